This is an optimization exercise on Yosys and OpenROAD, whose aim is small area, not a production implementation. The RTL was checked by simulation tests, not by an equivalence proof against the original design. The runs stand in the order in which they began. Some may have run side by side, so a run need not build on the results above it, and the first need not be the original design. Not every run is shown, and edits may drop behaviour that the tests do not exercise. Power is estimated from default activity; no workload was simulated.

File: design/flow/design.v
`timescale 1ns/1ns
module pixel_processing#(
    parameter          ROW_NUM = 9'd96,      
    parameter          COL_NUM = 9'd32,      
    parameter          DATA_WIDTH  = 16
)(
    input              rst,
    input              video_clk,
	input     [15:0]   rgb565_i,
    input              data_valid,
	output    [15:0]   pixel_mean,
    output             odata_val
   );
localparam AW = 22;             
localparam NL = 4;              
localparam NS = 8;              
reg [4:0]   col_cnt;
reg [6:0]   row_cnt;
reg         pend;
reg [15:0]  pix;
reg [2:0]   ph;
reg [NL*AW-1:0] ring [0:NS-1];
wire [NL*AW-1:0] port_q = ring[NS-1];
wire        hit  = pend && (ph == col_cnt[4:2]);
wire [1:0]  lane = col_cnt[1:0];
wire        clr  = row_cnt[1:0] == 2'd0;
wire        last_col = col_cnt == COL_NUM-1;
wire        edge_row = (row_cnt[6:2] == 5'd0) || (row_cnt[6:2] == ROW_NUM/4-1);
wire        emit = (row_cnt[1:0] == 2'd3) && (edge_row || col_cnt == 5'd0 || last_col);
wire [AW-1:0] acc = clr ? {AW{1'b0}} : port_q[lane*AW +: AW];
wire [6:0]  sum_r = acc[21:15] + pix[15:11];
wire [7:0]  sum_g = acc[14:7]  + pix[10:5];
wire [6:0]  sum_b = acc[6:0]   + pix[4:0];
wire [AW-1:0] sum = {sum_r, sum_g, sum_b};
assign pixel_mean = {sum_r[6:2], sum_g[7:2], sum_b[6:2]};
assign odata_val  = hit && emit;
integer i;
always@(posedge video_clk)begin
    for (i = 1; i < NS; i = i + 1) ring[i] <= ring[i-1];
    for (i = 0; i < NL; i = i + 1)
        ring[0][i*AW +: AW] <= (hit && lane == i) ? sum : port_q[i*AW +: AW];
end
always@(posedge video_clk)begin
    if (data_valid) pix <= rgb565_i;
end
always@(posedge video_clk or posedge rst)begin
    if(rst)begin
        ph      <= 'b0;
        pend    <= 1'b0;
        col_cnt <= 'b0;
        row_cnt <= 'b0;
    end else begin
        ph <= ph + 1'b1;
        if (data_valid)  pend <= 1'b1;
        else if (hit)    pend <= 1'b0;
        if (hit) begin
            col_cnt <= col_cnt + 1'b1;
            if (last_col) row_cnt <= (row_cnt == ROW_NUM-1) ? 7'd0 : row_cnt + 1'b1;
        end
    end
end
endmodule
File: design/flow/run.sh
#!/bin/bash
# synth_recipe.tcl (not shown) runs the flow's synth.tcl, then flattens the netlist and writes it again
# the make line also repeats each setting of config.mk as NAME=value (left out here)
make -C /OpenROAD-flow-scripts/flow DESIGN_CONFIG=/design/flow/config.mk WORK_HOME=/design/flow/orfs CLKGATE_MAP_FILE= SYNTH_SCRIPT=/design/flow/synth_recipe.tcl finish
File: design/flow/config.mk
export PLATFORM = sky130hd
export DESIGN_NAME = pixel_processing
export DESIGN_NICKNAME = pixel_processing
export VERILOG_FILES = /design/flow/design.v
export SDC_FILE = /design/flow/constraint.sdc
export NUM_CORES = 4
export LEC_CHECK = 0
export CAP_MARGIN = 20
export CORE_MARGIN = 2
export CORE_UTILIZATION = 40
export SLEW_MARGIN = 20
File: design/flow/constraint.sdc
create_clock -name core_clock -period 10.0 [get_ports {video_clk}]
set_input_delay 2.0000 -clock core_clock [delete_from_list [all_inputs] [get_ports {video_clk}]]
set_output_delay 2.0000 -clock core_clock [all_outputs]
set_load 0.01 [all_outputs]
==> results of run 1 <==
[cell usage in the layout (no fill, tap or decap), types with 8 or more instances in the layout]
cell type and instances:
xnor2_1 13, clkbuf_1 14, o21ai_0 38, clkbuf_8 12, clkbuf_16 68, dfrtp_1 15, edfxtp_1 16, mux2_2 38
bufinv_16 9, clkdlybuf4s50_1 34, ha_1 24, buf_4 11, clkinv_2 9, nand2_1 117, dfxtp_1 704, mux4_2 19
inv_1 18, a21oi_1 10, nor2b_1 24, nor2_1 8
[power groups by stage]
| stage | Combinational, mW | Sequential [mW] | Clock, mW |
|---|---|---|---|
| 2_1_floorplan | 0.327 | 3.35 | 0 |
| 3_3_place_gp | 0.471 | 3.40 | 0 |
| 6_report | 0.466 | 3.34 | 2.63 |
| 3_5_place_dp | 0.473 | 3.40 | 0 |
| 4_1_cts | 0.478 | 3.34 | 2.69 |
| 5_1_grt | 0.515 | 3.37 | 2.82 |
[registers in the layout, summed over array words and instances, names as in the netlist]
register and cells:
col_cnt 5, pend 1, ph 3, pix 16
ring 704, row_cnt 7
[cells by family (layout without fill, tap and decap cells)]
family / count (synthesis) / in the layout / share of synthesized area
xor gates and xnor gates: 19 / 19 / 0.0101
and+or+nand+nor: 178 / 178 / 0.0454
DFF: 736 / 736 / 0.836
AOI/OAI and AO/OA: 78 / 78 / 0.0276
adders and majority gates: 27 / 27 / 0.0201
buffers and inverters: 45 / 187 / 0.0112
muxes: 61 / 61 / 0.0500
[synthesized netlist by cell type, types with 10 or more instances]
cell type    n
xnor2_1     13
dfrtp_1     16
a21oi_1     10
edfxtp_1    16
mux4_2      19
o21ai_0     38
buf_2       17
ha_1        24
inv_1       18
dfxtp_1    704
nand2_1    117
mux2_2      38
nor2b_1     24
[worst max-delay path: cells and delay by family (launching register included)]
kind,cells,cell delay (ns)
AND/OR/NAND/NOR,2,0.22
AO/OA/AOI/OAI,2,0.71
flip-flops,1,0.34
adder cells (fa/ha/maj),2,0.42
buffers and inverters,3,1.05
multiplexers,2,1.02
[through the flow]
stage                util  area (um^2)
global placement    0.429        19000
CTS                 0.482        21300
global route        0.482        21300
detailed placement  0.429        19000
finish              0.482        21300
floorplan               -        17900
[final timing paths]
check,slack [ns],from,depth (start not counted),endpoint
hold / removal,0.31,ring[0][76],0,ring[1][76]
setup / recovery,3.64,col_cnt[0],11,pixel_mean[15]
setup reg to reg,6.31,col_cnt[0],11,ring[0][87]
max in group asynchronous,7.73,rst,2,col_cnt[0]
hold reg to reg,0.31,ring[0][76],0,ring[1][76]
min in group asynchronous,1.83,rst,2,row_cnt[2]
[metal layers]
metal / up-vias / part of all wire
li1: 3913 / -
met1: 3771 / 0.48
met2: 142 / 0.45
met3: 62 / 0.046
met4: 0 / 0.025
met5: - / 0
[final cells by class]
| class | instances | area [um^2] |
|---|---|---|
| fillers | 3794 | 22900 |
| flip-flops and latches | 736 | 15000 |
| multi-input cells | 363 | 2750 |
| clock buffers | 94 | 1920 |
| well taps | 592 | 741 |
| repair buffers | 46 | 428 |
| clock inverters | 29 | 417 |
| inverters | 18 | 67.6 |
==> run notes, run 1 <==
Critical path class = register to primary output
Final Wtd Congestion = 0.735
PwrDens = 302 nW/um^2
Grt ovf = 0
Post-synthesis cell type count = 45
Antenna violations before repair = 0
Worst rel slew slack = 0.533
Via Count = 7888
Nets = 1278
# diodes = 0
Startpoint Class = register
Outcome = timing/DRC/antenna clean
Layout area overhead = 18.8%
Worst hold path type = register to register
Int Power = 5.01 mW
Clock period minus worst slack = 6.36 ns
Routed WL = 27.9 mm
Share of power burned in registers = 0.519
Layout cell share with drive strength beyond 1 = 0.142
Asr flop ratio synth = 0.0217
Grt peak-use layer = met2
Tightest Pin Transition = 0.695 ns
Logic pwr share = 0.073
Worst vdd ir = 237 uV
Most used cell, CP = nor2b_1
Flops & latches, synth = 736
GRT met1 Usage = 0.163
Ys flop type = dfxtp_1
Slowest cell delay on critical path = 0.58 ns
Ys Warns = 2
Largest net degree at the start of global routing = 33
CTS max path bufs = 3
WP data required = 8.00 ns
Max_cap viols = 0
IO Pins = 36
Share of the yosys chip area belonging to registers = 0.836
Clock Skew = 0.0249 ns
Final period utilization = 0.636
Final routed DRC violation total = 0
Clock Power Share = 0.408
Hpwl dp = 16.2 mm
TritonCTS clock tree = built
Power, Total = 6.43 mW
Post-cts resize count = 0
Routed WL per cell = 14.8 um
Dpl cells = 1755
Data arrival, critical path = 4.36 ns
Clock Latency Late Sink = 0.57 ns
Endpoints failing setup = 0
Number of port buffers = 35
Pre-CTS setup slack = 4.16 ns
Global-route wire length before repair = 44.7 mm
Iter 0 DRT Violations = 298
CTS Sinks = 736
Number of flops mapped to enable cells by yosys = 16
Fmax achieved = 157 MHz
Die height = 216 um
Setup bufs post-CTS = 0
Vias in the first global route = 8258
Horiz. Die Dim = 216 um
Syn_nets = 1190
FP Rows = 77
Fin cells = 1878
Slowest stage cell, crit path = mux4_2
Inserted Clock Buffers = 67
Post-synth top area share = 0.786
Grt met2 use = 0.200
Final critical-path setup slack = 3.64 ns
Yosys top cell by area = dfxtp_1
Synth area leaders = dfxtp_1, edfxtp_1, nand2_1, mux2_2, mux4_2
Max H-tree Level = 3
All-layer global routing usage = 0.125
ANT nets after route = 0
Crit end category = primary output
CORE AREA = 44200 um^2
Die outline area = 46500 um^2
Mapped Cells = 1144
Met3 Use GR = 0.0303
Via density = 4.20
Hold_buf cts = 0
TNS Setup = 0 ns
Initial core utilization = 0.405
Unrepaired setup endpoints after global routing = no
Pins Over Slew Limit = 0
Syn Area/Cell = 15.7 um^2
Root Driver = clkbuf_16
First-pass DRT Iterations = 4
Synthesized area = 17900 um^2
WHS = 0.310 ns
Crit path cell chain = buf_4, mux4_2, nor2b_1, ha_1, inv_1, fa_1, nor2b_1, o31a_1, o21ai_0, mux2_2, clkdlybuf4s50_1
Worst-path fanout max = 29
Fin. Hold Viols = 0
Net Sw Frac = 0.221
Sw power = 1.42 mW
CTS clk-pin slew, worst paths = 0.06 ns
Static Leak = 8.66 nW
==> inputs of run 2 (changes only) <==
--- a/design/flow/config.mk
+++ b/design/flow/config.mk
@@ -7,5 +7,8 @@
 export LEC_CHECK = 0
 export CAP_MARGIN = 20
 export CORE_MARGIN = 2
-export CORE_UTILIZATION = 40
+export CORE_UTILIZATION = 70
+export CTS_BUF_LIST = sky130_fd_sc_hd__clkbuf_8
+export CTS_CLUSTER_DIAMETER = 40
+export CTS_CLUSTER_SIZE = 20
 export SLEW_MARGIN = 20
==> run 2 against run 1 <==
Effect of this change: via count fell by 1.3%; flip-flop and latch count did not move; largest power group unchanged; clock skew rose by 0.0019 ns; maximum frequency barely moved; synthesized area did not move; still clean; critical path depth did not move; clock power fell by about 40%.
==> run notes, run 2 <==
R2r setup slk = 6.34 ns
Critical R2R Capture = ring[0][87]
Post-synth top area share = 0.786
Share of the yosys chip area belonging to registers = 0.836
Dpl cell area = 18600 um^2
Worst hold path type = register to register
Inserted Clock Buffers = 51
Data arrival, critical path = 4.36 ns
Fin cells = 1583
Yosys top cell by area = dfxtp_1
WP data required = 8.00 ns
Ys Warns = 2
Nets = 1259
Final Wtd Congestion = 0.806
Post-cts resize count = 0
Number of port buffers = 35
Worst rel slew slack = 0.315
WHS = 0.315 ns
Vias in the first global route = 7805
Commonest non-fill, non-tap cell in the layout = dfxtp_1
Most frequent cell after synthesis = dfxtp_1
ANT nets after route = 0
Logic pwr share = 0.077
Final routed DRC violation total = 0
Commonest cells after routing, fill and taps aside = dfxtp_1, nand2_1, clkbuf_8
Util after Layout = 0.785
Setup bufs post-CTS = 0
Routed WL per cell = 17.4 um
Outcome = timing/DRC/antenna clean
Root Driver = clkbuf_8
Crit end category = primary output
Largest registers = ring x704, pix x16, row_cnt x7
Worst R2R Path Depth = 10
Initial core utilization = 0.712
Iter 0 DRT Violations = 405
Largest net degree at the start of global routing = 30
Number of flops mapped to enable cells by yosys = 16
CORE AREA = 25200 um^2
Via density = 4.92
Horiz. Die Dim = 164 um
FP Rows = 58
TritonCTS clock tree = built
Final critical-path setup slack = 3.64 ns
PwrDens = 272 nW/um^2
Clock period minus worst slack = 6.36 ns
Via Count = 7786
Layout area overhead = 10.2%
Fin. Hold Viols = 0
Antenna violations before repair = 0
Startpoint Class = register
Critical path class = register to primary output
CP endpoint = pixel_mean[9]
First-pass DRT Iterations = 4
Setup crit start = col_cnt[0]
CTS max path bufs = 3
Global-route wire length before repair = 42.7 mm
# diodes = 0
Static Leak = 8.10 nW
Max_cap viols = 0
Synth area leaders = dfxtp_1, edfxtp_1, nand2_1, mux2_2, mux4_2
Largest register FFs = 704
Sw power = 1.31 mW
Worst-path fanout max = 29
Dpl cells = 1490
Net Sw Frac = 0.244
Syn_nets = 1190
Design Area, Final = 19800 um^2
RR Startpoint = col_cnt[0]
Syn Area/Cell = 15.7 um^2
Routed WL = 27.5 mm
Layout cell share with drive strength beyond 1 = 0.123
IO Pins = 36
Die height = 164 um
Biggest register = ring
Endpoints failing setup = 0
Mapped Cells = 1144
Pins Over Slew Limit = 0
CTS Sinks = 736
Max H-tree Level = 2
TNS Setup = 0 ns
Flops & latches, synth = 736
Most frequent cells after synthesis = dfxtp_1, nand2_1, mux2_2, o21ai_0
Synthesized area = 17900 um^2
Grt ovf = 0
Power, Total = 5.38 mW
Worst vdd ir = 231 uV
Die outline area = 26900 um^2
Final period utilization = 0.636
Pre-CTS setup slack = 4.24 ns
Unrepaired setup endpoints after global routing = no
Share of power burned in registers = 0.630
Ys flop type = dfxtp_1
Int Power = 4.07 mW
Clock Power Share = 0.293
Clock Skew = 0.0268 ns
CTS clk-pin slew, worst paths = 0.11 ns
Tightest Pin Transition = 1.03 ns
Hold_buf cts = 0
All-layer global routing usage = 0.213
Post-synthesis cell type count = 45
Fmax achieved = 157 MHz
Asr flop ratio synth = 0.0217
Clock Latency Late Sink = 0.62 ns
Hpwl dp = 16.8 mm
==> run 2: cell types whose count changed in the layout (fill, tap and decap cells not counted), moves of 5 or more <==
| cell | change |
|---|---|
| clkbuf_1 | -14 |
| inv_1 | +10 |
| clkbuf_16 | -68 |
| bufinv_16 | -5 |
| clkinv_2 | -7 |
| clkbuf_8 | +44 |
==> run 2: layout make-up <==
| class | instances | area [um^2] |
|---|---|---|
| sequential | 736 | 15000 |
| fill | 1397 | 5420 |
| multi-input combinational | 363 | 2750 |
| clock buffer | 56 | 771 |
| tap | 330 | 413 |
| timing repair buffer | 43 | 405 |
| clock inverter | 37 | 380 |
| inverter | 18 | 67.6 |
==> run 2: cells by family after synthesis <==
family	synth area share
xor+xnor	0.0101
flops	0.836
buf+inv	0.0112
simple gates	0.0454
fa+ha+maj	0.0201
compound gates	0.0276
mux	0.0500
==> run 2: worst min-delay path by stage <==
stage / slack (ns) / from / cells past startpoint / end
after floorplan: 0.31 / ring[0][0] / 0 / ring[1][0]
after global placement: 0.31 / ring[5][72] / 0 / ring[6][72]
after detailed placement: 0.31 / ring[0][55] / 0 / ring[1][55]
after CTS: 0.32 / ring[1][56] / 0 / ring[2][56]
after global routing: 0.32 / ring[1][56] / 0 / ring[2][56]
final: 0.31 / ring[1][56] / 0 / ring[2][56]
==> run 2: routing by layer <==
layer / routed length, um / global-route usage
met5: 0 / 0
met4: 770 / 0.0746
met3: 1420 / 0.0485
met2: 12600 / 0.341
met1: 12800 / 0.291
==> run 2: worst max-delay path, cell delays in order (launching register included) <==
cell and delay (ns):
dfrtp_2 0.97, mux4_2 0.58, nor2b_1 0.14, ha_1 0.22, inv_1 0.08, fa_1 0.22, nor2b_1 0.07, o31a_1 0.28
o21a_1 0.27, nor2_1 0.16, xnor2_1 0.17, clkdlybuf4s50_1 0.58
==> run 2: power by group through the flow <==
stage / sequential (mW) / combinational, mW / clock [mW]
after detailed placement: 3.45 / 0.406 / 0
after global routing: 3.42 / 0.451 / 1.72
after global placement: 3.44 / 0.401 / 0
final: 3.39 / 0.412 / 1.58
after floorplan: 3.35 / 0.327 / 0
after CTS: 3.40 / 0.414 / 1.62
==> inputs of run 3 (changes only) <==
--- a/design/flow/config.mk
+++ b/design/flow/config.mk
@@ -8,7 +8,7 @@
 export CAP_MARGIN = 20
 export CORE_MARGIN = 2
 export CORE_UTILIZATION = 70
-export CTS_BUF_LIST = sky130_fd_sc_hd__clkbuf_8
-export CTS_CLUSTER_DIAMETER = 40
-export CTS_CLUSTER_SIZE = 20
+export CTS_BUF_LIST = sky130_fd_sc_hd__clkbuf_4
+export CTS_CLUSTER_DIAMETER = 25
+export CTS_CLUSTER_SIZE = 10
 export SLEW_MARGIN = 20
==> run 3 against run 2 <==
Effect of this change: still clean; design area up 3.1%; critical path depth fell by 1; maximum frequency is 2.1% lower; largest power group unchanged; highest routed layer is now met5.
==> run notes, run 3 <==
Outcome = timing/DRC/antenna clean
Final period utilization = 0.650
R2r setup slk = 6.32 ns
FP Rows = 58
TNS Setup = 0 ns
Max_cap viols = 0
Flops & latches, synth = 736
Data arrival, critical path = 4.50 ns
Tightest Pin Transition = 1.05 ns
Most frequent cell after synthesis = dfxtp_1
CP endpoint = pixel_mean[15]
Ys flop type = dfxtp_1
Mapped Cells = 1144
Final routed DRC violation total = 0
Via Count = 8207
Buf/Inv on CP = 2
Worst vdd ir = 223 uV
Initial core utilization = 0.712
Final Wtd Congestion = 0.806
Synthesized area = 17900 um^2
Synth area leaders = dfxtp_1, edfxtp_1, nand2_1, mux2_2, mux4_2
Routed length on met3 = 1.21 mm
Setup bufs post-CTS = 0
Iter 0 DRT Violations = 449
ANT nets after route = 0
Hold_buf cts = 0
Top Layer Used = met5
Nets = 1323
Syn Area/Cell = 15.7 um^2
PwrDens = 286 nW/um^2
Slowest cell delay on critical path = 0.97 ns
Horiz. Die Dim = 164 um
Cell family with most CP delay = multiplexers
Root Driver = clkbuf_4
RR Startpoint = col_cnt[0]
Critical path class = register to primary output
Commonest non-fill, non-tap cell in the layout = dfxtp_1
TritonCTS clock tree = built
Crit path cell chain = mux4_2, nor2b_1, ha_1, inv_1, fa_1, nor2b_1, o31a_1, o21ai_0, mux2_2, clkdlybuf4s50_1
Unrepaired setup endpoints after global routing = no
Vias in the first global route = 8431
Post-cts resize count = 0
Syn_nets = 1190
Via density = 4.81
Worst hold path depth = 0
Global-route wire length before repair = 44.0 mm
All-layer global routing usage = 0.219
Endpoints failing setup = 0
Grt ovf = 0
Yosys top cell by area = dfxtp_1
Fmax achieved = 154 MHz
CTS max path bufs = 3
Max H-tree Level = 3
Clock period minus worst slack = 6.50 ns
CORE AREA = 25200 um^2
Crit. path cell count = 10
Routed WL per cell = 16.4 um
Worst hold path type = register to register
Ys Warns = 2
IO Pins = 36
Pins Over Slew Limit = 0
Layout area overhead = 13.7%
Layout cell share with drive strength beyond 1 = 0.191
Worst rel slew slack = 0.297
Biggest register = ring
Post-synthesis cell type count = 45
Largest register FFs = 704
Power, Total = 5.82 mW
CTS clk-pin slew, worst paths = 0.10 ns
WP data required = 8.00 ns
Slowest stage cell, crit path = dfrtp_2
Worst R2R Path Depth = 10
Startpoint Class = register
Util after Layout = 0.809
Worst-path fanout max = 29
Antenna violations before repair = 1
Routed WL = 28.0 mm
Largest registers = ring x704, pix x16, row_cnt x7
Fin. Hold Viols = 0
First-pass DRT Iterations = 4
Number of flops mapped to enable cells by yosys = 16
Clock Skew = 0.0340 ns
Number of port buffers = 35
Inserted Clock Buffers = 115
Post-synth top area share = 0.786
Most frequent cells after synthesis = dfxtp_1, nand2_1, mux2_2, o21ai_0
Metal2 WL = 12.9 mm
Die outline area = 26900 um^2
Clock Latency Late Sink = 0.78 ns
Hpwl dp = 16.8 mm
Metal1 wirelength = 13.1 mm
Setup crit start = col_cnt[0]
Commonest cells after routing, fill and taps aside = dfxtp_1, clkbuf_4, nand2_1
Largest net degree at the start of global routing = 30
Die height = 164 um
Static Leak = 8.43 nW
Critical R2R Capture = ring[0][65]
CTS Sinks = 736
Asr flop ratio synth = 0.0217
Most used cell, CP = nor2b_1
Crit end category = primary output
Share of the yosys chip area belonging to registers = 0.836
[run 3: cell types whose count changed in the layout (fill, tap and decap cells not counted), sizes merged]
cell      previous run  this run
clkinv              10        42
diode                0         3
bufinv               4        11
inv                 36        25
clkbuf              56       137
clkinvlp             5        17
[run 3: worst register-to-register path, delay by kind of cell (launching register included)]
| family | cells | cell delay, ns |
|---|---|---|
| and+or+nand+nor | 2 | 0.21 |
| DFF | 1 | 0.97 |
| adders and majority gates | 2 | 0.44 |
| muxes | 3 | 1.31 |
| AOI/OAI and AO/OA | 2 | 0.55 |
| buffers and inverters | 1 | 0.07 |
[run 3: area by class of cell]
class | instances | area [um^2]
diodes | 3 | 7.51
clock buffers | 137 | 1030
clock inverters | 77 | 729
fillers | 1321 | 4810
inverters | 18 | 67.6
multi-input cells | 363 | 2750
flip-flops and latches | 736 | 15000
well taps | 330 | 413
repair buffers | 43 | 405
[run 3: worst min path at each step]
stage | startpoint | end | slack (ns)
finish | ring[0][20] | ring[1][20] | 0.31
global route | ring[4][51] | ring[5][51] | 0.30
CTS | ring[4][51] | ring[5][51] | 0.30
detailed placement | ring[0][55] | ring[1][55] | 0.31
global placement | ring[5][72] | ring[6][72] | 0.31
floorplan | ring[0][0] | ring[1][0] | 0.31
[run 3: cells by family (layout without fill, tap and decap cells)]
logic type                 Yosys count  count (layout)  synth area share
DFF                                736             736             0.836
and+or+nand+nor                    178             178            0.0454
AOI/OAI and AO/OA                   78              78            0.0276
muxes                               61              61            0.0500
buffers and inverters               45             275            0.0112
adders and majority gates           27              27            0.0201
xor gates and xnor gates            19              19            0.0101
other                                0               3                 0
[run 3: routing by layer]
layer | vias to the layer above | global-route usage
met2 | 175 | 0.341
met4 | 2 | 0.0893
met5 | - | 0.0133
met3 | 67 | 0.0654
li1 | 4078 | -
met1 | 3885 | 0.290
[run 3: per-stage QoR]
| step | instances | hold WS (ns) | setup slack [ns] | area [um^2] |
|---|---|---|---|---|
| after CTS | 1704 | 0.298 | 3.42 | 20400 |
| after global placement | 1490 | 0.310 | 4.30 | 18600 |
| after global routing | 1707 | 0.299 | 3.14 | 20400 |
| after floorplan | 1144 | 0.310 | 5.23 | 17900 |
| final | 1707 | 0.310 | 3.50 | 20400 |
| after detailed placement | 1490 | 0.312 | 4.24 | 18600 |
[run 3: where the power goes]
part           leakage, nW  switching, mW  internal, mW  total, mW
clock                0.934           1.04         0.981       2.02
combinational         1.42          0.225         0.187      0.412
sequential            6.07          0.165          3.23       3.39
==> inputs of run 4 (changes only) <==
==> design/flow/config.mk (replaced) <==
export PLATFORM = sky130hd
export DESIGN_NAME = pixel_processing
export DESIGN_NICKNAME = pixel_processing
export VERILOG_FILES = /design/flow/design.v
export SDC_FILE = /design/flow/constraint.sdc
export NUM_CORES = 4
export LEC_CHECK = 0
export ABC_AREA = 1
export CAP_MARGIN = 20
export CORE_MARGIN = 2
export CORE_UTILIZATION = 85
export CTS_BUF_LIST = sky130_fd_sc_hd__clkbuf_8
export CTS_CLUSTER_DIAMETER = 40
export CTS_CLUSTER_SIZE = 24
export PLACE_DENSITY = 0.9
export SLEW_MARGIN = 20
==> run 4 against run 3 <==
Effect of this change: the run now fails in detailed placement (3_5_place_dp); synthesized area grew 1.0%; synthesized cell count rose by 18%.
==> run notes, run 4 <==
Outcome = aborted with a tool error
Exit stage = detailed placement (3_5_place_dp)
Halt Reason = Error: detail_place.tcl, 38 bad optional access
Syn Area/Cell = 13.4 um^2
Horiz. Die Dim = 150 um
Post-synth top area share = 0.779
Ys flop type = dfxtp_1
FP Rows = 53
Yosys top cell by area = dfxtp_1
Synthesized area = 18100 um^2
Initial core utilization = 0.864
Mapped Cells = 1355
IO Pins = 36
Post-synthesis cell type count = 35
Synth area leaders = dfxtp_1, nand2_1, edfxtp_1, dfrtp_1, o21ai_0
Number of flops mapped to enable cells by yosys = 16
Most frequent cell after synthesis = dfxtp_1
Final Wtd Congestion = 0.816
Syn_nets = 1401
Die height = 150 um
Most frequent cells after synthesis = dfxtp_1, nand2_1, o21ai_0, inv_1, a21oi_1
Ys Warns = 2
Flops & latches, synth = 736
Share of the yosys chip area belonging to registers = 0.827
Number of port buffers = 35
Asr flop ratio synth = 0.0217
==> run 4: kinds of logic after synthesis <==
logic type      after synthesis  synth area share
xor+xnor                     22            0.0106
buf+inv                     100            0.0248
compound gates              145            0.0422
flops                       736             0.827
simple gates                325            0.0753
fa+ha+maj                    27            0.0199
==> run 4: worst max-delay path by stage <==
stage,start,to,slack (ns)
after floorplan,col_cnt[0],pixel_mean[4],5.30
after global placement,col_cnt[0],pixel_mean[9],4.52
==> run 4: metrics by stage <==
step	hold slack, ns	setup slack (ns)	instance area (um^2)
after floorplan	0.310	5.30	18100
after global placement	0.309	4.52	18600
==> run 4: power groups by stage <==
stage                   Combinational [mW]  Clock [mW]  Sequential, mW
after global placement               0.546           0            3.45
after floorplan                      0.414           0            3.41
==> inputs of run 5 (changes only) <==
--- a/design/flow/config.mk
+++ b/design/flow/config.mk
@@ -8,9 +8,8 @@
 export ABC_AREA = 1
 export CAP_MARGIN = 20
 export CORE_MARGIN = 2
-export CORE_UTILIZATION = 85
+export CORE_UTILIZATION = 70
 export CTS_BUF_LIST = sky130_fd_sc_hd__clkbuf_8
 export CTS_CLUSTER_DIAMETER = 40
-export CTS_CLUSTER_SIZE = 24
-export PLACE_DENSITY = 0.9
+export CTS_CLUSTER_SIZE = 20
 export SLEW_MARGIN = 20
==> run 5 against run 4 <==
Effect of this change: synthesized cell count unchanged; synthesized area unchanged; the run now finishes clean.
==> run notes, run 5 <==
Grt ovf = 0
Commonest non-fill, non-tap cell in the layout = dfxtp_1
Data arrival, critical path = 4.79 ns
Hold_buf cts = 0
Number of port buffers = 35
Iter 0 DRT Violations = 662
Synth area leaders = dfxtp_1, nand2_1, edfxtp_1, dfrtp_1, o21ai_0
Nets = 1458
Pins Over Slew Limit = 0
Asr flop ratio synth = 0.0217
Worst R2R Path Depth = 11
Routed WL per cell = 16.8 um
Largest net degree at the start of global routing = 52
Biggest register = ring
Largest registers = ring x704, pix x16, row_cnt x7
Fin. Hold Viols = 0
Post-synthesis mux area share = 0
Critical path class = register to primary output
Mapped Cells = 1355
Post-synth top area share = 0.779
Sw power = 1.44 mW
RR Startpoint = col_cnt[1]
Largest register FFs = 704
Worst Hold End = ring[1][70]
Syn Area/Cell = 13.4 um^2
Die height = 165 um
Via Count = 8657
Synth Area in XOR/XNOR = 0.0106
Util after Layout = 0.781
Max H-tree Level = 2
FP Rows = 58
Endpoints failing setup = 0
Crit end category = primary output
Startpoint Class = register
CTS Sinks = 736
Hpwl dp = 18.5 mm
Share of power burned in registers = 0.630
Most frequent cell after synthesis = dfxtp_1
Fmax achieved = 147 MHz
Register area = 15000 um^2
Int Power = 4.05 mW
All-layer global routing usage = 0.227
TritonCTS clock tree = built
Number of flops mapped to enable cells by yosys = 16
First-pass DRT Iterations = 5
Antenna violations before repair = 1
Most frequent cells after synthesis = dfxtp_1, nand2_1, o21ai_0, inv_1, a21oi_1
Design Area, Final = 19700 um^2
# diodes = 0
Clock Latency Late Sink = 0.62 ns
Dpl cell area = 18700 um^2
Net Sw Frac = 0.262
Layout area overhead = 8.96%
Post-synthesis adder-cell area fraction = 0.0199
Layout cell share with drive strength beyond 1 = 0.0653
WHS = 0.306 ns
Ys Warns = 2
Share of the yosys chip area belonging to registers = 0.827
Setup bufs post-CTS = 0
Horiz. Die Dim = 165 um
WP data required = 8.00 ns
Largest family of logic cells by synthesized area = simple AND/OR/NAND/NOR gates
Commonest cells after routing, fill and taps aside = dfxtp_1, nand2_1, o21ai_0
Worst-path fanout max = 27
Clock Skew = 0.0324 ns
Outcome = timing/DRC/antenna clean
Worst rel slew slack = 0.310
Post-cts resize count = 0
Hold Startpoint = ring[0][70]
Multi-input combinational cell area = 2680 um^2
IO Pins = 36
Worst hold path depth = 0
Layout filler cell count = 1507
Global-route wire length before repair = 45.7 mm
Max_cap viols = 0
Tightest Pin Transition = 1.04 ns
Power, Total = 5.49 mW
Vias in the first global route = 8413
Clock period minus worst slack = 6.79 ns
Static Leak = 8.35 nW
Initial core utilization = 0.717
ANT nets after route = 0
Critical R2R Capture = ring[0][41]
Clock Power Share = 0.274
Worst vdd ir = 246 uV
Logic pwr share = 0.096
Routed WL = 29.7 mm
Post-synthesis cell type count = 35
Simple-gate share of the synthesized area = 0.0753
Flops & latches, synth = 736
Root Driver = clkbuf_8
PwrDens = 278 nW/um^2
Syn_nets = 1401
Unrepaired setup endpoints after global routing = no
Die outline area = 27200 um^2
Final period utilization = 0.679
Ys flop type = dfxtp_1
CTS max path bufs = 3
CTS clk-pin slew, worst paths = 0.12 ns
Via density = 4.89
Yosys top cell by area = dfxtp_1
TNS Setup = 0 ns
Final Wtd Congestion = 0.796
Inserted Clock Buffers = 49
CORE AREA = 25300 um^2
Final routed DRC violation total = 0
Synthesized area = 18100 um^2
Compound-Gate Fraction of Synth Area = 0.0422
Worst hold path type = register to register
R2r setup slk = 6.21 ns
## run 5: cell counts after synthesis
No cell type changed its count.
## run 5: metrics by stage
| stage | setup slack [ns] | instances |
|---|---|---|
| CTS | 3.19 | 1770 |
| global route | 2.88 | 1770 |
| detailed placement | 3.90 | 1691 |
| finish | 3.21 | 1770 |
| global placement | 3.97 | 1691 |
| floorplan | 5.30 | 1355 |
## run 5: power groups by stage
stage | combinational, mW | clock [mW] | sequential (mW)
floorplan | 0.414 | 0 | 3.41
global placement | 0.510 | 0 | 3.50
detailed placement | 0.522 | 0 | 3.52
CTS | 0.526 | 1.53 | 3.46
global route | 0.594 | 1.63 | 3.49
finish | 0.528 | 1.50 | 3.46
## run 5: cell families (layout without fill, tap and decap cells)
family | count (synthesis) | after routing
XOR/XNOR | 22 | 22
AO/OA/AOI/OAI | 145 | 145
AND/OR/NAND/NOR | 325 | 325
buffers and inverters | 100 | 185
flip-flops | 736 | 736
adder cells (fa/ha/maj) | 27 | 27
## run 5: area by class of cell
type | count | share of cell area
clock buffers | 55 | 0.0384
repair buffers | 36 | 0.0181
flip-flops and latches | 736 | 0.759
clock inverters | 24 | 0.0140
well taps | 330 | 0.0209
inverters | 70 | 0.0136
multi-input cells | 519 | 0.136
## run 5: how the worst max path moves through the flow
| stage | cells past startpoint | slack, ns | endpoint | startpoint |
|---|---|---|---|---|
| finish | 14 | 3.21 | pixel_mean[15] | col_cnt[1] |
| global route | 14 | 2.88 | pixel_mean[15] | col_cnt[0] |
| CTS | 14 | 3.19 | pixel_mean[15] | col_cnt[0] |
| detailed placement | 14 | 3.90 | pixel_mean[15] | col_cnt[0] |
| global placement | 10 | 3.97 | pixel_mean[13] | col_cnt[1] |
| floorplan | 13 | 5.30 | pixel_mean[4] | col_cnt[0] |
## run 5: critical path, cell delays in order, from the launching register on
cell and delay [ns]:
dfrtp_1 1.03, inv_2 0.52, nor2_1 0.20, o21ai_0 0.09, a21oi_1 0.14, ha_1 0.25
inv_1 0.09, fa_1 0.41, o21ai_0 0.31, nand2_1 0.09, nand2_1 0.09, nand2_1 0.05
nand2_1 0.13, and2_1 0.21, clkdlybuf4s50_1 0.56
## run 5: per-layer routing
layer  routed length, um  up-vias  GRT usage
met3                1300       44     0.0417
met2               13500      182      0.360
met4                 598        2     0.0731
li1                    -     4366          -
met1               14300     4063      0.322
met5                  13        -          0
==> inputs of run 6 (changes only) <==
==> design/flow/flow/run.sh (new file) <==
#!/bin/bash
# Own layout flow: the standard flow (standard.sh) with two changes:
# CTS without dummy loads and with smaller clock buffers, and the smallest
# buffer cell for the port buffers. Each tool's output is in orfs/logs/;
# the whole make output is in flow_make.log.
set -euo pipefail
here=$(cd "$(dirname "$0")" && pwd)
source "$here/knobs.sh"
export CTS_ARGS BUFFER_PORTS_ARGS
bash standard.sh finish > flow_make.log 2>&1
==> design/flow/flow/knobs.sh (new file) <==
CTS_ARGS="-sink_clustering_enable -repair_clock_nets -sink_clustering_size 20 -sink_clustering_max_diameter 40 -buf_list sky130_fd_sc_hd__clkbuf_8 -dont_use_dummy_load"
BUFFER_PORTS_ARGS="-buffer_cell sky130_fd_sc_hd__buf_1"
==> design/flow/standard.sh (new file) <==
#!/bin/bash
# synth_recipe.tcl (not shown) runs the flow's synth.tcl, then flattens the netlist and writes it again
# the make line also repeats each setting of config.mk as NAME=value (left out here)
make -C /OpenROAD-flow-scripts/flow DESIGN_CONFIG=/design/flow/config.mk WORK_HOME=/design/flow/orfs CLKGATE_MAP_FILE= SYNTH_SCRIPT=/design/flow/synth_recipe.tcl "${@:-finish}"
==> design/flow/config.mk (replaced) <==
export PLATFORM = sky130hd
export DESIGN_NAME = pixel_processing
export DESIGN_NICKNAME = pixel_processing
export VERILOG_FILES = /design/flow/design.v
export SDC_FILE = /design/flow/constraint.sdc
export NUM_CORES = 4
export LEC_CHECK = 0
export CAP_MARGIN = 20
export CORE_MARGIN = 2
export CORE_UTILIZATION = 70
export SLEW_MARGIN = 20
removed: design/flow/run.sh
==> run 6 against run 5 <==
Effect of this change: still clean; clock power decreased by 18%; global-route usage decreased by 2.3 points; core utilization decreased by 2.3 points; design area decreased by 3.2%; wire length decreased by 11%; non-clock buffer count increased by 9; worst hold slack got worse by 0.023 ns; flip-flop and latch count unchanged; first-iteration DRC count decreased by 34%; cell count decreased by 13%; die area decreased by 0.97%; power decreased by 8.5%; critical endpoint is now pixel_mean[4].
==> run notes, run 6 <==
Die outline area = 26900 um^2
Outcome = timing/DRC/antenna clean
CTS max path bufs = 3
Dpl cell area = 18400 um^2
Data arrival, critical path = 4.03 ns
Iter 0 DRT Violations = 437
Asr flop ratio synth = 0.0217
Pre-CTS setup slack = 4.60 ns
Biggest register = ring
Synthesized area = 17900 um^2
WP data required = 8.00 ns
RR Startpoint = col_cnt[1]
Hpwl dp = 16.3 mm
Initial core utilization = 0.712
TritonCTS clock tree = built
Synth area leaders = dfxtp_1, edfxtp_1, nand2_1, mux2_2, mux4_2
Clock period minus worst slack = 6.03 ns
Pins Over Slew Limit = 0
Commonest non-fill, non-tap cell in the layout = dfxtp_1
TNS Setup = 0 ns
Antenna violations before repair = 1
Yosys top cell by area = dfxtp_1
Inserted Clock Buffers = 50
Commonest cells after routing, fill and taps aside = dfxtp_1, nand2_1, clkbuf_8
Dpl cells = 1492
Die height = 164 um
Fin. Hold Viols = 0
IO Pins = 36
Number of flops mapped to enable cells by yosys = 16
FP Rows = 58
Critical R2R Capture = ring[0][6]
Layout area overhead = 6.57%
Final routed DRC violation total = 0
Root Driver = clkbuf_8
Largest register FFs = 704
Routed WL = 26.3 mm
Post-synthesis cell type count = 45
Horiz. Die Dim = 164 um
Via Count = 7594
PwrDens = 263 nW/um^2
Grt ovf = 0
Tightest Pin Transition = 0.981 ns
Fmax achieved = 166 MHz
Crit end category = primary output
Most frequent cells after synthesis = dfxtp_1, nand2_1, mux2_2, o21ai_0
CTS Sinks = 736
Layout cell share with drive strength beyond 1 = 0.101
Worst R2R Path Depth = 11
Startpoint Class = register
Unrepaired setup endpoints after global routing = no
WHS = 0.283 ns
Ys flop type = dfxtp_1
Vias in the first global route = 7692
Power, Total = 5.02 mW
Util after Layout = 0.758
Most frequent cell after synthesis = dfxtp_1
Design Area, Final = 19100 um^2
Layout filler cell count = 1476
Ys Warns = 2
Critical path class = register to primary output
Max_cap viols = 0
Share of the yosys chip area belonging to registers = 0.836
Flops & latches, synth = 736
Worst-path fanout max = 19
Largest net degree at the start of global routing = 26
Syn_nets = 1190
Global-route wire length before repair = 41.1 mm
Setup bufs post-CTS = 0
Syn Area/Cell = 15.7 um^2
Nets = 1260
Routed WL per cell = 17.1 um
Worst rel slew slack = 0.345
Worst hold path type = register to register
Largest registers = ring x704, pix x16, row_cnt x7
Final Wtd Congestion = 0.784
Hold_buf cts = 0
Post-cts resize count = 0
Number of port buffers = 35
Final period utilization = 0.603
Fin cells = 1543
Max H-tree Level = 2
CTS clk-pin slew, worst paths = 0.11 ns
First-pass DRT Iterations = 4
Final critical-path setup slack = 3.97 ns
Via density = 4.92
R2r setup slk = 6.30 ns
Endpoints failing setup = 0
Clock Skew = 0.0629 ns
Worst hold path depth = 0
Static Leak = 7.77 nW
Clock Latency Late Sink = 0.61 ns
Worst vdd ir = 193 uV
Hold Startpoint = ring[3][56]
Mapped Cells = 1144
ANT nets after route = 0
All-layer global routing usage = 0.204
Post-synth top area share = 0.786
CORE AREA = 25200 um^2
Worst Hold End = ring[4][56]
-- run 6: layout make-up --
class,instances,area [um^2],area share
flip-flops and latches,736,15000,0.784
multi-input cells,363,2750,0.144
clock buffers,50,688,0.0360
well taps,330,413,0.0216
repair buffers,45,206,0.0108
inverters,18,67.6,0.00354
diodes,1,2.50,0.000131
-- run 6: report_power, final --
group	switching, mW	total (mW)	leakage [nW]	internal (mW)
clock	0.780	1.23	0.360	0.450
sequential	0.141	3.37	6.07	3.23
combinational	0.241	0.422	1.34	0.181
total	1.16	5.02	7.77	3.86
-- run 6: worst max path at each step --
stage	from	end	slack (ns)	depth (start not counted)
floorplan	col_cnt[0]	pixel_mean[4]	5.23	11
global placement	col_cnt[1]	pixel_mean[4]	4.67	11
detailed placement	col_cnt[1]	pixel_mean[4]	4.60	11
CTS	col_cnt[1]	pixel_mean[4]	3.94	11
global route	col_cnt[1]	pixel_mean[9]	3.69	12
finish	col_cnt[1]	pixel_mean[4]	3.97	11
-- run 6: per-layer routing --
metal  wire length, um  vias to the layer above  track usage
li1                  -                     3820            -
met1             12800                     3591        0.290
met2             11600                      125        0.312
met3              1270                       58       0.0475
met4               708                        0       0.0746
met5                 0                        -            0
-- run 6: logic make-up after synthesis --
group,Yosys count,synth area share
buffers and inverters,45,0.0112
AND/OR/NAND/NOR,178,0.0454
XOR/XNOR,19,0.0101
AO/OA/AOI/OAI,78,0.0276
adder cells (fa/ha/maj),27,0.0201
flip-flops,736,0.836
multiplexers,61,0.0500
-- run 6: worst max-delay path, cell delays in order, from the launching register on --
cell and delay [ns]:
dfrtp_1 0.78, buf_4 0.43, mux4_2 0.34, nor2b_1 0.14, ha_1 0.23, inv_1 0.08, fa_1 0.20, nor2b_1 0.07
o31a_1 0.27, o21ai_0 0.31, mux2_2 0.42, buf_1 0.14
==> inputs of run 7 (changes only) <==
==> design/flow/flow/knobs.sh (replaced) <==
CTS_ARGS="-sink_clustering_enable -repair_clock_nets -sink_clustering_size 40 -sink_clustering_max_diameter 60 -buf_list sky130_fd_sc_hd__clkbuf_16 -dont_use_dummy_load"
BUFFER_PORTS_ARGS="-buffer_cell sky130_fd_sc_hd__buf_1"
==> run 7 against run 6 <==
Effect of this change: flip-flop and latch count is the same; power grew 4.6%; sequential share of layout area shrank 0.85 points; register-to-register slack gained 0.04 ns; largest cell class unchanged; sequential power is essentially flat; maximum frequency grew 1.5%; still clean on timing, DRC and antenna; synthesized area is the same; synthesized cell count is the same; global-route usage grew 0.67 points; non-clock buffer count is the same; critical endpoint is now pixel_mean[10]; design area grew 1.1%.
==> run notes, run 7 <==
Layout area overhead = 7.74%
Hold_buf cts = 0
Commonest non-fill, non-tap cell in the layout = dfxtp_1
Via density = 4.98
Largest register FFs = 704
Routed WL = 27.1 mm
Most frequent cell after synthesis = dfxtp_1
Ys Warns = 2
Final routed DRC violation total = 0
Syn_nets = 1190
Endpoints failing setup = 0
Hpwl dp = 16.3 mm
Fin. Hold Viols = 0
Clock Latency Late Sink = 0.55 ns
Worst-path fanout max = 19
IO Pins = 36
Antenna violations before repair = 1
Most frequent cells after synthesis = dfxtp_1, nand2_1, mux2_2, o21ai_0
Largest family of logic cells by synthesized area = multiplexers
Clock period minus worst slack = 5.94 ns
PwrDens = 272 nW/um^2
FP Rows = 58
Data arrival, critical path = 3.94 ns
Asr flop ratio synth = 0.0217
Ys flop type = dfxtp_1
Worst vdd ir = 216 uV
Post-synthesis cell type count = 45
Grt ovf = 0
Die height = 164 um
TritonCTS clock tree = built
Unrepaired setup endpoints after global routing = no
Outcome = timing/DRC/antenna clean
Synth Area in XOR/XNOR = 0.0101
Share of the yosys chip area belonging to registers = 0.836
Vias in the first global route = 7876
Post-cts resize count = 0
Post-synthesis mux area share = 0.0500
Compound-Gate Fraction of Synth Area = 0.0276
Number of flops mapped to enable cells by yosys = 16
WP data required = 8.00 ns
Post-synthesis adder-cell area fraction = 0.0201
Nets = 1246
Register area = 15000 um^2
Inserted Clock Buffers = 36
Crit end category = primary output
Tightest Pin Transition = 1.03 ns
Static Leak = 7.86 nW
CTS clk-pin slew, worst paths = 0.12 ns
Worst hold path type = register to register
Synth area leaders = dfxtp_1, edfxtp_1, nand2_1, mux2_2, mux4_2
Pins Over Slew Limit = 0
TNS Setup = 0 ns
Multi-input combinational cell area = 2750 um^2
Horiz. Die Dim = 164 um
Routed WL per cell = 17.7 um
Biggest register = ring
First-pass DRT Iterations = 5
Largest registers = ring x704, pix x16, row_cnt x7
CTS Sinks = 736
Max_cap viols = 0
Final period utilization = 0.594
Mapped Cells = 1144
Yosys top cell by area = dfxtp_1
Worst rel slew slack = 0.310
Number of port buffers = 35
Critical path class = register to primary output
Fmax achieved = 168 MHz
CORE AREA = 25200 um^2
Setup bufs post-CTS = 0
Via Count = 7610
Commonest cells after routing, fill and taps aside = dfxtp_1, nand2_1, mux2_2, o21ai_0, clkbuf_16
Syn Area/Cell = 15.7 um^2
Flops & latches, synth = 736
Final Wtd Congestion = 0.784
Max H-tree Level = 2
Layout cell share with drive strength beyond 1 = 0.0902
# diodes = 0
Post-synth top area share = 0.786
CTS max path bufs = 3
Largest net degree at the start of global routing = 41
ANT nets after route = 0
Layout filler cell count = 1435
Die outline area = 26900 um^2
Final critical-path setup slack = 4.06 ns
Iter 0 DRT Violations = 487
Synthesized area = 17900 um^2
Global-route wire length before repair = 42.5 mm
Pre-CTS setup slack = 4.60 ns
All-layer global routing usage = 0.211
Initial core utilization = 0.712
Startpoint Class = register
Root Driver = clkbuf_16
Simple-gate share of the synthesized area = 0.0454
Clock Skew = 0.0498 ns
run 7: kinds of logic after synthesis:
family,Yosys count
multiplexers,61
adder cells (fa/ha/maj),27
AND/OR/NAND/NOR,178
flip-flops,736
buffers and inverters,45
XOR/XNOR,19
AO/OA/AOI/OAI,78
run 7: layout make-up:
| type | instances | share of cell area |
|---|---|---|
| Sequential cell | 736 | 0.776 |
| Multi-Input combinational cell | 363 | 0.142 |
| Clock buffer | 36 | 0.0467 |
| Tap cell | 330 | 0.0214 |
| Timing Repair Buffer | 45 | 0.0107 |
| Inverter | 18 | 0.00350 |
run 7: metal layers:
| layer | wire, um | track usage | vias to the layer above | share of wire |
|---|---|---|---|---|
| li1 | - | - | 3797 | - |
| met3 | 1170 | 0.0359 | 62 | 0.043 |
| met1 | 13000 | 0.301 | 3622 | 0.48 |
| met4 | 801 | 0.0750 | 0 | 0.030 |
| met5 | 0 | 0 | - | 0 |
| met2 | 12100 | 0.331 | 129 | 0.45 |
run 7: path summary, 6_finish.rpt:
| check | startpoint | endpoint | slack, ns | cells after the start |
|---|---|---|---|---|
| max in group asynchronous | rst | col_cnt[0] | 8.00 | 2 |
| min in group asynchronous | rst | row_cnt[5] | 1.54 | 2 |
| hold / removal | ring[5][44] | ring[6][44] | 0.27 | 0 |
| hold reg to reg | ring[5][44] | ring[6][44] | 0.27 | 0 |
| setup / recovery | col_cnt[1] | pixel_mean[10] | 4.06 | 11 |
| setup reg to reg | col_cnt[1] | ring[0][6] | 6.34 | 11 |
run 7: through the flow:
stage               hold WS (ns)  utilization  area (um^2)  total power [mW]  std cells
detailed placement         0.312        0.731        18400              3.85       1492
global route               0.282        0.767        19300              5.45       1528
floorplan                  0.310            -        17900              3.68       1144
global placement           0.309        0.731        18400              3.84       1492
CTS                        0.271        0.767        19300              5.28       1528
finish                     0.272        0.767        19300              5.25       1528
run 7: worst max-delay path: stages (launching register included):
cell	delay, ns
dfrtp_1	0.77
buf_4	0.43
nor2b_1	0.08
a211oi_1	0.22
a211o_1	0.18
inv_1	0.05
ha_1	0.29
a211oi_1	0.29
o21bai_1	0.22
o311ai_4	0.30
mux2i_1	0.38
buf_1	0.21
run 7: power by group:
part	switching, mW	internal [mW]
clock	0.803	0.646
sequential	0.145	3.23
combinational	0.246	0.181
total	1.19	4.05
==> inputs of run 8 (changes only) <==
==> design/flow/flow/knobs.sh (replaced) <==
CTS_ARGS="-sink_clustering_enable -repair_clock_nets -sink_clustering_size 22 -sink_clustering_max_diameter 30 -buf_list sky130_fd_sc_hd__clkbuf_8 -dont_use_dummy_load"
BUFFER_PORTS_ARGS="-buffer_cell sky130_fd_sc_hd__buf_1"
--- a/design/flow/config.mk
+++ b/design/flow/config.mk
@@ -8,4 +8,5 @@
 export CAP_MARGIN = 20
 export CORE_MARGIN = 2
 export CORE_UTILIZATION = 70
+export PLACE_DENSITY = 0.85
 export SLEW_MARGIN = 20
==> run 8 against run 7 <==
Effect of this change: flip-flop and latch count stayed put; clock power is about 10% higher; worst setup slack worse by 0.076 ns; synthesized area stayed put; sequential share of layout area is 0.92 points lower; via count is 5.7% higher; critical path type unchanged; critical endpoint is now pixel_mean[4]; largest power group unchanged.
==> run notes, run 8 <==
Outcome = timing/DRC/antenna clean
Initial core utilization = 0.712
Largest registers = ring x704, pix x16, row_cnt x7
Static Leak = 8.00 nW
Endpoints failing setup = 0
Routed WL = 28.0 mm
Layout area overhead = 9.04%
Hold_buf cts = 0
CTS clk-pin slew, worst paths = 0.07 ns
Number of flops mapped to enable cells by yosys = 16
Final Wtd Congestion = 0.780
PwrDens = 276 nW/um^2
Root Driver = clkbuf_8
Worst rel slew slack = 0.262
Most frequent cells after synthesis = dfxtp_1, nand2_1, mux2_2, o21ai_0
Via Count = 8045
Final critical-path setup slack = 3.98 ns
TNS Setup = 0 ns
Die height = 164 um
Synth area leaders = dfxtp_1, edfxtp_1, nand2_1, mux2_2, mux4_2
Max_cap viols = 0
Crit end category = primary output
Post-synth top area share = 0.786
Nets = 1291
CTS max path bufs = 3
Ys Warns = 2
Grt ovf = 0
Synthesized area = 17900 um^2
WHS = 0.283 ns
Syn Area/Cell = 15.7 um^2
Share of the yosys chip area belonging to registers = 0.836
Flops & latches, synth = 736
CTS Sinks = 736
Iter 0 DRT Violations = 477
WP data required = 8.00 ns
Vias in the first global route = 8498
Most frequent cell after synthesis = dfxtp_1
Layout cell share with drive strength beyond 1 = 0.123
Routed WL per cell = 17.8 um
# diodes = 0
Worst hold path type = register to register
R2r setup slk = 6.32 ns
Worst Hold End = ring[3][63]
Setup crit start = col_cnt[0]
Worst hold path depth = 0
Number of port buffers = 35
RR Startpoint = col_cnt[0]
Antenna violations before repair = 0
Final period utilization = 0.602
Pre-CTS setup slack = 4.60 ns
Final routed DRC violation total = 0
Biggest register = ring
CORE AREA = 25200 um^2
Worst R2R Path Depth = 10
Fmax achieved = 166 MHz
Critical R2R Capture = ring[0][6]
Startpoint Class = register
Largest net degree at the start of global routing = 33
Critical path class = register to primary output
Yosys top cell by area = dfxtp_1
Ys flop type = dfxtp_1
IO Pins = 36
Syn_nets = 1190
Post-cts resize count = 0
Inserted Clock Buffers = 84
Largest register FFs = 704
Horiz. Die Dim = 164 um
Die outline area = 26900 um^2
Unrepaired setup endpoints after global routing = no
Tightest Pin Transition = 1.11 ns
Commonest non-fill, non-tap cell in the layout = dfxtp_1
Asr flop ratio synth = 0.0217
Setup bufs post-CTS = 0
Clock Skew = 0.0577 ns
FP Rows = 58
Hpwl dp = 17.1 mm
All-layer global routing usage = 0.218
Worst-path fanout max = 29
Clock period minus worst slack = 6.02 ns
Fin. Hold Viols = 0
Via density = 5.11
TritonCTS clock tree = built
Post-synthesis cell type count = 45
Max H-tree Level = 3
ANT nets after route = 0
Global-route wire length before repair = 43.8 mm
First-pass DRT Iterations = 5
Pins Over Slew Limit = 0
Worst vdd ir = 195 uV
Mapped Cells = 1144
Clock Latency Late Sink = 0.61 ns
Hold Startpoint = ring[2][63]
Commonest cells after routing, fill and taps aside = dfxtp_1, nand2_1, clkbuf_8
Data arrival, critical path = 4.02 ns
run 8: critical path, cell delays in order, from the launching register on:
cell and delay (ns):
dfrtp_2 0.98, mux4_2 0.58, nor2b_1 0.15, ha_1 0.24
inv_1 0.08, fa_1 0.20, nor2b_1 0.08, o31a_1 0.27
o21ai_0 0.27, mux2_2 0.42, buf_1 0.14
run 8: stage by stage:
step	cells	power, mW	cell area (um^2)	utilization
after floorplan	1144	3.68	17900	-
after global placement	1489	3.82	18400	0.730
after detailed placement	1489	3.85	18400	0.730
after CTS	1573	5.44	19500	0.776
after global routing	1573	5.61	19500	0.776
final	1573	5.40	19500	0.776
run 8: logic make-up after synthesis:
family	synth area share
AO/OA/AOI/OAI	0.0276
XOR/XNOR	0.0101
adder cells (fa/ha/maj)	0.0201
buffers and inverters	0.0112
flip-flops	0.836
multiplexers	0.0500
AND/OR/NAND/NOR	0.0454
run 8: where the power goes:
| group | internal (mW) | total [mW] | switching [mW] |
|---|---|---|---|
| logic | 0.177 | 0.410 | 0.233 |
| clock network | 0.744 | 1.60 | 0.860 |
| registers | 3.23 | 3.39 | 0.157 |
| total | 4.15 | 5.40 | 1.25 |
run 8: cell type report:
type	count	area (um^2)
Fill cell	1327	5640
Timing Repair Buffer	42	184
Tap cell	330	413
Multi-Input combinational cell	363	2750
Inverter	18	67.6
Clock buffer	84	1160
Sequential cell	736	15000
run 8: per-layer routing:
| metal | vias up | wire length (um) | GRT usage |
|---|---|---|---|
| li1 | 3878 | - | - |
| met1 | 3922 | 12500 | 0.288 |
| met2 | 176 | 13400 | 0.351 |
| met3 | 69 | 1180 | 0.0467 |
| met4 | 0 | 923 | 0.0985 |
| met5 | - | 0 | 0 |
run 8: worst max-delay path by stage:
| stage | endpoint | slack (ns) | depth (start not counted) |
|---|---|---|---|
| 2_1_floorplan | pixel_mean[4] | 5.23 | 11 |
| 3_3_place_gp | pixel_mean[4] | 4.58 | 10 |
| 3_5_place_dp | pixel_mean[4] | 4.60 | 10 |
| 4_1_cts | pixel_mean[4] | 3.94 | 10 |
| 5_1_grt | pixel_mean[4] | 3.72 | 10 |
| 6_report | pixel_mean[4] | 3.98 | 10 |
==> inputs of run 9 (changes only) <==
--- a/design/flow/design.v
+++ b/design/flow/design.v
@@ -27,18 +27,38 @@
 wire        last_col = col_cnt == COL_NUM-1;
 wire        edge_row = (row_cnt[6:2] == 5'd0) || (row_cnt[6:2] == ROW_NUM/4-1);
 wire        emit = (row_cnt[1:0] == 2'd3) && (edge_row || col_cnt == 5'd0 || last_col);
-wire [AW-1:0] acc = clr ? {AW{1'b0}} : port_q[lane*AW +: AW];
-wire [6:0]  sum_r = acc[21:15] + pix[15:11];
-wire [7:0]  sum_g = acc[14:7]  + pix[10:5];
-wire [6:0]  sum_b = acc[6:0]   + pix[4:0];
-wire [AW-1:0] sum = {sum_r, sum_g, sum_b};
+wire [NL-1:0] wsel;    
+wire [NL-1:0] rsel;    
+reg  [AW-1:0] acc;
+genvar g;
+generate for (g = 0; g < NL; g = g + 1) begin : dec
+    assign wsel[g] = hit && lane == g;
+    assign rsel[g] = !clr && lane == g;
+end endgenerate
+integer k;
+always @(*) begin
+    acc = {AW{1'b0}};
+    for (k = 0; k < NL; k = k + 1) acc = acc | ({AW{rsel[k]}} & port_q[k*AW +: AW]);
+end
+wire [AW-1:0] addend = {2'b0, pix[15:11], 2'b0, pix[10:5], 2'b0, pix[4:0]};
+wire [AW-1:0] sum;
+wire [AW:0]   cy;
+genvar b;
+generate for (b = 0; b < AW; b = b + 1) begin : add
+    wire cin = (b == 0 || b == 7 || b == 15) ? 1'b0 : cy[b];
+    assign sum[b]  = acc[b] ^ addend[b] ^ cin;
+    assign cy[b+1] = (acc[b] & addend[b]) | (cin & (acc[b] ^ addend[b]));
+end endgenerate
+wire [6:0]  sum_r = sum[21:15];
+wire [7:0]  sum_g = sum[14:7];
+wire [6:0]  sum_b = sum[6:0];
 assign pixel_mean = {sum_r[6:2], sum_g[7:2], sum_b[6:2]};
 assign odata_val  = hit && emit;
 integer i;
 always@(posedge video_clk)begin
     for (i = 1; i < NS; i = i + 1) ring[i] <= ring[i-1];
     for (i = 0; i < NL; i = i + 1)
-        ring[0][i*AW +: AW] <= (hit && lane == i) ? sum : port_q[i*AW +: AW];
+        ring[0][i*AW +: AW] <= ({AW{wsel[i]}} & sum) | ({AW{~wsel[i]}} & port_q[i*AW +: AW]);
 end
 always@(posedge video_clk)begin
     if (data_valid) pix <= rgb565_i;
==> design/flow/flow/run.sh (replaced) <==
#!/bin/bash
# Own layout flow: the standard flow (standard.sh) with these changes:
#  - synthesis maps the logic with an area-oriented ABC script (abc_map.script)
#    instead of ORFS's speed script; the rest of the synthesis is unchanged,
#    so the registers are the standard synthesis's;
#  - CTS without dummy loads and with smaller clock buffers;
#  - the smallest buffer cell for the port buffers.
# Each tool's output is in orfs/logs/; the make output is in flow_make.log.
set -euo pipefail
here=$(cd "$(dirname "$0")" && pwd)
rm -rf scripts_local
cp -r "$FLOW_HOME/scripts" scripts_local
cp "$here/abc_map.script" scripts_local/abc_speed.script
export SCRIPTS_DIR=$PWD/scripts_local
source "$here/knobs.sh"
export CTS_ARGS BUFFER_PORTS_ARGS
bash standard.sh finish > flow_make.log 2>&1
==> design/flow/flow/abc_map.script (new file) <==
&get -n
&st
&dch
&nf
&st
&syn2
&if -g -K 6
&synch2
&nf
&st
&syn2
&if -g -K 6
&synch2
&nf
&put
topo
dnsize -c
==> design/flow/flow/knobs.sh (replaced) <==
CTS_ARGS="-sink_clustering_enable -repair_clock_nets -sink_clustering_size 20 -sink_clustering_max_diameter 40 -buf_list sky130_fd_sc_hd__clkbuf_8 -dont_use_dummy_load"
BUFFER_PORTS_ARGS="-buffer_cell sky130_fd_sc_hd__buf_1"
--- a/design/flow/config.mk
+++ b/design/flow/config.mk
@@ -8,5 +8,4 @@
 export CAP_MARGIN = 20
 export CORE_MARGIN = 2
 export CORE_UTILIZATION = 70
-export PLACE_DENSITY = 0.85
 export SLEW_MARGIN = 20
==> run 9 against run 8 <==
Effect of this change: power decreased by 9.7%; first-iteration DRC count increased by 12%; synthesized cell count decreased by 7.9%; sequential power decreased by 1%; die area decreased by 3.8%; design area decreased by 5.1%; maximum frequency decreased by 14%; combinational power decreased by 33%; clock power decreased by 22%; worst setup slack got worse by 1.0 ns; core utilization decreased by 1.2 points; register-to-register slack got worse by 0.72 ns; critical path type unchanged; highest routed layer unchanged.
==> run notes, run 9 <==
Outcome = timing/DRC/antenna clean
Root Driver = clkbuf_8
Dpl cells = 1421
Worst vdd ir = 205 uV
Yosys top cell by area = dfxtp_1
Hpwl dp = 15.7 mm
Number of flops mapped to enable cells by yosys = 16
Tightest Pin Transition = 0.847 ns
CTS clk-pin slew, worst paths = 0.11 ns
WHS = 0.279 ns
Worst Hold End = ring[6][20]
Die height = 161 um
TritonCTS clock tree = built
Most frequent cell after synthesis = dfxtp_1
Horiz. Die Dim = 161 um
First-pass DRT Iterations = 4
Share of power burned in registers = 0.687
Worst rel slew slack = 0.435
Share of the yosys chip area belonging to registers = 0.869
# diodes = 0
Most frequent cells after synthesis = dfxtp_1, nand2_1, o21ai_0, mux2_1, clkinv_1
Static Leak = 7.40 nW
Pins Over Slew Limit = 0
Global-route wire length before repair = 39.5 mm
All-layer global routing usage = 0.203
Power, Total = 4.88 mW
Final period utilization = 0.703
Fin. Hold Viols = 0
Buf/Inv on CP = 8
Cell family with most CP delay = adder cells
Commonest cells after routing, fill and taps aside = dfxtp_1, nand2_1, o21ai_0
Hold_buf cts = 0
Final routed DRC violation total = 0
IO Pins = 36
Int Power = 3.78 mW
CORE AREA = 24200 um^2
Worst hold path depth = 0
Antenna violations before repair = 0
CTS max path bufs = 3
Data arrival, critical path = 5.03 ns
Slowest cell delay on critical path = 0.41 ns
Critical path class = register to primary output
Largest net degree at the start of global routing = 37
Final Wtd Congestion = 0.800
GRT met1 Usage = 0.302
Via density = 4.88
Nets = 1197
RR Startpoint = row_cnt[1]
Clock Skew = 0.0719 ns
Number of port buffers = 35
Layout cell share with drive strength beyond 1 = 0.0566
PwrDens = 263 nW/um^2
Sw power = 1.10 mW
Syn_nets = 1100
Clock Power Share = 0.257
Ys flop type = dfxtp_1
Setup bufs post-CTS = 0
Max H-tree Level = 2
Syn Area/Cell = 16.3 um^2
Layout area overhead = 7.64%
Worst-path fanout max = 19
Startpoint Class = register
Flops & latches, synth = 736
Asr flop ratio synth = 0.0217
Slowest stage cell, crit path = dfrtp_1
Post-synth top area share = 0.818
Post-cts resize count = 0
Worst R2R Path Depth = 19
Commonest non-fill, non-tap cell in the layout = dfxtp_1
Biggest register = ring
FP Rows = 57
Post-synthesis cell type count = 29
Die outline area = 25900 um^2
Net Sw Frac = 0.225
ANT nets after route = 0
Max_cap viols = 0
Crit path cell chain = clkinv_1, ha_1, nor2b_2, buf_4, a22oi_1, nand2_1, ha_1, clkinv_1, fa_1, fa_1, fa_1, clkinv_1, fa_1, clkinv_1, fa_1, clkinv_1, ha_1, xnor2_1, clkinv_1, buf_1
Clock Latency Late Sink = 0.61 ns
TNS Setup = 0 ns
Fmax achieved = 142 MHz
R2r setup slk = 5.60 ns
Grt peak-use layer = met2
Grt met2 use = 0.305
Routed WL = 25.2 mm
Logic pwr share = 0.056
Via Count = 7192
Worst hold path type = register to register
Endpoints failing setup = 0
Synthesized area = 17200 um^2
Synth area leaders = dfxtp_1, edfxtp_1, mux2_1, dfrtp_1, o21ai_0
Unrepaired setup endpoints after global routing = no
Mapped Cells = 1054
Iter 0 DRT Violations = 536
CTS Sinks = 736
Hold Startpoint = ring[5][20]
WP data required = 8.00 ns
Routed WL per cell = 17.1 um
Largest registers = ring x704, pix x16, row_cnt x7
Util after Layout = 0.764
Critical R2R Capture = ring[0][58]
Initial core utilization = 0.710
Vias in the first global route = 7269
Largest register FFs = 704
Ys Warns = 2
Clock period minus worst slack = 7.03 ns
Grt ovf = 0
Crit end category = primary output
Most used cell, CP = clkinv_1
Met3 Use GR = 0.0364
Inserted Clock Buffers = 51
Fin cells = 1473
[run 9: cell types whose count changed after synthesis, sizes merged, moves of 18 or more]
cell / before / now
inv: 18 / 0
nor2b: 25 / 5
a22oi: 0 / 24
nand2: 117 / 69
clkinv: 0 / 34
o21ai: 38 / 56
mux4: 19 / 0
buf: 21 / 0
[run 9: worst reg2reg max path, stage by stage (launching register included)]
cell,delay (ns)
dfrtp_1,0.41
clkinv_1,0.11
ha_1,0.31
nor2b_2,0.15
buf_4,0.29
a22oi_1,0.15
nand2_1,0.08
ha_1,0.15
clkinv_1,0.08
fa_1,0.38
fa_1,0.39
fa_1,0.37
clkinv_1,0.06
fa_1,0.16
clkinv_1,0.12
fa_1,0.38
clkinv_1,0.06
ha_1,0.25
xnor2_1,0.25
o21ai_0,0.16
[run 9: metal layers]
layer	share of wire	up-vias
met5	0	-
met4	0.024	0
met3	0.035	49
met2	0.43	120
met1	0.51	3432
li1	-	3591
[run 9: metrics by stage]
step                      area, um^2  worst slack [ns]
final                          18500              2.97
after global routing           18500              2.69
after CTS                      18500              2.93
after detailed placement       17800              3.53
after global placement         17800              3.64
after floorplan                17200              3.82
[run 9: area by class of cell]
class | count | area [um^2]
clock buffers | 51 | 702
multi-input cells | 284 | 2130
inverters | 34 | 128
well taps | 324 | 405
flip-flops and latches | 736 | 15000
repair buffers | 44 | 196
fillers | 1452 | 5710
[run 9: power groups by stage]
stage / clock network, mW / logic, mW / registers (mW)
6_report: 1.25 / 0.275 / 3.35
5_1_grt: 1.39 / 0.307 / 3.38
4_1_cts: 1.28 / 0.279 / 3.35
3_5_place_dp: 0 / 0.276 / 3.42
3_3_place_gp: 0 / 0.268 / 3.41
2_1_floorplan: 0 / 0.174 / 3.36
[run 9: cells by family after synthesis]
| kind of cell | share of synthesized area |
|---|---|
| adder cells (fa/ha/maj) | 0.0253 |
| flip-flops | 0.869 |
| multiplexers | 0.0261 |
| AND/OR/NAND/NOR | 0.0251 |
| XOR/XNOR | 0.00763 |
| AO/OA/AOI/OAI | 0.0391 |
| buffers and inverters | 0.00741 |
[run 9: worst max-delay path by stage]
stage / start / to / slack, ns / cells after the start
finish: row_cnt[1] / pixel_mean[10] / 2.97 / 20
global route: row_cnt[1] / pixel_mean[10] / 2.69 / 20
CTS: row_cnt[1] / pixel_mean[10] / 2.93 / 20
detailed placement: row_cnt[0] / pixel_mean[10] / 3.53 / 20
global placement: row_cnt[0] / pixel_mean[10] / 3.64 / 20
floorplan: row_cnt[0] / pixel_mean[10] / 3.82 / 18
==> inputs of run 10 (changes only) <==
==> design/flow/flow/run.sh (replaced) <==
#!/bin/bash
# Own layout flow: the standard flow (standard.sh) with two changes:
# CTS without dummy loads and with smaller clock buffers, and the smallest
# buffer cell for the port buffers. Each tool's output is in orfs/logs/;
# the whole make output is in flow_make.log.
set -euo pipefail
here=$(cd "$(dirname "$0")" && pwd)
source "$here/knobs.sh"
export CTS_ARGS BUFFER_PORTS_ARGS
bash standard.sh finish > flow_make.log 2>&1
removed: design/flow/flow/abc_map.script
==> run 10 against run 9 <==
Effect of this change: first-iteration DRC count shrank 16%; critical path type unchanged; largest power group unchanged; global-route usage fell by 0.26 points; design area is 0.28% higher; wire length increased by 1.7%.
==> run notes, run 10 <==
Largest register FFs = 704
Number of flops mapped to enable cells by yosys = 16
Asr flop ratio synth = 0.0217
Most frequent cells after synthesis = dfxtp_1, nand2_1, o21ai_0, inv_1
Unrepaired setup endpoints after global routing = no
Fmax achieved = 143 MHz
Register area = 15000 um^2
Critical R2R Capture = ring[0][58]
Ys Warns = 2
Worst R2R Path Depth = 19
First-pass DRT Iterations = 4
Post-synth top area share = 0.806
TNS Setup = 0 ns
Multi-input combinational cell area = 2220 um^2
Crit path cell chain = inv_1, ha_1, nor2b_2, buf_4, a22oi_1, nand2_1, ha_1, inv_1, fa_1, fa_1, fa_1, inv_1, fa_1, inv_1, fa_1, inv_1, ha_1, xnor2_1, inv_1, buf_1
Inserted Clock Buffers = 49
CTS max path bufs = 3
Data arrival, critical path = 4.99 ns
Most frequent cell after synthesis = dfxtp_1
Nets = 1193
Buf/Inv on CP = 8
Hold Startpoint = ring[4][68]
Layout filler cell count = 1517
All-layer global routing usage = 0.200
Most used cell, CP = inv_1
PwrDens = 263 nW/um^2
Startpoint Class = register
Max_cap viols = 0
Slowest stage cell, crit path = dfrtp_1
Global-route wire length before repair = 39.5 mm
Worst rel slew slack = 0.384
Flops & latches, synth = 736
Final routed DRC violation total = 0
Endpoints failing setup = 0
TritonCTS clock tree = built
Post-synthesis mux area share = 0.0289
Crit. path cell count = 20
Vias in the first global route = 7394
Initial core utilization = 0.717
ANT nets after route = 0
FP Rows = 57
Layout cell share with drive strength beyond 1 = 0.0908
Syn Area/Cell = 16.2 um^2
CTS clk-pin slew, worst paths = 0.11 ns
Hold_buf cts = 0
Clock Skew = 0.0593 ns
Critical path class = register to primary output
Number of port buffers = 35
Synthesized area = 17500 um^2
Power, Total = 4.89 mW
Slowest cell delay on critical path = 0.43 ns
Biggest register = ring
# diodes = 0
Post-synthesis adder-cell area fraction = 0.0249
Via Count = 7205
Grt ovf = 0
Root Driver = clkbuf_8
Ys flop type = dfxtp_1
Hpwl dp = 15.6 mm
Syn_nets = 1126
Clock period minus worst slack = 6.99 ns
IO Pins = 36
Iter 0 DRT Violations = 448
Worst hold path type = register to register
Pins Over Slew Limit = 0
Worst vdd ir = 184 uV
WP data required = 8.00 ns
Horiz. Die Dim = 162 um
Share of the yosys chip area belonging to registers = 0.857
Fin. Hold Viols = 0
Routed WL = 25.6 mm
Post-cts resize count = 0
Commonest cells after routing, fill and taps aside = dfxtp_1, nand2_1, o21ai_0
Die height = 162 um
Final period utilization = 0.699
Yosys top cell by area = dfxtp_1
Via density = 4.90
Max H-tree Level = 2
Compound-Gate Fraction of Synth Area = 0.0385
Commonest non-fill, non-tap cell in the layout = dfxtp_1
Setup bufs post-CTS = 0
Routed WL per cell = 17.4 um
Mapped Cells = 1080
Largest net degree at the start of global routing = 37
Setup crit start = col_cnt[0]
CORE AREA = 24400 um^2
Static Leak = 7.55 nW
Die outline area = 26300 um^2
Clock Latency Late Sink = 0.59 ns
Post-synthesis cell type count = 36
Outcome = timing/DRC/antenna clean
Synth area leaders = dfxtp_1, edfxtp_1, dfrtp_1, o21ai_0, mux2_2
Layout area overhead = 6.33%
Worst-path fanout max = 19
CP endpoint = pixel_mean[10]
RR Startpoint = col_cnt[0]
Largest family of logic cells by synthesized area = compound AO/OA/AOI/OAI gates
R2r setup slk = 5.51 ns
CTS Sinks = 736
Simple-gate share of the synthesized area = 0.0256
Synth Area in XOR/XNOR = 0.00859
Tightest Pin Transition = 0.924 ns
Antenna violations before repair = 0
Cell family with most CP delay = adder cells
Crit end category = primary output
Final Wtd Congestion = 0.765
Largest registers = ring x704, pix x16, row_cnt x7
run 10: changes by cell type after synthesis, moves of 2 or more:
cell / before / now
mux2_2: 0 / 24
mux2_1: 39 / 0
buf_2: 0 / 3
inv_1: 0 / 34
mux2_4: 0 / 15
clkbuf_1: 0 / 12
clkinv_1: 34 / 0
buf_6: 0 / 9
buf_1: 0 / 2
run 10: worst min path at each step:
stage,endpoint,cells past startpoint
after CTS,ring[5][68],0
after global routing,ring[5][68],0
after detailed placement,ring[7][83],0
after floorplan,ring[1][0],0
after global placement,ring[5][31],0
final,ring[5][68],0
run 10: report_power, final:
part	switching, mW	total, mW	internal (mW)
combinational	0.190	0.310	0.120
clock	0.784	1.22	0.441
sequential	0.129	3.35	3.23
run 10: routing by layer:
metal  GRT usage  up-vias  routed length, um
met5           0        -                  0
met2       0.312      158              11300
met4      0.0849        0                892
met1       0.279     3397              12200
li1            -     3583                  -
met3      0.0393       67               1160
run 10: worst reg2reg max path, cell delays in order (launching register included):
cell and delay [ns]:
dfrtp_1 0.43, inv_1 0.13, ha_1 0.29, nor2b_2 0.20
buf_4 0.31, a22oi_1 0.15, nand2_1 0.09, ha_1 0.15
inv_1 0.05, fa_1 0.38, fa_1 0.39, fa_1 0.38
inv_1 0.08, fa_1 0.16, inv_1 0.05, fa_1 0.37
inv_1 0.13, ha_1 0.21, xnor2_1 0.22, o21ai_0 0.17
run 10: cells by family after synthesis:
group | count (synthesis)
AOI/OAI and AO/OA | 106
buffers and inverters | 60
and+or+nand+nor | 96
muxes | 40
DFF | 736
adders and majority gates | 27
xor gates and xnor gates | 15
run 10: area by class of cell:
class,instances,share of cell area
sequential,736,0.806
multi-input combinational,284,0.120
clock buffer,49,0.0363
tap,324,0.0218
timing repair buffer,42,0.00989
inverter,34,0.00687
run 10: metrics by stage:
step / cell area [um^2] / utilization / setup slack [ns] / instances / hold slack, ns
6_report: 18600 / 0.762 / 3.01 / 1469 / 0.270
3_5_place_dp: 17900 / 0.734 / 3.71 / 1420 / 0.312
3_3_place_gp: 17900 / 0.734 / 3.83 / 1420 / 0.310
5_1_grt: 18600 / 0.762 / 2.63 / 1469 / 0.267
2_1_floorplan: 17500 / - / 4.02 / 1080 / 0.310
4_1_cts: 18600 / 0.762 / 2.95 / 1469 / 0.270
==> inputs of run 11 (changes only) <==
==> design/flow/flow/knobs.sh (replaced) <==
CTS_ARGS="-sink_clustering_enable -repair_clock_nets -sink_clustering_size 20 -sink_clustering_max_diameter 60 -buf_list sky130_fd_sc_hd__clkbuf_8 -dont_use_dummy_load"
BUFFER_PORTS_ARGS="-buffer_cell sky130_fd_sc_hd__buf_1"
==> run 11 against run 10 <==
Effect of this change: still clean on timing, DRC and antenna; count of clock-buffer cells in the layout is 7 lower; design area is 0.52% lower; critical path depth is the same.
==> run notes, run 11 <==
Final Wtd Congestion = 0.765
Most frequent cell after synthesis = dfxtp_1
Static Leak = 7.50 nW
Worst vdd ir = 180 uV
Crit path cell chain = inv_1, ha_1, nor2b_2, buf_4, a22oi_1, nand2_1, ha_1, inv_1, fa_1, fa_1, fa_1, inv_1, fa_1, inv_1, fa_1, inv_1, ha_1, xnor2_1, inv_1, buf_1
Final period utilization = 0.691
All-layer global routing usage = 0.200
Share of the yosys chip area belonging to registers = 0.857
Pre-CTS setup slack = 3.71 ns
Via Count = 7184
Initial core utilization = 0.717
Post-synthesis mux area share = 0.0289
Commonest cells after routing, fill and taps aside = dfxtp_1, nand2_1, o21ai_0
ANT nets after route = 0
Yosys top cell by area = dfxtp_1
Dpl cell area = 17900 um^2
Fmax achieved = 145 MHz
Most used cell, CP = inv_1
Layout cell share with drive strength beyond 1 = 0.0852
Final routed DRC violation total = 0
Mapped Cells = 1080
Synth area leaders = dfxtp_1, edfxtp_1, dfrtp_1, o21ai_0, mux2_2
Fin. Hold Viols = 0
Die height = 162 um
Routed WL per cell = 17.5 um
CTS clk-pin slew, worst paths = 0.11 ns
Via density = 4.91
IO Pins = 36
Number of port buffers = 35
TritonCTS clock tree = built
Clock period minus worst slack = 6.91 ns
Endpoints failing setup = 0
Hold_buf cts = 0
Post-synthesis adder-cell area fraction = 0.0249
Nets = 1186
Simple-gate share of the synthesized area = 0.0256
Grt ovf = 0
Tightest Pin Transition = 0.916 ns
Slowest stage cell, crit path = dfrtp_1
Ys Warns = 2
Largest net degree at the start of global routing = 37
First-pass DRT Iterations = 4
Crit end category = primary output
Number of flops mapped to enable cells by yosys = 16
TNS Setup = 0 ns
Max H-tree Level = 2
Post-synth top area share = 0.806
Outcome = timing/DRC/antenna clean
Die outline area = 26300 um^2
Iter 0 DRT Violations = 438
R2r setup slk = 5.57 ns
Routed WL = 25.5 mm
Synth Area in XOR/XNOR = 0.00859
Ys flop type = dfxtp_1
CTS max path bufs = 3
Hpwl dp = 15.6 mm
Vias in the first global route = 7312
# diodes = 0
Post-cts resize count = 0
Post-synthesis cell type count = 36
PwrDens = 260 nW/um^2
Data arrival, critical path = 4.91 ns
Setup bufs post-CTS = 0
Asr flop ratio synth = 0.0217
Worst-path fanout max = 19
Max_cap viols = 0
Largest register FFs = 704
Global-route wire length before repair = 39.6 mm
Syn Area/Cell = 16.2 um^2
Syn_nets = 1126
Synthesized area = 17500 um^2
CTS Sinks = 736
Design Area, Final = 18500 um^2
Horiz. Die Dim = 162 um
Worst rel slew slack = 0.389
Flops & latches, synth = 736
Compound-Gate Fraction of Synth Area = 0.0385
FP Rows = 57
Largest registers = ring x704, pix x16, row_cnt x7
Final critical-path setup slack = 3.09 ns
Pins Over Slew Limit = 0
Inserted Clock Buffers = 42
Clock Skew = 0.0278 ns
Startpoint Class = register
WP data required = 8.00 ns
Slowest cell delay on critical path = 0.43 ns
Layout area overhead = 5.78%
Root Driver = clkbuf_8
Clock Latency Late Sink = 0.59 ns
Biggest register = ring
Largest family of logic cells by synthesized area = compound AO/OA/AOI/OAI gates
CORE AREA = 24400 um^2
Most frequent cells after synthesis = dfxtp_1, nand2_1, o21ai_0, inv_1
Unrepaired setup endpoints after global routing = no
Antenna violations before repair = 0
Worst hold path type = register to register
Critical path class = register to primary output
Commonest non-fill, non-tap cell in the layout = dfxtp_1
## run 11: cell counts after synthesis
Identical to the previous run, type by type.
## run 11: cells by family after synthesis
| logic type | Yosys count |
|---|---|
| AOI/OAI and AO/OA | 106 |
| muxes | 40 |
| xor gates and xnor gates | 15 |
| and+or+nand+nor | 96 |
| DFF | 736 |
| adders and majority gates | 27 |
| buffers and inverters | 60 |
## run 11: final cells by class
cell class | count | area (um^2)
Clock buffer | 42 | 578
Fill cell | 1508 | 5900
Inverter | 34 | 128
Multi-Input combinational cell | 284 | 2220
Sequential cell | 736 | 15000
Tap cell | 324 | 405
Timing Repair Buffer | 42 | 184
## run 11: per-layer routing
metal,GRT usage,part of all wire,routed length (um),vias to the layer above
met5,0,0,0,-
met4,0.0700,0.028,704,0
met3,0.0386,0.033,854,50
met2,0.315,0.45,11500,111
met1,0.283,0.49,12500,3460
li1,-,-,-,3563
## run 11: per-stage QoR
step	total power [mW]	utilization	cells	hold WS, ns
detailed placement	3.72	0.734	1420	0.312
global route	5.00	0.758	1462	0.324
floorplan	3.59	-	1080	0.310
CTS	4.85	0.758	1462	0.317
finish	4.82	0.758	1462	0.319
global placement	3.71	0.734	1420	0.310
## run 11: worst max-delay path, delay by kind of cell (launching register included)
| kind | cells | cell delay (ns) |
|---|---|---|
| and+or+nand+nor | 2 | 0.25 |
| adders and majority gates | 8 | 2.32 |
| AOI/OAI and AO/OA | 1 | 0.14 |
| DFF | 1 | 0.43 |
| buffers and inverters | 8 | 0.98 |
| xor gates and xnor gates | 1 | 0.22 |
## run 11: worst paths after layout
path,start,to,depth (start not counted)
max,col_cnt[0],pixel_mean[10],20
min,ring[3][46],ring[4][46],0
max reg2reg,col_cnt[0],ring[0][58],19
min reg2reg,ring[3][46],ring[4][46],0
max in group asynchronous,rst,pend,2
min in group asynchronous,rst,row_cnt[3],2
## run 11: report_power, final
group | total, mW | internal, mW | leakage [nW] | switching, mW
Clock | 1.15 | 0.382 | 0.302 | 0.771
Sequential | 3.35 | 3.23 | 6.07 | 0.129
Combinational | 0.309 | 0.120 | 1.12 | 0.189
Total | 4.82 | 3.73 | 7.50 | 1.09
==> inputs of run 12 (changes only) <==
--- a/design/flow/config.mk
+++ b/design/flow/config.mk
@@ -5,7 +5,7 @@
 export SDC_FILE = /design/flow/constraint.sdc
 export NUM_CORES = 4
 export LEC_CHECK = 0
-export CAP_MARGIN = 20
+export CAP_MARGIN = 0
 export CORE_MARGIN = 2
 export CORE_UTILIZATION = 70
-export SLEW_MARGIN = 20
+export SLEW_MARGIN = 0
==> run 12 against run 11 <==
Effect of this change: global-route usage is the same; worst hold slack unchanged; still clean; core utilization unchanged; cell count unchanged; largest cell class unchanged.
==> run notes, run 12 <==
Outcome = timing/DRC/antenna clean
CTS clk-pin slew, worst paths = 0.11 ns
All-layer global routing usage = 0.200
Largest registers = ring x704, pix x16, row_cnt x7
Fmax achieved = 145 MHz
Dpl cells = 1420
Final period utilization = 0.691
Max_cap viols = 0
Die outline area = 26300 um^2
Largest register FFs = 704
Largest net degree at the start of global routing = 37
Int Power = 3.73 mW
Flops & latches, synth = 736
Root Driver = clkbuf_8
CORE AREA = 24400 um^2
Cell family with most CP delay = adder cells
Clock period minus worst slack = 6.91 ns
Routed WL = 25.5 mm
Ys Warns = 2
ANT nets after route = 0
Sw power = 1.09 mW
Syn Area/Cell = 16.2 um^2
Most used cell, CP = inv_1
Pre-CTS setup slack = 3.71 ns
Crit path cell chain = inv_1, ha_1, nor2b_2, buf_4, a22oi_1, nand2_1, ha_1, inv_1, fa_1, fa_1, fa_1, inv_1, fa_1, inv_1, fa_1, inv_1, ha_1, xnor2_1, inv_1, buf_1
Endpoints failing setup = 0
Die height = 162 um
Vias in the first global route = 7312
Crit end category = primary output
Most frequent cells after synthesis = dfxtp_1, nand2_1, o21ai_0, inv_1
Worst hold path type = register to register
Net Sw Frac = 0.226
Power, Total = 4.82 mW
Commonest cells after routing, fill and taps aside = dfxtp_1, nand2_1, o21ai_0
Via Count = 7184
Hold_buf cts = 0
CTS Sinks = 736
Critical path class = register to primary output
Synthesized area = 17500 um^2
Biggest register = ring
# diodes = 0
Nets = 1186
Most frequent cell after synthesis = dfxtp_1
Iter 0 DRT Violations = 438
First-pass DRT Iterations = 4
IO Pins = 36
Fin cells = 1462
Post-synth top area share = 0.806
Initial core utilization = 0.717
Static Leak = 7.50 nW
Fin. Hold Viols = 0
Antenna violations before repair = 0
Share of power burned in registers = 0.696
Final critical-path setup slack = 3.09 ns
Synth area leaders = dfxtp_1, edfxtp_1, dfrtp_1, o21ai_0, mux2_2
Layout cell share with drive strength beyond 1 = 0.0852
Ys flop type = dfxtp_1
Final routed DRC violation total = 0
Util after Layout = 0.758
Commonest non-fill, non-tap cell in the layout = dfxtp_1
Layout area overhead = 5.78%
Tightest Pin Transition = 0.916 ns
Routed WL per cell = 17.5 um
Post-cts resize count = 0
Final Wtd Congestion = 0.765
Clock Power Share = 0.239
Post-synthesis cell type count = 36
Horiz. Die Dim = 162 um
Worst vdd ir = 180 uV
Slowest stage cell, crit path = dfrtp_1
Yosys top cell by area = dfxtp_1
Number of port buffers = 35
Worst rel slew slack = 0.389
Clock Skew = 0.0278 ns
TritonCTS clock tree = built
Pins Over Slew Limit = 0
Grt ovf = 0
TNS Setup = 0 ns
Number of flops mapped to enable cells by yosys = 16
CTS max path bufs = 3
Unrepaired setup endpoints after global routing = no
Global-route wire length before repair = 39.6 mm
Inserted Clock Buffers = 42
Buf/Inv on CP = 8
Mapped Cells = 1080
Share of the yosys chip area belonging to registers = 0.857
FP Rows = 57
Worst-path fanout max = 19
Via density = 4.91
Startpoint Class = register
Setup bufs post-CTS = 0
Layout filler cell count = 1508
Syn_nets = 1126
Logic pwr share = 0.064
WP data required = 8.00 ns
Hpwl dp = 15.6 mm
Asr flop ratio synth = 0.0217
Data arrival, critical path = 4.91 ns
Max H-tree Level = 2
Clock Latency Late Sink = 0.59 ns
PwrDens = 260 nW/um^2
Slowest cell delay on critical path = 0.43 ns
-- run 12: cell counts after synthesis --
Identical to the previous run, type by type.
-- run 12: routing by layer --
layer  share of wire  vias up  global-route usage
li1                -     3563                   -
met1            0.49     3460               0.283
met2            0.45      111               0.315
met3           0.033       50              0.0386
met4           0.028        0              0.0700
met5               0        -                   0
-- run 12: worst paths after layout --
kind	from	to	slack, ns	cells past startpoint
min in group asynchronous	rst	row_cnt[3]	1.48	2
max in group asynchronous	rst	pend	8.08	2
setup / recovery	col_cnt[0]	pixel_mean[10]	3.09	20
hold reg to reg	ring[3][46]	ring[4][46]	0.32	0
hold / removal	ring[3][46]	ring[4][46]	0.32	0
setup reg to reg	col_cnt[0]	ring[0][58]	5.57	19
-- run 12: layout make-up --
cell class	instances	area [um^2]	share of cell area
clock buffer	42	578	0.0313
inverter	34	128	0.00690
multi-input combinational	284	2220	0.120
sequential	736	15000	0.810
tap	324	405	0.0219
timing repair buffer	42	184	0.00995
-- run 12: cell families (layout without fill, tap and decap cells) --
family	count (synthesis)	after routing	synth area share
AO/OA/AOI/OAI	106	106	0.0385
XOR/XNOR	15	15	0.00859
adder cells (fa/ha/maj)	27	27	0.0249
buffers and inverters	60	118	0.0170
flip-flops	736	736	0.857
multiplexers	40	40	0.0289
AND/OR/NAND/NOR	96	96	0.0256
-- run 12: power by group through the flow --
stage                     sequential (mW)  clock, mW  combinational, mW
final                                3.35       1.15              0.309
after global routing                 3.38       1.29              0.340
after CTS                            3.36       1.18              0.310
after detailed placement             3.42          0              0.306
after global placement               3.41          0              0.302
after floorplan                      3.35          0              0.240
-- run 12: per-stage QoR --
step           area, um^2  hold slack, ns
4_1_cts             18500           0.317
6_report            18500           0.319
3_5_place_dp        17900           0.312
3_3_place_gp        17900           0.310
2_1_floorplan       17500           0.310
5_1_grt             18500           0.324
==> inputs of run 13 (changes only) <==
==> design/flow/flow/run.sh (replaced) <==
#!/bin/bash
# Own layout flow: the standard flow (standard.sh) with these changes:
#  - synthesis maps the logic with an area-oriented ABC script (abc_map.script)
#    instead of ORFS's speed script; the rest of the synthesis is unchanged,
#    so the registers are the standard synthesis's;
#  - CTS without dummy loads and with smaller clock buffers;
#  - the smallest buffer cell for the port buffers.
# Each tool's output is in orfs/logs/; the make output is in flow_make.log.
set -euo pipefail
here=$(cd "$(dirname "$0")" && pwd)
rm -rf scripts_local
cp -r "$FLOW_HOME/scripts" scripts_local
cp "$here/abc_map.script" scripts_local/abc_speed.script
export SCRIPTS_DIR=$PWD/scripts_local
source "$here/knobs.sh"
export CTS_ARGS BUFFER_PORTS_ARGS
bash standard.sh finish > flow_make.log 2>&1
==> design/flow/flow/abc_map.script (new file) <==
&get -n
&st
&syn2
&dch -f
&nf -R 1000 -p
&st
&syn2
&dch -f
&nf -R 1000 -p
&put
--- a/design/flow/config.mk
+++ b/design/flow/config.mk
@@ -5,7 +5,7 @@
 export SDC_FILE = /design/flow/constraint.sdc
 export NUM_CORES = 4
 export LEC_CHECK = 0
-export CAP_MARGIN = 0
+export CAP_MARGIN = 20
 export CORE_MARGIN = 2
 export CORE_UTILIZATION = 70
-export SLEW_MARGIN = 0
+export SLEW_MARGIN = 20
==> run 13 against run 12 <==
Effect of this change: still clean; wire length down 8.5%; synthesized cell count down 2.9%; non-clock buffer count up 1; critical path depth unchanged; design area down 0.93%; critical endpoint unchanged; synthesized area down 2.0%.
==> run notes, run 13 <==
Post-synthesis cell type count = 33
WP data required = 8.00 ns
Final routed DRC violation total = 0
Yosys top cell by area = dfxtp_1
Startpoint Class = register
Global-route wire length before repair = 36.7 mm
Max H-tree Level = 2
# diodes = 0
Ys flop type = dfxtp_1
Crit end category = primary output
Inserted Clock Buffers = 42
Layout cell share with drive strength beyond 1 = 0.0503
Post-synth top area share = 0.823
Register area = 15000 um^2
Layout area overhead = 6.96%
Most used cell, CP = clkinv_1
Slowest cell delay on critical path = 0.44 ns
PwrDens = 254 nW/um^2
ANT nets after route = 0
Post-cts resize count = 0
Number of flops mapped to enable cells by yosys = 16
Slowest stage cell, crit path = fa_1
TritonCTS clock tree = built
Worst R2R Path Depth = 18
CORE AREA = 24200 um^2
Horiz. Die Dim = 160 um
Asr flop ratio synth = 0.0217
Multi-input combinational cell area = 2040 um^2
Root Driver = clkbuf_8
Crit path cell chain = clkinv_1, ha_1, nor2b_2, buf_4, a222oi_1, nand2_1, ha_1, clkinv_1, fa_1, fa_1, fa_1, clkinv_1, fa_1, clkinv_1, fa_1, clkinv_1, ha_1, xnor2_1, clkinv_1, buf_1
Final period utilization = 0.696
Nets = 1182
Hold Startpoint = ring[0][87]
Commonest non-fill, non-tap cell in the layout = dfxtp_1
Endpoints failing setup = 0
Largest net degree at the start of global routing = 37
Largest registers = ring x704, pix x16, row_cnt x7
Clock Latency Late Sink = 0.58 ns
R2r setup slk = 5.55 ns
Commonest cells after routing, fill and taps aside = dfxtp_1, nand2_1, o21ai_0
Vias in the first global route = 7091
IO Pins = 36
Critical path class = register to primary output
Static Leak = 7.36 nW
Worst Hold End = ring[1][87]
Syn_nets = 1095
Flops & latches, synth = 736
CTS max path bufs = 3
Tightest Pin Transition = 0.955 ns
Cell family with most CP delay = adder cells
Layout filler cell count = 1467
Fmax achieved = 144 MHz
Synthesized area = 17100 um^2
Routed WL = 23.4 mm
Outcome = timing/DRC/antenna clean
First-pass DRT Iterations = 5
Worst rel slew slack = 0.361
Routed WL per cell = 16.0 um
Setup bufs post-CTS = 0
WHS = 0.318 ns
All-layer global routing usage = 0.187
Clock Skew = 0.0333 ns
Mapped Cells = 1049
Initial core utilization = 0.708
Grt ovf = 0
Critical R2R Capture = ring[0][57]
RR Startpoint = row_cnt[0]
Most frequent cells after synthesis = dfxtp_1, nand2_1, o21ai_0, mux2_1, clkinv_1
Biggest register = ring
Buf/Inv on CP = 8
CTS clk-pin slew, worst paths = 0.11 ns
TNS Setup = 0 ns
Iter 0 DRT Violations = 543
Antenna violations before repair = 0
Share of the yosys chip area belonging to registers = 0.874
Worst-path fanout max = 22
Worst vdd ir = 187 uV
Largest register FFs = 704
Hpwl dp = 13.5 mm
Clock period minus worst slack = 6.96 ns
Hold_buf cts = 0
FP Rows = 57
Worst hold path type = register to register
Die height = 160 um
Worst hold path depth = 0
Max_cap viols = 0
Die outline area = 25700 um^2
Most frequent cell after synthesis = dfxtp_1
Fin. Hold Viols = 0
Ys Warns = 2
Pins Over Slew Limit = 0
Number of port buffers = 35
CTS Sinks = 736
Synth area leaders = dfxtp_1, edfxtp_1, mux2_1, dfrtp_1, nand2_1
Unrepaired setup endpoints after global routing = no
Final Wtd Congestion = 0.704
Syn Area/Cell = 16.3 um^2
Data arrival, critical path = 4.96 ns
Via Count = 7031
Via density = 4.82
-- run 13: cells by family (layout without fill, tap and decap cells) --
family | after synthesis | in the layout | synth area share
buffers and inverters | 36 | 121 | 0.00789
xor gates and xnor gates | 9 | 9 | 0.00460
and+or+nand+nor | 106 | 106 | 0.0257
AOI/OAI and AO/OA | 98 | 98 | 0.0378
adders and majority gates | 27 | 27 | 0.0254
muxes | 37 | 37 | 0.0243
DFF | 736 | 736 | 0.874
-- run 13: how the worst max path moves through the flow --
stage / start / end / slack, ns / cells after the start
after floorplan: row_cnt[0] / pixel_mean[10] / 3.76 / 18
after global placement: row_cnt[0] / pixel_mean[10] / 3.77 / 20
after detailed placement: row_cnt[0] / pixel_mean[10] / 3.67 / 20
after CTS: row_cnt[0] / pixel_mean[10] / 3.01 / 20
after global routing: row_cnt[0] / pixel_mean[10] / 2.71 / 20
final: row_cnt[0] / pixel_mean[10] / 3.04 / 20
-- run 13: cell type report --
cell class / instances / share of cell area
Clock buffer: 42 / 0.0316
Multi-Input combinational cell: 277 / 0.111
Tap cell: 324 / 0.0221
Timing Repair Buffer: 43 / 0.0104
Inverter: 36 / 0.00738
Sequential cell: 736 / 0.817
-- run 13: worst register-to-register path: cells and delay by family, from the launching register on --
kind	cells	cell delay, ns
multiplexers	1	0.31
buffers and inverters	6	0.75
flip-flops	1	0.41
AND/OR/NAND/NOR	2	0.22
adder cells (fa/ha/maj)	8	2.48
AO/OA/AOI/OAI	1	0.18
-- run 13: report_power, final --
part           leakage (nW)  internal [mW]  switching, mW  total, mW
Clock                 0.302          0.382          0.766       1.15
Combinational         0.972         0.0992          0.196      0.295
Sequential             6.09           3.13         0.0814       3.21
Total                  7.36           3.61           1.04       4.65
-- run 13: per-stage QoR --
step,worst slack [ns],utilization,power (mW),cell area [um^2],instances
3_5_place_dp,3.67,0.734,3.57,17700,1416
5_1_grt,2.71,0.758,4.84,18300,1458
6_report,3.04,0.758,4.65,18300,1458
4_1_cts,3.01,0.758,4.69,18300,1458
2_1_floorplan,3.76,-,3.42,17100,1049
3_3_place_gp,3.77,0.734,3.56,17700,1416
-- run 13: routing by layer --
metal	share of wire	up-vias	global-route usage
li1	-	3545	-
met1	0.50	3311	0.273
met2	0.43	131	0.286
met3	0.043	44	0.0341
met4	0.022	0	0.0659
met5	0	-	0
==> inputs of run 14 (changes only) <==
--- a/design/flow/design.v
+++ b/design/flow/design.v
@@ -22,24 +22,11 @@
 reg [NL*AW-1:0] ring [0:NS-1];
 wire [NL*AW-1:0] port_q = ring[NS-1];
 wire        hit  = pend && (ph == col_cnt[4:2]);
-wire [1:0]  lane = col_cnt[1:0];
 wire        clr  = row_cnt[1:0] == 2'd0;
 wire        last_col = col_cnt == COL_NUM-1;
 wire        edge_row = (row_cnt[6:2] == 5'd0) || (row_cnt[6:2] == ROW_NUM/4-1);
 wire        emit = (row_cnt[1:0] == 2'd3) && (edge_row || col_cnt == 5'd0 || last_col);
-wire [NL-1:0] wsel;    
-wire [NL-1:0] rsel;    
-reg  [AW-1:0] acc;
-genvar g;
-generate for (g = 0; g < NL; g = g + 1) begin : dec
-    assign wsel[g] = hit && lane == g;
-    assign rsel[g] = !clr && lane == g;
-end endgenerate
-integer k;
-always @(*) begin
-    acc = {AW{1'b0}};
-    for (k = 0; k < NL; k = k + 1) acc = acc | ({AW{rsel[k]}} & port_q[k*AW +: AW]);
-end
+wire [AW-1:0] acc = clr ? {AW{1'b0}} : port_q[AW-1:0];
 wire [AW-1:0] addend = {2'b0, pix[15:11], 2'b0, pix[10:5], 2'b0, pix[4:0]};
 wire [AW-1:0] sum;
 wire [AW:0]   cy;
@@ -49,16 +36,12 @@
     assign sum[b]  = acc[b] ^ addend[b] ^ cin;
     assign cy[b+1] = (acc[b] & addend[b]) | (cin & (acc[b] ^ addend[b]));
 end endgenerate
-wire [6:0]  sum_r = sum[21:15];
-wire [7:0]  sum_g = sum[14:7];
-wire [6:0]  sum_b = sum[6:0];
-assign pixel_mean = {sum_r[6:2], sum_g[7:2], sum_b[6:2]};
+assign pixel_mean = {sum[21:17], sum[14:9], sum[6:2]};
 assign odata_val  = hit && emit;
 integer i;
 always@(posedge video_clk)begin
     for (i = 1; i < NS; i = i + 1) ring[i] <= ring[i-1];
-    for (i = 0; i < NL; i = i + 1)
-        ring[0][i*AW +: AW] <= ({AW{wsel[i]}} & sum) | ({AW{~wsel[i]}} & port_q[i*AW +: AW]);
+    ring[0] <= hit ? {sum, port_q[NL*AW-1:AW]} : port_q;
 end
 always@(posedge video_clk)begin
     if (data_valid) pix <= rgb565_i;
==> run 14 against run 13 <==
Effect of this change: sequential power is essentially flat; worst hold slack lost 0.0053 ns; synthesized cell count shrank 9.1%; maximum frequency grew 13%; worst setup slack gained 0.80 ns; design area shrank 1.5%; critical path depth shrank 4; flip-flop and latch count is the same; largest cell class unchanged.
==> run notes, run 14 <==
Outcome = timing/DRC/antenna clean
Most frequent cells after synthesis = dfxtp_1, mux2_1, clkinv_1, dfrtp_1, edfxtp_1
CTS Sinks = 736
R2r setup slk = 6.22 ns
Synth area leaders = dfxtp_1, mux2_1, edfxtp_1, dfrtp_1, fa_1
Dpl cell area = 17500 um^2
Int Power = 3.66 mW
ANT nets after route = 0
Worst hold path depth = 0
Layout cell share with drive strength beyond 1 = 0.0445
Largest register FFs = 704
Share of power burned in registers = 0.685
Ys flop type = dfxtp_1
PwrDens = 259 nW/um^2
Crit path cell chain = clkinv_1, ha_1, nor2b_1, ha_1, clkinv_1, fa_1, fa_1, clkinv_1, fa_1, clkinv_1, fa_1, fa_1, clkinv_1, ha_1, xnor2_1, buf_1
Largest registers = ring x704, pix x16, row_cnt x7
Buf/Inv on CP = 6
TNS Setup = 0 ns
Data arrival, critical path = 4.16 ns
Worst R2R Path Depth = 15
Endpoints failing setup = 0
Tightest Pin Transition = 1.05 ns
Hold Startpoint = ring[1][34]
Asr flop ratio synth = 0.0217
Mapped Cells = 954
TritonCTS clock tree = built
Grt ovf = 0
Syn Area/Cell = 17.7 um^2
WHS = 0.313 ns
Register area = 15000 um^2
Via density = 4.69
Cell family with most CP delay = adder cells
Die outline area = 25400 um^2
First-pass DRT Iterations = 4
Critical path class = register to primary output
Horiz. Die Dim = 159 um
Design Area, Final = 18000 um^2
Post-synth top area share = 0.833
Commonest non-fill, non-tap cell in the layout = dfxtp_1
Layout filler cell count = 1412
Startpoint Class = register
Worst rel slew slack = 0.300
Clock Latency Late Sink = 0.57 ns
Inserted Clock Buffers = 42
Routed WL per cell = 15.1 um
Max_cap viols = 0
Share of the yosys chip area belonging to registers = 0.886
Ys Warns = 2
Post-cts resize count = 0
Yosys top cell by area = dfxtp_1
All-layer global routing usage = 0.170
Iter 0 DRT Violations = 285
Hpwl dp = 12.1 mm
Synthesized area = 16900 um^2
Number of flops mapped to enable cells by yosys = 16
Pre-CTS setup slack = 4.46 ns
Multi-input combinational cell area = 1830 um^2
Nets = 1080
Final routed DRC violation total = 0
Flops & latches, synth = 736
Fmax achieved = 162 MHz
Vias in the first global route = 6934
Setup bufs post-CTS = 0
Commonest cells after routing, fill and taps aside = dfxtp_1, mux2_1, clkbuf_8
Die height = 159 um
Global-route wire length before repair = 34.7 mm
Sw power = 1.01 mW
Layout area overhead = 6.72%
Final Wtd Congestion = 0.764
Via Count = 6352
CORE AREA = 23600 um^2
Slowest stage cell, crit path = dfrtp_1
Unrepaired setup endpoints after global routing = no
# diodes = 0
FP Rows = 56
Hold_buf cts = 0
CTS clk-pin slew, worst paths = 0.11 ns
Root Driver = clkbuf_8
Net Sw Frac = 0.216
Syn_nets = 998
IO Pins = 36
RR Startpoint = row_cnt[0]
Clock Power Share = 0.245
Static Leak = 7.29 nW
Fin. Hold Viols = 0
Crit end category = primary output
WP data required = 8.00 ns
Critical R2R Capture = ring[0][79]
Fin cells = 1353
Most frequent cell after synthesis = dfxtp_1
Routed WL = 20.5 mm
Worst Hold End = ring[2][34]
Biggest register = ring
Logic pwr share = 0.070
Dpl cells = 1311
Clock Skew = 0.0292 ns
Slowest cell delay on critical path = 0.46 ns
Worst hold path type = register to register
Worst-path fanout max = 6
Antenna violations before repair = 0
Number of port buffers = 35
Largest net degree at the start of global routing = 76
Pins Over Slew Limit = 0
Post-synthesis cell type count = 26
Crit. path cell count = 16
Final period utilization = 0.616
Worst vdd ir = 206 uV
Clock period minus worst slack = 6.16 ns
Final critical-path setup slack = 3.84 ns
Initial core utilization = 0.716
Max H-tree Level = 2
CTS max path bufs = 3
==> run 14: layout make-up <==
cell class,count,share of cell area
clock buffer,42,0.0320
sequential,736,0.830
tap,319,0.0221
timing repair buffer,38,0.00853
multi-input combinational,188,0.101
inverter,30,0.00624
==> run 14: cell families after synthesis <==
| group | count (synthesis) | synth area share |
|---|---|---|
| DFF | 736 | 0.886 |
| muxes | 82 | 0.0546 |
| and+or+nand+nor | 49 | 0.0158 |
| buffers and inverters | 30 | 0.00666 |
| adders and majority gates | 25 | 0.0243 |
| AOI/OAI and AO/OA | 20 | 0.00696 |
| xor gates and xnor gates | 12 | 0.00622 |
==> run 14: how the worst max path moves through the flow <==
| stage | startpoint | end | slack (ns) |
|---|---|---|---|
| 3_3_place_gp | row_cnt[0] | pixel_mean[10] | 4.51 |
| 2_1_floorplan | col_cnt[3] | odata_val | 4.44 |
| 5_1_grt | row_cnt[0] | pixel_mean[10] | 3.44 |
| 4_1_cts | row_cnt[0] | pixel_mean[10] | 3.76 |
| 6_report | row_cnt[0] | pixel_mean[10] | 3.84 |
| 3_5_place_dp | row_cnt[0] | pixel_mean[10] | 4.46 |
==> run 14: layer usage <==
layer,track usage,share of wire,up-vias
li1,-,-,3167
met1,0.246,0.51,3062
met2,0.262,0.43,78
met3,0.0336,0.033,45
met4,0.0595,0.025,0
met5,0,0,-
==> run 14: stage by stage <==
| step | utilization | power, mW |
|---|---|---|
| 5_1_grt | 0.764 | 4.87 |
| 4_1_cts | 0.764 | 4.72 |
| 3_3_place_gp | 0.740 | 3.58 |
| 6_report | 0.764 | 4.67 |
| 2_1_floorplan | - | 3.50 |
| 3_5_place_dp | 0.740 | 3.60 |
==> run 14: power by group through the flow <==
| stage | registers (mW) | logic (mW) | clock network (mW) |
|---|---|---|---|
| floorplan | 3.24 | 0.264 | 0 |
| global placement | 3.26 | 0.322 | 0 |
| detailed placement | 3.27 | 0.334 | 0 |
| CTS | 3.20 | 0.336 | 1.18 |
| global route | 3.22 | 0.362 | 1.28 |
| finish | 3.20 | 0.327 | 1.14 |
==> inputs of run 15 (changes only) <==
--- a/design/flow/design.v
+++ b/design/flow/design.v
@@ -21,7 +21,11 @@
 reg [2:0]   ph;
 reg [NL*AW-1:0] ring [0:NS-1];
 wire [NL*AW-1:0] port_q = ring[NS-1];
-wire        hit  = pend && (ph == col_cnt[4:2]);
+reg         hit, hit_n;
+wire        pend_nx = data_valid || (pend && !hit);
+wire [4:0]  col_nx  = hit ? col_cnt + 1'b1 : col_cnt;
+wire [2:0]  ph_nx   = ph + 1'b1;
+wire        hit_nx  = pend_nx && (ph_nx == col_nx[4:2]);
 wire        clr  = row_cnt[1:0] == 2'd0;
 wire        last_col = col_cnt == COL_NUM-1;
 wire        edge_row = (row_cnt[6:2] == 5'd0) || (row_cnt[6:2] == ROW_NUM/4-1);
@@ -41,7 +45,8 @@
 integer i;
 always@(posedge video_clk)begin
     for (i = 1; i < NS; i = i + 1) ring[i] <= ring[i-1];
-    ring[0] <= hit ? {sum, port_q[NL*AW-1:AW]} : port_q;
+    ring[0] <= ({NL*AW{hit}}   & {sum, port_q[NL*AW-1:AW]})
+             | ({NL*AW{hit_n}} & port_q);
 end
 always@(posedge video_clk)begin
     if (data_valid) pix <= rgb565_i;
@@ -50,14 +55,17 @@
     if(rst)begin
         ph      <= 'b0;
         pend    <= 1'b0;
+        hit     <= 1'b0;
+        hit_n   <= 1'b1;
         col_cnt <= 'b0;
         row_cnt <= 'b0;
     end else begin
-        ph <= ph + 1'b1;
-        if (data_valid)  pend <= 1'b1;
-        else if (hit)    pend <= 1'b0;
+        ph    <= ph_nx;
+        pend  <= pend_nx;
+        hit   <= hit_nx;
+        hit_n <= !hit_nx;
+        col_cnt <= col_nx;
         if (hit) begin
-            col_cnt <= col_cnt + 1'b1;
             if (last_col) row_cnt <= (row_cnt == ROW_NUM-1) ? 7'd0 : row_cnt + 1'b1;
         end
     end
==> design/flow/flow/run.sh (replaced) <==
#!/bin/bash
# Own layout flow: the standard flow (standard.sh) with two changes:
# CTS without dummy loads and with smaller clock buffers, and the smallest
# buffer cell for the port buffers. Each tool's output is in orfs/logs/;
# the whole make output is in flow_make.log.
set -euo pipefail
here=$(cd "$(dirname "$0")" && pwd)
source "$here/knobs.sh"
export CTS_ARGS BUFFER_PORTS_ARGS
bash standard.sh finish > flow_make.log 2>&1
removed: design/flow/flow/abc_map.script
==> run 15 against run 14 <==
Effect of this change: core utilization fell by 0.24 points; maximum frequency fell by 4.8%; register-to-register slack got worse by 0.24 ns; clock skew fell by 0.0072 ns; sequential share of layout area rose by 0.59 points; sequential power fell by 2%; clock power barely moved; combinational power fell by 63%; critical endpoint unchanged; flip-flop and latch count rose by 2; non-clock buffer count did not move; wire length rose by 2.4%.
==> run notes, run 15 <==
Outcome = timing/DRC/antenna clean
Root Driver = clkbuf_8
Fin cells = 1369
Commonest cells after routing, fill and taps aside = dfxtp_1, a22o_1, clkbuf_8
Static Leak = 7.27 nW
Antenna violations before repair = 2
Pins Over Slew Limit = 0
First-pass DRT Iterations = 4
Data arrival, critical path = 4.47 ns
WP data required = 8.00 ns
Post-cts resize count = 0
FP Rows = 56
Critical R2R Capture = ring[0][79]
Endpoints failing setup = 0
Via Count = 6496
Final critical-path setup slack = 3.53 ns
Worst-path fanout max = 22
Power, Total = 4.40 mW
All-layer global routing usage = 0.170
Multi-input combinational cell area = 1690 um^2
Ys flop type = dfxtp_1
Crit end category = primary output
Pre-CTS setup slack = 4.08 ns
Hpwl dp = 11.9 mm
Nets = 1096
Final routed DRC violation total = 0
# diodes = 0
Register area = 15000 um^2
Via density = 4.75
Hold_buf cts = 0
CTS clk-pin slew, worst paths = 0.11 ns
Ys Warns = 2
WHS = 0.321 ns
Die height = 160 um
Unrepaired setup endpoints after global routing = no
Post-synthesis cell type count = 39
Iter 0 DRT Violations = 411
CORE AREA = 23600 um^2
TritonCTS clock tree = built
Tightest Pin Transition = 0.911 ns
Startpoint Class = register
Worst R2R Path Depth = 14
Largest register FFs = 704
Number of port buffers = 35
Synthesized area = 17000 um^2
Synth area leaders = dfxtp_1, a22o_1, edfxtp_1, dfrtp_1, fa_1
Die outline area = 25500 um^2
Worst Hold End = ring[4][4]
Share of the yosys chip area belonging to registers = 0.886
Most frequent cells after synthesis = dfxtp_1, a22o_1, inv_1, nand2_1, dfrtp_1
Dpl cells = 1327
Layout cell share with drive strength beyond 1 = 0.0495
Commonest non-fill, non-tap cell in the layout = dfxtp_1
Setup bufs post-CTS = 0
Post-synth top area share = 0.831
CTS max path bufs = 3
Mapped Cells = 993
Final Wtd Congestion = 0.734
Critical path class = register to primary output
Clock period minus worst slack = 6.47 ns
PwrDens = 244 nW/um^2
Yosys top cell by area = dfxtp_1
TNS Setup = 0 ns
Layout filler cell count = 1400
Inserted Clock Buffers = 42
Syn Area/Cell = 17.1 um^2
Fmax achieved = 155 MHz
Hold Startpoint = ring[3][4]
Number of flops mapped to enable cells by yosys = 16
Worst hold path depth = 0
Grt ovf = 0
Initial core utilization = 0.718
ANT nets after route = 0
Largest net degree at the start of global routing = 89
Asr flop ratio synth = 0.0244
Vias in the first global route = 6563
Biggest register = ring
CTS Sinks = 738
RR Startpoint = row_cnt[0]
Syn_nets = 1037
Largest registers = ring x704, pix x16, row_cnt x7
Layout area overhead = 6.12%
R2r setup slk = 5.98 ns
Global-route wire length before repair = 33.9 mm
Final period utilization = 0.647
Worst rel slew slack = 0.393
Clock Latency Late Sink = 0.57 ns
Worst hold path type = register to register
Max_cap viols = 0
Max H-tree Level = 2
Flops & latches, synth = 738
Routed WL = 21.0 mm
Fin. Hold Viols = 0
Horiz. Die Dim = 160 um
IO Pins = 36
Clock Skew = 0.0220 ns
Worst vdd ir = 176 uV
Routed WL per cell = 15.3 um
Most frequent cell after synthesis = dfxtp_1
-- run 15: cell families after synthesis --
logic type	synth area share
flops	0.886
compound gates	0.0464
simple gates	0.0194
buf+inv	0.0137
fa+ha+maj	0.0242
xor+xnor	0.00782
mux	0.00214
-- run 15: how the worst max path moves through the flow --
stage | from | end | slack, ns | depth (start not counted)
global route | row_cnt[0] | pixel_mean[10] | 3.25 | 15
global placement | row_cnt[0] | pixel_mean[10] | 4.23 | 15
detailed placement | row_cnt[0] | pixel_mean[10] | 4.08 | 15
CTS | row_cnt[0] | pixel_mean[10] | 3.43 | 15
floorplan | row_cnt[0] | pixel_mean[10] | 4.60 | 13
finish | row_cnt[0] | pixel_mean[10] | 3.53 | 15
-- run 15: cell type report --
cell class                 instances  area share
sequential                       738       0.836
multi-input combinational        197      0.0942
clock buffer                      42      0.0321
tap                              319      0.0222
timing repair buffer              38     0.00855
inverter                          35     0.00730
-- run 15: power breakdown --
group | leakage (nW) | switching [mW] | internal [mW]
Combinational | 0.861 | 0.0650 | 0.0557
Sequential | 6.11 | 0.0920 | 3.04
Clock | 0.302 | 0.763 | 0.382
Total | 7.27 | 0.920 | 3.48
-- run 15: worst max-delay path, cell delays in order (launching register included) --
cell	delay (ns)
dfrtp_1	0.39
inv_1	0.08
ha_1	0.20
buf_4	0.21
nor2b_1	0.16
ha_1	0.17
inv_1	0.05
fa_1	0.38
fa_1	0.42
fa_1	0.41
fa_1	0.41
fa_1	0.41
inv_1	0.10
ha_1	0.17
xnor2_1	0.14
buf_1	0.17
-- run 15: routing by layer --
metal	GRT usage	vias up	share of wire
met5	0	-	0.00052
met4	0.0558	2	0.023
met3	0.0345	43	0.040
met2	0.246	82	0.41
met1	0.262	3095	0.52
li1	-	3274	-
-- run 15: stage by stage --
stage           util  instance area [um^2]
2_1_floorplan      -                 17000
3_5_place_dp   0.737                 17400
4_1_cts        0.762                 18000
3_3_place_gp   0.737                 17400
6_report       0.762                 18000
5_1_grt        0.762                 18000
==> inputs of run 16 (changes only) <==
==> design/flow/flow/run.sh (replaced) <==
#!/bin/bash
# Own layout flow: the standard flow (standard.sh) with these changes:
#  - synthesis maps the logic with an area-oriented ABC script (abc_map.script)
#    instead of ORFS's speed script; the rest of the synthesis is unchanged,
#    so the registers are the standard synthesis's;
#  - CTS without dummy loads and with smaller clock buffers;
#  - the smallest buffer cell for the port buffers.
# Each tool's output is in orfs/logs/; the make output is in flow_make.log.
set -euo pipefail
here=$(cd "$(dirname "$0")" && pwd)
rm -rf scripts_local
cp -r "$FLOW_HOME/scripts" scripts_local
cp "$here/abc_map.script" scripts_local/abc_speed.script
export SCRIPTS_DIR=$PWD/scripts_local
source "$here/knobs.sh"
export CTS_ARGS BUFFER_PORTS_ARGS
bash standard.sh finish > flow_make.log 2>&1
==> design/flow/flow/abc_map.script (new file) <==
&get -n
&st
&syn2
&dch -f
&nf -R 1000 -p
&st
&syn2
&dch -f
&nf -R 1000 -p
&put
==> run 16 against run 15 <==
Effect of this change: first-iteration DRC count fell by 21%; largest cell class unchanged; sequential power fell by 2%; synthesized area decreased by 1.0%; clock power barely moved; still clean; critical endpoint unchanged; synthesized cell count decreased by 2.6%; combinational power is 44% higher; design area fell by 0.38%; power up 0.26%; critical path depth unchanged; via count up 1.9%.
==> run notes, run 16 <==
Routed WL per cell = 16.3 um
Antenna violations before repair = 0
Hold Startpoint = ring[6][29]
IO Pins = 36
Final period utilization = 0.648
Endpoints failing setup = 0
Mapped Cells = 967
Asr flop ratio synth = 0.0244
FP Rows = 56
Inserted Clock Buffers = 42
Synth area leaders = dfxtp_1, a22o_1, edfxtp_1, dfrtp_1, fa_1
Layout area overhead = 6.79%
Ys Warns = 2
Tightest Pin Transition = 1.04 ns
Routed WL = 22.3 mm
Post-synth top area share = 0.840
Clock period minus worst slack = 6.48 ns
Global-route wire length before repair = 37.1 mm
Clock Skew = 0.0225 ns
Critical R2R Capture = ring[0][79]
Largest registers = ring x704, pix x16, row_cnt x7
Final Wtd Congestion = 0.751
Worst Hold End = ring[7][29]
Pins Over Slew Limit = 0
Worst-path fanout max = 22
Commonest cells after routing, fill and taps aside = dfxtp_1, a22o_1, clkbuf_8
All-layer global routing usage = 0.184
CTS Sinks = 738
Horiz. Die Dim = 159 um
Post-cts resize count = 0
RR Startpoint = row_cnt[0]
Vias in the first global route = 7138
CORE AREA = 23500 um^2
Post-synthesis cell type count = 27
Worst rel slew slack = 0.306
Via density = 4.84
Most frequent cell after synthesis = dfxtp_1
Hold_buf cts = 0
# diodes = 0
Largest register FFs = 704
Clock Latency Late Sink = 0.58 ns
Worst hold path depth = 0
Setup bufs post-CTS = 0
Initial core utilization = 0.715
Final routed DRC violation total = 0
Ys flop type = dfxtp_1
CTS clk-pin slew, worst paths = 0.11 ns
Crit end category = primary output
Most used cell, CP = fa_1
Nets = 1094
Most frequent cells after synthesis = dfxtp_1, a22o_1, clkinv_1, nand2_1, dfrtp_1
Slowest cell delay on critical path = 0.45 ns
Layout cell share with drive strength beyond 1 = 0.0458
Largest net degree at the start of global routing = 89
Slowest stage cell, crit path = dfrtp_1
Number of flops mapped to enable cells by yosys = 16
Biggest register = ring
Syn_nets = 1011
Max H-tree Level = 2
Power, Total = 4.41 mW
Static Leak = 7.11 nW
Crit path cell chain = clkinv_1, ha_1, buf_4, nor2b_1, ha_1, clkinv_1, fa_1, fa_1, fa_1, fa_1, fa_1, clkinv_1, ha_1, xnor2_1, buf_1
Flops & latches, synth = 738
Worst hold path type = register to register
PwrDens = 246 nW/um^2
Cell family with most CP delay = adder cells
Number of port buffers = 35
Syn Area/Cell = 17.4 um^2
Hpwl dp = 12.5 mm
Data arrival, critical path = 4.48 ns
WP data required = 8.00 ns
Yosys top cell by area = dfxtp_1
Worst R2R Path Depth = 14
Unrepaired setup endpoints after global routing = no
Grt ovf = 0
Die outline area = 25200 um^2
Commonest non-fill, non-tap cell in the layout = dfxtp_1
First-pass DRT Iterations = 4
Iter 0 DRT Violations = 323
Die height = 159 um
Fmax achieved = 154 MHz
CTS max path bufs = 3
Buf/Inv on CP = 5
Fin. Hold Viols = 0
Max_cap viols = 0
ANT nets after route = 0
R2r setup slk = 5.99 ns
Outcome = timing/DRC/antenna clean
Root Driver = clkbuf_8
Critical path class = register to primary output
TNS Setup = 0 ns
Synthesized area = 16800 um^2
Via Count = 6620
TritonCTS clock tree = built
Worst vdd ir = 158 uV
Share of the yosys chip area belonging to registers = 0.895
Setup crit start = row_cnt[0]
Startpoint Class = register
-- run 16: changes by cell type in the layout (fill, tap and decap cells not counted), moves of 3 or more --
cell / delta
clkinv_1: +35
inv_1: -35
a21oi_1: +5
xnor2_1: +3
and3_1: +3
-- run 16: kinds of logic after synthesis --
kind of cell	after synthesis	synth area share
buffers and inverters	35	0.00783
adder cells (fa/ha/maj)	25	0.0245
flip-flops	738	0.895
multiplexers	1	0.000671
XOR/XNOR	12	0.00626
AND/OR/NAND/NOR	57	0.0182
AO/OA/AOI/OAI	99	0.0472
-- run 16: worst max path at each step --
stage	to	slack (ns)	cells past startpoint
CTS	pixel_mean[10]	3.46	15
floorplan	pixel_mean[10]	4.58	13
detailed placement	pixel_mean[10]	4.10	15
global placement	pixel_mean[10]	4.19	15
finish	pixel_mean[10]	3.52	15
global route	pixel_mean[10]	3.31	15
-- run 16: area by class of cell --
class | instances | area [um^2]
Sequential cell | 738 | 15000
Fill cell | 1381 | 5550
Multi-Input combinational cell | 194 | 1620
Clock buffer | 42 | 578
Tap cell | 319 | 399
Timing Repair Buffer | 39 | 161
Inverter | 35 | 131
-- run 16: per-layer routing --
| layer | vias up | GRT usage | routed length, um | part of all wire |
|---|---|---|---|---|
| met5 | - | 0 | 0 | 0 |
| met4 | 0 | 0.0634 | 546 | 0.025 |
| met3 | 48 | 0.0327 | 700 | 0.031 |
| met2 | 86 | 0.282 | 9920 | 0.45 |
| met1 | 3218 | 0.268 | 11100 | 0.50 |
| li1 | 3268 | - | - | - |
-- run 16: power breakdown --
part / leakage, nW / switching (mW) / internal [mW]
Clock: 0.302 / 0.771 / 0.382
Combinational: 0.706 / 0.118 / 0.0563
Sequential: 6.11 / 0.0443 / 3.04
Total: 7.11 / 0.933 / 3.48
-- run 16: worst register-to-register path: stages, from the launching register on --
cell and delay (ns):
dfrtp_1 0.45, clkinv_1 0.10, ha_1 0.20, buf_4 0.23, nor2b_1 0.16, ha_1 0.15, clkinv_1 0.07, fa_1 0.39
fa_1 0.39, fa_1 0.41, fa_1 0.44, fa_1 0.39, clkinv_1 0.06, ha_1 0.25, a22o_1 0.24
-- run 16: through the flow --
| stage | util | hold slack, ns | std cells | setup WS (ns) | cell area [um^2] |
|---|---|---|---|---|---|
| 2_1_floorplan | - | 0.310 | 967 | 4.58 | 16800 |
| 3_3_place_gp | 0.739 | 0.311 | 1325 | 4.19 | 17300 |
| 3_5_place_dp | 0.739 | 0.312 | 1325 | 4.10 | 17300 |
| 4_1_cts | 0.763 | 0.316 | 1367 | 3.46 | 17900 |
| 5_1_grt | 0.763 | 0.324 | 1367 | 3.31 | 17900 |
| 6_report | 0.763 | 0.326 | 1367 | 3.52 | 17900 |
==> inputs of run 17 (changes only) <==
==> design/flow/flow/knobs.sh (replaced) <==
CTS_ARGS="-sink_clustering_enable -repair_clock_nets -sink_clustering_size 20 -sink_clustering_max_diameter 60 -buf_list sky130_fd_sc_hd__clkbuf_8 -root_buf sky130_fd_sc_hd__clkbuf_4 -tree_buf sky130_fd_sc_hd__clkbuf_4 -dont_use_dummy_load"
BUFFER_PORTS_ARGS="-buffer_cell sky130_fd_sc_hd__buf_1"
==> run 17 against run 16 <==
Effect of this change: sequential share of layout area rose by 0.13 points; worst setup slack got worse by 0.12 ns; wire length fell by 0.13%; maximum frequency fell by 1.8%; flip-flop and latch count did not move; sequential power barely moved; critical path type unchanged; critical endpoint unchanged; highest routed layer unchanged.
==> run notes, run 17 <==
Outcome = timing/DRC/antenna clean
Most frequent cells after synthesis = dfxtp_1, a22o_1, clkinv_1, nand2_1, dfrtp_1
FP Rows = 56
Horiz. Die Dim = 159 um
Clock Latency Late Sink = 0.70 ns
Layout filler cell count = 1385
Flops & latches, synth = 738
Vias in the first global route = 7138
TNS Setup = 0 ns
Grt ovf = 0
Design Area, Final = 17900 um^2
Largest register FFs = 704
Data arrival, critical path = 4.60 ns
Worst hold path type = register to register
Antenna violations before repair = 1
Fin. Hold Viols = 0
Routed WL = 22.2 mm
RR Startpoint = row_cnt[0]
Worst rel slew slack = 0.306
Dpl cell area = 17300 um^2
R2r setup slk = 6.00 ns
Syn Area/Cell = 17.4 um^2
Setup crit start = row_cnt[0]
Worst R2R Path Depth = 14
First-pass DRT Iterations = 4
Asr flop ratio synth = 0.0244
Synthesized area = 16800 um^2
Max H-tree Level = 2
Tightest Pin Transition = 1.04 ns
Final period utilization = 0.660
Most frequent cell after synthesis = dfxtp_1
Largest registers = ring x704, pix x16, row_cnt x7
PwrDens = 244 nW/um^2
Register area = 15000 um^2
Hold_buf cts = 0
CTS clk-pin slew, worst paths = 0.11 ns
Max_cap viols = 0
Global-route wire length before repair = 37.1 mm
Root Driver = clkbuf_4
Number of port buffers = 35
CORE AREA = 23500 um^2
Biggest register = ring
Die height = 159 um
Pins Over Slew Limit = 0
Ys flop type = dfxtp_1
Critical R2R Capture = ring[0][79]
WP data required = 8.00 ns
All-layer global routing usage = 0.183
Via Count = 6641
Critical path class = register to primary output
Final Wtd Congestion = 0.751
Post-synth top area share = 0.840
Via density = 4.85
Commonest non-fill, non-tap cell in the layout = dfxtp_1
Layout cell share with drive strength beyond 1 = 0.0458
Syn_nets = 1011
Post-cts resize count = 0
Inserted Clock Buffers = 42
Ys Warns = 2
Power, Total = 4.37 mW
Post-synthesis cell type count = 27
Die outline area = 25200 um^2
Fmax achieved = 152 MHz
Hpwl dp = 12.5 mm
Startpoint Class = register
Yosys top cell by area = dfxtp_1
Synth area leaders = dfxtp_1, a22o_1, edfxtp_1, dfrtp_1, fa_1
Worst-path fanout max = 22
Pre-CTS setup slack = 4.10 ns
TritonCTS clock tree = built
ANT nets after route = 0
Mapped Cells = 967
Clock Skew = 0.0319 ns
Worst vdd ir = 158 uV
Largest net degree at the start of global routing = 89
Setup bufs post-CTS = 0
Clock period minus worst slack = 6.60 ns
Unrepaired setup endpoints after global routing = no
Number of flops mapped to enable cells by yosys = 16
Share of the yosys chip area belonging to registers = 0.895
IO Pins = 36
Routed WL per cell = 16.3 um
CP endpoint = pixel_mean[10]
Endpoints failing setup = 0
Crit end category = primary output
Layout area overhead = 6.62%
Nets = 1094
Static Leak = 7.10 nW
Final critical-path setup slack = 3.40 ns
CTS max path bufs = 3
Commonest cells after routing, fill and taps aside = dfxtp_1, a22o_1, clkbuf_8
CTS Sinks = 738
Multi-input combinational cell area = 1620 um^2
Final routed DRC violation total = 0
Initial core utilization = 0.715
Iter 0 DRT Violations = 350
==> run 17: changes by cell type in the layout (fill, tap and decap cells not counted) <==
cell      previous run  this run
clkbuf_4             0         5
clkbuf_8            42        37
diode_2              0         1
==> run 17: worst min path at each step <==
| stage | start | to | slack (ns) | cells past startpoint |
|---|---|---|---|---|
| 6_report | ring[6][29] | ring[7][29] | 0.32 | 0 |
| 5_1_grt | ring[3][43] | ring[4][43] | 0.31 | 0 |
| 4_1_cts | ring[6][29] | ring[7][29] | 0.30 | 0 |
| 3_5_place_dp | ring[2][84] | ring[3][84] | 0.31 | 0 |
| 3_3_place_gp | ring[6][80] | ring[7][80] | 0.31 | 0 |
| 2_1_floorplan | ring[0][0] | ring[1][0] | 0.31 | 0 |
==> run 17: worst max-delay path, stage by stage (launching register included) <==
cell	delay (ns)
dfrtp_1	0.45
clkinv_1	0.10
ha_1	0.20
buf_4	0.23
nor2b_1	0.15
ha_1	0.15
clkinv_1	0.07
fa_1	0.39
fa_1	0.39
fa_1	0.41
fa_1	0.44
fa_1	0.38
clkinv_1	0.06
ha_1	0.15
xnor2_1	0.15
buf_1	0.19
==> run 17: cells by family (layout without fill, tap and decap cells) <==
| family | after synthesis | count (layout) | share of synthesized area |
|---|---|---|---|
| fa+ha+maj | 25 | 25 | 0.0245 |
| mux | 1 | 1 | 0.000671 |
| compound gates | 99 | 99 | 0.0472 |
| flops | 738 | 738 | 0.895 |
| simple gates | 57 | 57 | 0.0182 |
| other cells | 0 | 1 | 0 |
| xor+xnor | 12 | 12 | 0.00626 |
| buf+inv | 35 | 116 | 0.00783 |
==> run 17: report_power, final <==
part	switching, mW	internal [mW]
registers	0.0441	3.04
logic	0.118	0.0563
clock network	0.765	0.355
total	0.927	3.45
==> run 17: stage by stage <==
stage	utilization	hold WS [ns]	cells
after floorplan	-	0.310	967
after global placement	0.739	0.311	1325
after global routing	0.762	0.307	1368
after CTS	0.762	0.299	1367
after detailed placement	0.739	0.312	1325
final	0.762	0.322	1368
==> run 17: layout make-up <==
cell class / instances / share of cell area
inverters: 35 / 0.00734
repair buffers: 39 / 0.00902
clock buffers: 42 / 0.0306
diodes: 1 / 0.000140
flip-flops and latches: 738 / 0.840
multi-input cells: 194 / 0.0908
well taps: 319 / 0.0223
==> run 17: routing by layer <==
metal | part of all wire | up-vias | track usage
met5 | 0 | - | 0
met4 | 0.025 | 0 | 0.0609
met3 | 0.030 | 49 | 0.0327
met2 | 0.45 | 84 | 0.282
met1 | 0.50 | 3237 | 0.268
li1 | - | 3271 | -
==> inputs of run 18 (changes only) <==
==> design/flow/flow/knobs.sh (replaced) <==
CTS_ARGS="-sink_clustering_enable -repair_clock_nets -sink_clustering_size 20 -sink_clustering_max_diameter 60 -buf_list sky130_fd_sc_hd__clkbuf_8 -root_buf sky130_fd_sc_hd__clkbuf_4 -tree_buf sky130_fd_sc_hd__clkbuf_2 -dont_use_dummy_load"
BUFFER_PORTS_ARGS="-buffer_cell sky130_fd_sc_hd__buf_1"
==> run 18 against run 17 <==
Effect of this change: sequential power hardly changed; critical path depth stayed put; design area stayed put; clock skew stayed put; largest cell class unchanged; power stayed put; global-route usage stayed put; count of clock-buffer cells in the layout stayed put; sequential share of layout area stayed put.
==> run notes, run 18 <==
Outcome = timing/DRC/antenna clean
Layout cell share with drive strength beyond 1 = 0.0458
Most frequent cell after synthesis = dfxtp_1
Most frequent cells after synthesis = dfxtp_1, a22o_1, clkinv_1, nand2_1, dfrtp_1
Syn Area/Cell = 17.4 um^2
Root Driver = clkbuf_4
Horiz. Die Dim = 159 um
Layout area overhead = 6.62%
Fin. Hold Viols = 0
Asr flop ratio synth = 0.0244
PwrDens = 244 nW/um^2
Via Count = 6641
Worst rel slew slack = 0.306
CTS Sinks = 738
Unrepaired setup endpoints after global routing = no
RR Startpoint = row_cnt[0]
Vias in the first global route = 7138
Number of port buffers = 35
Ys flop type = dfxtp_1
Dpl cell area = 17300 um^2
FP Rows = 56
Post-synth top area share = 0.840
Antenna violations before repair = 1
Synthesized area = 16800 um^2
Share of the yosys chip area belonging to registers = 0.895
Max H-tree Level = 2
Worst-path fanout max = 22
Flops & latches, synth = 738
Hpwl dp = 12.5 mm
Compound-Gate Fraction of Synth Area = 0.0472
Tightest Pin Transition = 1.04 ns
WP data required = 8.00 ns
Largest register FFs = 704
Fmax achieved = 152 MHz
Final routed DRC violation total = 0
Via density = 4.85
Commonest non-fill, non-tap cell in the layout = dfxtp_1
ANT nets after route = 0
Syn_nets = 1011
Clock Latency Late Sink = 0.70 ns
Static Leak = 7.10 nW
Post-synthesis cell type count = 27
Post-cts resize count = 0
Hold_buf cts = 0
Critical R2R Capture = ring[0][79]
Yosys top cell by area = dfxtp_1
Worst R2R Path Depth = 14
Routed WL = 22.2 mm
Largest family of logic cells by synthesized area = compound AO/OA/AOI/OAI gates
Clock Skew = 0.0319 ns
Worst hold path type = register to register
Die outline area = 25200 um^2
Synth Area in XOR/XNOR = 0.00626
Inserted Clock Buffers = 42
Nets = 1094
Number of flops mapped to enable cells by yosys = 16
Pins Over Slew Limit = 0
IO Pins = 36
Max_cap viols = 0
Setup bufs post-CTS = 0
Post-synthesis mux area share = 0.000671
Iter 0 DRT Violations = 350
CTS max path bufs = 3
Clock period minus worst slack = 6.60 ns
R2r setup slk = 6.00 ns
Synth area leaders = dfxtp_1, a22o_1, edfxtp_1, dfrtp_1, fa_1
All-layer global routing usage = 0.183
Die height = 159 um
Largest net degree at the start of global routing = 89
Grt ovf = 0
Data arrival, critical path = 4.60 ns
Critical path class = register to primary output
TNS Setup = 0 ns
Global-route wire length before repair = 37.1 mm
Largest registers = ring x704, pix x16, row_cnt x7
Commonest cells after routing, fill and taps aside = dfxtp_1, a22o_1, clkbuf_8
Mapped Cells = 967
TritonCTS clock tree = built
Design Area, Final = 17900 um^2
Endpoints failing setup = 0
Setup crit start = row_cnt[0]
Routed WL per cell = 16.3 um
CTS clk-pin slew, worst paths = 0.11 ns
Crit end category = primary output
Simple-gate share of the synthesized area = 0.0182
Worst vdd ir = 158 uV
Initial core utilization = 0.715
Final Wtd Congestion = 0.751
CORE AREA = 23500 um^2
WHS = 0.322 ns
Startpoint Class = register
Ys Warns = 2
Final period utilization = 0.660
Biggest register = ring
Post-synthesis adder-cell area fraction = 0.0245
First-pass DRT Iterations = 4
CP endpoint = pixel_mean[10]
## run 18: metal layers
layer	track usage	vias to the layer above	part of all wire
li1	-	3271	-
met3	0.0327	49	0.030
met2	0.282	84	0.45
met4	0.0609	0	0.025
met5	0	-	0
met1	0.268	3237	0.50
## run 18: critical path, stage by stage (launching register included)
cell and delay, ns:
dfrtp_1 0.45, clkinv_1 0.10, ha_1 0.20, buf_4 0.23, nor2b_1 0.15, ha_1 0.15
clkinv_1 0.07, fa_1 0.39, fa_1 0.39, fa_1 0.41, fa_1 0.44, fa_1 0.38
clkinv_1 0.06, ha_1 0.15, xnor2_1 0.15, buf_1 0.19
## run 18: stage by stage
step	util	power, mW	instances	setup WS, ns
after global routing	0.762	4.54	1368	3.17
final	0.762	4.37	1368	3.40
after floorplan	-	3.24	967	4.58
after detailed placement	0.739	3.32	1325	4.10
after CTS	0.762	4.41	1367	3.32
after global placement	0.739	3.32	1325	4.19
## run 18: area by class of cell
type	instances	area (um^2)
multi-input combinational	194	1620
clock buffer	42	547
timing repair buffer	39	161
fill	1385	5580
antenna	1	2.50
sequential	738	15000
inverter	35	131
tap	319	399
## run 18: how the worst min path moves through the flow
stage	cells after the start	end	slack (ns)	start
final	0	ring[7][29]	0.32	ring[6][29]
after global routing	0	ring[4][43]	0.31	ring[3][43]
after global placement	0	ring[7][80]	0.31	ring[6][80]
after floorplan	0	ring[1][0]	0.31	ring[0][0]
after CTS	0	ring[7][29]	0.30	ring[6][29]
after detailed placement	0	ring[3][84]	0.31	ring[2][84]
## run 18: report_power, final
part,switching (mW),leakage (nW),internal (mW)
Combinational,0.118,0.706,0.0563
Clock,0.765,0.289,0.355
Sequential,0.0441,6.11,3.04
## run 18: kinds of logic after synthesis
| family | after synthesis |
|---|---|
| XOR/XNOR | 12 |
| buffers and inverters | 35 |
| AND/OR/NAND/NOR | 57 |
| flip-flops | 738 |
| multiplexers | 1 |
| AO/OA/AOI/OAI | 99 |
| adder cells (fa/ha/maj) | 25 |
==> inputs of run 19 (changes only) <==
==> design/flow/flow/knobs.sh (replaced) <==
CTS_ARGS="-sink_clustering_enable -repair_clock_nets -sink_clustering_size 21 -sink_clustering_max_diameter 60 -buf_list sky130_fd_sc_hd__clkbuf_8 -root_buf sky130_fd_sc_hd__clkbuf_4 -tree_buf sky130_fd_sc_hd__clkbuf_4 -dont_use_dummy_load"
BUFFER_PORTS_ARGS="-buffer_cell sky130_fd_sc_hd__buf_1"
==> run 19 against run 18 <==
Effect of this change: maximum frequency rose by 1.5%; clock skew is 0.062 ns higher; wire length barely moved; synthesized area unchanged; synthesized cell count unchanged; count of clock-buffer cells in the layout fell by 1; worst setup slack improved by 0.096 ns; core utilization is 0.059 points lower; combinational power about the same; non-clock buffer count unchanged.
==> run notes, run 19 <==
Buf/Inv on CP = 5
Nets = 1093
Die outline area = 25200 um^2
Ys Warns = 2
Unrepaired setup endpoints after global routing = no
Fmax achieved = 154 MHz
Fin cells = 1367
Layout area overhead = 6.54%
Routed WL = 22.2 mm
CORE AREA = 23500 um^2
Worst-path fanout max = 22
All-layer global routing usage = 0.183
Ys flop type = dfxtp_1
Outcome = timing/DRC/antenna clean
Hold_buf cts = 0
Clock Skew = 0.0939 ns
Most frequent cell after synthesis = dfxtp_1
Layout cell share with drive strength beyond 1 = 0.0449
Fin. Hold Viols = 0
Most used cell, CP = fa_1
Startpoint Class = register
Largest net degree at the start of global routing = 89
CTS Sinks = 738
Iter 0 DRT Violations = 303
Worst hold path type = register to register
CTS clk-pin slew, worst paths = 0.11 ns
Data arrival, critical path = 4.50 ns
Final Wtd Congestion = 0.751
Worst rel slew slack = 0.307
Biggest register = ring
Pins Over Slew Limit = 0
Largest registers = ring x704, pix x16, row_cnt x7
Routed WL per cell = 16.3 um
Flops & latches, synth = 738
Die height = 159 um
Syn_nets = 1011
Grt ovf = 0
Asr flop ratio synth = 0.0244
Initial core utilization = 0.715
Slowest stage cell, crit path = fa_1
Share of the yosys chip area belonging to registers = 0.895
IO Pins = 36
Final period utilization = 0.650
Clock period minus worst slack = 6.50 ns
Layout filler cell count = 1389
Synthesized area = 16800 um^2
Inserted Clock Buffers = 41
Max_cap viols = 0
Slowest cell delay on critical path = 0.44 ns
Via density = 4.84
Setup bufs post-CTS = 0
Max H-tree Level = 2
Synth area leaders = dfxtp_1, a22o_1, edfxtp_1, dfrtp_1, fa_1
Hpwl dp = 12.5 mm
Syn Area/Cell = 17.4 um^2
Crit path cell chain = clkinv_1, ha_1, buf_4, nor2b_1, ha_1, clkinv_1, fa_1, fa_1, fa_1, fa_1, fa_1, clkinv_1, ha_1, xnor2_1, buf_1
Horiz. Die Dim = 159 um
Static Leak = 7.09 nW
Via Count = 6615
Global-route wire length before repair = 37.0 mm
FP Rows = 56
Root Driver = clkbuf_4
Number of port buffers = 35
Largest register FFs = 704
Final routed DRC violation total = 0
Post-cts resize count = 0
Most frequent cells after synthesis = dfxtp_1, a22o_1, clkinv_1, nand2_1, dfrtp_1
Tightest Pin Transition = 1.04 ns
TNS Setup = 0 ns
TritonCTS clock tree = built
First-pass DRT Iterations = 5
ANT nets after route = 0
Clock Latency Late Sink = 0.71 ns
Critical path class = register to primary output
Worst vdd ir = 199 uV
Antenna violations before repair = 1
WP data required = 8.00 ns
Post-synth top area share = 0.840
Commonest cells after routing, fill and taps aside = dfxtp_1, a22o_1, clkbuf_8
Mapped Cells = 967
Commonest non-fill, non-tap cell in the layout = dfxtp_1
Endpoints failing setup = 0
Cell family with most CP delay = adder cells
Crit end category = primary output
Post-synthesis cell type count = 27
Yosys top cell by area = dfxtp_1
CTS max path bufs = 3
Dpl cells = 1325
Vias in the first global route = 7106
PwrDens = 244 nW/um^2
Number of flops mapped to enable cells by yosys = 16
## run 19: cell count changes in the layout (fill, tap and decap cells not counted)
cell | previous run | this run
clkbuf_8 | 37 | 36
## run 19: logic make-up after synthesis
kind of cell,after synthesis,synth area share
DFF,738,0.895
adders and majority gates,25,0.0245
buffers and inverters,35,0.00783
and+or+nand+nor,57,0.0182
AOI/OAI and AO/OA,99,0.0472
xor gates and xnor gates,12,0.00626
muxes,1,0.000671
## run 19: layer usage
metal / routed length [um] / GRT usage
met1: 11200 / 0.268
met2: 10000 / 0.284
met3: 644 / 0.0329
met4: 421 / 0.0530
met5: 0 / 0
## run 19: cell type report
cell class,count,area [um^2],area share
Tap cell,319,399,0.0223
Multi-Input combinational cell,194,1620,0.0908
Antenna cell,1,2.50,0.000140
Inverter,35,131,0.00735
Sequential cell,738,15000,0.841
Timing Repair Buffer,39,161,0.00903
Clock buffer,41,533,0.0298
## run 19: worst reg2reg max path, stage by stage, from the launching register on
cell,delay [ns]
dfrtp_1,0.43
clkinv_1,0.10
ha_1,0.20
buf_4,0.23
nor2b_1,0.16
ha_1,0.15
clkinv_1,0.07
fa_1,0.39
fa_1,0.39
fa_1,0.41
fa_1,0.44
fa_1,0.39
clkinv_1,0.06
ha_1,0.25
a22o_1,0.25
## run 19: where the power goes
group,switching (mW),internal [mW]
Clock,0.762,0.347
Combinational,0.118,0.0563
Sequential,0.0444,3.04
## run 19: final timing paths
| check | slack, ns | startpoint | to | depth (start not counted) |
|---|---|---|---|---|
| setup / recovery | 3.50 | row_cnt[0] | pixel_mean[10] | 15 |
| hold / removal | 0.28 | ring[4][84] | ring[5][84] | 0 |
| setup reg to reg | 6.08 | row_cnt[0] | ring[0][79] | 14 |
| hold reg to reg | 0.28 | ring[4][84] | ring[5][84] | 0 |
| max in group asynchronous | 8.34 | rst | row_cnt[2] | 2 |
| min in group asynchronous | 1.30 | rst | col_cnt[1] | 2 |
## run 19: stage by stage
stage               instance area [um^2]  hold WS [ns]  worst slack, ns  power (mW)   util
finish                             17900         0.275             3.50        4.36  0.762
detailed placement                 17300         0.312             4.10        3.32  0.739
global route                       17900         0.263             3.28        4.53  0.762
floorplan                          16800         0.310             4.58        3.24      -
CTS                                17900         0.272             3.42        4.40  0.762
global placement                   17300         0.311             4.19        3.32  0.739
==> inputs of run 20 (changes only) <==
==> design/flow/flow/run.sh (replaced) <==
#!/bin/bash
# Own layout flow: the standard flow (standard.sh) with these changes:
#  - synthesis maps the logic with an area-oriented ABC script (abc_map.script)
#    instead of ORFS's speed script, and looks for full adders (extract_fa)
#    on the design's own gates, before Yosys's generic ABC pass restructures
#    them (patch_synth.py); registers are mapped exactly as in the standard
#    synthesis;
#  - CTS without dummy loads and with smaller clock buffers (knobs.sh);
#  - the smallest buffer cell for the port buffers (knobs.sh).
# Each tool's output is in orfs/logs/; the make output is in flow_make.log.
set -euo pipefail
here=$(cd "$(dirname "$0")" && pwd)
rm -rf scripts_local
cp -r "$FLOW_HOME/scripts" scripts_local
cp "$here/abc_map.script" scripts_local/abc_speed.script
python3 "$here/patch_synth.py" scripts_local/synth.tcl
export SCRIPTS_DIR=$PWD/scripts_local
source "$here/knobs.sh"
export CTS_ARGS BUFFER_PORTS_ARGS
bash standard.sh finish > flow_make.log 2>&1
==> design/flow/flow/patch_synth.py (new file) <==
import sys
p=sys.argv[1]; s=open(p).read()
anchor="  synth -top $::env(DESIGN_NAME) -run fine: {*}$synth_full_args\n"
assert anchor in s
s=s.replace(anchor,"  techmap\n  opt -fast\n  extract_fa\n  techmap -map $::env(ADDER_MAP_FILE)\n  opt -fast\n"+anchor,1)
open(p,'w').write(s)
==> run 20 against run 19 <==
Effect of this change: still clean; worst setup slack improved by 0.092 ns; synthesized cell count decreased by 2.3%; global-route usage decreased by 0.48 points; count of clock-buffer cells in the layout unchanged; die area increased by 0.35%; register-to-register slack improved by 0.08 ns; critical endpoint unchanged; largest cell class unchanged.
==> run notes, run 20 <==
Worst hold path type = register to register
Post-synth top area share = 0.837
Layout area overhead = 5.81%
Layout cell share with drive strength beyond 1 = 0.0456
CTS clk-pin slew, worst paths = 0.12 ns
Final routed DRC violation total = 0
Critical R2R Capture = ring[0][80]
Share of power burned in registers = 0.716
Worst hold path depth = 0
Clock Skew = 0.0586 ns
Sw power = 0.938 mW
Via density = 4.87
TritonCTS clock tree = built
CTS max path bufs = 3
Yosys top cell by area = dfxtp_1
Worst vdd ir = 152 uV
Iter 0 DRT Violations = 344
Flops & latches, synth = 738
Syn Area/Cell = 17.8 um^2
Mapped Cells = 945
Post-cts resize count = 0
CORE AREA = 23500 um^2
Design Area, Final = 17800 um^2
Largest registers = ring x704, pix x16, row_cnt x7
Antenna violations before repair = 2
Clock period minus worst slack = 6.41 ns
Critical path class = register to primary output
Routed WL = 21.8 mm
Initial core utilization = 0.715
Asr flop ratio synth = 0.0244
Final period utilization = 0.641
Commonest cells after routing, fill and taps aside = dfxtp_1, a22o_1, clkbuf_8
Most frequent cell after synthesis = dfxtp_1
WP data required = 8.00 ns
First-pass DRT Iterations = 5
Tightest Pin Transition = 0.927 ns
Crit end category = primary output
TNS Setup = 0 ns
Layout filler cell count = 1422
FP Rows = 56
Grt ovf = 0
Synthesized area = 16800 um^2
Horiz. Die Dim = 159 um
IO Pins = 36
Clock Power Share = 0.250
CTS Sinks = 738
Unrepaired setup endpoints after global routing = no
Final Wtd Congestion = 0.734
R2r setup slk = 6.16 ns
Inserted Clock Buffers = 41
Net Sw Frac = 0.213
Clock Latency Late Sink = 0.67 ns
Most frequent cells after synthesis = dfxtp_1, a22o_1, nor2b_1, dfrtp_1
Global-route wire length before repair = 36.0 mm
Routed WL per cell = 16.4 um
Util after Layout = 0.757
Die outline area = 25300 um^2
Worst Hold End = ring[2][14]
Number of flops mapped to enable cells by yosys = 16
Fmax achieved = 156 MHz
Dpl cell area = 17300 um^2
Commonest non-fill, non-tap cell in the layout = dfxtp_1
Vias in the first global route = 6897
Worst R2R Path Depth = 12
Via Count = 6476
Pins Over Slew Limit = 0
Startpoint Class = register
Post-synthesis cell type count = 29
Outcome = timing/DRC/antenna clean
Fin. Hold Viols = 0
Hold Startpoint = ring[1][14]
Worst-path fanout max = 5
Static Leak = 7.14 nW
Largest register FFs = 704
Die height = 159 um
Syn_nets = 993
Ys Warns = 2
Setup bufs post-CTS = 0
Hpwl dp = 12.3 mm
Ys flop type = dfxtp_1
Share of the yosys chip area belonging to registers = 0.892
Data arrival, critical path = 4.41 ns
Largest net degree at the start of global routing = 89
All-layer global routing usage = 0.178
Number of port buffers = 35
Max H-tree Level = 2
Hold_buf cts = 0
Max_cap viols = 0
RR Startpoint = row_cnt[0]
Worst rel slew slack = 0.382
Int Power = 3.47 mW
Nets = 1058
ANT nets after route = 0
Biggest register = ring
PwrDens = 247 nW/um^2
Endpoints failing setup = 0
Synth area leaders = dfxtp_1, a22o_1, edfxtp_1, dfrtp_1, fa_1
Root Driver = clkbuf_4
Logic pwr share = 0.034
run 20: cell types whose count changed after synthesis, moves of 2 or more:
cell      previous run  this run
clkinv_1            35         9
buf_4                0        16
a22o_1              76        90
nand2_1             18         4
nand2b_1            15         3
o21ai_0             15         3
nor2b_1              8        19
ha_1                12        16
and3_1               4         1
xnor2_1              8         5
a311oi_1             0         2
run 20: logic make-up (layout without fill, tap and decap cells):
family          after synthesis  count (layout)  share of synthesized area
mux                           1               1                   0.000669
other cells                   0               2                          0
xor+xnor                     10              10                    0.00520
simple gates                 40              40                     0.0142
compound gates              102             102                     0.0513
fa+ha+maj                    29              29                     0.0273
buf+inv                      25              88                    0.00914
flops                       738             738                      0.892
run 20: critical path, stage by stage (launching register included):
cell,delay (ns)
dfrtp_1,0.44
clkinv_1,0.06
ha_1,0.25
nor2b_1,0.07
ha_1,0.20
fa_1,0.40
fa_1,0.40
fa_1,0.40
fa_1,0.48
fa_1,0.40
ha_1,0.22
xnor2_1,0.24
buf_1,0.19
run 20: stage by stage:
step / setup WS, ns / cells / hold WS (ns) / power, mW
final: 3.59 / 1329 / 0.264 / 4.40
after global routing: 3.32 / 1329 / 0.266 / 4.58
after CTS: 3.52 / 1327 / 0.266 / 4.45
after detailed placement: 4.32 / 1286 / 0.312 / 3.37
after global placement: 4.38 / 1286 / 0.310 / 3.36
after floorplan: 4.40 / 945 / 0.310 / 3.29
run 20: power groups by stage:
stage	Combinational (mW)	Clock [mW]	Sequential, mW
2_1_floorplan	0.0912	0	3.19
3_3_place_gp	0.144	0	3.22
3_5_place_dp	0.148	0	3.22
4_1_cts	0.151	1.14	3.16
5_1_grt	0.168	1.24	3.17
6_report	0.150	1.10	3.15
run 20: final cells by class:
| type | instances | area [um^2] | area share |
|---|---|---|---|
| Sequential cell | 738 | 15000 | 0.844 |
| Multi-Input combinational cell | 182 | 1660 | 0.0932 |
| Clock buffer | 41 | 533 | 0.0299 |
| Tap cell | 319 | 399 | 0.0224 |
| Timing Repair Buffer | 38 | 154 | 0.00864 |
| Inverter | 9 | 33.8 | 0.00190 |
| Antenna cell | 2 | 5.00 | 0.000281 |
run 20: how the worst max path moves through the flow:
stage                     startpoint              to  slack [ns]  cells past startpoint
after floorplan           row_cnt[0]  pixel_mean[10]        4.40                     12
after global placement    row_cnt[0]  pixel_mean[10]        4.38                     12
after detailed placement  row_cnt[0]  pixel_mean[10]        4.32                     12
after CTS                 row_cnt[0]  pixel_mean[10]        3.52                     12
after global routing      row_cnt[0]  pixel_mean[10]        3.32                     12
final                     row_cnt[0]  pixel_mean[10]        3.59                     12
run 20: per-layer routing:
layer  global-route usage  up-vias  part of all wire
li1                     -     3194                 -
met2                0.269       91              0.44
met4               0.0583        2             0.019
met1                0.264     3148              0.51
met3               0.0339       41             0.033
met5                    0        -           0.00050
==> inputs of run 21 (changes only) <==
==> design/flow/flow/knobs.sh (replaced) <==
CTS_ARGS="-sink_clustering_enable -repair_clock_nets -sink_clustering_size 22 -sink_clustering_max_diameter 60 -buf_list sky130_fd_sc_hd__clkbuf_8 -root_buf sky130_fd_sc_hd__clkbuf_4 -tree_buf sky130_fd_sc_hd__clkbuf_4 -dont_use_dummy_load"
BUFFER_PORTS_ARGS="-buffer_cell sky130_fd_sc_hd__buf_1"
--- a/design/flow/config.mk
+++ b/design/flow/config.mk
@@ -8,4 +8,5 @@
 export CAP_MARGIN = 20
 export CORE_MARGIN = 2
 export CORE_UTILIZATION = 70
+export PLACE_DENSITY = 0.8
 export SLEW_MARGIN = 20
==> run 21 against run 20 <==
Effect of this change: worst hold slack better by 0.043 ns; still clean on timing, DRC and antenna; count of clock-buffer cells in the layout fell by 2; wire length fell by 0.22%; via count about the same; first-iteration DRC count down 1.2%; largest power group unchanged; worst setup slack got worse by 0.29 ns; clock skew shrank 0.013 ns; critical path type unchanged.
==> run notes, run 21 <==
Clock Skew = 0.0455 ns
Dpl cells = 1286
Post-cts resize count = 0
Worst hold path type = register to register
Buf/Inv on CP = 3
Synthesized area = 16800 um^2
Global-route wire length before repair = 34.9 mm
Hold_buf cts = 0
Outcome = timing/DRC/antenna clean
Commonest cells after routing, fill and taps aside = dfxtp_1, a22o_1, buf_1
Slowest cell delay on critical path = 0.47 ns
CTS Sinks = 738
Commonest non-fill, non-tap cell in the layout = dfxtp_1
Number of flops mapped to enable cells by yosys = 16
Largest registers = ring x704, pix x16, row_cnt x7
Most used cell, CP = fa_1
Setup bufs post-CTS = 0
Pre-CTS setup slack = 3.92 ns
Setup crit start = row_cnt[0]
PwrDens = 247 nW/um^2
Most frequent cell after synthesis = dfxtp_1
Slowest stage cell, crit path = ha_1
Biggest register = ring
Pins Over Slew Limit = 0
Layout area overhead = 5.63%
Mapped Cells = 945
Clock Latency Late Sink = 0.70 ns
RR Startpoint = row_cnt[0]
Static Leak = 7.13 nW
Via Count = 6473
TritonCTS clock tree = built
Routed WL per cell = 16.4 um
Via density = 4.88
Worst-path fanout max = 13
Initial core utilization = 0.715
Most frequent cells after synthesis = dfxtp_1, a22o_1, nor2b_1, dfrtp_1
Final critical-path setup slack = 3.30 ns
ANT nets after route = 0
All-layer global routing usage = 0.176
Antenna violations before repair = 2
Syn_nets = 993
Number of port buffers = 35
Largest net degree at the start of global routing = 98
Final period utilization = 0.670
FP Rows = 56
Asr flop ratio synth = 0.0244
Grt ovf = 0
Horiz. Die Dim = 159 um
IO Pins = 36
Final routed DRC violation total = 0
Die outline area = 25300 um^2
Worst vdd ir = 172 uV
Hold Startpoint = ring[4][69]
Data arrival, critical path = 4.70 ns
WP data required = 8.00 ns
Syn Area/Cell = 17.8 um^2
Hpwl dp = 12.8 mm
Yosys top cell by area = dfxtp_1
CTS max path bufs = 3
Die height = 159 um
Clock period minus worst slack = 6.70 ns
CORE AREA = 23500 um^2
Crit end category = primary output
Root Driver = clkbuf_4
Nets = 1056
Synth area leaders = dfxtp_1, a22o_1, edfxtp_1, dfrtp_1, fa_1
Fin. Hold Viols = 0
Ys Warns = 2
Post-synth top area share = 0.837
Endpoints failing setup = 0
CTS clk-pin slew, worst paths = 0.12 ns
Unrepaired setup endpoints after global routing = no
Cell family with most CP delay = adder cells
Post-synthesis cell type count = 29
Crit path cell chain = clkinv_1, ha_1, buf_4, nor2b_1, ha_1, fa_1, fa_1, fa_1, fa_1, ha_1, xnor2_1, buf_1
Routed WL = 21.8 mm
Flops & latches, synth = 738
Share of the yosys chip area belonging to registers = 0.892
Startpoint Class = register
Final Wtd Congestion = 0.708
Vias in the first global route = 6676
Worst rel slew slack = 0.286
First-pass DRT Iterations = 4
Tightest Pin Transition = 1.07 ns
Fin cells = 1326
Iter 0 DRT Violations = 340
Ys flop type = dfxtp_1
Critical path class = register to primary output
Fmax achieved = 149 MHz
Layout cell share with drive strength beyond 1 = 0.0437
Largest register FFs = 704
Inserted Clock Buffers = 39
TNS Setup = 0 ns
Max_cap viols = 0
Max H-tree Level = 2
-- run 21: cell counts after synthesis --
Identical to the previous run, type by type.
-- run 21: kinds of logic (layout without fill, tap and decap cells) --
kind of cell	Yosys count	after routing	synth area share
xor+xnor	10	10	0.00520
simple gates	40	40	0.0142
other cells	0	1	0
buf+inv	25	86	0.00914
compound gates	102	102	0.0513
flops	738	738	0.892
fa+ha+maj	29	29	0.0273
mux	1	1	0.000669
-- run 21: power by group --
part	switching (mW)	internal [mW]	total [mW]
sequential	0.0832	3.05	3.14
clock	0.762	0.330	1.09
combinational	0.0961	0.0687	0.165
total	0.941	3.45	4.39
-- run 21: cell type report --
type	instances	area, um^2
sequential	738	15000
fill	1373	5750
multi-input combinational	182	1660
clock buffer	39	505
tap	319	399
timing repair buffer	38	154
inverter	9	33.8
antenna	1	2.50
-- run 21: metrics by stage --
| step | util | cell area, um^2 | total power [mW] | hold slack [ns] |
|---|---|---|---|---|
| 3_3_place_gp | 0.734 | 17300 | 3.36 | 0.310 |
| 4_1_cts | 0.756 | 17800 | 4.42 | 0.308 |
| 5_1_grt | 0.756 | 17800 | 4.56 | 0.313 |
| 2_1_floorplan | - | 16800 | 3.29 | 0.310 |
| 3_5_place_dp | 0.734 | 17300 | 3.37 | 0.312 |
| 6_report | 0.756 | 17800 | 4.39 | 0.307 |
-- run 21: path summary, 6_finish.rpt --
path / cells after the start / to / slack (ns)
max in group asynchronous: 2 / hit / 8.36
worst min register to register: 0 / ring[5][69] / 0.31
worst max-delay path: 12 / pixel_mean[4] / 3.30
worst max register to register: 12 / ring[0][72] / 5.95
min in group asynchronous: 2 / ph[1] / 1.29
worst min-delay path: 0 / ring[5][69] / 0.31
-- run 21: per-layer routing --
layer  vias up  part of all wire  track usage
met2        92              0.43        0.260
li1       3191                 -            -
met3        39             0.036       0.0339
met1      3149              0.51        0.270
met5         -           0.00060            0
met4         2             0.021       0.0517
==> inputs of run 22 (changes only) <==
==> design/flow/flow/knobs.sh (replaced) <==
CTS_ARGS="-sink_clustering_enable -repair_clock_nets -sink_clustering_size 21 -sink_clustering_max_diameter 80 -buf_list sky130_fd_sc_hd__clkbuf_8 -root_buf sky130_fd_sc_hd__clkbuf_4 -tree_buf sky130_fd_sc_hd__clkbuf_4 -dont_use_dummy_load"
BUFFER_PORTS_ARGS="-buffer_cell sky130_fd_sc_hd__buf_1"
--- a/design/flow/config.mk
+++ b/design/flow/config.mk
@@ -8,5 +8,4 @@
 export CAP_MARGIN = 20
 export CORE_MARGIN = 2
 export CORE_UTILIZATION = 70
-export PLACE_DENSITY = 0.8
 export SLEW_MARGIN = 20
==> run 22 against run 21 <==
Effect of this change: still clean on timing, DRC and antenna; via count barely moved; cell count up 0.23%; worst hold slack worse by 0.054 ns; sequential share of layout area shrank 0.14 points; register-to-register slack improved by 0.21 ns; critical path depth is the same; synthesized cell count is the same; wire length is 0.34% higher; first-iteration DRC count grew 8.8%; critical path type unchanged.
==> run notes, run 22 <==
Fmax achieved = 156 MHz
Die outline area = 25300 um^2
CORE AREA = 23500 um^2
Inserted Clock Buffers = 41
Unrepaired setup endpoints after global routing = no
Grt ovf = 0
Startpoint Class = register
Root Driver = clkbuf_4
Routed WL = 21.9 mm
Worst vdd ir = 169 uV
Ys Warns = 2
Worst hold path type = register to register
Biggest register = ring
Grt met2 use = 0.269
RR Startpoint = row_cnt[0]
Global-route wire length before repair = 35.9 mm
Final routed DRC violation total = 0
All-layer global routing usage = 0.178
Ys flop type = dfxtp_1
R2r setup slk = 6.16 ns
Largest net degree at the start of global routing = 89
Syn Area/Cell = 17.8 um^2
Post-cts resize count = 0
GRT met1 Usage = 0.263
Clock Skew = 0.0679 ns
Worst rel slew slack = 0.381
Layout area overhead = 5.81%
Via density = 4.87
Worst-path fanout max = 5
Synthesized area = 16800 um^2
Endpoints failing setup = 0
Util after Layout = 0.757
Iter 0 DRT Violations = 370
Worst hold path depth = 0
Share of the yosys chip area belonging to registers = 0.892
Initial core utilization = 0.715
Yosys top cell by area = dfxtp_1
Commonest cells after routing, fill and taps aside = dfxtp_1, a22o_1, clkbuf_8
Final Wtd Congestion = 0.734
Most frequent cells after synthesis = dfxtp_1, a22o_1, nor2b_1, dfrtp_1
Fin. Hold Viols = 0
Worst R2R Path Depth = 12
Hpwl dp = 12.3 mm
Routed WL per cell = 16.5 um
Synth area leaders = dfxtp_1, a22o_1, edfxtp_1, dfrtp_1, fa_1
Static Leak = 7.14 nW
Met3 Use GR = 0.0336
Pins Over Slew Limit = 0
Via Count = 6467
First-pass DRT Iterations = 4
Antenna violations before repair = 2
Hold_buf cts = 0
Outcome = timing/DRC/antenna clean
Grt peak-use layer = met2
Asr flop ratio synth = 0.0244
Horiz. Die Dim = 159 um
Hold Startpoint = ring[3][14]
Largest registers = ring x704, pix x16, row_cnt x7
Number of port buffers = 35
Setup bufs post-CTS = 0
Post-synthesis cell type count = 29
Mapped Cells = 945
Worst Hold End = ring[4][14]
Vias in the first global route = 6884
TNS Setup = 0 ns
Critical path class = register to primary output
CTS max path bufs = 3
ANT nets after route = 0
TritonCTS clock tree = built
Max H-tree Level = 2
Nets = 1058
Layout cell share with drive strength beyond 1 = 0.0456
Clock Latency Late Sink = 0.69 ns
Max_cap viols = 0
Post-synth top area share = 0.837
Clock period minus worst slack = 6.41 ns
CTS Sinks = 738
Final period utilization = 0.641
Commonest non-fill, non-tap cell in the layout = dfxtp_1
WP data required = 8.00 ns
Most frequent cell after synthesis = dfxtp_1
Critical R2R Capture = ring[0][80]
CTS clk-pin slew, worst paths = 0.12 ns
PwrDens = 247 nW/um^2
Number of flops mapped to enable cells by yosys = 16
Tightest Pin Transition = 0.929 ns
Flops & latches, synth = 738
Largest register FFs = 704
Syn_nets = 993
IO Pins = 36
Die height = 159 um
Data arrival, critical path = 4.41 ns
Crit end category = primary output
FP Rows = 56
run 22: cell types whose count changed in the layout (fill, tap and decap cells not counted), sizes merged:
cell	before	now
clkbuf	39	41
diode	1	2
run 22: logic make-up after synthesis:
| group | Yosys count | synth area share |
|---|---|---|
| muxes | 1 | 0.000669 |
| xor gates and xnor gates | 10 | 0.00520 |
| and+or+nand+nor | 40 | 0.0142 |
| adders and majority gates | 29 | 0.0273 |
| buffers and inverters | 25 | 0.00914 |
| DFF | 738 | 0.892 |
| AOI/OAI and AO/OA | 102 | 0.0513 |
run 22: metal layers:
metal / routed length [um] / part of all wire
met2: 9480 / 0.43
met3: 727 / 0.033
met5: 0 / 0
met4: 460 / 0.021
met1: 11200 / 0.51
run 22: final cells by class:
class                   count  area (um^2)
diodes                      2         5.00
multi-input cells         182         1660
repair buffers             38          154
well taps                 319          399
clock buffers              41          533
inverters                   9         33.8
flip-flops and latches    738        15000
fillers                  1428         5720
run 22: worst max path at each step:
stage	start	to	slack, ns	cells after the start
floorplan	row_cnt[0]	pixel_mean[10]	4.40	12
global placement	row_cnt[0]	pixel_mean[10]	4.38	12
detailed placement	row_cnt[0]	pixel_mean[10]	4.32	12
CTS	row_cnt[0]	pixel_mean[10]	3.51	12
global route	row_cnt[0]	pixel_mean[10]	3.32	12
finish	row_cnt[0]	pixel_mean[10]	3.59	12
run 22: where the power goes:
part | switching, mW | leakage [nW] | total (mW) | internal, mW
Combinational | 0.0816 | 0.753 | 0.149 | 0.0679
Clock | 0.760 | 0.282 | 1.11 | 0.346
Sequential | 0.102 | 6.11 | 3.15 | 3.05
Total | 0.943 | 7.14 | 4.41 | 3.47
run 22: worst max-delay path, stage by stage (launching register included):
cell and delay (ns):
dfrtp_1 0.44, clkinv_1 0.06, ha_1 0.25, nor2b_1 0.07, ha_1 0.20, fa_1 0.40, fa_1 0.40, fa_1 0.40
fa_1 0.48, fa_1 0.40, ha_1 0.22, xnor2_1 0.22, buf_1 0.18
run 22: stage by stage:
stage,cells,area [um^2],hold WS [ns],setup slack (ns),power (mW)
6_report,1329,17800,0.253,3.59,4.41
5_1_grt,1328,17800,0.244,3.32,4.58
4_1_cts,1327,17800,0.250,3.51,4.45
3_5_place_dp,1286,17300,0.312,4.32,3.37
3_3_place_gp,1286,17300,0.310,4.38,3.36
2_1_floorplan,945,16800,0.310,4.40,3.29
==> inputs of run 23 (changes only) <==
==> design/flow/flow/knobs.sh (replaced) <==
CTS_ARGS="-sink_clustering_enable -repair_clock_nets -sink_clustering_size 21 -sink_clustering_max_diameter 45 -buf_list sky130_fd_sc_hd__clkbuf_8 -root_buf sky130_fd_sc_hd__clkbuf_4 -tree_buf sky130_fd_sc_hd__clkbuf_4 -dont_use_dummy_load"
BUFFER_PORTS_ARGS="-buffer_cell sky130_fd_sc_hd__buf_1"
==> run 23 against run 22 <==
Effect of this change: global-route usage grew 0.082 points; sequential power about the same; still clean on timing, DRC and antenna; largest cell class unchanged; sequential share of layout area shrank 0.25 points; cell count is 0.23% higher; count of clock-buffer cells in the layout up 4; worst hold slack gained 0.029 ns; via count shrank 0.32%; synthesized area unchanged; synthesized cell count stayed put; core utilization grew 0.22 points; clock skew down 0.011 ns.
==> run notes, run 23 <==
Clock Power Share = 0.258
Share of power burned in registers = 0.708
Most frequent cell after synthesis = dfxtp_1
Final routed DRC violation total = 0
CTS max path bufs = 3
Iter 0 DRT Violations = 287
FP Rows = 56
Most frequent cells after synthesis = dfxtp_1, a22o_1, nor2b_1, dfrtp_1
Number of flops mapped to enable cells by yosys = 16
Data arrival, critical path = 4.37 ns
WP data required = 8.00 ns
First-pass DRT Iterations = 4
Static Leak = 7.17 nW
Asr flop ratio synth = 0.0244
Met3 Use GR = 0.0341
Post-synthesis cell type count = 29
Setup bufs post-CTS = 0
Dpl cell area = 17300 um^2
Routed WL per cell = 16.6 um
Via density = 4.84
Horiz. Die Dim = 159 um
Startpoint Class = register
Synthesized area = 16800 um^2
Share of the yosys chip area belonging to registers = 0.892
Post-synth top area share = 0.837
Worst vdd ir = 165 uV
Die outline area = 25300 um^2
Worst R2R Path Depth = 11
Largest registers = ring x704, pix x16, row_cnt x7
Outcome = timing/DRC/antenna clean
IO Pins = 36
Logic pwr share = 0.034
CORE AREA = 23500 um^2
Grt ovf = 0
Fin. Hold Viols = 0
Nets = 1062
Final critical-path setup slack = 3.63 ns
Design Area, Final = 17900 um^2
Number of port buffers = 35
Yosys top cell by area = dfxtp_1
Die height = 159 um
Global-route wire length before repair = 36.0 mm
Commonest cells after routing, fill and taps aside = dfxtp_1, a22o_1, clkbuf_8
Sw power = 0.952 mW
Multi-input combinational cell area = 1660 um^2
Register area = 15000 um^2
Commonest non-fill, non-tap cell in the layout = dfxtp_1
Worst-path fanout max = 5
Syn_nets = 993
Critical path class = register to primary output
CTS Sinks = 738
Biggest register = ring
Inserted Clock Buffers = 45
Crit end category = primary output
Fin cells = 1332
Via Count = 6446
TritonCTS clock tree = built
Synth area leaders = dfxtp_1, a22o_1, edfxtp_1, dfrtp_1, fa_1
PwrDens = 249 nW/um^2
Dpl cells = 1286
Largest net degree at the start of global routing = 89
Final period utilization = 0.637
Max_cap viols = 0
Grt peak-use layer = met2
Antenna violations before repair = 2
Max H-tree Level = 2
Ys Warns = 2
Flops & latches, synth = 738
Post-cts resize count = 0
Mapped Cells = 945
Power, Total = 4.45 mW
Initial core utilization = 0.715
Ys flop type = dfxtp_1
Layout filler cell count = 1422
Pre-CTS setup slack = 4.32 ns
Pins Over Slew Limit = 0
Unrepaired setup endpoints after global routing = no
Tightest Pin Transition = 0.933 ns
Net Sw Frac = 0.214
Int Power = 3.50 mW
All-layer global routing usage = 0.179
Worst rel slew slack = 0.378
Syn Area/Cell = 17.8 um^2
Root Driver = clkbuf_4
TNS Setup = 0 ns
GRT met1 Usage = 0.267
Hold_buf cts = 0
WHS = 0.283 ns
Largest register FFs = 704
Hpwl dp = 12.3 mm
ANT nets after route = 0
Fmax achieved = 157 MHz
Layout area overhead = 6.12%
Routed WL = 22.1 mm
Worst hold path type = register to register
Grt met2 use = 0.267
Clock Skew = 0.0572 ns
Endpoints failing setup = 0
Clock period minus worst slack = 6.37 ns
Util after Layout = 0.759
Final Wtd Congestion = 0.734
Vias in the first global route = 6859
Clock Latency Late Sink = 0.71 ns
Layout cell share with drive strength beyond 1 = 0.0494
Worst hold path depth = 0
CTS clk-pin slew, worst paths = 0.11 ns
## run 23: worst max-delay path, stage by stage, from the launching register on
cell and delay (ns):
dfrtp_1 0.43, clkinv_1 0.06, ha_1 0.25, nor2b_1 0.07, ha_1 0.20, fa_1 0.40
fa_1 0.40, fa_1 0.40, fa_1 0.48, fa_1 0.40, ha_1 0.21, xnor2_1 0.22
buf_1 0.18
## run 23: power by group through the flow
stage / Clock [mW] / Sequential (mW) / Combinational, mW
final: 1.15 / 3.15 / 0.149
after global routing: 1.29 / 3.17 / 0.168
after CTS: 1.18 / 3.16 / 0.151
after detailed placement: 0 / 3.22 / 0.148
after global placement: 0 / 3.22 / 0.144
after floorplan: 0 / 3.19 / 0.0912
## run 23: kinds of logic after synthesis
group / share of synthesized area
flops: 0.892
buf+inv: 0.00914
compound gates: 0.0513
xor+xnor: 0.00520
simple gates: 0.0142
mux: 0.000669
fa+ha+maj: 0.0273
## run 23: worst paths after layout
kind | slack (ns) | startpoint | end
min in group asynchronous | 1.29 | rst | col_cnt[4]
worst max register to register | 6.25 | row_cnt[0] | ring[0][79]
worst min-delay path | 0.28 | ring[6][18] | ring[7][18]
worst max-delay path | 3.63 | row_cnt[0] | pixel_mean[10]
worst min register to register | 0.28 | ring[6][18] | ring[7][18]
max in group asynchronous | 8.34 | rst | hit
## run 23: layer usage
layer / up-vias / wire (um)
met1: 3116 / 11200
met2: 83 / 9680
met4: 2 / 469
li1: 3203 / -
met5: - / 11
met3: 42 / 734
## run 23: final cells by class
type | count | area share
diodes | 1 | 0.000140
clock buffers | 45 | 0.0329
inverters | 9 | 0.00189
multi-input cells | 182 | 0.0930
flip-flops and latches | 738 | 0.841
well taps | 319 | 0.0223
repair buffers | 38 | 0.00861
==> inputs of run 24 (changes only) <==
--- a/design/flow/design.v
+++ b/design/flow/design.v
@@ -12,6 +12,7 @@
     output             odata_val
    );
 localparam AW = 22;             
+localparam SW = 21;             
 localparam NL = 4;              
 localparam NS = 8;              
 reg [4:0]   col_cnt;
@@ -19,8 +20,8 @@
 reg         pend;
 reg [15:0]  pix;
 reg [2:0]   ph;
-reg [NL*AW-1:0] ring [0:NS-1];
-wire [NL*AW-1:0] port_q = ring[NS-1];
+reg [NL*SW-1:0] ring [0:NS-1];
+wire [NL*SW-1:0] port_q = ring[NS-1];
 reg         hit, hit_n;
 wire        pend_nx = data_valid || (pend && !hit);
 wire [4:0]  col_nx  = hit ? col_cnt + 1'b1 : col_cnt;
@@ -30,7 +31,16 @@
 wire        last_col = col_cnt == COL_NUM-1;
 wire        edge_row = (row_cnt[6:2] == 5'd0) || (row_cnt[6:2] == ROW_NUM/4-1);
 wire        emit = (row_cnt[1:0] == 2'd3) && (edge_row || col_cnt == 5'd0 || last_col);
-wire [AW-1:0] acc = clr ? {AW{1'b0}} : port_q[AW-1:0];
+wire [SW-1:0] q0 = port_q[SW-1:0];
+wire        h4 = q0[20];
+wire [1:0]  rf = q0[19:18];
+wire [1:0]  gf = q0[17:16];
+wire        rf3 = &rf;
+wire        gf3 = &gf;
+wire [1:0]  hi_r = rf3 ? {1'b0, h4} : gf3 ? 2'd2 : rf;
+wire [1:0]  hi_g = (rf3 || !gf3) ? gf : rf;
+wire [1:0]  hi_b = (rf3 || gf3) ? 2'd2 : {1'b0, h4};
+wire [AW-1:0] acc = clr ? {AW{1'b0}} : {hi_r, q0[15:11], hi_g, q0[10:5], hi_b, q0[4:0]};
 wire [AW-1:0] addend = {2'b0, pix[15:11], 2'b0, pix[10:5], 2'b0, pix[4:0]};
 wire [AW-1:0] sum;
 wire [AW:0]   cy;
@@ -41,12 +51,20 @@
     assign cy[b+1] = (acc[b] & addend[b]) | (cin & (acc[b] ^ addend[b]));
 end endgenerate
 assign pixel_mean = {sum[21:17], sum[14:9], sum[6:2]};
+wire [1:0]  s_r = sum[21:20];
+wire [1:0]  s_g = sum[14:13];
+wire [1:0]  s_b = sum[6:5];
+wire        st_h4 = s_b[1] ? (!s_r[1] && s_r[0]) : s_b[0];
+wire [1:0]  st_rf = s_b[1] ? (s_r[1] ? s_g : 2'd3) : s_r;
+wire [1:0]  st_gf = (s_b[1] && s_r[1]) ? 2'd3 : s_g;
+wire [4:0]  sum_hi = {st_h4, st_rf, st_gf};
+wire [SW-1:0] sum_st = {sum_hi, sum[19:15], sum[12:7], sum[4:0]};
 assign odata_val  = hit && emit;
 integer i;
 always@(posedge video_clk)begin
     for (i = 1; i < NS; i = i + 1) ring[i] <= ring[i-1];
-    ring[0] <= ({NL*AW{hit}}   & {sum, port_q[NL*AW-1:AW]})
-             | ({NL*AW{hit_n}} & port_q);
+    ring[0] <= ({NL*SW{hit}}   & {sum_st, port_q[NL*SW-1:SW]})
+             | ({NL*SW{hit_n}} & port_q);
 end
 always@(posedge video_clk)begin
     if (data_valid) pix <= rgb565_i;
==> design/flow/flow/run.sh (replaced) <==
#!/bin/bash
# Own layout flow: the standard flow (standard.sh) with two changes:
# CTS without dummy loads and with smaller clock buffers, and the smallest
# buffer cell for the port buffers. Each tool's output is in orfs/logs/;
# the whole make output is in flow_make.log.
set -euo pipefail
here=$(cd "$(dirname "$0")" && pwd)
source "$here/knobs.sh"
export CTS_ARGS BUFFER_PORTS_ARGS
bash standard.sh finish > flow_make.log 2>&1
==> design/flow/flow/knobs.sh (replaced) <==
CTS_ARGS="-sink_clustering_enable -repair_clock_nets -sink_clustering_size 21 -sink_clustering_max_diameter 60 -buf_list sky130_fd_sc_hd__clkbuf_8 -root_buf sky130_fd_sc_hd__clkbuf_4 -tree_buf sky130_fd_sc_hd__clkbuf_4 -dont_use_dummy_load"
BUFFER_PORTS_ARGS="-buffer_cell sky130_fd_sc_hd__buf_1"
removed: design/flow/flow/abc_map.script
removed: design/flow/flow/patch_synth.py
==> run 24 against run 23 <==
Effect of this change: largest power group unchanged; synthesized area down 2.6%; cell count up 2.5%; core utilization down 1.2 points; critical endpoint unchanged; combinational power up 46%.
==> run notes, run 24 <==
Inserted Clock Buffers = 39
Ys Warns = 2
Cell family with most CP delay = adder cells
Global-route wire length before repair = 35.8 mm
Sw power = 0.993 mW
Via density = 4.86
Iter 0 DRT Violations = 368
Asr flop ratio synth = 0.0255
Fin. Hold Viols = 0
Setup bufs post-CTS = 0
Syn Area/Cell = 16.6 um^2
Largest net degree at the start of global routing = 69
Slowest cell delay on critical path = 0.59 ns
Number of flops mapped to enable cells by yosys = 16
Final routed DRC violation total = 0
Mapped Cells = 990
Antenna violations before repair = 1
Biggest register = ring
Register area = 14400 um^2
Dpl cell area = 16900 um^2
Final Wtd Congestion = 0.834
Final period utilization = 0.719
Die outline area = 24700 um^2
Clock Latency Late Sink = 0.70 ns
Horiz. Die Dim = 157 um
Fmax achieved = 139 MHz
Slowest stage cell, crit path = inv_1
Hold_buf cts = 0
CORE AREA = 23300 um^2
CTS clk-pin slew, worst paths = 0.12 ns
Outcome = timing/DRC/antenna clean
Pins Over Slew Limit = 0
Dpl cells = 1325
Most used cell, CP = fa_1
Fin cells = 1365
Crit end category = primary output
Initial core utilization = 0.705
CTS Sinks = 706
Largest registers = ring x672, pix x16, row_cnt x7
Startpoint Class = register
WP data required = 8.00 ns
Layout cell share with drive strength beyond 1 = 0.0517
Unrepaired setup endpoints after global routing = no
Number of port buffers = 35
Grt ovf = 0
Most frequent cells after synthesis = dfxtp_1, a22o_1, inv_1, nand2_1, clkbuf_1
Vias in the first global route = 6962
CTS max path bufs = 3
Synth area leaders = dfxtp_1, a22o_1, edfxtp_1, dfrtp_1, fa_1
Routed WL per cell = 16.3 um
Commonest cells after routing, fill and taps aside = dfxtp_1, a22o_1, nand2_1, inv_1, buf_1
Multi-input combinational cell area = 1780 um^2
Logic pwr share = 0.049
Max H-tree Level = 2
Yosys top cell by area = dfxtp_1
R2r setup slk = 5.30 ns
Endpoints failing setup = 0
Share of the yosys chip area belonging to registers = 0.877
PwrDens = 258 nW/um^2
Clock Skew = 0.0613 ns
Routed WL = 22.3 mm
Post-cts resize count = 0
Flops & latches, synth = 706
Synthesized area = 16400 um^2
Clock period minus worst slack = 7.19 ns
Buf/Inv on CP = 4
Most frequent cell after synthesis = dfxtp_1
Nets = 1091
Largest register FFs = 672
Syn_nets = 1034
IO Pins = 36
Tightest Pin Transition = 0.847 ns
Int Power = 3.49 mW
Layout filler cell count = 1490
Post-synth top area share = 0.820
TNS Setup = 0 ns
Share of power burned in registers = 0.715
Design Area, Final = 17400 um^2
Layout area overhead = 5.92%
First-pass DRT Iterations = 4
FP Rows = 56
Worst hold path type = register to register
Worst rel slew slack = 0.435
Worst-path fanout max = 16
All-layer global routing usage = 0.189
Clock Power Share = 0.236
Static Leak = 7.04 nW
Max_cap viols = 0
Via Count = 6631
Hpwl dp = 13.1 mm
Worst vdd ir = 195 uV
Root Driver = clkbuf_4
Commonest non-fill, non-tap cell in the layout = dfxtp_1
Die height = 157 um
Net Sw Frac = 0.222
Critical path class = register to primary output
TritonCTS clock tree = built
Data arrival, critical path = 5.19 ns
Power, Total = 4.48 mW
Ys flop type = dfxtp_1
Crit path cell chain = inv_1, ha_1, inv_1, nand2_1, fa_1, fa_1, fa_1, fa_1, fa_1, inv_1, ha_1, nor4_1, or2_2, buf_1
ANT nets after route = 0
Post-synthesis cell type count = 54
WHS = 0.271 ns
[run 24: cell type report]
cell class                 count  share of cell area
multi-input combinational    221               0.102
sequential                   706               0.828
clock buffer                  39              0.0291
antenna                        1            0.000144
timing repair buffer          38             0.00885
tap                          319              0.0230
inverter                      41             0.00885
[run 24: logic make-up after synthesis]
kind of cell               Yosys count  share of synthesized area
AOI/OAI and AO/OA                  106                     0.0515
xor gates and xnor gates            10                    0.00580
adders and majority gates           25                     0.0250
buffers and inverters               63                     0.0149
DFF                                706                      0.877
muxes                                3                    0.00229
and+or+nand+nor                     77                     0.0238
[run 24: metal layers]
layer / share of wire / global-route usage / vias up / routed length [um]
met1: 0.49 / 0.268 / 3204 / 11000
met4: 0.024 / 0.0658 / 0 / 542
met5: 0 / 0 / - / 0
li1: - / - / 3288 / -
met2: 0.45 / 0.296 / 93 / 9970
met3: 0.035 / 0.0350 / 46 / 785
[run 24: power by group through the flow]
stage	Clock, mW	Combinational (mW)	Sequential (mW)
after floorplan	0	0.179	3.20
after global placement	0	0.216	3.25
after detailed placement	0	0.222	3.26
after CTS	1.09	0.225	3.21
after global routing	1.19	0.245	3.23
final	1.06	0.218	3.20
[run 24: worst reg2reg max path, cell delays in order, from the launching register on]
cell and delay, ns:
dfrtp_1 0.44, inv_1 0.08, ha_1 0.42, inv_1 0.59, nand2_1 0.14, fa_1 0.42
fa_1 0.44, fa_1 0.44, fa_1 0.40, inv_1 0.10, ha_1 0.16, inv_1 0.07
or3_2 0.51, a221oi_2 0.26, o21ai_1 0.11
[run 24: worst paths after layout]
kind                                        to  cells past startpoint         from
worst max register to register     ring[0][81]                     14   row_cnt[0]
worst max-delay path            pixel_mean[10]                     14   row_cnt[0]
worst min register to register     ring[3][62]                      0  ring[2][62]
min in group asynchronous           row_cnt[6]                      2          rst
max in group asynchronous                  hit                      2          rst
worst min-delay path               ring[3][62]                      0  ring[2][62]
[run 24: per-stage QoR]
step / worst slack (ns) / util
6_report: 2.81 / 0.747
4_1_cts: 2.69 / 0.747
3_5_place_dp: 3.45 / 0.725
5_1_grt: 2.51 / 0.747
2_1_floorplan: 4.13 / -
3_3_place_gp: 3.56 / 0.725
==> inputs of run 25 (changes only) <==
==> design/flow/flow/run.sh (replaced) <==
#!/bin/bash
# Own layout flow: the standard flow (standard.sh) with these changes:
#  - synthesis maps the logic with an area-oriented ABC script (abc_map.script)
#    instead of ORFS's speed script, and looks for full adders (extract_fa)
#    on the design's own gates, before Yosys's generic ABC pass restructures
#    them (patch_synth.py); registers are mapped exactly as in the standard
#    synthesis;
#  - CTS without dummy loads and with smaller clock buffers (knobs.sh);
#  - the smallest buffer cell for the port buffers (knobs.sh).
# Each tool's output is in orfs/logs/; the make output is in flow_make.log.
set -euo pipefail
here=$(cd "$(dirname "$0")" && pwd)
rm -rf scripts_local
cp -r "$FLOW_HOME/scripts" scripts_local
cp "$here/abc_map.script" scripts_local/abc_speed.script
python3 "$here/patch_synth.py" scripts_local/synth.tcl
export SCRIPTS_DIR=$PWD/scripts_local
source "$here/knobs.sh"
export CTS_ARGS BUFFER_PORTS_ARGS
bash standard.sh finish > flow_make.log 2>&1
==> design/flow/flow/abc_map.script (new file) <==
&get -n
&st
&syn2
&dch -f
&nf -R 1000 -p
&st
&syn2
&dch -f
&nf -R 1000 -p
&put
==> design/flow/flow/patch_synth.py (new file) <==
import sys
p=sys.argv[1]; s=open(p).read()
anchor="  synth -top $::env(DESIGN_NAME) -run fine: {*}$synth_full_args\n"
assert anchor in s
s=s.replace(anchor,"  techmap\n  opt -fast\n  extract_fa\n  techmap -map $::env(ADDER_MAP_FILE)\n  opt -fast\n"+anchor,1)
open(p,'w').write(s)
==> run 25 against run 24 <==
Effect of this change: still clean; clock skew is 0.013 ns lower; sequential power is 7.5% lower; sequential share of layout area is 0.99 points higher; synthesized area is 0.87% lower; power is 5.6% lower; flip-flop and latch count stayed put; worst hold slack better by 0.034 ns; first-iteration DRC count is 12% lower; wire length is 5.0% lower; critical path depth stayed put; register-to-register slack better by 0.40 ns; worst setup slack better by 0.44 ns; critical endpoint unchanged.
==> run notes, run 25 <==
Die outline area = 24500 um^2
Pins Over Slew Limit = 0
Net Sw Frac = 0.214
Hold_buf cts = 0
Global-route wire length before repair = 34.5 mm
Syn_nets = 985
Clock Power Share = 0.250
Final period utilization = 0.675
Grt ovf = 0
Fin. Hold Viols = 0
Layout filler cell count = 1360
Endpoints failing setup = 0
Buf/Inv on CP = 4
Ys Warns = 2
Worst-path fanout max = 22
Largest register FFs = 672
Mapped Cells = 937
Static Leak = 6.91 nW
Hold Startpoint = ring[4][13]
RR Startpoint = row_cnt[0]
Via density = 4.99
Outcome = timing/DRC/antenna clean
Routed WL = 21.2 mm
Max_cap viols = 0
Nets = 1049
Final routed DRC violation total = 0
TNS Setup = 0 ns
Layout cell share with drive strength beyond 1 = 0.0450
Data arrival, critical path = 4.75 ns
Critical R2R Capture = ring[0][80]
Share of power burned in registers = 0.699
Most used cell, CP = fa_1
Slowest cell delay on critical path = 0.48 ns
CTS max path bufs = 3
Worst hold path type = register to register
Flops & latches, synth = 706
Final critical-path setup slack = 3.25 ns
First-pass DRT Iterations = 4
Clock period minus worst slack = 6.75 ns
Critical path class = register to primary output
Hpwl dp = 11.9 mm
Die height = 156 um
Vias in the first global route = 6867
PwrDens = 246 nW/um^2
Largest net degree at the start of global routing = 92
Sw power = 0.906 mW
Post-synthesis adder-cell area fraction = 0.0283
Horiz. Die Dim = 156 um
ANT nets after route = 0
Routed WL per cell = 16.5 um
Worst Hold End = ring[5][13]
FP Rows = 55
TritonCTS clock tree = built
CORE AREA = 22700 um^2
Asr flop ratio synth = 0.0255
Number of flops mapped to enable cells by yosys = 16
Crit. path cell count = 14
Crit end category = primary output
R2r setup slk = 5.70 ns
All-layer global routing usage = 0.180
Number of port buffers = 35
CTS clk-pin slew, worst paths = 0.11 ns
Most frequent cell after synthesis = dfxtp_1
Via Count = 6406
Worst R2R Path Depth = 15
Unrepaired setup endpoints after global routing = no
IO Pins = 36
Yosys top cell by area = dfxtp_1
Biggest register = ring
Post-synthesis cell type count = 31
Startpoint Class = register
Root Driver = clkbuf_4
Largest registers = ring x672, pix x16, row_cnt x7
Final Wtd Congestion = 0.740
Share of the yosys chip area belonging to registers = 0.884
Antenna violations before repair = 1
Fmax achieved = 148 MHz
Commonest non-fill, non-tap cell in the layout = dfxtp_1
Cell family with most CP delay = adder cells
Syn Area/Cell = 17.4 um^2
Synth area leaders = dfxtp_1, a22o_1, edfxtp_1, dfrtp_1, fa_1
Synthesized area = 16300 um^2
Post-cts resize count = 0
Post-synth top area share = 0.827
Clock Latency Late Sink = 0.69 ns
Most frequent cells after synthesis = dfxtp_1, a22o_1, nor2b_1, dfrtp_1
WP data required = 8.00 ns
Clock Skew = 0.0486 ns
Logic pwr share = 0.050
Pre-CTS setup slack = 3.96 ns
Max H-tree Level = 2
Crit path cell chain = clkinv_1, ha_1, buf_4, nor2b_1, ha_1, fa_1, fa_1, fa_1, fa_1, fa_1, ha_1, xnor2_1, clkinv_1, buf_1
Setup bufs post-CTS = 0
Tightest Pin Transition = 1.09 ns
Int Power = 3.32 mW
Commonest cells after routing, fill and taps aside = dfxtp_1, a22o_1, buf_1
Post-synthesis mux area share = 0.000692
Simple-gate share of the synthesized area = 0.0194
Layout area overhead = 5.58%
CTS Sinks = 706
Largest family of logic cells by synthesized area = compound AO/OA/AOI/OAI gates
Ys flop type = dfxtp_1
Slowest stage cell, crit path = fa_1
Compound-Gate Fraction of Synth Area = 0.0520
Synth Area in XOR/XNOR = 0.00538
Worst vdd ir = 187 uV
Initial core utilization = 0.716
Worst hold path depth = 0
Inserted Clock Buffers = 39
Worst rel slew slack = 0.275
Iter 0 DRT Violations = 324
[run 25: worst max path at each step]
stage | from | endpoint
2_1_floorplan | row_cnt[0] | pixel_mean[10]
5_1_grt | row_cnt[0] | pixel_mean[10]
3_5_place_dp | row_cnt[0] | pixel_mean[10]
3_3_place_gp | row_cnt[0] | pixel_mean[10]
4_1_cts | row_cnt[0] | pixel_mean[10]
6_report | row_cnt[0] | pixel_mean[10]
[run 25: metal layers]
metal / part of all wire / GRT usage
met5: 0 / 0
met1: 0.51 / 0.263
met2: 0.44 / 0.278
met4: 0.022 / 0.0568
met3: 0.031 / 0.0316
[run 25: cell families after synthesis]
| family | Yosys count |
|---|---|
| buffers and inverters | 27 |
| AOI/OAI and AO/OA | 105 |
| DFF | 706 |
| xor gates and xnor gates | 10 |
| and+or+nand+nor | 59 |
| adders and majority gates | 29 |
| muxes | 1 |
[run 25: cell type report]
class / instances / area [um^2] / area share
timing repair buffer: 39 / 161 / 0.00940
sequential: 706 / 14400 / 0.838
multi-input combinational: 204 / 1720 / 0.100
clock buffer: 39 / 505 / 0.0294
inverter: 11 / 41.3 / 0.00240
antenna: 1 / 2.50 / 0.000146
tap: 285 / 357 / 0.0208
[run 25: worst register-to-register path: stages, from the launching register on]
cell      delay (ns)
dfrtp_1         0.44
clkinv_1        0.06
ha_1            0.13
buf_4           0.30
nor2b_1         0.10
ha_1            0.21
fa_1            0.41
fa_1            0.41
fa_1            0.39
fa_1            0.39
fa_1            0.48
ha_1            0.25
xnor2_1         0.25
clkinv_1        0.13
o21ai_0         0.18
nand2_1         0.08
[run 25: power by group through the flow]
stage / combinational (mW) / clock, mW / sequential, mW
3_5_place_dp: 0.215 / 0 / 3.02
2_1_floorplan: 0.0933 / 0 / 3.06
3_3_place_gp: 0.211 / 0 / 3.02
6_report: 0.212 / 1.06 / 2.96
4_1_cts: 0.217 / 1.09 / 2.96
5_1_grt: 0.235 / 1.18 / 2.97
[run 25: stage by stage]
| stage | instances | hold WS, ns | util | instance area [um^2] | total power, mW |
|---|---|---|---|---|---|
| after floorplan | 937 | 0.310 | - | 16300 | 3.15 |
| final | 1285 | 0.305 | 0.756 | 17200 | 4.23 |
| after detailed placement | 1245 | 0.312 | 0.734 | 16700 | 3.24 |
| after CTS | 1284 | 0.302 | 0.756 | 17200 | 4.27 |
| after global routing | 1285 | 0.308 | 0.756 | 17200 | 4.39 |
| after global placement | 1245 | 0.310 | 0.734 | 16700 | 3.23 |
==> inputs of run 26 (changes only) <==
--- a/design/flow/config.mk
+++ b/design/flow/config.mk
@@ -7,5 +7,5 @@
 export LEC_CHECK = 0
 export CAP_MARGIN = 20
 export CORE_MARGIN = 2
-export CORE_UTILIZATION = 70
+export CORE_UTILIZATION = 75
 export SLEW_MARGIN = 20
==> run 26 against run 25 <==
Effect of this change: core utilization increased by 5.5 points; synthesized area unchanged; flip-flop and latch count stayed put; critical endpoint unchanged; combinational power is essentially flat.
==> run notes, run 26 <==
Outcome = timing/DRC/antenna clean
Routed WL per cell = 17.0 um
R2r setup slk = 5.61 ns
Fmax achieved = 148 MHz
FP Rows = 53
TNS Setup = 0 ns
Final Wtd Congestion = 0.745
Worst-path fanout max = 22
Tightest Pin Transition = 1.07 ns
Ys Warns = 2
Compound-Gate Fraction of Synth Area = 0.0520
Iter 0 DRT Violations = 257
Syn_nets = 985
ANT nets after route = 0
Asr flop ratio synth = 0.0255
Unrepaired setup endpoints after global routing = no
Commonest cells after routing, fill and taps aside = dfxtp_1, a22o_1, buf_1
Setup bufs post-CTS = 0
Synthesized area = 16300 um^2
Worst vdd ir = 172 uV
Global-route wire length before repair = 35.2 mm
CTS max path bufs = 3
First-pass DRT Iterations = 4
Root Driver = clkbuf_4
Die height = 151 um
Dpl cell area = 16700 um^2
Clock Latency Late Sink = 0.68 ns
Register area = 14400 um^2
CTS clk-pin slew, worst paths = 0.12 ns
Number of flops mapped to enable cells by yosys = 16
IO Pins = 36
Die outline area = 22900 um^2
Commonest non-fill, non-tap cell in the layout = dfxtp_1
Crit end category = primary output
Vias in the first global route = 6992
Endpoints failing setup = 0
Largest family of logic cells by synthesized area = compound AO/OA/AOI/OAI gates
Layout filler cell count = 1101
Mapped Cells = 937
Synth Area in XOR/XNOR = 0.00538
Critical path class = register to primary output
Max_cap viols = 0
Synth area leaders = dfxtp_1, a22o_1, edfxtp_1, dfrtp_1, fa_1
Post-synth top area share = 0.827
Antenna violations before repair = 1
Via density = 5.05
Design Area, Final = 17200 um^2
Util after Layout = 0.811
Max H-tree Level = 2
Hpwl dp = 12.6 mm
Biggest register = ring
Largest register FFs = 672
Most frequent cells after synthesis = dfxtp_1, a22o_1, nor2b_1, dfrtp_1
Post-synthesis adder-cell area fraction = 0.0283
Clock period minus worst slack = 6.75 ns
Initial core utilization = 0.769
Post-synthesis mux area share = 0.000692
Clock Skew = 0.0579 ns
Yosys top cell by area = dfxtp_1
Largest registers = ring x672, pix x16, row_cnt x7
Worst rel slew slack = 0.290
CORE AREA = 21200 um^2
Post-synthesis cell type count = 31
Via Count = 6444
All-layer global routing usage = 0.199
Simple-gate share of the synthesized area = 0.0194
Share of the yosys chip area belonging to registers = 0.884
Routed WL = 21.7 mm
Multi-input combinational cell area = 1720 um^2
TritonCTS clock tree = built
Grt ovf = 0
Worst hold path type = register to register
Syn Area/Cell = 17.4 um^2
Hold_buf cts = 0
Nets = 1049
PwrDens = 246 nW/um^2
Most frequent cell after synthesis = dfxtp_1
CTS Sinks = 706
Inserted Clock Buffers = 39
Final period utilization = 0.675
Horiz. Die Dim = 151 um
Startpoint Class = register
Static Leak = 6.91 nW
Layout cell share with drive strength beyond 1 = 0.0450
Pins Over Slew Limit = 0
Largest net degree at the start of global routing = 92
Data arrival, critical path = 4.75 ns
Flops & latches, synth = 706
Number of port buffers = 35
WP data required = 8.00 ns
Post-cts resize count = 0
Ys flop type = dfxtp_1
Final routed DRC violation total = 0
Fin. Hold Viols = 0
Layout area overhead = 5.50%
run 26: path summary, 6_finish.rpt:
kind | startpoint | to | cells past startpoint
hold reg to reg | ring[1][24] | ring[2][24] | 0
hold / removal | ring[1][24] | ring[2][24] | 0
setup reg to reg | row_cnt[0] | ring[0][80] | 15
setup / recovery | row_cnt[0] | pixel_mean[10] | 14
max in group asynchronous | rst | hit_n | 2
min in group asynchronous | rst | row_cnt[6] | 2
run 26: layout make-up:
cell class	instances	share of cell area
Sequential cell	706	0.838
Multi-Input combinational cell	204	0.100
Clock buffer	39	0.0295
Antenna cell	1	0.000146
Inverter	11	0.00241
Tap cell	275	0.0200
Timing Repair Buffer	39	0.00941
run 26: kinds of logic (layout without fill, tap and decap cells):
family | count (synthesis) | in the layout
compound gates | 105 | 105
xor+xnor | 10 | 10
fa+ha+maj | 29 | 29
buf+inv | 27 | 89
flops | 706 | 706
mux | 1 | 1
other cells | 0 | 1
simple gates | 59 | 59
run 26: report_power, final:
group	switching [mW]	internal (mW)
registers	0.0362	2.92
logic	0.141	0.0731
clock network	0.726	0.330
run 26: metal layers:
metal	track usage	vias up	part of all wire
met4	0.0547	0	0.015
met2	0.320	93	0.46
li1	-	3165	-
met5	0	-	0
met1	0.284	3158	0.49
met3	0.0349	28	0.031
run 26: worst max-delay path: stages, from the launching register on:
cell and delay (ns):
dfrtp_1 0.45, clkinv_1 0.07, ha_1 0.13, buf_4 0.29, nor2b_1 0.10, ha_1 0.22
fa_1 0.39, fa_1 0.41, fa_1 0.40, fa_1 0.39, fa_1 0.47, ha_1 0.24
xnor2_1 0.27, clkinv_1 0.13, buf_1 0.14
run 26: per-stage QoR:
| stage | cells | hold slack, ns | worst slack (ns) | power, mW |
|---|---|---|---|---|
| after CTS | 1274 | 0.295 | 3.18 | 4.26 |
| after global placement | 1235 | 0.310 | 4.05 | 3.22 |
| after detailed placement | 1235 | 0.312 | 3.92 | 3.24 |
| final | 1275 | 0.303 | 3.25 | 4.23 |
| after global routing | 1275 | 0.304 | 2.98 | 4.39 |
| after floorplan | 937 | 0.310 | 4.28 | 3.15 |
==> inputs of run 27 (changes only) <==
--- a/design/flow/config.mk
+++ b/design/flow/config.mk
@@ -7,5 +7,5 @@
 export LEC_CHECK = 0
 export CAP_MARGIN = 20
 export CORE_MARGIN = 2
-export CORE_UTILIZATION = 75
+export CORE_UTILIZATION = 60
 export SLEW_MARGIN = 20
==> run 27 against run 26 <==
Effect of this change: count of clock-buffer cells in the layout is the same; sequential share of layout area shrank 0.40 points; register-to-register slack gained 0.22 ns; worst hold slack lost 0.018 ns; maximum frequency grew 1.4%; combinational power is essentially flat; non-clock buffer count is the same.
==> run notes, run 27 <==
Number of port buffers = 35
Setup bufs post-CTS = 0
Largest registers = ring x672, pix x16, row_cnt x7
Hpwl dp = 12.1 mm
Synth area leaders = dfxtp_1, a22o_1, edfxtp_1, dfrtp_1, fa_1
Iter 0 DRT Violations = 319
Unrepaired setup endpoints after global routing = no
Crit end category = primary output
Via Count = 6386
Post-synth top area share = 0.827
Most frequent cells after synthesis = dfxtp_1, a22o_1, nor2b_1, dfrtp_1
ANT nets after route = 0
Antenna violations before repair = 1
Logic pwr share = 0.050
Syn Area/Cell = 17.4 um^2
Worst rel slew slack = 0.291
Max H-tree Level = 2
TNS Setup = 0 ns
Commonest non-fill, non-tap cell in the layout = dfxtp_1
Final period utilization = 0.665
Vias in the first global route = 6625
CTS max path bufs = 3
CORE AREA = 26800 um^2
IO Pins = 36
Asr flop ratio synth = 0.0255
Static Leak = 6.91 nW
Horiz. Die Dim = 169 um
Biggest register = ring
Most frequent cell after synthesis = dfxtp_1
Crit path cell chain = clkinv_1, ha_1, buf_4, nor2b_1, ha_1, fa_1, fa_1, fa_1, fa_1, fa_1, ha_1, xnor2_1, clkinv_1, buf_1
Worst hold path type = register to register
Int Power = 3.32 mW
Via density = 4.76
Buf/Inv on CP = 4
Simple-gate share of the synthesized area = 0.0194
First-pass DRT Iterations = 4
Fin. Hold Viols = 0
Post-cts resize count = 0
CTS Sinks = 706
Initial core utilization = 0.607
Synth Area in XOR/XNOR = 0.00538
Max_cap viols = 0
Clock Power Share = 0.250
Global-route wire length before repair = 34.7 mm
Largest net degree at the start of global routing = 92
Pins Over Slew Limit = 0
Hold_buf cts = 0
Post-synthesis mux area share = 0.000692
Fmax achieved = 150 MHz
Ys flop type = dfxtp_1
Nets = 1049
Cell family with most CP delay = adder cells
Data arrival, critical path = 4.65 ns
Commonest cells after routing, fill and taps aside = dfxtp_1, a22o_1, buf_1
Clock period minus worst slack = 6.65 ns
Pre-CTS setup slack = 3.97 ns
Worst-path fanout max = 22
Most used cell, CP = fa_1
Final routed DRC violation total = 0
Startpoint Class = register
Die outline area = 28400 um^2
Share of power burned in registers = 0.700
CTS clk-pin slew, worst paths = 0.11 ns
Die height = 169 um
Sw power = 0.905 mW
R2r setup slk = 5.83 ns
Largest family of logic cells by synthesized area = compound AO/OA/AOI/OAI gates
All-layer global routing usage = 0.155
Clock Latency Late Sink = 0.68 ns
Clock Skew = 0.0551 ns
Net Sw Frac = 0.214
Synthesized area = 16300 um^2
Inserted Clock Buffers = 39
Syn_nets = 985
Endpoints failing setup = 0
Ys Warns = 2
PwrDens = 245 nW/um^2
Final Wtd Congestion = 0.744
Routed WL = 21.5 mm
Largest register FFs = 672
Slowest cell delay on critical path = 0.46 ns
Compound-Gate Fraction of Synth Area = 0.0520
Final critical-path setup slack = 3.35 ns
Yosys top cell by area = dfxtp_1
FP Rows = 60
Post-synthesis adder-cell area fraction = 0.0283
Worst vdd ir = 173 uV
Design Area, Final = 17200 um^2
TritonCTS clock tree = built
Mapped Cells = 937
WHS = 0.285 ns
WP data required = 8.00 ns
Layout area overhead = 6.02%
Routed WL per cell = 16.0 um
Critical path class = register to primary output
Post-synthesis cell type count = 31
Dpl cell area = 16700 um^2
Tightest Pin Transition = 1.06 ns
Slowest stage cell, crit path = fa_1
Layout cell share with drive strength beyond 1 = 0.0450
Outcome = timing/DRC/antenna clean
Grt ovf = 0
Flops & latches, synth = 706
Share of the yosys chip area belonging to registers = 0.884
Util after Layout = 0.644
Root Driver = clkbuf_4
Number of flops mapped to enable cells by yosys = 16
[run 27: path summary, 6_finish.rpt]
kind,end,start,cells after the start
hold / removal,ring[1][12],ring[0][12],0
max in group asynchronous,hit,rst,2
setup reg to reg,ring[0][80],row_cnt[0],15
min in group asynchronous,col_cnt[4],rst,2
setup / recovery,pixel_mean[10],row_cnt[0],14
hold reg to reg,ring[1][12],ring[0][12],0
[run 27: area by class of cell]
cell class,count,area (um^2)
Antenna cell,1,2.50
Multi-Input combinational cell,204,1720
Inverter,11,41.3
Timing Repair Buffer,39,161
Tap cell,341,427
Sequential cell,706,14400
Clock buffer,39,505
Fill cell,1868,9550
[run 27: through the flow]
step | total power, mW | instances
after floorplan | 3.15 | 937
after global placement | 3.23 | 1301
after detailed placement | 3.24 | 1301
after CTS | 4.28 | 1340
after global routing | 4.41 | 1341
final | 4.23 | 1341
[run 27: kinds of logic after synthesis]
| logic type | Yosys count |
|---|---|
| simple gates | 59 |
| fa+ha+maj | 29 |
| flops | 706 |
| compound gates | 105 |
| mux | 1 |
| buf+inv | 27 |
| xor+xnor | 10 |
[run 27: routing by layer]
metal	track usage	vias up	wire [um]
met5	0	-	0
met4	0.0517	0	506
met3	0.0320	44	760
met2	0.240	83	9470
met1	0.223	3093	10700
li1	-	3166	-
[run 27: power by group through the flow]
stage | logic [mW] | registers, mW | clock network, mW
detailed placement | 0.217 | 3.02 | 0
finish | 0.213 | 2.96 | 1.06
global placement | 0.214 | 3.02 | 0
floorplan | 0.0933 | 3.06 | 0
global route | 0.237 | 2.97 | 1.20
CTS | 0.220 | 2.96 | 1.10
==> inputs of run 28 (changes only) <==
==> design/flow/flow/abc_map.script (replaced) <==
&get -n
&st
&dch
&nf -R 1000 -p
&put
--- a/design/flow/config.mk
+++ b/design/flow/config.mk
@@ -7,5 +7,5 @@
 export LEC_CHECK = 0
 export CAP_MARGIN = 20
 export CORE_MARGIN = 2
-export CORE_UTILIZATION = 60
+export CORE_UTILIZATION = 70
 export SLEW_MARGIN = 20
==> run 28 against run 27 <==
Effect of this change: synthesized area shrank 0.12%; flip-flop and latch count unchanged; critical path depth stayed put; non-clock buffer count stayed put; cell count down 4.4%; count of clock-buffer cells in the layout unchanged; first-iteration DRC count shrank 23%; power fell by 0.30%; wire length fell by 3.0%; via count hardly changed; synthesized cell count down 0.32%; clock power about the same.
==> run notes, run 28 <==
Unrepaired setup endpoints after global routing = no
Hpwl dp = 11.9 mm
Worst-path fanout max = 21
Multi-input combinational cell area = 1700 um^2
CTS clk-pin slew, worst paths = 0.11 ns
Initial core utilization = 0.715
All-layer global routing usage = 0.180
Hold_buf cts = 0
Biggest register = ring
Nets = 1046
TNS Setup = 0 ns
Die height = 156 um
Die outline area = 24400 um^2
Endpoints failing setup = 0
Worst rel slew slack = 0.301
Root Driver = clkbuf_4
Most frequent cell after synthesis = dfxtp_1
Iter 0 DRT Violations = 247
Top Layer Used = met4
Pins Over Slew Limit = 0
Max_cap viols = 0
Post-synth top area share = 0.828
PwrDens = 246 nW/um^2
CTS max path bufs = 3
Startpoint Class = register
Final critical-path setup slack = 3.32 ns
ANT nets after route = 0
Tightest Pin Transition = 1.05 ns
Util after Layout = 0.755
CTS Sinks = 706
Max H-tree Level = 2
Grt ovf = 0
Layout area overhead = 5.58%
Layout cell share with drive strength beyond 1 = 0.0452
WHS = 0.298 ns
Static Leak = 6.91 nW
Asr flop ratio synth = 0.0255
Horiz. Die Dim = 156 um
Largest register FFs = 672
Register area = 14400 um^2
Syn_nets = 982
Crit end category = primary output
Flops & latches, synth = 706
WP data required = 8.00 ns
First-pass DRT Iterations = 4
Inserted Clock Buffers = 39
Antenna violations before repair = 1
FP Rows = 55
Commonest cells after routing, fill and taps aside = dfxtp_1, a22o_1, buf_1
Mapped Cells = 934
Data arrival, critical path = 4.68 ns
Synth area leaders = dfxtp_1, a22o_1, edfxtp_1, dfrtp_1, fa_1
IO Pins = 36
Critical path class = register to primary output
Clock Skew = 0.0568 ns
Logic pwr share = 0.045
Pre-CTS setup slack = 3.98 ns
Final Wtd Congestion = 0.793
Fmax achieved = 150 MHz
Fin. Hold Viols = 0
Sw power = 0.892 mW
Routed WL per cell = 16.2 um
Share of the yosys chip area belonging to registers = 0.885
TritonCTS clock tree = built
Via density = 4.98
Routed length on met3 = 653 um
Synthesized area = 16200 um^2
CORE AREA = 22700 um^2
Outcome = timing/DRC/antenna clean
Final period utilization = 0.668
Clock period minus worst slack = 6.68 ns
Clock Latency Late Sink = 0.69 ns
Ys Warns = 2
Worst vdd ir = 174 uV
Net Sw Frac = 0.212
Int Power = 3.32 mW
Largest net degree at the start of global routing = 93
Clock Power Share = 0.249
Routed WL = 20.8 mm
Vias in the first global route = 6743
Syn Area/Cell = 17.4 um^2
Most frequent cells after synthesis = dfxtp_1, a22o_1, dfrtp_1, nor2b_1
Number of port buffers = 35
Share of power burned in registers = 0.706
Yosys top cell by area = dfxtp_1
Ys flop type = dfxtp_1
Via Count = 6388
Setup bufs post-CTS = 0
Final routed DRC violation total = 0
Metal2 WL = 9.21 mm
Number of flops mapped to enable cells by yosys = 16
Metal1 wirelength = 10.5 mm
Worst hold path type = register to register
Post-synthesis cell type count = 26
Layout filler cell count = 1398
Largest registers = ring x672, pix x16, row_cnt x7
Post-cts resize count = 0
Global-route wire length before repair = 34.5 mm
Commonest non-fill, non-tap cell in the layout = dfxtp_1
[run 28: area by class of cell]
class | instances | area share
Tap cell | 285 | 0.0208
Sequential cell | 706 | 0.839
Timing Repair Buffer | 39 | 0.00941
Antenna cell | 1 | 0.000146
Clock buffer | 39 | 0.0295
Inverter | 12 | 0.00263
Multi-Input combinational cell | 200 | 0.0989
[run 28: final timing paths]
path	startpoint	slack [ns]	end	depth (start not counted)
worst max-delay path	row_cnt[0]	3.32	pixel_mean[10]	14
worst min-delay path	ring[1][46]	0.30	ring[2][46]	0
worst max register to register	row_cnt[0]	5.69	ring[0][80]	15
worst min register to register	ring[1][46]	0.30	ring[2][46]	0
max in group asynchronous	rst	8.32	hit_n	2
min in group asynchronous	rst	1.31	row_cnt[1]	2
[run 28: cells by family after synthesis]
logic type      Yosys count  synth area share
flops                   706             0.885
compound gates          106            0.0521
simple gates             53            0.0173
fa+ha+maj                29            0.0283
buf+inv                  28            0.0102
xor+xnor                 11           0.00593
mux                       1          0.000693
[run 28: per-layer routing]
layer,up-vias,global-route usage
met5,-,0
met4,0,0.0607
met3,43,0.0321
met2,90,0.277
met1,3097,0.262
li1,3158,-
[run 28: metrics by stage]
stage | cells | area [um^2] | total power, mW
detailed placement | 1242 | 16600 | 3.23
finish | 1282 | 17200 | 4.22
global placement | 1242 | 16600 | 3.22
floorplan | 934 | 16200 | 3.15
global route | 1282 | 17200 | 4.39
CTS | 1281 | 17200 | 4.26
[run 28: power by group through the flow]
stage          registers, mW  logic, mW  clock network (mW)
2_1_floorplan           3.06     0.0926                   0
3_3_place_gp            3.04      0.187                   0
3_5_place_dp            3.04      0.193                   0
4_1_cts                 2.98      0.195                1.09
5_1_grt                 2.99      0.213                1.18
6_report                2.98      0.189                1.05
[run 28: worst max-delay path, stage by stage (launching register included)]
cell and delay, ns:
dfrtp_1 0.44, clkinv_1 0.07, ha_1 0.13, buf_4 0.29, nor2b_1 0.09, ha_1 0.20, fa_1 0.38, fa_1 0.40
fa_1 0.42, fa_1 0.47, fa_1 0.41, ha_1 0.21, xnor2_1 0.24, clkinv_1 0.12, buf_1 0.14
==> inputs of run 29 (changes only) <==
==> design/flow/flow/abc_map.script (replaced) <==
&get -n
&st
&dch
&nf -R 1000 -p -E 50
&put
==> run 29 against run 28 <==
Effect of this change: critical path type unchanged; power up 0.11%; wire length up 1.4%; design area about the same; worst setup slack worse by 0.10 ns; sequential share of layout area about the same; synthesized area about the same.
==> run notes, run 29 <==
ANT nets after route = 0
Synthesized area = 16200 um^2
Largest register FFs = 672
CTS Sinks = 706
Outcome = timing/DRC/antenna clean
PwrDens = 246 nW/um^2
Commonest non-fill, non-tap cell in the layout = dfxtp_1
Iter 0 DRT Violations = 266
Post-synthesis mux area share = 0.000693
Simple-gate share of the synthesized area = 0.0162
Sw power = 0.897 mW
Ys Warns = 2
Setup crit start = row_cnt[0]
Data arrival, critical path = 4.78 ns
TNS Setup = 0 ns
Net Sw Frac = 0.213
Register area = 14400 um^2
Most frequent cells after synthesis = dfxtp_1, a22o_1, dfrtp_1
Hold Startpoint = ring[4][42]
Compound-Gate Fraction of Synth Area = 0.0531
Routed WL = 21.1 mm
Worst-path fanout max = 22
Horiz. Die Dim = 156 um
Ys flop type = dfxtp_1
Via Count = 6411
All-layer global routing usage = 0.181
Layout area overhead = 5.60%
Flops & latches, synth = 706
Clock Latency Late Sink = 0.69 ns
Max_cap viols = 0
Final period utilization = 0.678
Power, Total = 4.22 mW
Pre-CTS setup slack = 3.94 ns
TritonCTS clock tree = built
Largest registers = ring x672, pix x16, row_cnt x7
Met3 Use GR = 0.0310
Layout cell share with drive strength beyond 1 = 0.0453
Setup bufs post-CTS = 0
Nets = 1044
Yosys top cell by area = dfxtp_1
Clock period minus worst slack = 6.78 ns
Most frequent cell after synthesis = dfxtp_1
Grt met2 use = 0.289
Endpoints failing setup = 0
Clock Skew = 0.0383 ns
Post-cts resize count = 0
Crit end category = primary output
Routed WL per cell = 16.5 um
Int Power = 3.32 mW
Mapped Cells = 932
Max H-tree Level = 2
Root Driver = clkbuf_4
Via density = 5.00
Pins Over Slew Limit = 0
Synth Area in XOR/XNOR = 0.00593
Global-route wire length before repair = 34.5 mm
Initial core utilization = 0.715
Hpwl dp = 12.0 mm
Multi-input combinational cell area = 1690 um^2
CTS clk-pin slew, worst paths = 0.12 ns
Fin. Hold Viols = 0
Post-synth top area share = 0.828
RR Startpoint = row_cnt[0]
Critical path class = register to primary output
Startpoint Class = register
Share of power burned in registers = 0.701
Die outline area = 24400 um^2
Post-synthesis cell type count = 30
Largest family of logic cells by synthesized area = compound AO/OA/AOI/OAI gates
Commonest cells after routing, fill and taps aside = dfxtp_1, a22o_1, buf_1
Logic pwr share = 0.050
Antenna violations before repair = 1
Post-synthesis adder-cell area fraction = 0.0283
Final Wtd Congestion = 0.733
Worst hold path type = register to register
Tightest Pin Transition = 1.06 ns
Layout filler cell count = 1373
Number of flops mapped to enable cells by yosys = 16
Share of the yosys chip area belonging to registers = 0.886
Grt peak-use layer = met2
IO Pins = 36
Final critical-path setup slack = 3.22 ns
Static Leak = 6.89 nW
Grt ovf = 0
CTS max path bufs = 3
Largest net degree at the start of global routing = 93
Asr flop ratio synth = 0.0255
Unrepaired setup endpoints after global routing = no
GRT met1 Usage = 0.258
Syn_nets = 980
Biggest register = ring
Inserted Clock Buffers = 39
Worst vdd ir = 179 uV
CORE AREA = 22700 um^2
FP Rows = 55
Final routed DRC violation total = 0
Synth area leaders = dfxtp_1, a22o_1, edfxtp_1, dfrtp_1, fa_1
Worst rel slew slack = 0.291
Fmax achieved = 148 MHz
Syn Area/Cell = 17.4 um^2
First-pass DRT Iterations = 4
WP data required = 8.00 ns
Clock Power Share = 0.249
Die height = 156 um
Vias in the first global route = 6755
Hold_buf cts = 0
Number of port buffers = 35
-- run 29: cell types whose count changed after synthesis, moves of 2 or more --
cell and delta:
nand2_1 +2, nand2b_1 -2, a21oi_1 -2, a211oi_1 +2
-- run 29: through the flow --
| step | cells | utilization | hold WS [ns] | cell area, um^2 |
|---|---|---|---|---|
| CTS | 1279 | 0.755 | 0.307 | 17100 |
| global route | 1281 | 0.755 | 0.311 | 17200 |
| finish | 1281 | 0.755 | 0.315 | 17200 |
| detailed placement | 1240 | 0.733 | 0.312 | 16600 |
| floorplan | 932 | - | 0.310 | 16200 |
| global placement | 1240 | 0.733 | 0.311 | 16600 |
-- run 29: metal layers --
| metal | vias up | wire [um] |
|---|---|---|
| met4 | 0 | 419 |
| met5 | - | 0 |
| met2 | 89 | 9630 |
| met1 | 3132 | 10400 |
| li1 | 3153 | - |
| met3 | 37 | 639 |
-- run 29: worst paths after layout --
| check | endpoint | slack [ns] | cells after the start |
|---|---|---|---|
| worst max-delay path | pixel_mean[10] | 3.22 | 13 |
| worst min-delay path | ring[5][42] | 0.31 | 0 |
| worst max register to register | ring[0][82] | 5.65 | 14 |
| worst min register to register | ring[5][42] | 0.31 | 0 |
| max in group asynchronous | hit_n | 8.39 | 2 |
| min in group asynchronous | pend | 1.27 | 2 |
-- run 29: logic make-up (layout without fill, tap and decap cells) --
kind of cell,count (synthesis),count (layout)
mux,1,1
compound gates,107,107
fa+ha+maj,29,29
other cells,0,2
buf+inv,28,90
flops,706,706
xor+xnor,11,11
simple gates,50,50
-- run 29: worst max-delay path, stage by stage, from the launching register on --
cell	delay (ns)
dfrtp_1	0.46
clkinv_1	0.07
ha_1	0.14
buf_4	0.30
nor2b_1	0.10
ha_1	0.20
fa_1	0.39
fa_1	0.44
fa_1	0.43
fa_1	0.40
fa_1	0.44
ha_1	0.22
xor2_1	0.29
buf_1	0.19
-- run 29: power by group through the flow --
stage	clock (mW)	sequential, mW	combinational, mW
after detailed placement	0	3.02	0.212
after CTS	1.08	2.96	0.215
after global placement	0	3.02	0.207
after global routing	1.18	2.97	0.232
after floorplan	0	3.06	0.0922
final	1.05	2.96	0.211
-- run 29: final cells by class --
class | instances | share of cell area
Antenna cell | 2 | 0.000292
Tap cell | 285 | 0.0208
Sequential cell | 706 | 0.839
Multi-Input combinational cell | 198 | 0.0987
Clock buffer | 39 | 0.0295
Timing Repair Buffer | 39 | 0.00941
Inverter | 12 | 0.00263
==> inputs of run 30 (changes only) <==
==> design/flow/flow/knobs.sh (replaced) <==
CTS_ARGS="-sink_clustering_enable -repair_clock_nets -sink_clustering_size 22 -sink_clustering_max_diameter 60 -buf_list sky130_fd_sc_hd__clkbuf_8 -root_buf sky130_fd_sc_hd__clkbuf_4 -tree_buf sky130_fd_sc_hd__clkbuf_4 -dont_use_dummy_load"
BUFFER_PORTS_ARGS="-buffer_cell sky130_fd_sc_hd__buf_1"
==> run 30 against run 29 <==
Effect of this change: flip-flop and latch count is the same; worst hold slack barely moved; combinational power hardly changed; wire length is 0.57% lower; highest routed layer unchanged.
==> run notes, run 30 <==
Worst-path fanout max = 22
Synth area leaders = dfxtp_1, a22o_1, edfxtp_1, dfrtp_1, fa_1
Share of the yosys chip area belonging to registers = 0.886
Inserted Clock Buffers = 38
Final period utilization = 0.676
Routed length on met3 = 648 um
Grt ovf = 0
Yosys top cell by area = dfxtp_1
Layout cell share with drive strength beyond 1 = 0.0443
Most used cell, CP = fa_1
Slowest stage cell, crit path = dfrtp_1
Worst rel slew slack = 0.293
Commonest non-fill, non-tap cell in the layout = dfxtp_1
Crit end category = primary output
TritonCTS clock tree = built
Critical path class = register to primary output
Via density = 4.98
Syn_nets = 980
Top Layer Used = met4
Layout area overhead = 5.52%
Crit path cell chain = clkinv_1, ha_1, buf_4, nor2b_1, ha_1, fa_1, fa_1, fa_1, fa_1, fa_1, ha_1, xor2_1, buf_1
Die height = 156 um
Clock period minus worst slack = 6.76 ns
Static Leak = 6.88 nW
Routed WL = 21.0 mm
Largest net degree at the start of global routing = 93
Fin. Hold Viols = 0
Syn Area/Cell = 17.4 um^2
Slowest cell delay on critical path = 0.45 ns
RR Startpoint = row_cnt[0]
CTS clk-pin slew, worst paths = 0.12 ns
Fmax achieved = 148 MHz
Most frequent cells after synthesis = dfxtp_1, a22o_1, dfrtp_1
Largest registers = ring x672, pix x16, row_cnt x7
Tightest Pin Transition = 1.06 ns
Worst Hold End = ring[7][66]
Largest register FFs = 672
Post-cts resize count = 0
Pins Over Slew Limit = 0
CORE AREA = 22700 um^2
Data arrival, critical path = 4.76 ns
Clock Skew = 0.0336 ns
Worst hold path depth = 0
Final Wtd Congestion = 0.733
Biggest register = ring
Clock Latency Late Sink = 0.68 ns
Post-synth top area share = 0.828
Synthesized area = 16200 um^2
TNS Setup = 0 ns
Global-route wire length before repair = 34.2 mm
Asr flop ratio synth = 0.0255
Number of flops mapped to enable cells by yosys = 16
Root Driver = clkbuf_4
Antenna violations before repair = 1
PwrDens = 246 nW/um^2
Hpwl dp = 12.0 mm
Worst hold path type = register to register
Critical R2R Capture = ring[0][82]
Outcome = timing/DRC/antenna clean
Ys flop type = dfxtp_1
Number of port buffers = 35
IO Pins = 36
Power, Total = 4.21 mW
Nets = 1043
Initial core utilization = 0.715
Max_cap viols = 0
ANT nets after route = 0
Die outline area = 24400 um^2
Metal1 wirelength = 10.5 mm
FP Rows = 55
Startpoint Class = register
Final routed DRC violation total = 0
Flops & latches, synth = 706
Post-synthesis cell type count = 30
Horiz. Die Dim = 156 um
WP data required = 8.00 ns
Mapped Cells = 932
Via Count = 6376
Ys Warns = 2
All-layer global routing usage = 0.180
First-pass DRT Iterations = 4
Metal2 WL = 9.40 mm
Max H-tree Level = 2
Worst R2R Path Depth = 14
Worst vdd ir = 167 uV
Endpoints failing setup = 0
Layout filler cell count = 1384
Routed WL per cell = 16.4 um
Commonest cells after routing, fill and taps aside = dfxtp_1, a22o_1, buf_1
Most frequent cell after synthesis = dfxtp_1
Hold Startpoint = ring[6][66]
Unrepaired setup endpoints after global routing = no
R2r setup slk = 5.63 ns
Iter 0 DRT Violations = 247
CTS max path bufs = 3
CTS Sinks = 706
Hold_buf cts = 0
Vias in the first global route = 6697
Setup bufs post-CTS = 0
==> run 30: cell types whose count changed in the layout (fill, tap and decap cells not counted), sizes merged <==
cell / change
clkbuf: -1
==> run 30: layer usage <==
metal	vias up	global-route usage
met4	0	0.0507
li1	3153	-
met5	-	0
met2	91	0.286
met1	3092	0.257
met3	40	0.0341
==> run 30: area by class of cell <==
type / count / area, um^2 / share of cell area
Antenna cell: 2 / 5.00 / 0.000292
Clock buffer: 38 / 492 / 0.0287
Inverter: 12 / 45.0 / 0.00263
Multi-Input combinational cell: 198 / 1690 / 0.0988
Sequential cell: 706 / 14400 / 0.839
Tap cell: 285 / 357 / 0.0208
Timing Repair Buffer: 39 / 161 / 0.00942
==> run 30: metrics by stage <==
step,cell area [um^2],setup slack (ns),util,std cells,hold WS [ns]
3_5_place_dp,16600,3.94,0.733,1240,0.312
4_1_cts,17100,3.15,0.754,1278,0.312
2_1_floorplan,16200,4.35,-,932,0.310
6_report,17100,3.24,0.755,1280,0.315
5_1_grt,17100,3.02,0.755,1280,0.319
3_3_place_gp,16600,4.08,0.733,1240,0.311
==> run 30: cell families after synthesis <==
kind of cell / synth area share
flops: 0.886
xor+xnor: 0.00593
buf+inv: 0.0102
fa+ha+maj: 0.0283
simple gates: 0.0162
mux: 0.000693
compound gates: 0.0531
==> run 30: where the power goes <==
| part | leakage [nW] | internal [mW] | switching (mW) | total (mW) |
|---|---|---|---|---|
| clock | 0.260 | 0.320 | 0.722 | 1.04 |
| sequential | 5.85 | 2.92 | 0.0363 | 2.96 |
| combinational | 0.775 | 0.0721 | 0.138 | 0.210 |
==> run 30: how the worst max path moves through the flow <==
stage	slack [ns]	depth (start not counted)	endpoint	from
floorplan	4.35	12	pixel_mean[10]	row_cnt[0]
global placement	4.08	13	pixel_mean[10]	row_cnt[0]
detailed placement	3.94	13	pixel_mean[10]	row_cnt[0]
CTS	3.15	13	pixel_mean[10]	row_cnt[0]
global route	3.02	13	pixel_mean[10]	row_cnt[0]
finish	3.24	13	pixel_mean[10]	row_cnt[0]
==> run 30: worst max-delay path: cells and delay by family (launching register included) <==
kind,cells,cell delay [ns]
adders and majority gates,8,2.67
DFF,1,0.45
xor gates and xnor gates,1,0.29
buffers and inverters,3,0.57
and+or+nand+nor,1,0.10
==> inputs of run 31 (changes only) <==
==> design/flow/flow/knobs.sh (replaced) <==
CTS_ARGS="-sink_clustering_enable -repair_clock_nets -sink_clustering_size 21 -sink_clustering_max_diameter 60 -buf_list sky130_fd_sc_hd__clkbuf_8 -root_buf sky130_fd_sc_hd__clkbuf_2 -tree_buf sky130_fd_sc_hd__clkbuf_2 -dont_use_dummy_load"
BUFFER_PORTS_ARGS="-buffer_cell sky130_fd_sc_hd__buf_1"
==> run 31 against run 30 <==
Effect of this change: maximum frequency decreased by 2.3%; global-route usage increased by 0.094 points; synthesized area unchanged; flip-flop and latch count unchanged; worst hold slack got worse by 0.011 ns; wire length increased by 0.65%; first-iteration DRC count decreased by 2.0%; clock skew increased by 0.013 ns; count of clock-buffer cells in the layout increased by 1; register-to-register slack improved by 0.03 ns; critical path type unchanged; largest cell class unchanged.
==> run notes, run 31 <==
Static Leak = 6.89 nW
Worst vdd ir = 179 uV
Fin. Hold Viols = 0
Syn_nets = 980
Via density = 4.99
Worst hold path depth = 0
CTS Sinks = 706
Final routed DRC violation total = 0
Nets = 1044
Worst Hold End = ring[5][83]
Via Count = 6392
Net Sw Frac = 0.214
PwrDens = 245 nW/um^2
Global-route wire length before repair = 34.5 mm
Largest register FFs = 672
Ys Warns = 2
Commonest non-fill, non-tap cell in the layout = dfxtp_1
Synth area leaders = dfxtp_1, a22o_1, edfxtp_1, dfrtp_1, fa_1
Clock Skew = 0.0463 ns
Inserted Clock Buffers = 39
Layout cell share with drive strength beyond 1 = 0.0453
Ys flop type = dfxtp_1
Dpl cells = 1240
Initial core utilization = 0.715
Final period utilization = 0.692
Grt ovf = 0
Iter 0 DRT Violations = 242
Setup crit start = row_cnt[0]
Horiz. Die Dim = 156 um
WP data required = 8.00 ns
R2r setup slk = 5.66 ns
Biggest register = ring
First-pass DRT Iterations = 4
Sw power = 0.898 mW
Mapped Cells = 932
IO Pins = 36
Share of the yosys chip area belonging to registers = 0.886
ANT nets after route = 0
Clock Power Share = 0.247
Tightest Pin Transition = 1.07 ns
Asr flop ratio synth = 0.0255
Fin cells = 1281
Hold Startpoint = ring[4][83]
TNS Setup = 0 ns
Clock period minus worst slack = 6.92 ns
Pins Over Slew Limit = 0
Startpoint Class = register
Int Power = 3.31 mW
Worst R2R Path Depth = 14
Antenna violations before repair = 1
Number of flops mapped to enable cells by yosys = 16
Root Driver = clkbuf_2
Critical path class = register to primary output
Unrepaired setup endpoints after global routing = no
Die outline area = 24400 um^2
Largest net degree at the start of global routing = 93
Most frequent cell after synthesis = dfxtp_1
Worst rel slew slack = 0.289
Logic pwr share = 0.050
Fmax achieved = 145 MHz
Number of port buffers = 35
Worst-path fanout max = 22
Hpwl dp = 12.0 mm
Most frequent cells after synthesis = dfxtp_1, a22o_1, dfrtp_1
Crit end category = primary output
FP Rows = 55
RR Startpoint = row_cnt[0]
Max H-tree Level = 2
Layout filler cell count = 1378
CTS clk-pin slew, worst paths = 0.12 ns
Hold_buf cts = 0
Flops & latches, synth = 706
Synthesized area = 16200 um^2
Post-synthesis cell type count = 30
Routed WL = 21.1 mm
Layout area overhead = 5.52%
Vias in the first global route = 6757
Outcome = timing/DRC/antenna clean
CTS max path bufs = 3
Max_cap viols = 0
Worst hold path type = register to register
Data arrival, critical path = 4.92 ns
Yosys top cell by area = dfxtp_1
Largest registers = ring x672, pix x16, row_cnt x7
CORE AREA = 22700 um^2
Final Wtd Congestion = 0.733
Post-cts resize count = 0
Die height = 156 um
Clock Latency Late Sink = 0.84 ns
Post-synth top area share = 0.828
Endpoints failing setup = 0
Setup bufs post-CTS = 0
Commonest cells after routing, fill and taps aside = dfxtp_1, a22o_1, buf_1
Share of power burned in registers = 0.703
TritonCTS clock tree = built
Routed WL per cell = 16.5 um
All-layer global routing usage = 0.181
Syn Area/Cell = 17.4 um^2
Critical R2R Capture = ring[0][82]
-- run 31: how the worst max path moves through the flow --
stage / slack, ns / end
6_report: 3.08 / pixel_mean[10]
3_5_place_dp: 3.94 / pixel_mean[10]
5_1_grt: 2.82 / pixel_mean[10]
2_1_floorplan: 4.35 / pixel_mean[10]
3_3_place_gp: 4.08 / pixel_mean[10]
4_1_cts: 2.94 / pixel_mean[10]
-- run 31: worst max-delay path: stages (launching register included) --
cell and delay (ns):
dfrtp_1 0.46, clkinv_1 0.07, ha_1 0.14, buf_4 0.30, nor2b_1 0.10, ha_1 0.20, fa_1 0.39, fa_1 0.44
fa_1 0.43, fa_1 0.40, fa_1 0.43, ha_1 0.22, xor2_1 0.29, buf_1 0.19
-- run 31: kinds of logic (layout without fill, tap and decap cells) --
family / after synthesis / after routing / share of synthesized area
fa+ha+maj: 29 / 29 / 0.0283
flops: 706 / 706 / 0.886
other cells: 0 / 2 / 0
mux: 1 / 1 / 0.000693
xor+xnor: 11 / 11 / 0.00593
simple gates: 50 / 50 / 0.0162
buf+inv: 28 / 90 / 0.0102
compound gates: 107 / 107 / 0.0531
-- run 31: power groups by stage --
stage / clock, mW / sequential (mW) / combinational (mW)
after floorplan: 0 / 3.06 / 0.0922
after global placement: 0 / 3.02 / 0.207
after detailed placement: 0 / 3.02 / 0.212
after CTS: 1.07 / 2.96 / 0.215
after global routing: 1.17 / 2.97 / 0.232
final: 1.04 / 2.96 / 0.211
-- run 31: layer usage --
layer / wire [um] / track usage
met2: 9620 / 0.289
met5: 0 / 0
met1: 10400 / 0.258
met3: 699 / 0.0307
met4: 414 / 0.0542
-- run 31: cell type report --
cell class / count / area [um^2] / area share
clock buffers: 39 / 493 / 0.0288
flip-flops and latches: 706 / 14400 / 0.839
diodes: 2 / 5.00 / 0.000292
well taps: 285 / 357 / 0.0208
repair buffers: 39 / 161 / 0.00942
multi-input cells: 198 / 1690 / 0.0988
inverters: 12 / 45.0 / 0.00263
-- run 31: through the flow --
step	power (mW)	hold WS [ns]	cell area (um^2)	setup slack (ns)	util
2_1_floorplan	3.15	0.310	16200	4.35	-
3_3_place_gp	3.22	0.311	16600	4.08	0.733
3_5_place_dp	3.23	0.312	16600	3.94	0.733
4_1_cts	4.25	0.288	17100	2.94	0.755
5_1_grt	4.37	0.297	17100	2.82	0.755
6_report	4.21	0.303	17100	3.08	0.755

-- re-timing with driven ports --
In the flow no input, the clock included, has a driving cell. The finished layouts below were timed again as built, in two steps.
Step 1, drivers: a clkbuf_16 drives video_clk and a buf_2 each remaining input, both assumed.
Step 2, shift: input delay + t, output delay - t, t = (earliest + latest rising clock arrival at the registers) / 2. This alone moves slack from input paths to output paths.
Slacks: ideal ports / drivers / drivers and shift; pairs: ideal ports / drivers.
run	t, ns	slack for setup (ns)	worst setup path after step 2	clock arrival spread, ns	slew at the worst register clock pin (ns)
run 1	0.609	3.637 / 3.584 / 4.193	register to output	0.026 / 0.026	0.06 / 0.06
run 2	0.645	3.635 / 3.590 / 4.235	register to output	0.030 / 0.030	0.12 / 0.12
run 3	0.798	3.497 / 3.452 / 4.250	register to output	0.045 / 0.044	0.11 / 0.11
run 5	0.643	3.209 / 3.167 / 3.810	register to output	0.037 / 0.037	0.12 / 0.12
run 6	0.619	3.973 / 3.928 / 4.547	register to output	0.081 / 0.082	0.12 / 0.12
run 7	0.569	4.060 / 4.013 / 4.582	register to output	0.050 / 0.050	0.12 / 0.12
run 8	0.626	3.983 / 3.939 / 4.565	register to output	0.072 / 0.072	0.09 / 0.09
run 9	0.625	2.970 / 2.921 / 3.546	register to output	0.073 / 0.073	0.11 / 0.11
run 10	0.607	3.009 / 2.967 / 3.574	register to output	0.059 / 0.059	0.11 / 0.11
run 11	0.617	3.091 / 3.046 / 3.663	register to output	0.030 / 0.030	0.12 / 0.12
run 12	0.617	3.091 / 3.046 / 3.663	register to output	0.030 / 0.030	0.12 / 0.12
run 13	0.606	3.039 / 2.997 / 3.603	register to output	0.039 / 0.038	0.11 / 0.11
run 14	0.603	3.841 / 3.799 / 4.401	register to output	0.031 / 0.031	0.11 / 0.11
run 15	0.599	3.528 / 3.486 / 4.084	register to output	0.024 / 0.023	0.11 / 0.11
run 16	0.609	3.519 / 3.476 / 4.085	register to output	0.024 / 0.024	0.11 / 0.11
run 17	0.727	3.403 / 3.362 / 4.089	register to output	0.036 / 0.036	0.11 / 0.11
run 18	0.727	3.403 / 3.362 / 4.089	register to output	0.036 / 0.036	0.11 / 0.11
run 19	0.706	3.498 / 3.457 / 4.163	register to output	0.096 / 0.096	0.12 / 0.12
run 20	0.693	3.591 / 3.551 / 4.244	register to output	0.084 / 0.084	0.12 / 0.12
run 21	0.718	3.300 / 3.258 / 3.976	register to output	0.048 / 0.047	0.12 / 0.12
run 22	0.709	3.588 / 3.545 / 4.254	register to output	0.088 / 0.088	0.12 / 0.12
run 23	0.725	3.628 / 3.585 / 4.310	register to output	0.066 / 0.066	0.12 / 0.12
run 24	0.710	2.808 / 2.770 / 3.480	register to output	0.064 / 0.064	0.12 / 0.12
run 25	0.710	3.250 / 3.209 / 3.919	register to output	0.051 / 0.051	0.12 / 0.12
run 26	0.693	3.254 / 3.210 / 3.903	register to output	0.059 / 0.058	0.12 / 0.12
run 27	0.693	3.347 / 3.308 / 4.001	register to output	0.062 / 0.062	0.12 / 0.12
run 28	0.706	3.323 / 3.282 / 3.988	register to output	0.059 / 0.059	0.12 / 0.12
run 29	0.707	3.223 / 3.184 / 3.891	register to output	0.042 / 0.042	0.12 / 0.12
run 30	0.700	3.239 / 3.201 / 3.901	register to output	0.044 / 0.044	0.12 / 0.12
run 31	0.855	3.083 / 3.044 / 3.899	register to output	0.050 / 0.050	0.12 / 0.12
After both steps every run listed still meets setup and hold.
